Context: an optimization exercise on an open-source flow, tuned for small area, a short achievable clock period and few clock cycles. The choices shown serve that exercise and are no tape-out recipe. RTL that was checked went through simulation tests only; none was proved equivalent to the original. The runs stand in the order in which they began. Some may have run side by side, so a run need not build on the results above it, and the first need not be the original design. Some runs may be left out. An edit can pass the tests and still lose a function that they never use. The RTL of runs 5 to 7, 11 and 12 was laid out without a check of its function.

File: flow/config.mk
export PLATFORM = sky130hd
export DESIGN_NAME = matrix_alu
export DESIGN_NICKNAME = matrix_alu
export VERILOG_FILES = /design/flow/design.v
export SDC_FILE = /design/flow/constraint.sdc
export NUM_CORES = 4
export LEC_CHECK = 0
export CAP_MARGIN = 20
export CORE_MARGIN = 2
export CORE_UTILIZATION = 40
export SLEW_MARGIN = 20
File: flow/design.v
`timescale 1ns / 1ps
module matrix_alu (
    input wire clk,
    input wire rst_n,
    input wire        start,
    input wire [2:0]  opcode,      
    input wire [15:0] scalar_val,  
    input wire [1:0]  slot_a_idx,  
    input wire [1:0]  slot_b_idx,  
    output reg        done,        
    output reg        error,       
    output reg [1:0]  mem_rd_slot, 
    output reg [2:0]  mem_rd_row,
    output reg [2:0]  mem_rd_col,
    input  wire [15:0] mem_rd_data, 
    input wire [2:0]  mem_current_m, 
    input wire [2:0]  mem_current_n,
    output wire [1:0]  mem_wr_slot, 
    output reg [2:0]  mem_wr_row,
    output reg [2:0]  mem_wr_col,
    output reg [15:0] mem_wr_data,
    output reg        mem_wr_we,
    output reg [2:0]  mem_res_m,   
    output reg [2:0]  mem_res_n,
    output reg        mem_dim_we   
);
    localparam OP_ADD = 3'b000;
    localparam OP_SUB = 3'b001;
    localparam OP_MUL = 3'b010;
    localparam OP_SCA = 3'b011;
    localparam OP_TRA = 3'b100;
    localparam SLOT_C = 2'd2;
    localparam S_IDLE        = 0;
    localparam S_GET_DIM_A   = 1;
    localparam S_GET_DIM_B   = 2;
    localparam S_CHECK       = 3;
    localparam S_INIT_CALC   = 4;
    localparam S_READ_OP1    = 5; 
    localparam S_READ_OP2    = 6; 
    localparam S_MAT_MUL_ACC = 7; 
    localparam S_WRITE       = 8; 
    localparam S_DONE        = 9;
    localparam S_ERROR       = 10;
    reg [3:0] state;
    reg [2:0] dim_ma, dim_na, dim_mb, dim_nb;
    reg [2:0] i, j, k;
    reg signed [15:0] reg_op_a;
    reg signed [15:0] reg_op_b;
    reg signed [31:0] accumulator; 
    assign mem_wr_slot = SLOT_C;
    always @(posedge clk or negedge rst_n) begin
        if (!rst_n) begin
            state <= S_IDLE;
            done <= 0; error <= 0;
            mem_wr_we <= 0; mem_dim_we <= 0;
            i <= 0; j <= 0; k <= 0;
            mem_res_m <= 0; mem_res_n <= 0;
            dim_ma <=0; dim_na<=0; dim_mb<=0; dim_nb<=0;
            reg_op_a <= 0; reg_op_b <= 0; accumulator <= 0;
        end else begin
            mem_wr_we <= 0;
            mem_dim_we <= 0;
            done <= 0;
            if (start) error <= 0;
            case (state)
                S_IDLE: if (start) state <= S_GET_DIM_A;
                S_GET_DIM_A: begin
                    dim_ma <= mem_current_m; 
                    dim_na <= mem_current_n;
                    state <= S_GET_DIM_B;
                end
                S_GET_DIM_B: begin
                    dim_mb <= mem_current_m;
                    dim_nb <= mem_current_n;
                    state <= S_CHECK; 
                end
                S_CHECK: begin
                    case (opcode)
                        OP_ADD, OP_SUB: begin
                            if (dim_ma == dim_mb && dim_na == dim_nb) begin
                                mem_res_m <= dim_ma; mem_res_n <= dim_na;
                                state <= S_INIT_CALC;
                            end else state <= S_ERROR;
                        end
                        OP_MUL: begin
                            if (dim_na == dim_mb) begin  
                                mem_res_m <= dim_ma; mem_res_n <= dim_nb;
                                state <= S_INIT_CALC;
                            end else state <= S_ERROR;
                        end
                        OP_TRA: begin
                            mem_res_m <= dim_na; mem_res_n <= dim_ma; 
                            state <= S_INIT_CALC;
                        end
                        OP_SCA: begin
                            mem_res_m <= dim_ma; mem_res_n <= dim_na;
                            state <= S_INIT_CALC;
                        end
                        default: state <= S_ERROR;
                    endcase
                end
                S_INIT_CALC: begin
                    mem_dim_we <= 1;  
                    i <= 0; j <= 0; k <= 0;
                    accumulator <= 0;
                    state <= S_READ_OP1;
                end
                S_READ_OP1: begin
                    reg_op_a <= mem_rd_data;  
                    if (opcode == OP_TRA || opcode == OP_SCA) begin
                        state <= S_WRITE; 
                    end else if (opcode == OP_MUL) begin
                        state <= S_MAT_MUL_ACC; 
                    end else begin
                        state <= S_READ_OP2; 
                    end
                end
                S_READ_OP2: begin
                    reg_op_b <= mem_rd_data;  
                    state <= S_WRITE;
                end
                S_MAT_MUL_ACC: begin
                    accumulator <= accumulator + $signed(reg_op_a) * $signed(mem_rd_data);
                    if (k == dim_na - 1) begin
                        state <= S_WRITE;
                    end else begin
                        k <= k + 1;
                        state <= S_READ_OP1;  
                    end
                end
                S_WRITE: begin
                    mem_wr_we <= 1;
                    mem_wr_row <= i;
                    mem_wr_col <= j;
                    case (opcode)
                        OP_ADD: mem_wr_data <= $signed(reg_op_a) + $signed(reg_op_b);
                        OP_SUB: mem_wr_data <= $signed(reg_op_a) - $signed(reg_op_b);
                        OP_SCA: mem_wr_data <= $signed(reg_op_a) * $signed(scalar_val);
                        OP_TRA: mem_wr_data <= reg_op_a;
                        OP_MUL: mem_wr_data <= accumulator[15:0];
                    endcase
                    if (j == mem_res_n - 1) begin
                        j <= 0;
                        if (i == mem_res_m - 1) begin
                            state <= S_DONE;
                        end else begin
                            i <= i + 1;
                            k <= 0; accumulator <= 0;
                            state <= S_READ_OP1;
                        end
                    end else begin
                        j <= j + 1;
                        k <= 0; accumulator <= 0;
                        state <= S_READ_OP1;
                    end
                end
                S_DONE: begin
                    done <= 1;
                    if (!start) state <= S_IDLE;
                end
                S_ERROR: begin
                    error <= 1;
                    if (!start) state <= S_IDLE;
                end
            endcase
        end
    end
    always @(*) begin
        mem_rd_slot = slot_a_idx;
        mem_rd_row = 0;
        mem_rd_col = 0;
        case (state)
            S_IDLE:      mem_rd_slot = slot_a_idx;
            S_GET_DIM_A: mem_rd_slot = slot_a_idx;  
            S_GET_DIM_B: mem_rd_slot = slot_b_idx;  
            S_READ_OP1: begin
                mem_rd_slot = slot_a_idx;
                if (opcode == OP_TRA) begin
                    mem_rd_row = j;  
                    mem_rd_col = i;
                end else if (opcode == OP_MUL) begin
                    mem_rd_row = i;  
                    mem_rd_col = k;
                end else begin
                    mem_rd_row = i;  
                    mem_rd_col = j;
                end
            end
            S_READ_OP2: begin
                mem_rd_slot = slot_b_idx;
                mem_rd_row = i; 
                mem_rd_col = j;
            end
            S_MAT_MUL_ACC: begin
                mem_rd_slot = slot_b_idx;
                mem_rd_row = k;  
                mem_rd_col = j;
            end
        endcase
    end
endmodule
File: flow/run.sh
#!/bin/bash
# synth_recipe.tcl (not shown) runs the flow's synth.tcl, then flattens the netlist and writes it again
# the make line also repeats each setting of config.mk as NAME=value (left out here)
make -C /OpenROAD-flow-scripts/flow DESIGN_CONFIG=/design/flow/config.mk WORK_HOME=/design/flow/orfs CLKGATE_MAP_FILE= SYNTH_SCRIPT=/design/flow/synth_recipe.tcl finish
File: flow/constraint.sdc
create_clock -name core_clock -period 8.0 [get_ports {clk}]
set_input_delay 1.6000 -clock core_clock [delete_from_list [all_inputs] [get_ports {clk}]]
set_output_delay 1.6000 -clock core_clock [all_outputs]
set_load 0.01 [all_outputs]
==> flow_summary.yaml, run 1 <==
run_status:
  status: "finished clean"
global_route:
  largest_net_degree_at_the_start_of_global_routing: 75
  gr-total-overflow: 0
  number_of_global_route_vias_before_repair: 12135
  first_pass_grt_wire_length_mm: 65.71
  global_route.usage.total_pct: 21.66
  grt_antenna_before_repair: 1
critical_path:
  crit_arrival_ns: 7.50
  crit_path_max_incr_delay_ns: 0.76
  worst_r2r_path_depth: 19
  reg2reg_from: "reg_op_a[5]$_DFFE_PN0P_"
  worst_path_dominant_cell_family: "adder cells"
  worst_setup_path_start_kind: "input port"
  critical_path_required_ns: 8.25
  reg2reg_setup_slack_ns: 1.83
  crit_type: "in2reg"
  crit_path_end_kind: "flop"
  highest_delay_cell_along_the_critical_path: "sky130_fd_sc_hd__clkdlybuf4s50_1"
  most_prevalent_standard_cell_on_the_critical_path: "sky130_fd_sc_hd__fa_1"
  worst_r2r_endpoint: "mem_wr_data[13]$_DFFE_PP_"
  critical_path_cell_by_cell: "clkdlybuf4s50_1, and2_1, fa_1, inv_1, fa_1, fa_1, fa_1, inv_1, fa_1, inv_1, fa_1, inv_1, ha_1, o2111a_1, a221o_1, a21oi_1, o21bai_1, xnor2_1, a22o_1"
  path_buf_inv: 5
  worstSetupStartpoint: "mem_rd_data[5]"
  crit_fanout: 13
route:
  detail_route.vias_per_cell: 5.240
  detail_route.drc_violations: 0
  vias: 11444
  wl_per_cell_um: 18.32
  finalWirelength_mm: 40.02
  dr.pass1.iters: 6
  final_antenna_net_count: 0
  drt-initial-drc-count: 585
final_layout:
  multi_input_comb_area_um2: 10670
  fillerInstances: 3596
  layout-drive-gt1-share_pct: 5.594
  syn_to_final_growth_pct: 11.24
  area.sequential_um2: 2738
  fin_cells: 2184
  antenna_cells_inserted: 0
  layout_common_cells: "327 x sky130_fd_sc_hd__inv_1, 183 x sky130_fd_sc_hd__nand2_1, 173 x sky130_fd_sc_hd__fa_1"
  finish.instance_area_um2: 16600
  final_net_count: 2081
  mostFrequentLayoutCell: "sky130_fd_sc_hd__inv_1"
timing:
  timing_hold_violations_final: 0
  fin_worst_skew_ns: 0.01906
  drv_slew: 0
  period_minus_slack_ns: 7.245
  layout_worst_path_cycle_share_pct: 90.56
  timing.fmax_mhz: 138.0
  fin_setup_tns_ns: 0
  whs_ns: 0.5191
  worst_pin_slew_ns: 0.8909
  grt_setup_unrepaired: "false"
  timing.slew.headroom_pct: 40.61
  report.final.setup_viol: 0
placement:
  hpwl_mm: 31.21
  numPortBuffers: 87
  placed_cells_incl_taps: 2167
  place_area_um2: 16270
  final_estimated_routing_congestion_in_global_placement: 0.8331
floorplanning:
  core_area_um2: 36700
  fp.dieW_um: 197.2
  die_y_um: 197.2
  die_ar_um2: 38870
  num_io_pins: 90
  initial_core_util_pct: 40.66
  rows: 70
cts:
  hold_buffers: 0
  number_of_instances_resized_during_post_cts_repair: 0
  cts-htree-levels: 3
  cts-buffers-inserted: 9
  clock_sink_count: 105
  clock_edge_transition_at_the_registers_on_the_reported_setup_and_hold_paths_ns: 0.08
  cts_tree: "yes"
  cts_setup_buffers: 0
  cts-root-to-sink-buffers: 2
  clk_root_buffer_cell: "sky130_fd_sc_hd__clkbuf_16"
  clock_insertion_delay_worst_skew_ns: 0.37
logic_synthesis:
  postSynthRegisterBits: 105
  synth_warnings: 1
  post_synth_fa_ha_maj_area_fraction_pct: 35.77
  yosys.area.top_type_share_pct: 23.21
  synth_edf_count: 22
  post_synth_xor_area_fraction_pct: 7.311
  syn_area_per_cell_um2: 8.995
  synth-seq-area-share_pct: 18.34
  synth.largest_area_cell: "sky130_fd_sc_hd__fa_1"
  synth-compound-area-share_pct: 9.910
  async_reset_ff_share_pct: 79.05
  dominantRegCellSynth: "sky130_fd_sc_hd__dfrtp_1"
  yosys.area_share.simple_pct: 14.58
  synth_area_leaders: "sky130_fd_sc_hd__fa_1 23%, sky130_fd_sc_hd__dfrtp_1 14%, sky130_fd_sc_hd__ha_1 12%"
  yosys-mux-area-fraction_pct: 3.832
  syn_inst: 1659
  largest_family_of_logic_cells_by_synthesized_area: "adder cells"
  yosys.cell_types.count: 71
  mappedNetlistNets: 2029
  netlist_area_um2: 14920
min_path:
  min-delay-start: "reg_op_a[4]$_DFFE_PN0P_"
  hold_depth: 1
  timing.hold.worst_endpoint: "reg_op_a[4]$_DFFE_PN0P_"
  hold_crit_class: "reg2reg"
flow_run:
  max_cap_violations: 0
[cells by family after synthesis]
| logic type | count (synthesis) |
|---|---|
| AOI/OAI and AO/OA | 219 |
| xor gates and xnor gates | 119 |
| adders and majority gates | 323 |
| buffers and inverters | 400 |
| DFF | 105 |
| muxes | 52 |
| other | 2 |
| and+or+nand+nor | 439 |
[area by class of cell]
class / instances / share of cell area [%]
sequential: 105 / 16.49
clock inverter: 6 / 0.5125
inverter: 328 / 7.416
multi-input combinational: 1154 / 64.26
tap: 468 / 3.527
timing repair buffer: 113 / 6.414
clock buffer: 10 / 1.379
[metal layers]
metal | share of wire (%) | vias up | GRT usage, % | wire, um
li1 | - | 5351 | - | -
met1 | 44 | 5765 | 29.49 | 17750
met2 | 48 | 272 | 36.74 | 19350
met3 | 5.2 | 56 | 2.749 | 2099
met4 | 2.1 | 0 | 5.235 | 822
met5 | 0 | - | 0 | 0
[cells in the mapped netlist, types with 3 or more instances]
cell	count
sky130_fd_sc_hd__a222oi_1	6
sky130_fd_sc_hd__a21o_1	14
sky130_fd_sc_hd__a21oi_1	43
sky130_fd_sc_hd__a22oi_1	6
sky130_fd_sc_hd__xnor2_1	84
sky130_fd_sc_hd__o21a_1	9
sky130_fd_sc_hd__dfrtp_1	83
sky130_fd_sc_hd__o21ai_0	51
sky130_fd_sc_hd__edfxtp_1	22
sky130_fd_sc_hd__buf_2	8
sky130_fd_sc_hd__o31ai_1	3
sky130_fd_sc_hd__xor2_1	31
sky130_fd_sc_hd__a221o_1	3
sky130_fd_sc_hd__a21boi_0	7
sky130_fd_sc_hd__a211o_1	4
sky130_fd_sc_hd__a31oi_1	7
sky130_fd_sc_hd__inv_1	327
sky130_fd_sc_hd__nand2_1	183
sky130_fd_sc_hd__nor2_1	42
sky130_fd_sc_hd__nor2b_1	12
sky130_fd_sc_hd__nor4_1	4
sky130_fd_sc_hd__o211ai_1	5
sky130_fd_sc_hd__or3_1	6
sky130_fd_sc_hd__and3_1	5
sky130_fd_sc_hd__nand3_1	10
sky130_fd_sc_hd__o21bai_1	7
sky130_fd_sc_hd__ha_1	149
sky130_fd_sc_hd__a22o_1	12
sky130_fd_sc_hd__fa_1	173
sky130_fd_sc_hd__o22ai_1	7
sky130_fd_sc_hd__a211oi_1	7
sky130_fd_sc_hd__buf_4	3
sky130_fd_sc_hd__nor3_1	20
sky130_fd_sc_hd__o221ai_1	4
sky130_fd_sc_hd__mux2_2	41
sky130_fd_sc_hd__mux2i_1	11
sky130_fd_sc_hd__and2_1	137
sky130_fd_sc_hd__xnor3_1	3
sky130_fd_sc_hd__clkbuf_1	60
sky130_fd_sc_hd__nand2b_1	9
[how the worst max path moves through the flow]
stage / endpoint / slack (ns) / depth (start not counted)
after floorplan: accumulator[15]$_DFFE_PN0P_ / 1.37 / 19
after global placement: accumulator[15]$_DFFE_PN0P_ / 0.44 / 19
after detailed placement: accumulator[15]$_DFFE_PN0P_ / 0.36 / 19
after CTS: accumulator[15]$_DFFE_PN0P_ / 0.74 / 19
after global routing: mem_wr_data[13]$_DFFE_PP_ / 0.43 / 19
final: accumulator[15]$_DFFE_PN0P_ / 0.76 / 19
[per-stage QoR]
| step | worst slack, ns | utilization (%) |
|---|---|---|
| after floorplan | 1.366 | - |
| after global routing | 0.4308 | 45.24 |
| final | 0.7553 | 45.24 |
| after global placement | 0.4396 | 44.34 |
| after detailed placement | 0.3610 | 44.34 |
| after CTS | 0.7392 | 45.20 |
Testbench counts, summed over its fixed seeds: cycles 16,084.
Power of run 1 is not shown: the default activity estimate is doubtful for this run.
==> run 2, diff against run 1 <==
==> flow/design.v (replaced) <==
`timescale 1ns / 1ps
module matrix_alu (
    input wire clk,
    input wire rst_n,
    input wire        start,
    input wire [2:0]  opcode,
    input wire [15:0] scalar_val,
    input wire [1:0]  slot_a_idx,
    input wire [1:0]  slot_b_idx,
    output reg        done,
    output reg        error,
    output reg [1:0]  mem_rd_slot,
    output reg [2:0]  mem_rd_row,
    output reg [2:0]  mem_rd_col,
    input  wire [15:0] mem_rd_data,
    input wire [2:0]  mem_current_m,
    input wire [2:0]  mem_current_n,
    output wire [1:0]  mem_wr_slot,
    output reg [2:0]  mem_wr_row,
    output reg [2:0]  mem_wr_col,
    output reg [15:0] mem_wr_data,
    output reg        mem_wr_we,
    output reg [2:0]  mem_res_m,
    output reg [2:0]  mem_res_n,
    output reg        mem_dim_we
);
    assign mem_wr_slot = 2'd2;
    wire is_add = (opcode == 3'd0);
    wire is_sub = (opcode == 3'd1);
    wire is_mul = (opcode == 3'd2);
    wire is_sca = (opcode == 3'd3);
    wire is_tra = (opcode == 3'd4);
    wire bad_op = opcode[2] & (opcode[1] | opcode[0]);
    wire two_ph = ~opcode[2] & ~(opcode[1] & opcode[0]);    
    reg       rd_act;      
    reg       c1;          
    reg       phb;         
    reg       phbm;        
    reg [2:0] i, j, k;
    reg [2:0] dma, dna;    
    reg        e_cmp, e_first, e_last;
    reg [15:0] rd_reg, a_reg;
    always @(*) begin
        mem_rd_slot = phb ? slot_b_idx : slot_a_idx;
        mem_rd_row  = phbm ? k : i;
        mem_rd_col  = phbm ? j : k;
    end
    wire       go     = start & ~bad_op;
    wire       rd_now = go | rd_act;
    wire [2:0] ma_e   = start ? mem_current_m : dma;
    wire [2:0] na_e   = start ? mem_current_n : dna;
    wire [2:0] nb_e   = c1 ? mem_current_n : mem_res_n;
    wire mism = c1 & (((is_add | is_sub) & ((mem_current_m != dma) | (mem_current_n != dna))) |
                      (is_mul & (mem_current_m != dna)));
    wire i_max = (i == ma_e - 3'd1);
    wire k_max = (k == na_e - 3'd1);
    wire j_max = (j == nb_e - 3'd1);
    wire adv = rd_now & (phb | ~two_ph) & ~mism;
    wire end_rd = adv & i_max & k_max & (~is_mul | j_max);
    always @(posedge clk or negedge rst_n) begin
        if (!rst_n) begin
            rd_act <= 1'b0; c1 <= 1'b0; phb <= 1'b0; phbm <= 1'b0;
            i <= 3'd0; j <= 3'd0; k <= 3'd0;
            dma <= 3'd0; dna <= 3'd0;
            e_cmp <= 1'b0; e_first <= 1'b0; e_last <= 1'b0;
            mem_wr_we <= 1'b0; mem_wr_row <= 3'd0; mem_wr_col <= 3'd0;
            mem_res_m <= 3'd0; mem_res_n <= 3'd0; mem_dim_we <= 1'b0;
            done <= 1'b0; error <= 1'b0;
        end else begin
            c1 <= go & two_ph;
            if (start) begin
                dma <= mem_current_m;
                dna <= mem_current_n;
                mem_res_m <= is_tra ? mem_current_n : mem_current_m;
                mem_res_n <= is_tra ? mem_current_m : mem_current_n;
            end
            if (c1 & is_mul) mem_res_n <= mem_current_n;
            if (mism | end_rd) rd_act <= 1'b0;
            else if (rd_now) rd_act <= 1'b1;
            if (rd_now & two_ph & ~mism) begin
                phb  <= ~phb;
                phbm <= ~phb & is_mul;
            end else begin
                phb  <= 1'b0;
                phbm <= 1'b0;
            end
            if (adv) begin
                if (is_tra) begin
                    if (i_max) begin
                        i <= 3'd0;
                        k <= k_max ? 3'd0 : k + 3'd1;
                    end else i <= i + 3'd1;
                end else if (k_max) begin
                    k <= 3'd0;
                    if (~is_mul | j_max) begin
                        j <= 3'd0;
                        i <= i_max ? 3'd0 : i + 3'd1;
                    end else j <= j + 3'd1;
                end else k <= k + 3'd1;
            end
            e_cmp   <= adv;
            e_first <= ~is_mul | (k == 3'd0);
            e_last  <= ~is_mul | k_max;
            mem_wr_we <= e_cmp & e_last;
            done <= 1'b0;
            if (mem_wr_we) begin
                if (mem_wr_col == mem_res_n - 3'd1) begin
                    mem_wr_col <= 3'd0;
                    if (mem_wr_row == mem_res_m - 3'd1) begin
                        mem_wr_row <= 3'd0;
                        done <= 1'b1;
                    end else mem_wr_row <= mem_wr_row + 3'd1;
                end else mem_wr_col <= mem_wr_col + 3'd1;
            end
            mem_dim_we <= (go & ~two_ph) | (c1 & two_ph & ~mism);
            if (start) error <= bad_op;
            else if (mism) error <= 1'b1;
        end
    end
    wire [15:0] prod = a_reg * rd_reg;
    wire [15:0] base = e_first ? 16'd0 : mem_wr_data;
    always @(posedge clk) begin
        rd_reg <= mem_rd_data;
        if (start | (rd_now & two_ph & ~phb))
            a_reg <= is_sca ? scalar_val : mem_rd_data;
        if (e_cmp) begin
            if (is_add)      mem_wr_data <= a_reg + rd_reg;
            else if (is_sub) mem_wr_data <= a_reg - rd_reg;
            else if (is_tra) mem_wr_data <= rd_reg;
            else             mem_wr_data <= base + prod;
        end
    end
endmodule
==> run 2 against run 1 <==
Compared with the run above:
- final area shrank 32%
- fmax grew 13%
- die area shrank 33%
- via count shrank 33%
- clock-buffer cell count shrank 1
==> flow_summary.yaml, run 2 <==
run_status:
  status: "finished clean"
critical_path:
  worst_path_dominant_cell_family: "adder cells"
  highest_delay_cell_along_the_critical_path: "sky130_fd_sc_hd__o41ai_1"
  crit_arrival_ns: 6.50
  crit_fanout: 11
  crit_path_max_incr_delay_ns: 0.77
  most_prevalent_standard_cell_on_the_critical_path: "sky130_fd_sc_hd__fa_1"
  worst_setup_path_start_kind: "flop"
  critical_path_cell_by_cell: "inv_1, nor2_1, fa_1, fa_1, ha_1, fa_1, inv_1, fa_1, fa_1, inv_1, ha_1, o21ai_0, a21oi_1, o41ai_1, o21ai_0, a31oi_1, xnor2_1, o211ai_1"
  critical_path_required_ns: 8.10
  crit_type: "reg2reg"
  crit_path_end_kind: "flop"
  path_buf_inv: 3
route:
  dr.pass1.iters: 4
  detail_route.vias_per_cell: 5.160
  final_antenna_net_count: 0
  detail_route.drc_violations: 0
  vias: 7688
  finalWirelength_mm: 26.35
  drt-initial-drc-count: 564
  wl_per_cell_um: 17.68
logic_synthesis:
  yosys.area.top_type_share_pct: 19.29
  netlist_area_um2: 9962
  synthTopCellsByCount: "192 x sky130_fd_sc_hd__inv_1, 130 x sky130_fd_sc_hd__nand2_1, 96 x sky130_fd_sc_hd__fa_1"
  synth_area_leaders: "sky130_fd_sc_hd__fa_1 19%, sky130_fd_sc_hd__ha_1 12%, sky130_fd_sc_hd__edfxtp_1 9.6%"
  synth-compound-area-share_pct: 11.55
  yosys-mux-area-fraction_pct: 4.446
  syn_area_per_cell_um2: 8.991
  async_reset_ff_share_pct: 44.19
  largest_family_of_logic_cells_by_synthesized_area: "adder cells"
  yosys.area_share.simple_pct: 14.91
  synth.largest_area_cell: "sky130_fd_sc_hd__fa_1"
  dominantRegCellSynth: "sky130_fd_sc_hd__dfrtp_1"
  post_synth_xor_area_fraction_pct: 6.330
  postSynthRegisterBits: 86
  synth-seq-area-share_pct: 22.41
  yosys.cell_types.count: 71
  syn_inst: 1108
  mappedNetlistNets: 1345
  synth_warnings: 1
  synth_edf_count: 32
  post-synth-top-count-cell: "sky130_fd_sc_hd__inv_1"
  post_synth_fa_ha_maj_area_fraction_pct: 30.97
global_route:
  global_route.usage.total_pct: 21.03
  largest_net_degree_at_the_start_of_global_routing: 39
  gr-total-overflow: 0
  number_of_global_route_vias_before_repair: 7724
  grt_antenna_before_repair: 0
  first_pass_grt_wire_length_mm: 42.45
flow_run:
  max_cap_violations: 0
timing:
  layout_worst_path_cycle_share_pct: 80.06
  setup_ws_ns: 1.595
  fin_setup_tns_ns: 0
  worst_pin_slew_ns: 1.146
  report.final.setup_viol: 0
  timing.slew.headroom_pct: 23.33
  timing.fmax_mhz: 156.1
  drv_slew: 0
  grt_setup_unrepaired: "false"
  whs_ns: 0.4448
  period_minus_slack_ns: 6.405
  timing_hold_violations_final: 0
  fin_worst_skew_ns: 0.01516
cts:
  clock_insertion_delay_worst_skew_ns: 0.37
  clk_root_buffer_cell: "sky130_fd_sc_hd__clkbuf_16"
  cts-buffers-inserted: 9
  hold_buffers: 0
  cts_tree: "yes"
  number_of_instances_resized_during_post_cts_repair: 0
  cts-root-to-sink-buffers: 2
  clock_edge_transition_at_the_registers_on_the_reported_setup_and_hold_paths_ns: 0.08
  clock_sink_count: 86
  cts_setup_buffers: 0
  cts-htree-levels: 3
floorplanning:
  num_io_pins: 90
  initial_core_util_pct: 40.84
  fp.dieW_um: 161.8
  core_area_um2: 24390
  die_y_um: 161.8
  rows: 57
  die_ar_um2: 26180
placement:
  numPortBuffers: 87
  place_area_um2: 11030
  hpwl_mm: 20.43
  place_ws_ns: 1.735
  final_estimated_routing_congestion_in_global_placement: 0.9148
final_layout:
  final_net_count: 1398
  fillerInstances: 2416
  layout-drive-gt1-share_pct: 5.060
  layout_common_cells: "192 x sky130_fd_sc_hd__inv_1, 130 x sky130_fd_sc_hd__nand2_1, 96 x sky130_fd_sc_hd__fa_1"
  mostFrequentLayoutCell: "sky130_fd_sc_hd__inv_1"
  antenna_cells_inserted: 0
  syn_to_final_growth_pct: 13.82
  finish.instance_area_um2: 11340
min_path:
  hold_crit_class: "reg2reg"
==> run 2: changes by cell type after synthesis, sizes merged, moves of 15 or more <==
cell and change:
dfrtp -45, fa -77, inv -135, xor2 -15
mux2 -17, and2 -98, clkbuf -28, xnor2 -29
dfxtp +16, nor2 +17, nand2 -53, ha -56
==> run 2: path summary, 6_finish.rpt <==
kind                               startpoint                        end  slack [ns]  cells past startpoint
hold / removal               e_last$_DFF_PN0_        mem_wr_we$_DFF_PN0_        0.44                      1
setup / recovery           a_reg[1]$_DFFE_PP_  mem_wr_data[15]$_DFFE_PP_        1.60                     18
min in group asynchronous               rst_n           i[2]$_DFFE_PN0P_        1.33                      1
hold reg to reg              e_last$_DFF_PN0_        mem_wr_we$_DFF_PN0_        0.44                      1
setup reg to reg           a_reg[1]$_DFFE_PP_  mem_wr_data[15]$_DFFE_PP_        1.60                     18
max in group asynchronous               rst_n   mem_res_m[1]$_DFFE_PN0P_        6.11                      1
==> run 2: cell type report <==
type / instances / area, um^2 / share of cell area (%)
multi-input combinational: 784 / 6803 / 60.00
sequential: 86 / 2232 / 19.69
timing repair buffer: 88 / 873.3 / 7.702
inverter: 192 / 720.7 / 6.356
tap: 324 / 405.4 / 3.575
clock buffer: 9 / 225.2 / 1.986
clock inverter: 7 / 78.83 / 0.6952
==> run 2: routing by layer <==
| metal | up-vias | global-route usage [%] | share of wire [%] |
|---|---|---|---|
| met4 | 0 | 6.879 | 2.2 |
| met1 | 3714 | 30.11 | 47 |
| li1 | 3681 | - | - |
| met2 | 257 | 33.29 | 45 |
| met5 | - | 0 | 0 |
| met3 | 36 | 2.477 | 5.3 |
==> run 2: through the flow <==
stage	utilization (%)	std cells
after floorplan	-	1108
after global placement	45.24	1474
after detailed placement	45.24	1474
after CTS	46.49	1490
after global routing	46.49	1490
final	46.49	1490
==> run 2: cells by family after synthesis <==
logic type | after synthesis
fa+ha+maj | 189
other cells | 2
simple gates | 312
mux | 40
flops | 86
buf+inv | 238
compound gates | 169
xor+xnor | 72
==> run 2: worst register-to-register path, delay by kind of cell, from the launching register on <==
kind	cells	cell delay (ns)
buffers and inverters	3	0.51
DFF	1	0.72
AOI/OAI and AO/OA	6	1.66
adders and majority gates	7	2.87
and+or+nand+nor	1	0.22
xor gates and xnor gates	1	0.17
Testbench counts for the RTL of run 2, summed over its fixed seeds: cycles 10,321.
Power of run 2 is not shown: the default activity estimate is doubtful for this run.
==> run 3, diff against run 2 <==
--- a/flow/config.mk
+++ b/flow/config.mk
@@ -9,3 +9,4 @@
 export CORE_MARGIN = 2
 export CORE_UTILIZATION = 40
+export SETUP_SLACK_MARGIN = 4
 export SLEW_MARGIN = 20
==> run 3 against run 2 <==
Compared with the run above:
- die area did not move
- via count rose by 3.9%
- clock skew decreased by 0.0045 ns
- clock-buffer cell count grew 3
- global-route usage up 0.71 points
==> flow_summary.yaml, run 3 <==
run_status:
  status: "finished clean"
timing:
  fin_setup_tns_ns: 0
  setup_ws_ns: 2.601
  layout_worst_path_cycle_share_pct: 67.49
  timing.fmax_mhz: 185.2
  drv_slew: 0
  timing_hold_violations_final: 0
  timing.slew.headroom_pct: 22.20
  worst_pin_slew_ns: 1.163
  period_minus_slack_ns: 5.399
  fin_worst_skew_ns: 0.01065
  grt_setup_unrepaired: "true"
  report.final.setup_viol: 0
route:
  detail_route.vias_per_cell: 5.178
  wl_per_cell_um: 18.06
  detail_route.drc_violations: 0
  dr.pass1.iters: 8
  final_antenna_net_count: 0
  drt-initial-drc-count: 741
  finalWirelength_mm: 27.85
  vias: 7984
critical_path:
  crit_path_end_kind: "flop"
  crit_type: "reg2reg"
  critical_path_required_ns: 8.10
  crit_fanout: 4
  crit_arrival_ns: 5.50
  worst_setup_path_start_kind: "flop"
floorplanning:
  core_area_um2: 24390
  rows: 57
  num_io_pins: 90
  fp.dieW_um: 161.8
  die_ar_um2: 26180
  initial_core_util_pct: 40.84
  die_y_um: 161.8
logic_synthesis:
  syn_area_per_cell_um2: 8.991
  synth_warnings: 1
  dominantRegCellSynth: "sky130_fd_sc_hd__dfrtp_1"
  yosys.area.top_type_share_pct: 19.29
  yosys.cell_types.count: 71
  post-synth-top-count-cell: "sky130_fd_sc_hd__inv_1"
  netlist_area_um2: 9962
  postSynthRegisterBits: 86
  synth-seq-area-share_pct: 22.41
  synth.largest_area_cell: "sky130_fd_sc_hd__fa_1"
  mappedNetlistNets: 1345
  synth_edf_count: 32
  synth_area_leaders: "sky130_fd_sc_hd__fa_1 19%, sky130_fd_sc_hd__ha_1 12%, sky130_fd_sc_hd__edfxtp_1 9.6%"
  async_reset_ff_share_pct: 44.19
  syn_inst: 1108
  synthTopCellsByCount: "192 x sky130_fd_sc_hd__inv_1, 130 x sky130_fd_sc_hd__nand2_1, 96 x sky130_fd_sc_hd__fa_1"
global_route:
  largest_net_degree_at_the_start_of_global_routing: 39
  gr-total-overflow: 0
  grt_antenna_before_repair: 0
  number_of_global_route_vias_before_repair: 8166
  global_route.usage.total_pct: 21.74
  first_pass_grt_wire_length_mm: 44.33
final_layout:
  antenna_cells_inserted: 0
  area.sequential_um2: 2248
  finish.utilization_pct: 50.79
  final_net_count: 1450
  syn_to_final_growth_pct: 24.35
  fillerInstances: 2326
  mostFrequentLayoutCell: "sky130_fd_sc_hd__inv_1"
  layout-drive-gt1-share_pct: 17.65
  fin_cells: 1542
  multi_input_comb_area_um2: 7376
  layout_common_cells: "181 x sky130_fd_sc_hd__inv_1, 126 x sky130_fd_sc_hd__nand2_1, 89 x sky130_fd_sc_hd__fa_1"
cts:
  cts-htree-levels: 3
  cts-buffers-inserted: 9
  clk_root_buffer_cell: "sky130_fd_sc_hd__clkbuf_16"
  clock_sink_count: 86
  clock_insertion_delay_worst_skew_ns: 0.35
  cts_tree: "yes"
  clock_edge_transition_at_the_registers_on_the_reported_setup_and_hold_paths_ns: 0.07
  cts-root-to-sink-buffers: 2
  hold_buffers: 0
flow_run:
  max_cap_violations: 0
placement:
  numPortBuffers: 87
  hpwl_mm: 20.42
  placed_cells_incl_taps: 1475
  final_estimated_routing_congestion_in_global_placement: 0.9492
  place_ws_ns: 2.269
min_path:
  hold_crit_class: "reg2reg"
## run 3: changes by cell type in the layout (fill, tap and decap cells not counted), sizes merged
cell	delta
buf	+54
clkbuf	+3
clkdlybuf4s15	+1
clkdlybuf4s50	-8
clkinv	-2
clkinvlp	+1
dlymetal6s2s	+5
inv	-2
## run 3: cells by family (layout without fill, tap and decap cells)
group	after synthesis	in the layout	share of synthesized area [%]
xor+xnor	72	72	6.330
flops	86	86	22.41
other cells	2	2	0.07539
simple gates	312	312	14.91
fa+ha+maj	189	189	30.97
compound gates	169	169	11.55
mux	40	40	4.446
buf+inv	238	348	9.307
## run 3: worst max-delay path, cell delays in order, from the launching register on
cell,delay (ns)
sky130_fd_sc_hd__edfxtp_1,0.43
sky130_fd_sc_hd__buf_4,0.16
sky130_fd_sc_hd__ha_2,0.21
sky130_fd_sc_hd__fa_1,0.49
sky130_fd_sc_hd__inv_1,0.05
sky130_fd_sc_hd__fa_1,0.47
sky130_fd_sc_hd__inv_1,0.05
sky130_fd_sc_hd__fa_1,0.47
sky130_fd_sc_hd__fa_2,0.59
sky130_fd_sc_hd__fa_1,0.42
sky130_fd_sc_hd__inv_1,0.08
sky130_fd_sc_hd__fa_1,0.42
sky130_fd_sc_hd__inv_1,0.11
sky130_fd_sc_hd__ha_4,0.22
sky130_fd_sc_hd__or3_1,0.40
sky130_fd_sc_hd__o21ai_1,0.13
sky130_fd_sc_hd__o21a_1,0.15
sky130_fd_sc_hd__o21ai_1,0.07
sky130_fd_sc_hd__a22o_1,0.25
## run 3: final cells by class
| class | instances | area share [%] |
|---|---|---|
| flip-flops and latches | 86 | 18.15 |
| multi-input cells | 784 | 59.54 |
| clock inverters | 4 | 0.2828 |
| clock buffers | 12 | 2.242 |
| inverters | 192 | 5.848 |
| repair buffers | 140 | 10.67 |
| well taps | 324 | 3.272 |
## run 3: what timing repair did
item / CTS / global route
pin swaps: 43 / 28
resized for setup: 80 / 34
setup buffers: 45 / 6
endpoints found under the setup margin: 26 / 19
## run 3: metal layers
metal,GRT usage (%),vias up,part of all wire (%)
li1,-,3782,-
met1,30.45,3900,45
met2,34.87,264,46
met3,3.856,38,6.9
met4,5.792,0,2.0
met5,0,-,0
## run 3: metrics by stage
stage | cell area, um^2 | hold slack, ns
3_3_place_gp | 11220 | 0.4419
5_1_grt | 12390 | 0.4801
3_5_place_dp | 11220 | 0.4393
2_1_floorplan | 10230 | 0.4277
6_report | 12390 | 0.4481
4_1_cts | 12170 | 0.4532
## run 3: path summary, 6_finish.rpt
kind | from | slack (ns) | endpoint | cells after the start
max in group asynchronous | rst_n | 6.09 | c1$_DFF_PN0_ | 1
worst min-delay path | e_last$_DFF_PN0_ | 0.45 | mem_wr_we$_DFF_PN0_ | 1
worst max-delay path | a_reg[6]$_DFFE_PP_ | 2.60 | mem_wr_data[14]$_DFFE_PP_ | 18
worst min register to register | e_last$_DFF_PN0_ | 0.45 | mem_wr_we$_DFF_PN0_ | 1
min in group asynchronous | rst_n | 1.36 | i[1]$_DFFE_PN0P_ | 1
worst max register to register | a_reg[6]$_DFFE_PP_ | 2.60 | mem_wr_data[14]$_DFFE_PP_ | 18
Power of run 3 is not shown: the default activity estimate is doubtful for this run.
==> run 4, diff against run 3 <==
--- a/flow/config.mk
+++ b/flow/config.mk
@@ -9,4 +9,4 @@
 export CORE_MARGIN = 2
 export CORE_UTILIZATION = 40
-export SETUP_SLACK_MARGIN = 4
+export SETUP_SLACK_MARGIN = 2.5
 export SLEW_MARGIN = 20
==> run 4 against run 3 <==
Compared with the run above:
- worst hold slack worse by 0.0033 ns
- critical path depth stayed put
- synthesized cell count unchanged
- clock skew increased by 0.0055 ns
- sequential share of layout area is 0.73 points higher
- non-clock buffer count decreased by 11
- die area did not move
- clock-buffer cell count is 3 lower
- fmax is 2.2% lower
- first-iteration DRC count decreased by 11%
- utilization decreased by 2.0 points
==> flow_summary.yaml, run 4 <==
critical_path:
  crit_path_end_kind: "flop"
  crit_fanout: 4
  reg2reg_from: "a_reg[7]$_DFFE_PP_"
  critical_path_required_ns: 8.10
  reg2reg_setup_slack_ns: 2.48
  crit_type: "reg2reg"
  worst_setup_path_start_kind: "flop"
  worst_r2r_endpoint: "mem_wr_data[15]$_DFFE_PP_"
  crit_arrival_ns: 5.62
  worst_r2r_path_depth: 18
min_path:
  hold_crit_class: "reg2reg"
  hold_depth: 1
  timing.hold.worst_endpoint: "mem_wr_we$_DFF_PN0_"
  min-delay-start: "e_last$_DFF_PN0_"
global_route:
  gr-usage-met2_pct: 34.27
  globalRouteMet3Util_pct: 2.732
  use_met1_pct: 30.84
  gr-total-overflow: 0
  global_route.usage.total_pct: 21.53
  number_of_global_route_vias_before_repair: 7831
  top_usage_layer: "met2"
  first_pass_grt_wire_length_mm: 43.35
  largest_net_degree_at_the_start_of_global_routing: 39
  grt_antenna_before_repair: 0
route:
  final_antenna_net_count: 0
  vias: 7901
  detail_route.vias_per_cell: 5.161
  finalWirelength_mm: 27.31
  dr.pass1.iters: 5
  drt-initial-drc-count: 661
  detail_route.drc_violations: 0
  wl_per_cell_um: 17.84
cts:
  clock_edge_transition_at_the_registers_on_the_reported_setup_and_hold_paths_ns: 0.08
  cts-htree-levels: 3
  cts-buffers-inserted: 9
  cts-root-to-sink-buffers: 2
  clk_root_buffer_cell: "sky130_fd_sc_hd__clkbuf_16"
  hold_buffers: 0
  clock_insertion_delay_worst_skew_ns: 0.37
  cts_tree: "yes"
  clock_sink_count: 86
logic_synthesis:
  syn_inst: 1108
  dominantRegCellSynth: "sky130_fd_sc_hd__dfrtp_1"
  syn_area_per_cell_um2: 8.991
  yosys.cell_types.count: 71
  postSynthRegisterBits: 86
  synthTopCellsByCount: "192 x sky130_fd_sc_hd__inv_1, 130 x sky130_fd_sc_hd__nand2_1, 96 x sky130_fd_sc_hd__fa_1"
  netlist_area_um2: 9962
  yosys.area.top_type_share_pct: 19.29
  mappedNetlistNets: 1345
  synth.largest_area_cell: "sky130_fd_sc_hd__fa_1"
  synth-seq-area-share_pct: 22.41
  post-synth-top-count-cell: "sky130_fd_sc_hd__inv_1"
  synth_warnings: 1
  synth_edf_count: 32
  async_reset_ff_share_pct: 44.19
  synth_area_leaders: "sky130_fd_sc_hd__fa_1 19%, sky130_fd_sc_hd__ha_1 12%, sky130_fd_sc_hd__edfxtp_1 9.6%"
floorplanning:
  rows: 57
  fp.dieW_um: 161.8
  die_ar_um2: 26180
  die_y_um: 161.8
  initial_core_util_pct: 40.84
  core_area_um2: 24390
  num_io_pins: 90
timing:
  drv_slew: 0
  grt_setup_unrepaired: "true"
  timing.fmax_mhz: 181.2
  period_minus_slack_ns: 5.519
  layout_worst_path_cycle_share_pct: 68.99
  timing_hold_violations_final: 0
  report.final.setup_viol: 0
  timing.slew.headroom_pct: 23.14
  fin_worst_skew_ns: 0.01618
  worst_pin_slew_ns: 1.149
  fin_setup_tns_ns: 0
run_status:
  status: "finished clean"
final_layout:
  final_net_count: 1439
  mostFrequentLayoutCell: "sky130_fd_sc_hd__inv_1"
  syn_to_final_growth_pct: 19.44
  layout_common_cells: "189 x sky130_fd_sc_hd__inv_1, 130 x sky130_fd_sc_hd__nand2_1, 91 x sky130_fd_sc_hd__fa_1"
  antenna_cells_inserted: 0
  layout-drive-gt1-share_pct: 11.35
placement:
  hpwl_mm: 20.43
  final_estimated_routing_congestion_in_global_placement: 0.9148
  numPortBuffers: 87
flow_run:
  max_cap_violations: 0
## run 4: worst max-delay path by stage
stage | from | endpoint | slack [ns]
2_1_floorplan | rd_reg[1]$_DFF_P_ | mem_wr_data[14]$_DFFE_PP_ | 2.72
3_3_place_gp | a_reg[1]$_DFFE_PP_ | mem_wr_data[15]$_DFFE_PP_ | 1.82
3_5_place_dp | a_reg[1]$_DFFE_PP_ | mem_wr_data[15]$_DFFE_PP_ | 1.74
4_1_cts | a_reg[8]$_DFFE_PP_ | mem_wr_data[14]$_DFFE_PP_ | 2.49
5_1_grt | a_reg[7]$_DFFE_PP_ | mem_wr_data[15]$_DFFE_PP_ | 2.37
6_report | a_reg[7]$_DFFE_PP_ | mem_wr_data[15]$_DFFE_PP_ | 2.48
## run 4: cells by family after synthesis
| group | share of synthesized area [%] |
|---|---|
| multiplexers | 4.446 |
| XOR/XNOR | 6.330 |
| AO/OA/AOI/OAI | 11.55 |
| other | 0.07539 |
| AND/OR/NAND/NOR | 14.91 |
| flip-flops | 22.41 |
| adder cells (fa/ha/maj) | 30.97 |
| buffers and inverters | 9.307 |
## run 4: cell type report
class                   count  area, um^2
clock buffers               9       225.2
repair buffers            129        1225
inverters                 192       724.4
clock inverters             7       78.83
flip-flops and latches     86        2246
well taps                 324       405.4
fillers                  2354       12490
multi-input cells         784        6994
## run 4: what timing repair did
item | CTS | global route
buffers inserted | 28 | 13
pin swaps | 9 | 19
setup endpoints to repair | 6 | 5
gates resized for setup | 27 | 26
## run 4: critical path: stages, from the launching register on
cell and delay [ns]:
sky130_fd_sc_hd__edfxtp_1 0.47, sky130_fd_sc_hd__buf_6 0.17, sky130_fd_sc_hd__ha_1 0.27, sky130_fd_sc_hd__inv_1 0.12, sky130_fd_sc_hd__fa_1 0.44, sky130_fd_sc_hd__fa_1 0.53, sky130_fd_sc_hd__inv_1 0.07, sky130_fd_sc_hd__fa_1 0.52
sky130_fd_sc_hd__fa_1 0.51, sky130_fd_sc_hd__inv_1 0.05, sky130_fd_sc_hd__fa_1 0.46, sky130_fd_sc_hd__fa_2 0.40, sky130_fd_sc_hd__xnor2_2 0.17, sky130_fd_sc_hd__xnor2_2 0.15, sky130_fd_sc_hd__xnor2_1 0.15, sky130_fd_sc_hd__xnor2_1 0.27
sky130_fd_sc_hd__xnor2_1 0.21, sky130_fd_sc_hd__xnor2_1 0.19, sky130_fd_sc_hd__o211ai_1 0.11
## run 4: layer usage
metal | wire length (um) | vias up
li1 | - | 3770
met1 | 12560 | 3802
met2 | 12470 | 291
met3 | 1732 | 38
met4 | 548 | 0
met5 | 0 | -
## run 4: per-stage QoR
stage / instance area [um^2] / utilization, % / hold WS [ns] / worst slack, ns / cells
3_5_place_dp: 11030 / 45.24 / 0.4404 / 1.735 / 1474
2_1_floorplan: 9962 / - / 0.4277 / 2.717 / 1108
3_3_place_gp: 11030 / 45.24 / 0.4380 / 1.824 / 1474
5_1_grt: 11900 / 48.78 / 0.4627 / 2.373 / 1531
4_1_cts: 11690 / 47.91 / 0.4485 / 2.490 / 1518
6_report: 11900 / 48.78 / 0.4447 / 2.481 / 1531
Power of run 4 is not shown: the default activity estimate is doubtful for this run.
==> run 5, diff against run 4 <==
--- a/flow/design.v
+++ b/flow/design.v
@@ -33,4 +33,6 @@
     wire bad_op = opcode[2] & (opcode[1] | opcode[0]);
     wire two_ph = ~opcode[2] & ~(opcode[1] & opcode[0]);    
+    wire mulsca = is_mul | is_sca;
+    reg       s1;          
     reg       rd_act;      
     reg       c1;          
@@ -39,15 +41,14 @@
     reg [2:0] i, j, k;
     reg [2:0] dma, dna;    
-    reg        e_cmp, e_first, e_last;
-    reg [15:0] rd_reg, a_reg;
+    reg        e_cmp, e_first, e_last, f_v;
+    reg [15:0] rd_reg, a_reg, cs_s, cs_c;
     always @(*) begin
-        mem_rd_slot = phb ? slot_b_idx : slot_a_idx;
-        mem_rd_row  = phbm ? k : i;
-        mem_rd_col  = phbm ? j : k;
+        mem_rd_row = phbm ? k : i;
+        mem_rd_col = phbm ? j : k;
     end
     wire       go     = start & ~bad_op;
-    wire       rd_now = go | rd_act;
-    wire [2:0] ma_e   = start ? mem_current_m : dma;
-    wire [2:0] na_e   = start ? mem_current_n : dna;
+    wire       rd_now = s1 | rd_act;
+    wire [2:0] ma_e   = s1 ? mem_current_m : dma;
+    wire [2:0] na_e   = s1 ? mem_current_n : dna;
     wire [2:0] nb_e   = c1 ? mem_current_n : mem_res_n;
     wire mism = c1 & (((is_add | is_sub) & ((mem_current_m != dma) | (mem_current_n != dna))) |
@@ -56,18 +57,21 @@
     wire k_max = (k == na_e - 3'd1);
     wire j_max = (j == nb_e - 3'd1);
-    wire adv = rd_now & (phb | ~two_ph) & ~mism;
+    wire adv    = rd_now & (phb | ~two_ph) & ~mism;
     wire end_rd = adv & i_max & k_max & (~is_mul | j_max);
+    wire nphb   = rd_now & two_ph & ~mism & ~phb;
     always @(posedge clk or negedge rst_n) begin
         if (!rst_n) begin
-            rd_act <= 1'b0; c1 <= 1'b0; phb <= 1'b0; phbm <= 1'b0;
+            s1 <= 1'b0; rd_act <= 1'b0; c1 <= 1'b0; phb <= 1'b0; phbm <= 1'b0;
+            mem_rd_slot <= 2'd0;
             i <= 3'd0; j <= 3'd0; k <= 3'd0;
             dma <= 3'd0; dna <= 3'd0;
-            e_cmp <= 1'b0; e_first <= 1'b0; e_last <= 1'b0;
+            e_cmp <= 1'b0; e_first <= 1'b0; e_last <= 1'b0; f_v <= 1'b0;
             mem_wr_we <= 1'b0; mem_wr_row <= 3'd0; mem_wr_col <= 3'd0;
             mem_res_m <= 3'd0; mem_res_n <= 3'd0; mem_dim_we <= 1'b0;
             done <= 1'b0; error <= 1'b0;
         end else begin
-            c1 <= go & two_ph;
-            if (start) begin
+            s1 <= go;
+            c1 <= s1 & two_ph;
+            if (s1) begin
                 dma <= mem_current_m;
                 dna <= mem_current_n;
@@ -78,11 +82,7 @@
             if (mism | end_rd) rd_act <= 1'b0;
             else if (rd_now) rd_act <= 1'b1;
-            if (rd_now & two_ph & ~mism) begin
-                phb  <= ~phb;
-                phbm <= ~phb & is_mul;
-            end else begin
-                phb  <= 1'b0;
-                phbm <= 1'b0;
-            end
+            phb  <= nphb;
+            phbm <= nphb & is_mul;
+            mem_rd_slot <= nphb ? slot_b_idx : slot_a_idx;
             if (adv) begin
                 if (is_tra) begin
@@ -102,5 +102,6 @@
             e_first <= ~is_mul | (k == 3'd0);
             e_last  <= ~is_mul | k_max;
-            mem_wr_we <= e_cmp & e_last;
+            f_v     <= e_cmp & e_last & mulsca;
+            mem_wr_we <= (e_cmp & e_last & ~mulsca) | f_v;
             done <= 1'b0;
             if (mem_wr_we) begin
@@ -113,20 +114,450 @@
                 end else mem_wr_col <= mem_wr_col + 3'd1;
             end
-            mem_dim_we <= (go & ~two_ph) | (c1 & two_ph & ~mism);
+            mem_dim_we <= (s1 & ~two_ph) | (c1 & two_ph & ~mism);
             if (start) error <= bad_op;
             else if (mism) error <= 1'b1;
         end
     end
-    wire [15:0] prod = a_reg * rd_reg;
-    wire [15:0] base = e_first ? 16'd0 : mem_wr_data;
+    wire acc_en = ~e_first;
+    wire t_w0 = a_reg[0] & rd_reg[0];
+    wire t_w1 = a_reg[0] & rd_reg[1];
+    wire t_w2 = a_reg[0] & rd_reg[2];
+    wire t_w3 = a_reg[0] & rd_reg[3];
+    wire t_w4 = a_reg[0] & rd_reg[4];
+    wire t_w5 = a_reg[0] & rd_reg[5];
+    wire t_w6 = a_reg[0] & rd_reg[6];
+    wire t_w7 = a_reg[0] & rd_reg[7];
+    wire t_w8 = a_reg[0] & rd_reg[8];
+    wire t_w9 = a_reg[0] & rd_reg[9];
+    wire t_w10 = a_reg[0] & rd_reg[10];
+    wire t_w11 = a_reg[0] & rd_reg[11];
+    wire t_w12 = a_reg[0] & rd_reg[12];
+    wire t_w13 = a_reg[0] & rd_reg[13];
+    wire t_w14 = a_reg[0] & rd_reg[14];
+    wire t_w15 = a_reg[0] & rd_reg[15];
+    wire t_w16 = a_reg[1] & rd_reg[0];
+    wire t_w17 = a_reg[1] & rd_reg[1];
+    wire t_w18 = a_reg[1] & rd_reg[2];
+    wire t_w19 = a_reg[1] & rd_reg[3];
+    wire t_w20 = a_reg[1] & rd_reg[4];
+    wire t_w21 = a_reg[1] & rd_reg[5];
+    wire t_w22 = a_reg[1] & rd_reg[6];
+    wire t_w23 = a_reg[1] & rd_reg[7];
+    wire t_w24 = a_reg[1] & rd_reg[8];
+    wire t_w25 = a_reg[1] & rd_reg[9];
+    wire t_w26 = a_reg[1] & rd_reg[10];
+    wire t_w27 = a_reg[1] & rd_reg[11];
+    wire t_w28 = a_reg[1] & rd_reg[12];
+    wire t_w29 = a_reg[1] & rd_reg[13];
+    wire t_w30 = a_reg[1] & rd_reg[14];
+    wire t_w31 = a_reg[2] & rd_reg[0];
+    wire t_w32 = a_reg[2] & rd_reg[1];
+    wire t_w33 = a_reg[2] & rd_reg[2];
+    wire t_w34 = a_reg[2] & rd_reg[3];
+    wire t_w35 = a_reg[2] & rd_reg[4];
+    wire t_w36 = a_reg[2] & rd_reg[5];
+    wire t_w37 = a_reg[2] & rd_reg[6];
+    wire t_w38 = a_reg[2] & rd_reg[7];
+    wire t_w39 = a_reg[2] & rd_reg[8];
+    wire t_w40 = a_reg[2] & rd_reg[9];
+    wire t_w41 = a_reg[2] & rd_reg[10];
+    wire t_w42 = a_reg[2] & rd_reg[11];
+    wire t_w43 = a_reg[2] & rd_reg[12];
+    wire t_w44 = a_reg[2] & rd_reg[13];
+    wire t_w45 = a_reg[3] & rd_reg[0];
+    wire t_w46 = a_reg[3] & rd_reg[1];
+    wire t_w47 = a_reg[3] & rd_reg[2];
+    wire t_w48 = a_reg[3] & rd_reg[3];
+    wire t_w49 = a_reg[3] & rd_reg[4];
+    wire t_w50 = a_reg[3] & rd_reg[5];
+    wire t_w51 = a_reg[3] & rd_reg[6];
+    wire t_w52 = a_reg[3] & rd_reg[7];
+    wire t_w53 = a_reg[3] & rd_reg[8];
+    wire t_w54 = a_reg[3] & rd_reg[9];
+    wire t_w55 = a_reg[3] & rd_reg[10];
+    wire t_w56 = a_reg[3] & rd_reg[11];
+    wire t_w57 = a_reg[3] & rd_reg[12];
+    wire t_w58 = a_reg[4] & rd_reg[0];
+    wire t_w59 = a_reg[4] & rd_reg[1];
+    wire t_w60 = a_reg[4] & rd_reg[2];
+    wire t_w61 = a_reg[4] & rd_reg[3];
+    wire t_w62 = a_reg[4] & rd_reg[4];
+    wire t_w63 = a_reg[4] & rd_reg[5];
+    wire t_w64 = a_reg[4] & rd_reg[6];
+    wire t_w65 = a_reg[4] & rd_reg[7];
+    wire t_w66 = a_reg[4] & rd_reg[8];
+    wire t_w67 = a_reg[4] & rd_reg[9];
+    wire t_w68 = a_reg[4] & rd_reg[10];
+    wire t_w69 = a_reg[4] & rd_reg[11];
+    wire t_w70 = a_reg[5] & rd_reg[0];
+    wire t_w71 = a_reg[5] & rd_reg[1];
+    wire t_w72 = a_reg[5] & rd_reg[2];
+    wire t_w73 = a_reg[5] & rd_reg[3];
+    wire t_w74 = a_reg[5] & rd_reg[4];
+    wire t_w75 = a_reg[5] & rd_reg[5];
+    wire t_w76 = a_reg[5] & rd_reg[6];
+    wire t_w77 = a_reg[5] & rd_reg[7];
+    wire t_w78 = a_reg[5] & rd_reg[8];
+    wire t_w79 = a_reg[5] & rd_reg[9];
+    wire t_w80 = a_reg[5] & rd_reg[10];
+    wire t_w81 = a_reg[6] & rd_reg[0];
+    wire t_w82 = a_reg[6] & rd_reg[1];
+    wire t_w83 = a_reg[6] & rd_reg[2];
+    wire t_w84 = a_reg[6] & rd_reg[3];
+    wire t_w85 = a_reg[6] & rd_reg[4];
+    wire t_w86 = a_reg[6] & rd_reg[5];
+    wire t_w87 = a_reg[6] & rd_reg[6];
+    wire t_w88 = a_reg[6] & rd_reg[7];
+    wire t_w89 = a_reg[6] & rd_reg[8];
+    wire t_w90 = a_reg[6] & rd_reg[9];
+    wire t_w91 = a_reg[7] & rd_reg[0];
+    wire t_w92 = a_reg[7] & rd_reg[1];
+    wire t_w93 = a_reg[7] & rd_reg[2];
+    wire t_w94 = a_reg[7] & rd_reg[3];
+    wire t_w95 = a_reg[7] & rd_reg[4];
+    wire t_w96 = a_reg[7] & rd_reg[5];
+    wire t_w97 = a_reg[7] & rd_reg[6];
+    wire t_w98 = a_reg[7] & rd_reg[7];
+    wire t_w99 = a_reg[7] & rd_reg[8];
+    wire t_w100 = a_reg[8] & rd_reg[0];
+    wire t_w101 = a_reg[8] & rd_reg[1];
+    wire t_w102 = a_reg[8] & rd_reg[2];
+    wire t_w103 = a_reg[8] & rd_reg[3];
+    wire t_w104 = a_reg[8] & rd_reg[4];
+    wire t_w105 = a_reg[8] & rd_reg[5];
+    wire t_w106 = a_reg[8] & rd_reg[6];
+    wire t_w107 = a_reg[8] & rd_reg[7];
+    wire t_w108 = a_reg[9] & rd_reg[0];
+    wire t_w109 = a_reg[9] & rd_reg[1];
+    wire t_w110 = a_reg[9] & rd_reg[2];
+    wire t_w111 = a_reg[9] & rd_reg[3];
+    wire t_w112 = a_reg[9] & rd_reg[4];
+    wire t_w113 = a_reg[9] & rd_reg[5];
+    wire t_w114 = a_reg[9] & rd_reg[6];
+    wire t_w115 = a_reg[10] & rd_reg[0];
+    wire t_w116 = a_reg[10] & rd_reg[1];
+    wire t_w117 = a_reg[10] & rd_reg[2];
+    wire t_w118 = a_reg[10] & rd_reg[3];
+    wire t_w119 = a_reg[10] & rd_reg[4];
+    wire t_w120 = a_reg[10] & rd_reg[5];
+    wire t_w121 = a_reg[11] & rd_reg[0];
+    wire t_w122 = a_reg[11] & rd_reg[1];
+    wire t_w123 = a_reg[11] & rd_reg[2];
+    wire t_w124 = a_reg[11] & rd_reg[3];
+    wire t_w125 = a_reg[11] & rd_reg[4];
+    wire t_w126 = a_reg[12] & rd_reg[0];
+    wire t_w127 = a_reg[12] & rd_reg[1];
+    wire t_w128 = a_reg[12] & rd_reg[2];
+    wire t_w129 = a_reg[12] & rd_reg[3];
+    wire t_w130 = a_reg[13] & rd_reg[0];
+    wire t_w131 = a_reg[13] & rd_reg[1];
+    wire t_w132 = a_reg[13] & rd_reg[2];
+    wire t_w133 = a_reg[14] & rd_reg[0];
+    wire t_w134 = a_reg[14] & rd_reg[1];
+    wire t_w135 = a_reg[15] & rd_reg[0];
+    wire t_w136 = acc_en & cs_s[0];
+    wire t_w137 = acc_en & cs_c[0];
+    wire t_w138 = acc_en & cs_s[1];
+    wire t_w139 = acc_en & cs_c[1];
+    wire t_w140 = acc_en & cs_s[2];
+    wire t_w141 = acc_en & cs_c[2];
+    wire t_w142 = acc_en & cs_s[3];
+    wire t_w143 = acc_en & cs_c[3];
+    wire t_w144 = acc_en & cs_s[4];
+    wire t_w145 = acc_en & cs_c[4];
+    wire t_w146 = acc_en & cs_s[5];
+    wire t_w147 = acc_en & cs_c[5];
+    wire t_w148 = acc_en & cs_s[6];
+    wire t_w149 = acc_en & cs_c[6];
+    wire t_w150 = acc_en & cs_s[7];
+    wire t_w151 = acc_en & cs_c[7];
+    wire t_w152 = acc_en & cs_s[8];
+    wire t_w153 = acc_en & cs_c[8];
+    wire t_w154 = acc_en & cs_s[9];
+    wire t_w155 = acc_en & cs_c[9];
+    wire t_w156 = acc_en & cs_s[10];
+    wire t_w157 = acc_en & cs_c[10];
+    wire t_w158 = acc_en & cs_s[11];
+    wire t_w159 = acc_en & cs_c[11];
+    wire t_w160 = acc_en & cs_s[12];
+    wire t_w161 = acc_en & cs_c[12];
+    wire t_w162 = acc_en & cs_s[13];
+    wire t_w163 = acc_en & cs_c[13];
+    wire t_w164 = acc_en & cs_s[14];
+    wire t_w165 = acc_en & cs_c[14];
+    wire t_w166 = acc_en & cs_s[15];
+    wire t_w167 = acc_en & cs_c[15];
+    wire t_w168 = t_w0 ^ t_w136;
+    wire t_w169 = t_w0 & t_w136;
+    wire t_w170 = t_w1 ^ t_w138 ^ t_w139;
+    wire t_w171 = (t_w1 & t_w138) | (t_w1 & t_w139) | (t_w138 & t_w139);
+    wire t_w172 = t_w16 ^ t_w169;
+    wire t_w173 = t_w16 & t_w169;
+    wire t_w174 = t_w140 ^ t_w141 ^ t_w17;
+    wire t_w175 = (t_w140 & t_w141) | (t_w140 & t_w17) | (t_w141 & t_w17);
+    wire t_w176 = t_w2 ^ t_w31 ^ t_w171;
+    wire t_w177 = (t_w2 & t_w31) | (t_w2 & t_w171) | (t_w31 & t_w171);
+    wire t_w178 = t_w173 ^ t_w174;
+    wire t_w179 = t_w173 & t_w174;
+    wire t_w180 = t_w142 ^ t_w143 ^ t_w18;
+    wire t_w181 = (t_w142 & t_w143) | (t_w142 & t_w18) | (t_w143 & t_w18);
+    wire t_w182 = t_w3 ^ t_w32 ^ t_w45;
+    wire t_w183 = (t_w3 & t_w32) | (t_w3 & t_w45) | (t_w32 & t_w45);
+    wire t_w184 = t_w175 ^ t_w180 ^ t_w182;
+    wire t_w185 = (t_w175 & t_w180) | (t_w175 & t_w182) | (t_w180 & t_w182);
+    wire t_w186 = t_w179 ^ t_w177;
+    wire t_w187 = t_w179 & t_w177;
+    wire t_w188 = t_w144 ^ t_w145 ^ t_w19;
+    wire t_w189 = (t_w144 & t_w145) | (t_w144 & t_w19) | (t_w145 & t_w19);
+    wire t_w190 = t_w33 ^ t_w4 ^ t_w46;
+    wire t_w191 = (t_w33 & t_w4) | (t_w33 & t_w46) | (t_w4 & t_w46);
+    wire t_w192 = t_w58 ^ t_w181 ^ t_w183;
+    wire t_w193 = (t_w58 & t_w181) | (t_w58 & t_w183) | (t_w181 & t_w183);
+    wire t_w194 = t_w188 ^ t_w190 ^ t_w185;
+    wire t_w195 = (t_w188 & t_w190) | (t_w188 & t_w185) | (t_w190 & t_w185);
+    wire t_w196 = t_w192 ^ t_w187;
+    wire t_w197 = t_w192 & t_w187;
+    wire t_w198 = t_w146 ^ t_w147 ^ t_w20;
+    wire t_w199 = (t_w146 & t_w147) | (t_w146 & t_w20) | (t_w147 & t_w20);
+    wire t_w200 = t_w34 ^ t_w47 ^ t_w5;
+    wire t_w201 = (t_w34 & t_w47) | (t_w34 & t_w5) | (t_w47 & t_w5);
+    wire t_w202 = t_w59 ^ t_w70 ^ t_w189;
+    wire t_w203 = (t_w59 & t_w70) | (t_w59 & t_w189) | (t_w70 & t_w189);
+    wire t_w204 = t_w191 ^ t_w198 ^ t_w200;
+    wire t_w205 = (t_w191 & t_w198) | (t_w191 & t_w200) | (t_w198 & t_w200);
+    wire t_w206 = t_w193 ^ t_w202 ^ t_w204;
+    wire t_w207 = (t_w193 & t_w202) | (t_w193 & t_w204) | (t_w202 & t_w204);
+    wire t_w208 = t_w195 ^ t_w197;
+    wire t_w209 = t_w195 & t_w197;
+    wire t_w210 = t_w148 ^ t_w149 ^ t_w21;
+    wire t_w211 = (t_w148 & t_w149) | (t_w148 & t_w21) | (t_w149 & t_w21);
+    wire t_w212 = t_w35 ^ t_w48 ^ t_w6;
+    wire t_w213 = (t_w35 & t_w48) | (t_w35 & t_w6) | (t_w48 & t_w6);
+    wire t_w214 = t_w60 ^ t_w71 ^ t_w81;
+    wire t_w215 = (t_w60 & t_w71) | (t_w60 & t_w81) | (t_w71 & t_w81);
+    wire t_w216 = t_w199 ^ t_w201 ^ t_w210;
+    wire t_w217 = (t_w199 & t_w201) | (t_w199 & t_w210) | (t_w201 & t_w210);
+    wire t_w218 = t_w212 ^ t_w214 ^ t_w203;
+    wire t_w219 = (t_w212 & t_w214) | (t_w212 & t_w203) | (t_w214 & t_w203);
+    wire t_w220 = t_w205 ^ t_w216 ^ t_w218;
+    wire t_w221 = (t_w205 & t_w216) | (t_w205 & t_w218) | (t_w216 & t_w218);
+    wire t_w222 = t_w207 ^ t_w209;
+    wire t_w223 = t_w207 & t_w209;
+    wire t_w224 = t_w150 ^ t_w151 ^ t_w22;
+    wire t_w225 = (t_w150 & t_w151) | (t_w150 & t_w22) | (t_w151 & t_w22);
+    wire t_w226 = t_w36 ^ t_w49 ^ t_w61;
+    wire t_w227 = (t_w36 & t_w49) | (t_w36 & t_w61) | (t_w49 & t_w61);
+    wire t_w228 = t_w7 ^ t_w72 ^ t_w82;
+    wire t_w229 = (t_w7 & t_w72) | (t_w7 & t_w82) | (t_w72 & t_w82);
+    wire t_w230 = t_w91 ^ t_w211 ^ t_w213;
+    wire t_w231 = (t_w91 & t_w211) | (t_w91 & t_w213) | (t_w211 & t_w213);
+    wire t_w232 = t_w215 ^ t_w224 ^ t_w226;
+    wire t_w233 = (t_w215 & t_w224) | (t_w215 & t_w226) | (t_w224 & t_w226);
+    wire t_w234 = t_w228 ^ t_w217 ^ t_w230;
+    wire t_w235 = (t_w228 & t_w217) | (t_w228 & t_w230) | (t_w217 & t_w230);
+    wire t_w236 = t_w232 ^ t_w219 ^ t_w234;
+    wire t_w237 = (t_w232 & t_w219) | (t_w232 & t_w234) | (t_w219 & t_w234);
+    wire t_w238 = t_w221 ^ t_w223;
+    wire t_w239 = t_w221 & t_w223;
+    wire t_w240 = t_w100 ^ t_w152 ^ t_w153;
+    wire t_w241 = (t_w100 & t_w152) | (t_w100 & t_w153) | (t_w152 & t_w153);
+    wire t_w242 = t_w23 ^ t_w37 ^ t_w50;
+    wire t_w243 = (t_w23 & t_w37) | (t_w23 & t_w50) | (t_w37 & t_w50);
+    wire t_w244 = t_w62 ^ t_w73 ^ t_w8;
+    wire t_w245 = (t_w62 & t_w73) | (t_w62 & t_w8) | (t_w73 & t_w8);
+    wire t_w246 = t_w83 ^ t_w92 ^ t_w225;
+    wire t_w247 = (t_w83 & t_w92) | (t_w83 & t_w225) | (t_w92 & t_w225);
+    wire t_w248 = t_w227 ^ t_w229 ^ t_w240;
+    wire t_w249 = (t_w227 & t_w229) | (t_w227 & t_w240) | (t_w229 & t_w240);
+    wire t_w250 = t_w242 ^ t_w244 ^ t_w231;
+    wire t_w251 = (t_w242 & t_w244) | (t_w242 & t_w231) | (t_w244 & t_w231);
+    wire t_w252 = t_w233 ^ t_w246 ^ t_w248;
+    wire t_w253 = (t_w233 & t_w246) | (t_w233 & t_w248) | (t_w246 & t_w248);
+    wire t_w254 = t_w235 ^ t_w250 ^ t_w252;
+    wire t_w255 = (t_w235 & t_w250) | (t_w235 & t_w252) | (t_w250 & t_w252);
+    wire t_w256 = t_w237 ^ t_w254;
+    wire t_w257 = t_w237 & t_w254;
+    wire t_w258 = t_w101 ^ t_w108 ^ t_w154;
+    wire t_w259 = (t_w101 & t_w108) | (t_w101 & t_w154) | (t_w108 & t_w154);
+    wire t_w260 = t_w155 ^ t_w24 ^ t_w38;
+    wire t_w261 = (t_w155 & t_w24) | (t_w155 & t_w38) | (t_w24 & t_w38);
+    wire t_w262 = t_w51 ^ t_w63 ^ t_w74;
+    wire t_w263 = (t_w51 & t_w63) | (t_w51 & t_w74) | (t_w63 & t_w74);
+    wire t_w264 = t_w84 ^ t_w9 ^ t_w93;
+    wire t_w265 = (t_w84 & t_w9) | (t_w84 & t_w93) | (t_w9 & t_w93);
+    wire t_w266 = t_w241 ^ t_w243 ^ t_w245;
+    wire t_w267 = (t_w241 & t_w243) | (t_w241 & t_w245) | (t_w243 & t_w245);
+    wire t_w268 = t_w258 ^ t_w260 ^ t_w262;
+    wire t_w269 = (t_w258 & t_w260) | (t_w258 & t_w262) | (t_w260 & t_w262);
+    wire t_w270 = t_w264 ^ t_w247 ^ t_w249;
+    wire t_w271 = (t_w264 & t_w247) | (t_w264 & t_w249) | (t_w247 & t_w249);
+    wire t_w272 = t_w266 ^ t_w268 ^ t_w251;
+    wire t_w273 = (t_w266 & t_w268) | (t_w266 & t_w251) | (t_w268 & t_w251);
+    wire t_w274 = t_w253 ^ t_w270 ^ t_w272;
+    wire t_w275 = (t_w253 & t_w270) | (t_w253 & t_w272) | (t_w270 & t_w272);
+    wire t_w276 = t_w255 ^ t_w274;
+    wire t_w277 = t_w255 & t_w274;
+    wire t_w278 = t_w10 ^ t_w102 ^ t_w109;
+    wire t_w279 = (t_w10 & t_w102) | (t_w10 & t_w109) | (t_w102 & t_w109);
+    wire t_w280 = t_w115 ^ t_w156 ^ t_w157;
+    wire t_w281 = (t_w115 & t_w156) | (t_w115 & t_w157) | (t_w156 & t_w157);
+    wire t_w282 = t_w25 ^ t_w39 ^ t_w52;
+    wire t_w283 = (t_w25 & t_w39) | (t_w25 & t_w52) | (t_w39 & t_w52);
+    wire t_w284 = t_w64 ^ t_w75 ^ t_w85;
+    wire t_w285 = (t_w64 & t_w75) | (t_w64 & t_w85) | (t_w75 & t_w85);
+    wire t_w286 = t_w94 ^ t_w259 ^ t_w261;
+    wire t_w287 = (t_w94 & t_w259) | (t_w94 & t_w261) | (t_w259 & t_w261);
+    wire t_w288 = t_w263 ^ t_w265 ^ t_w278;
+    wire t_w289 = (t_w263 & t_w265) | (t_w263 & t_w278) | (t_w265 & t_w278);
+    wire t_w290 = t_w280 ^ t_w282 ^ t_w284;
+    wire t_w291 = (t_w280 & t_w282) | (t_w280 & t_w284) | (t_w282 & t_w284);
+    wire t_w292 = t_w267 ^ t_w269 ^ t_w286;
+    wire t_w293 = (t_w267 & t_w269) | (t_w267 & t_w286) | (t_w269 & t_w286);
+    wire t_w294 = t_w288 ^ t_w290 ^ t_w271;
+    wire t_w295 = (t_w288 & t_w290) | (t_w288 & t_w271) | (t_w290 & t_w271);
+    wire t_w296 = t_w292 ^ t_w273 ^ t_w294;
+    wire t_w297 = (t_w292 & t_w273) | (t_w292 & t_w294) | (t_w273 & t_w294);
+    wire t_w298 = t_w275 ^ t_w296;
+    wire t_w299 = t_w275 & t_w296;
+    wire t_w300 = t_w103 ^ t_w11 ^ t_w110;
+    wire t_w301 = (t_w103 & t_w11) | (t_w103 & t_w110) | (t_w11 & t_w110);
+    wire t_w302 = t_w116 ^ t_w121 ^ t_w158;
+    wire t_w303 = (t_w116 & t_w121) | (t_w116 & t_w158) | (t_w121 & t_w158);
+    wire t_w304 = t_w159 ^ t_w26 ^ t_w40;
+    wire t_w305 = (t_w159 & t_w26) | (t_w159 & t_w40) | (t_w26 & t_w40);
+    wire t_w306 = t_w53 ^ t_w65 ^ t_w76;
+    wire t_w307 = (t_w53 & t_w65) | (t_w53 & t_w76) | (t_w65 & t_w76);
+    wire t_w308 = t_w86 ^ t_w95 ^ t_w279;
+    wire t_w309 = (t_w86 & t_w95) | (t_w86 & t_w279) | (t_w95 & t_w279);
+    wire t_w310 = t_w281 ^ t_w283 ^ t_w285;
+    wire t_w311 = (t_w281 & t_w283) | (t_w281 & t_w285) | (t_w283 & t_w285);
+    wire t_w312 = t_w300 ^ t_w302 ^ t_w304;
+    wire t_w313 = (t_w300 & t_w302) | (t_w300 & t_w304) | (t_w302 & t_w304);
+    wire t_w314 = t_w306 ^ t_w287 ^ t_w289;
+    wire t_w315 = (t_w306 & t_w287) | (t_w306 & t_w289) | (t_w287 & t_w289);
+    wire t_w316 = t_w291 ^ t_w308 ^ t_w310;
+    wire t_w317 = (t_w291 & t_w308) | (t_w291 & t_w310) | (t_w308 & t_w310);
+    wire t_w318 = t_w312 ^ t_w293 ^ t_w314;
+    wire t_w319 = (t_w312 & t_w293) | (t_w312 & t_w314) | (t_w293 & t_w314);
+    wire t_w320 = t_w316 ^ t_w295 ^ t_w318;
+    wire t_w321 = (t_w316 & t_w295) | (t_w316 & t_w318) | (t_w295 & t_w318);
+    wire t_w322 = t_w297 ^ t_w320;
+    wire t_w323 = t_w297 & t_w320;
+    wire t_w324 = t_w104 ^ t_w111 ^ t_w117;
+    wire t_w325 = (t_w104 & t_w111) | (t_w104 & t_w117) | (t_w111 & t_w117);
+    wire t_w326 = t_w12 ^ t_w122 ^ t_w126;
+    wire t_w327 = (t_w12 & t_w122) | (t_w12 & t_w126) | (t_w122 & t_w126);
+    wire t_w328 = t_w160 ^ t_w161 ^ t_w27;
+    wire t_w329 = (t_w160 & t_w161) | (t_w160 & t_w27) | (t_w161 & t_w27);
+    wire t_w330 = t_w41 ^ t_w54 ^ t_w66;
+    wire t_w331 = (t_w41 & t_w54) | (t_w41 & t_w66) | (t_w54 & t_w66);
+    wire t_w332 = t_w77 ^ t_w87 ^ t_w96;
+    wire t_w333 = (t_w77 & t_w87) | (t_w77 & t_w96) | (t_w87 & t_w96);
+    wire t_w334 = t_w301 ^ t_w303 ^ t_w305;
+    wire t_w335 = (t_w301 & t_w303) | (t_w301 & t_w305) | (t_w303 & t_w305);
+    wire t_w336 = t_w307 ^ t_w324 ^ t_w326;
+    wire t_w337 = (t_w307 & t_w324) | (t_w307 & t_w326) | (t_w324 & t_w326);
+    wire t_w338 = t_w328 ^ t_w330 ^ t_w332;
+    wire t_w339 = (t_w328 & t_w330) | (t_w328 & t_w332) | (t_w330 & t_w332);
+    wire t_w340 = t_w309 ^ t_w311 ^ t_w313;
+    wire t_w341 = (t_w309 & t_w311) | (t_w309 & t_w313) | (t_w311 & t_w313);
+    wire t_w342 = t_w334 ^ t_w336 ^ t_w338;
+    wire t_w343 = (t_w334 & t_w336) | (t_w334 & t_w338) | (t_w336 & t_w338);
+    wire t_w344 = t_w315 ^ t_w317 ^ t_w340;
+    wire t_w345 = (t_w315 & t_w317) | (t_w315 & t_w340) | (t_w317 & t_w340);
+    wire t_w346 = t_w342 ^ t_w319 ^ t_w344;
+    wire t_w347 = (t_w342 & t_w319) | (t_w342 & t_w344) | (t_w319 & t_w344);
+    wire t_w348 = t_w321 ^ t_w346;
+    wire t_w349 = t_w321 & t_w346;
+    wire t_w350 = t_w105 ^ t_w112 ^ t_w118;
+    wire t_w351 = (t_w105 & t_w112) | (t_w105 & t_w118) | (t_w112 & t_w118);
+    wire t_w352 = t_w123 ^ t_w127 ^ t_w13;
+    wire t_w353 = (t_w123 & t_w127) | (t_w123 & t_w13) | (t_w127 & t_w13);
+    wire t_w354 = t_w130 ^ t_w162 ^ t_w163;
+    wire t_w355 = (t_w130 & t_w162) | (t_w130 & t_w163) | (t_w162 & t_w163);
+    wire t_w356 = t_w28 ^ t_w42 ^ t_w55;
+    wire t_w357 = (t_w28 & t_w42) | (t_w28 & t_w55) | (t_w42 & t_w55);
+    wire t_w358 = t_w67 ^ t_w78 ^ t_w88;
+    wire t_w359 = (t_w67 & t_w78) | (t_w67 & t_w88) | (t_w78 & t_w88);
+    wire t_w360 = t_w97 ^ t_w325 ^ t_w327;
+    wire t_w361 = (t_w97 & t_w325) | (t_w97 & t_w327) | (t_w325 & t_w327);
+    wire t_w362 = t_w329 ^ t_w331 ^ t_w333;
+    wire t_w363 = (t_w329 & t_w331) | (t_w329 & t_w333) | (t_w331 & t_w333);
+    wire t_w364 = t_w350 ^ t_w352 ^ t_w354;
+    wire t_w365 = (t_w350 & t_w352) | (t_w350 & t_w354) | (t_w352 & t_w354);
+    wire t_w366 = t_w356 ^ t_w358 ^ t_w335;
+    wire t_w367 = (t_w356 & t_w358) | (t_w356 & t_w335) | (t_w358 & t_w335);
+    wire t_w368 = t_w337 ^ t_w339 ^ t_w360;
+    wire t_w369 = (t_w337 & t_w339) | (t_w337 & t_w360) | (t_w339 & t_w360);
+    wire t_w370 = t_w362 ^ t_w364 ^ t_w341;
+    wire t_w371 = (t_w362 & t_w364) | (t_w362 & t_w341) | (t_w364 & t_w341);
+    wire t_w372 = t_w366 ^ t_w343 ^ t_w368;
+    wire t_w373 = (t_w366 & t_w343) | (t_w366 & t_w368) | (t_w343 & t_w368);
+    wire t_w374 = t_w345 ^ t_w370 ^ t_w372;
+    wire t_w375 = (t_w345 & t_w370) | (t_w345 & t_w372) | (t_w370 & t_w372);
+    wire t_w376 = t_w347 ^ t_w374;
+    wire t_w377 = t_w347 & t_w374;
+    wire t_w378 = t_w106 ^ t_w113 ^ t_w119;
+    wire t_w379 = (t_w106 & t_w113) | (t_w106 & t_w119) | (t_w113 & t_w119);
+    wire t_w380 = t_w124 ^ t_w128 ^ t_w131;
+    wire t_w381 = (t_w124 & t_w128) | (t_w124 & t_w131) | (t_w128 & t_w131);
+    wire t_w382 = t_w133 ^ t_w14 ^ t_w164;
+    wire t_w383 = (t_w133 & t_w14) | (t_w133 & t_w164) | (t_w14 & t_w164);
+    wire t_w384 = t_w165 ^ t_w29 ^ t_w43;
+    wire t_w385 = (t_w165 & t_w29) | (t_w165 & t_w43) | (t_w29 & t_w43);
+    wire t_w386 = t_w56 ^ t_w68 ^ t_w79;
+    wire t_w387 = (t_w56 & t_w68) | (t_w56 & t_w79) | (t_w68 & t_w79);
+    wire t_w388 = t_w89 ^ t_w98 ^ t_w351;
+    wire t_w389 = (t_w89 & t_w98) | (t_w89 & t_w351) | (t_w98 & t_w351);
+    wire t_w390 = t_w353 ^ t_w355 ^ t_w357;
+    wire t_w391 = (t_w353 & t_w355) | (t_w353 & t_w357) | (t_w355 & t_w357);
+    wire t_w392 = t_w359 ^ t_w378 ^ t_w380;
+    wire t_w393 = (t_w359 & t_w378) | (t_w359 & t_w380) | (t_w378 & t_w380);
+    wire t_w394 = t_w382 ^ t_w384 ^ t_w386;
+    wire t_w395 = (t_w382 & t_w384) | (t_w382 & t_w386) | (t_w384 & t_w386);
+    wire t_w396 = t_w361 ^ t_w363 ^ t_w365;
+    wire t_w397 = (t_w361 & t_w363) | (t_w361 & t_w365) | (t_w363 & t_w365);
+    wire t_w398 = t_w388 ^ t_w390 ^ t_w392;
+    wire t_w399 = (t_w388 & t_w390) | (t_w388 & t_w392) | (t_w390 & t_w392);
+    wire t_w400 = t_w394 ^ t_w367 ^ t_w369;
+    wire t_w401 = (t_w394 & t_w367) | (t_w394 & t_w369) | (t_w367 & t_w369);
+    wire t_w402 = t_w396 ^ t_w398 ^ t_w371;
+    wire t_w403 = (t_w396 & t_w398) | (t_w396 & t_w371) | (t_w398 & t_w371);
+    wire t_w404 = t_w373 ^ t_w400 ^ t_w402;
+    wire t_w405 = (t_w373 & t_w400) | (t_w373 & t_w402) | (t_w400 & t_w402);
+    wire t_w406 = t_w375 ^ t_w377;
+    wire t_w407 = t_w375 & t_w377;
+    wire t_w408 = t_w107 ^ t_w114 ^ t_w120;
+    wire t_w409 = t_w125 ^ t_w129 ^ t_w132;
+    wire t_w410 = t_w134 ^ t_w135 ^ t_w15;
+    wire t_w411 = t_w166 ^ t_w167 ^ t_w30;
+    wire t_w412 = t_w44 ^ t_w57 ^ t_w69;
+    wire t_w413 = t_w80 ^ t_w90 ^ t_w99;
+    wire t_w414 = t_w379 ^ t_w381 ^ t_w383;
+    wire t_w415 = t_w385 ^ t_w387 ^ t_w408;
+    wire t_w416 = t_w409 ^ t_w410 ^ t_w411;
+    wire t_w417 = t_w412 ^ t_w413 ^ t_w389;
+    wire t_w418 = t_w391 ^ t_w393 ^ t_w395;
+    wire t_w419 = t_w414 ^ t_w415 ^ t_w416;
+    wire t_w420 = t_w397 ^ t_w417 ^ t_w399;
+    wire t_w421 = t_w418 ^ t_w419 ^ t_w401;
+    wire t_w422 = t_w420 ^ t_w403 ^ t_w421;
+    wire t_w423 = t_w405 ^ t_w422 ^ t_w407;
+    wire [15:0] cs_s_n = {t_w423, t_w404, t_w349, t_w323, t_w299, t_w277, t_w257, t_w239, t_w236, t_w220, t_w206, t_w196, t_w184, t_w178, t_w170, t_w137};
+    wire [15:0] cs_c_n = {1'b0, t_w406, t_w376, t_w348, t_w322, t_w298, t_w276, t_w256, t_w238, t_w222, t_w208, t_w194, t_w186, t_w176, t_w172, t_w168};
     always @(posedge clk) begin
         rd_reg <= mem_rd_data;
         if (start | (rd_now & two_ph & ~phb))
             a_reg <= is_sca ? scalar_val : mem_rd_data;
-        if (e_cmp) begin
+        if (e_cmp & mulsca) begin
+            cs_s <= cs_s_n;
+            cs_c <= cs_c_n;
+        end
+        if (f_v)
+            mem_wr_data <= cs_s + cs_c;
+        else if (e_cmp) begin
             if (is_add)      mem_wr_data <= a_reg + rd_reg;
             else if (is_sub) mem_wr_data <= a_reg - rd_reg;
-            else if (is_tra) mem_wr_data <= rd_reg;
-            else             mem_wr_data <= base + prod;
+            else             mem_wr_data <= rd_reg;
         end
     end
--- a/flow/config.mk
+++ b/flow/config.mk
@@ -9,4 +9,4 @@
 export CORE_MARGIN = 2
 export CORE_UTILIZATION = 40
-export SETUP_SLACK_MARGIN = 2.5
+export SETUP_SLACK_MARGIN = 5
 export SLEW_MARGIN = 20
==> run 5 against run 4 <==
Compared with the run above:
- still clean on timing, DRC and antenna
- fmax increased by 22%
- register-to-register slack improved by 1.0 ns
- die area increased by 9.6%
- final area increased by 19%
- via count increased by 8.5%
- synthesized area increased by 9.9%
- global-route usage increased by 0.42 points
- utilization increased by 4.0 points
- non-clock buffer count increased by 31
- clock skew decreased by 0.0029 ns
- first-iteration DRC count decreased by 5.1%
- sequential share of layout area increased by 4.4 points
- largest cell class unchanged
- highest routed layer is now met5
==> flow_summary.yaml, run 5 <==
timing:
  drv_slew: 0
  timing.slew.headroom_pct: 35.25
  worst_pin_slew_ns: 0.9712
  fin_worst_skew_ns: 0.01325
  report.final.setup_viol: 0
  grt_setup_unrepaired: "true"
  timing_hold_violations_final: 0
  period_minus_slack_ns: 4.517
  whs_ns: 0.5216
  layout_worst_path_cycle_share_pct: 56.47
  timing.fmax_mhz: 221.4
  fin_setup_tns_ns: 0
route:
  finalWirelength_mm: 30.76
  wl_per_cell_um: 19.08
  dr.pass1.iters: 5
  final_antenna_net_count: 0
  detail_route.drc_violations: 0
  vias: 8571
  detail_route.vias_per_cell: 5.317
  drt-initial-drc-count: 627
final_layout:
  final_net_count: 1485
  area.sequential_um2: 3301
  fin_cells: 1612
  layout_common_cells: "136 x sky130_fd_sc_hd__inv_1, 98 x sky130_fd_sc_hd__nand2_1, 72 x sky130_fd_sc_hd__fa_1"
  syn_to_final_growth_pct: 29.70
  multi_input_comb_area_um2: 7689
  antenna_cells_inserted: 0
  fillerInstances: 2428
  mostFrequentLayoutCell: "sky130_fd_sc_hd__inv_1"
  layout-drive-gt1-share_pct: 26.75
  finish.utilization_pct: 52.82
logic_synthesis:
  syn_area_per_cell_um2: 9.798
  synth_edf_count: 63
  post_synth_fa_ha_maj_area_fraction_pct: 27.87
  synth_warnings: 1
  synth-compound-area-share_pct: 9.763
  async_reset_ff_share_pct: 34.71
  dominantRegCellSynth: "sky130_fd_sc_hd__edfxtp_1"
  synth.largest_area_cell: "sky130_fd_sc_hd__fa_1"
  mappedNetlistNets: 1344
  largest_family_of_logic_cells_by_synthesized_area: "adder cells"
  synth_area_leaders: "sky130_fd_sc_hd__fa_1 20%, sky130_fd_sc_hd__edfxtp_1 17%, sky130_fd_sc_hd__dfrtp_1 9.6%"
  post-synth-top-count-cell: "sky130_fd_sc_hd__inv_1"
  yosys.cell_types.count: 67
  yosys-mux-area-fraction_pct: 4.436
  yosys.area.top_type_share_pct: 19.76
  yosys.area_share.simple_pct: 14.89
  syn_inst: 1117
  postSynthRegisterBits: 121
  netlist_area_um2: 10940
  synthTopCellsByCount: "154 x sky130_fd_sc_hd__inv_1, 108 x sky130_fd_sc_hd__fa_1, 100 x sky130_fd_sc_hd__nand2_1"
  post_synth_xor_area_fraction_pct: 6.242
  synth-seq-area-share_pct: 29.82
cts:
  cts-root-to-sink-buffers: 2
  clock_sink_count: 121
  cts_tree: "yes"
  cts-htree-levels: 4
  hold_buffers: 0
  cts-buffers-inserted: 17
  clock_edge_transition_at_the_registers_on_the_reported_setup_and_hold_paths_ns: 0.07
  clk_root_buffer_cell: "sky130_fd_sc_hd__clkbuf_16"
  clock_insertion_delay_worst_skew_ns: 0.43
placement:
  final_estimated_routing_congestion_in_global_placement: 0.8996
  numPortBuffers: 87
  placed_cells_incl_taps: 1511
  hpwl_mm: 21.17
critical_path:
  worst_setup_path_start_kind: "flop"
  critical_path_cell_by_cell: "and2_4, fa_1, inv_2, fa_2, inv_2, fa_2, fa_1, inv_1, fa_1, inv_2, ha_4, ha_4, xnor2_4, xnor2_2, xnor2_1, xnor2_1, xnor2_1"
  worstSetupStartpoint: "a_reg[3]$_DFFE_PP_"
  crit_arrival_ns: 4.70
  highest_delay_cell_along_the_critical_path: "sky130_fd_sc_hd__fa_2"
  reg2reg_setup_slack_ns: 3.48
  critical_path_required_ns: 8.18
  crit_type: "reg2reg"
  reg2reg_from: "a_reg[3]$_DFFE_PP_"
  crit_path_max_incr_delay_ns: 0.57
  crit_path_end_kind: "flop"
  crit_fanout: 3
global_route:
  global_route.usage.total_pct: 21.95
  gr-total-overflow: 0
  largest_net_degree_at_the_start_of_global_routing: 43
  first_pass_grt_wire_length_mm: 47.68
  grt_antenna_before_repair: 1
  number_of_global_route_vias_before_repair: 8754
min_path:
  min-delay-start: "e_last$_DFF_PN0_"
  hold_crit_class: "reg2reg"
flow_run:
  max_cap_violations: 0
floorplanning:
  num_io_pins: 90
  fp.dieW_um: 169.4
  rows: 60
  initial_core_util_pct: 40.72
  core_area_um2: 26880
  die_ar_um2: 28700
  die_y_um: 169.4
run_status:
  status: "finished clean"
[run 5: critical path, delay by kind of cell (launching register included)]
kind | cells | cell delay, ns
xor gates and xnor gates | 5 | 0.68
adders and majority gates | 7 | 2.74
buffers and inverters | 4 | 0.19
DFF | 1 | 0.46
and+or+nand+nor | 1 | 0.20
[run 5: metrics by stage]
stage	worst slack, ns	instance area, um^2
after floorplan	3.571	11200
final	3.483	14190
after CTS	3.461	13820
after detailed placement	3.187	12270
after global routing	3.339	14190
after global placement	3.226	12270
[run 5: cells by family (layout without fill, tap and decap cells)]
| logic type | after synthesis | in the layout |
|---|---|---|
| compound gates | 170 | 170 |
| buf+inv | 197 | 350 |
| fa+ha+maj | 179 | 179 |
| xor+xnor | 78 | 78 |
| simple gates | 326 | 327 |
| mux | 44 | 44 |
| other cells | 2 | 2 |
| flops | 121 | 121 |
[run 5: routing by layer]
layer	GRT usage (%)	part of all wire (%)	up-vias	wire (um)
met1	28.51	42	4213	12960
met3	3.405	5.9	76	1819
met2	36.33	48	335	14700
met5	0	0.042	-	13
li1	-	-	3945	-
met4	9.885	4.1	2	1266
[run 5: worst paths after layout]
path | endpoint | cells past startpoint
max in group asynchronous | mem_res_n[0]$_DFFE_PN0P_ | 1
worst min register to register | f_v$_DFF_PN0_ | 1
min in group asynchronous | dma[1]$_DFF_PN0_ | 1
worst min-delay path | f_v$_DFF_PN0_ | 1
worst max register to register | cs_s[15]$_DFFE_PP_ | 17
worst max-delay path | cs_s[15]$_DFFE_PP_ | 17
[run 5: timing repair]
item | CTS | global route
cloned | 3 | 0
pin swaps | 54 | 49
resized for setup | 199 | 76
setup endpoints to repair | 124 | 64
setup buffers | 54 | 12
[run 5: area by class of cell]
class | count | area share (%)
Clock buffer | 18 | 3.173
Clock inverter | 14 | 1.040
Inverter | 158 | 4.319
Multi-Input combinational cell | 800 | 54.16
Sequential cell | 121 | 23.25
Tap cell | 341 | 3.006
Timing Repair Buffer | 160 | 11.04
Power of run 5 is not shown: the default activity estimate is doubtful for this run.
==> run 6, diff against run 5 <==
==> flow/design.v (replaced) <==
`timescale 1ns / 1ps
module matrix_alu (
    input wire clk,
    input wire rst_n,
    input wire        start,
    input wire [2:0]  opcode,
    input wire [15:0] scalar_val,
    input wire [1:0]  slot_a_idx,
    input wire [1:0]  slot_b_idx,
    output reg        done,
    output reg        error,
    output reg [1:0]  mem_rd_slot,
    output reg [2:0]  mem_rd_row,
    output reg [2:0]  mem_rd_col,
    input  wire [15:0] mem_rd_data,
    input wire [2:0]  mem_current_m,
    input wire [2:0]  mem_current_n,
    output wire [1:0]  mem_wr_slot,
    output reg [2:0]  mem_wr_row,
    output reg [2:0]  mem_wr_col,
    output reg [15:0] mem_wr_data,
    output reg        mem_wr_we,
    output reg [2:0]  mem_res_m,
    output reg [2:0]  mem_res_n,
    output reg        mem_dim_we
);
    assign mem_wr_slot = 2'd2;
    wire is_add = (opcode == 3'd0);
    wire is_sub = (opcode == 3'd1);
    wire is_mul = (opcode == 3'd2);
    wire is_sca = (opcode == 3'd3);
    wire is_tra = (opcode == 3'd4);
    wire bad_op = opcode[2] & (opcode[1] | opcode[0]);
    wire two_ph = ~opcode[2];                   
    wire mulsca = is_mul | is_sca;
    reg       s1;          
    reg       rd_act;      
    reg       c1;          
    reg       phb;         
    reg       phbm;        
    reg [2:0] i, j, k;
    reg [2:0] dma, dna;    
    reg        e1, e2, e_first, e_last, e2_last, f_v;
    reg [15:0] a_hold, b_cur, cs_s, cs_c;
    reg [3:0]  bo, bt, bn;    
    always @(*) begin
        mem_rd_row = phbm ? k : i;
        mem_rd_col = phbm ? j : k;
    end
    wire       go     = start & ~bad_op;
    wire       rd_now = s1 | rd_act;
    wire [2:0] ma_e   = s1 ? mem_current_m : dma;
    wire [2:0] na_e   = s1 ? mem_current_n : dna;
    wire [2:0] nb_e   = c1 ? mem_current_n : mem_res_n;
    wire mism = c1 & (((is_add | is_sub) & ((mem_current_m != dma) | (mem_current_n != dna))) |
                      (is_mul & (mem_current_m != dna)));
    wire i_max = (i == ma_e - 3'd1);
    wire k_max = (k == na_e - 3'd1);
    wire j_max = (j == nb_e - 3'd1);
    wire adv    = rd_now & (phb | ~two_ph) & ~mism;
    wire end_rd = adv & i_max & k_max & (~is_mul | j_max);
    wire nphb   = rd_now & two_ph & ~mism & ~phb;
    always @(posedge clk or negedge rst_n) begin
        if (!rst_n) begin
            s1 <= 1'b0; rd_act <= 1'b0; c1 <= 1'b0; phb <= 1'b0; phbm <= 1'b0;
            mem_rd_slot <= 2'd0;
            i <= 3'd0; j <= 3'd0; k <= 3'd0;
            dma <= 3'd0; dna <= 3'd0;
            e1 <= 1'b0; e2 <= 1'b0; e_first <= 1'b0; e_last <= 1'b0; e2_last <= 1'b0; f_v <= 1'b0;
            mem_wr_we <= 1'b0; mem_wr_row <= 3'd0; mem_wr_col <= 3'd0;
            mem_res_m <= 3'd0; mem_res_n <= 3'd0; mem_dim_we <= 1'b0;
            done <= 1'b0; error <= 1'b0;
        end else begin
            s1 <= go;
            c1 <= s1 & two_ph;
            if (s1) begin
                dma <= mem_current_m;
                dna <= mem_current_n;
                mem_res_m <= is_tra ? mem_current_n : mem_current_m;
                mem_res_n <= is_tra ? mem_current_m : mem_current_n;
            end
            if (c1 & is_mul) mem_res_n <= mem_current_n;
            if (mism | end_rd) rd_act <= 1'b0;
            else if (rd_now) rd_act <= 1'b1;
            phb  <= nphb;
            phbm <= nphb & is_mul;
            mem_rd_slot <= (nphb & ~is_sca) ? slot_b_idx : slot_a_idx;
            if (adv) begin
                if (is_tra) begin
                    if (i_max) begin
                        i <= 3'd0;
                        k <= k_max ? 3'd0 : k + 3'd1;
                    end else i <= i + 3'd1;
                end else if (k_max) begin
                    k <= 3'd0;
                    if (~is_mul | j_max) begin
                        j <= 3'd0;
                        i <= i_max ? 3'd0 : i + 3'd1;
                    end else j <= j + 3'd1;
                end else k <= k + 3'd1;
            end
            e1      <= adv & mulsca;
            e_first <= ~is_mul | (k == 3'd0);
            e_last  <= ~is_mul | k_max;
            e2      <= e1;
            e2_last <= e_last;
            f_v     <= e2 & e2_last;
            mem_wr_we <= (adv & ~mulsca) | f_v;
            done <= 1'b0;
            if (mem_wr_we) begin
                if (mem_wr_col == mem_res_n - 3'd1) begin
                    mem_wr_col <= 3'd0;
                    if (mem_wr_row == mem_res_m - 3'd1) begin
                        mem_wr_row <= 3'd0;
                        done <= 1'b1;
                    end else mem_wr_row <= mem_wr_row + 3'd1;
                end else mem_wr_col <= mem_wr_col + 3'd1;
            end
            mem_dim_we <= (s1 & ~two_ph) | (c1 & two_ph & ~mism);
            if (start) error <= bad_op;
            else if (mism) error <= 1'b1;
        end
    end
    wire [8:0] bsrc = phb ? {a_hold[7:0], 1'b0} : a_hold[15:7];
    integer d;
    wire acc_en = ~(e1 & e_first);
    wire t0 = (bo[0] & b_cur[0]) ^ bn[0];
    wire t1 = ((bo[0] & b_cur[1]) | (bt[0] & b_cur[0])) ^ bn[0];
    wire t2 = ((bo[0] & b_cur[2]) | (bt[0] & b_cur[1])) ^ bn[0];
    wire t3 = ((bo[0] & b_cur[3]) | (bt[0] & b_cur[2])) ^ bn[0];
    wire t4 = ((bo[0] & b_cur[4]) | (bt[0] & b_cur[3])) ^ bn[0];
    wire t5 = ((bo[0] & b_cur[5]) | (bt[0] & b_cur[4])) ^ bn[0];
    wire t6 = ((bo[0] & b_cur[6]) | (bt[0] & b_cur[5])) ^ bn[0];
    wire t7 = ((bo[0] & b_cur[7]) | (bt[0] & b_cur[6])) ^ bn[0];
    wire t8 = ((bo[0] & b_cur[8]) | (bt[0] & b_cur[7])) ^ bn[0];
    wire t9 = ((bo[0] & b_cur[9]) | (bt[0] & b_cur[8])) ^ bn[0];
    wire t10 = ((bo[0] & b_cur[10]) | (bt[0] & b_cur[9])) ^ bn[0];
    wire t11 = ((bo[0] & b_cur[11]) | (bt[0] & b_cur[10])) ^ bn[0];
    wire t12 = ((bo[0] & b_cur[12]) | (bt[0] & b_cur[11])) ^ bn[0];
    wire t13 = ((bo[0] & b_cur[13]) | (bt[0] & b_cur[12])) ^ bn[0];
    wire t14 = ((bo[0] & b_cur[14]) | (bt[0] & b_cur[13])) ^ bn[0];
    wire t15 = ((bo[0] & b_cur[15]) | (bt[0] & b_cur[14])) ^ bn[0];
    wire t16 = bn[0];
    wire t17 = (bo[1] & b_cur[0]) ^ bn[1];
    wire t18 = ((bo[1] & b_cur[1]) | (bt[1] & b_cur[0])) ^ bn[1];
    wire t19 = ((bo[1] & b_cur[2]) | (bt[1] & b_cur[1])) ^ bn[1];
    wire t20 = ((bo[1] & b_cur[3]) | (bt[1] & b_cur[2])) ^ bn[1];
    wire t21 = ((bo[1] & b_cur[4]) | (bt[1] & b_cur[3])) ^ bn[1];
    wire t22 = ((bo[1] & b_cur[5]) | (bt[1] & b_cur[4])) ^ bn[1];
    wire t23 = ((bo[1] & b_cur[6]) | (bt[1] & b_cur[5])) ^ bn[1];
    wire t24 = ((bo[1] & b_cur[7]) | (bt[1] & b_cur[6])) ^ bn[1];
    wire t25 = ((bo[1] & b_cur[8]) | (bt[1] & b_cur[7])) ^ bn[1];
    wire t26 = ((bo[1] & b_cur[9]) | (bt[1] & b_cur[8])) ^ bn[1];
    wire t27 = ((bo[1] & b_cur[10]) | (bt[1] & b_cur[9])) ^ bn[1];
    wire t28 = ((bo[1] & b_cur[11]) | (bt[1] & b_cur[10])) ^ bn[1];
    wire t29 = ((bo[1] & b_cur[12]) | (bt[1] & b_cur[11])) ^ bn[1];
    wire t30 = ((bo[1] & b_cur[13]) | (bt[1] & b_cur[12])) ^ bn[1];
    wire t31 = bn[1];
    wire t32 = (bo[2] & b_cur[0]) ^ bn[2];
    wire t33 = ((bo[2] & b_cur[1]) | (bt[2] & b_cur[0])) ^ bn[2];
    wire t34 = ((bo[2] & b_cur[2]) | (bt[2] & b_cur[1])) ^ bn[2];
    wire t35 = ((bo[2] & b_cur[3]) | (bt[2] & b_cur[2])) ^ bn[2];
    wire t36 = ((bo[2] & b_cur[4]) | (bt[2] & b_cur[3])) ^ bn[2];
    wire t37 = ((bo[2] & b_cur[5]) | (bt[2] & b_cur[4])) ^ bn[2];
    wire t38 = ((bo[2] & b_cur[6]) | (bt[2] & b_cur[5])) ^ bn[2];
    wire t39 = ((bo[2] & b_cur[7]) | (bt[2] & b_cur[6])) ^ bn[2];
    wire t40 = ((bo[2] & b_cur[8]) | (bt[2] & b_cur[7])) ^ bn[2];
    wire t41 = ((bo[2] & b_cur[9]) | (bt[2] & b_cur[8])) ^ bn[2];
    wire t42 = ((bo[2] & b_cur[10]) | (bt[2] & b_cur[9])) ^ bn[2];
    wire t43 = ((bo[2] & b_cur[11]) | (bt[2] & b_cur[10])) ^ bn[2];
    wire t44 = bn[2];
    wire t45 = (bo[3] & b_cur[0]) ^ bn[3];
    wire t46 = ((bo[3] & b_cur[1]) | (bt[3] & b_cur[0])) ^ bn[3];
    wire t47 = ((bo[3] & b_cur[2]) | (bt[3] & b_cur[1])) ^ bn[3];
    wire t48 = ((bo[3] & b_cur[3]) | (bt[3] & b_cur[2])) ^ bn[3];
    wire t49 = ((bo[3] & b_cur[4]) | (bt[3] & b_cur[3])) ^ bn[3];
    wire t50 = ((bo[3] & b_cur[5]) | (bt[3] & b_cur[4])) ^ bn[3];
    wire t51 = ((bo[3] & b_cur[6]) | (bt[3] & b_cur[5])) ^ bn[3];
    wire t52 = ((bo[3] & b_cur[7]) | (bt[3] & b_cur[6])) ^ bn[3];
    wire t53 = ((bo[3] & b_cur[8]) | (bt[3] & b_cur[7])) ^ bn[3];
    wire t54 = ((bo[3] & b_cur[9]) | (bt[3] & b_cur[8])) ^ bn[3];
    wire t55 = bn[3];
    wire t56 = acc_en & cs_s[0];
    wire t57 = acc_en & cs_c[0];
    wire t58 = acc_en & cs_s[1];
    wire t59 = acc_en & cs_c[1];
    wire t60 = acc_en & cs_s[2];
    wire t61 = acc_en & cs_c[2];
    wire t62 = acc_en & cs_s[3];
    wire t63 = acc_en & cs_c[3];
    wire t64 = acc_en & cs_s[4];
    wire t65 = acc_en & cs_c[4];
    wire t66 = acc_en & cs_s[5];
    wire t67 = acc_en & cs_c[5];
    wire t68 = acc_en & cs_s[6];
    wire t69 = acc_en & cs_c[6];
    wire t70 = acc_en & cs_s[7];
    wire t71 = acc_en & cs_c[7];
    wire t72 = acc_en & cs_s[8];
    wire t73 = acc_en & cs_c[8];
    wire t74 = acc_en & cs_s[9];
    wire t75 = acc_en & cs_c[9];
    wire t76 = acc_en & cs_s[10];
    wire t77 = acc_en & cs_c[10];
    wire t78 = acc_en & cs_s[11];
    wire t79 = acc_en & cs_c[11];
    wire t80 = acc_en & cs_s[12];
    wire t81 = acc_en & cs_c[12];
    wire t82 = acc_en & cs_s[13];
    wire t83 = acc_en & cs_c[13];
    wire t84 = acc_en & cs_s[14];
    wire t85 = acc_en & cs_c[14];
    wire t86 = acc_en & cs_s[15];
    wire t87 = acc_en & cs_c[15];
    wire t88 = t16 ^ t56 ^ t57;
    wire t89 = (t16 & t56) | (t16 & t57) | (t56 & t57);
    wire t90 = t58 ^ t59 ^ t1;
    wire t91 = (t58 & t59) | (t58 & t1) | (t59 & t1);
    wire t92 = t31 ^ t60 ^ t61;
    wire t93 = (t31 & t60) | (t31 & t61) | (t60 & t61);
    wire t94 = t17 ^ t2 ^ t91;
    wire t95 = (t17 & t2) | (t17 & t91) | (t2 & t91);
    wire t96 = t62 ^ t63 ^ t18;
    wire t97 = (t62 & t63) | (t62 & t18) | (t63 & t18);
    wire t98 = t3 ^ t93 ^ t96;
    wire t99 = (t3 & t93) | (t3 & t96) | (t93 & t96);
    wire t100 = t44 ^ t64 ^ t65;
    wire t101 = (t44 & t64) | (t44 & t65) | (t64 & t65);
    wire t102 = t19 ^ t32 ^ t4;
    wire t103 = (t19 & t32) | (t19 & t4) | (t32 & t4);
    wire t104 = t100 ^ t97 ^ t102;
    wire t105 = (t100 & t97) | (t100 & t102) | (t97 & t102);
    wire t106 = t66 ^ t67 ^ t20;
    wire t107 = (t66 & t67) | (t66 & t20) | (t67 & t20);
    wire t108 = t33 ^ t5 ^ t101;
    wire t109 = (t33 & t5) | (t33 & t101) | (t5 & t101);
    wire t110 = t103 ^ t106 ^ t108;
    wire t111 = (t103 & t106) | (t103 & t108) | (t106 & t108);
    wire t112 = t55 ^ t68 ^ t69;
    wire t113 = (t55 & t68) | (t55 & t69) | (t68 & t69);
    wire t114 = t21 ^ t34 ^ t45;
    wire t115 = (t21 & t34) | (t21 & t45) | (t34 & t45);
    wire t116 = t6 ^ t107 ^ t112;
    wire t117 = (t6 & t107) | (t6 & t112) | (t107 & t112);
    wire t118 = t114 ^ t109 ^ t116;
    wire t119 = (t114 & t109) | (t114 & t116) | (t109 & t116);
    wire t120 = t70 ^ t71 ^ t22;
    wire t121 = (t70 & t71) | (t70 & t22) | (t71 & t22);
    wire t122 = t35 ^ t46 ^ t7;
    wire t123 = (t35 & t46) | (t35 & t7) | (t46 & t7);
    wire t124 = t113 ^ t115 ^ t120;
    wire t125 = (t113 & t115) | (t113 & t120) | (t115 & t120);
    wire t126 = t122 ^ t117 ^ t124;
    wire t127 = (t122 & t117) | (t122 & t124) | (t117 & t124);
    wire t128 = t72 ^ t73 ^ t23;
    wire t129 = (t72 & t73) | (t72 & t23) | (t73 & t23);
    wire t130 = t36 ^ t47 ^ t8;
    wire t131 = (t36 & t47) | (t36 & t8) | (t47 & t8);
    wire t132 = t121 ^ t123 ^ t128;
    wire t133 = (t121 & t123) | (t121 & t128) | (t123 & t128);
    wire t134 = t130 ^ t125 ^ t132;
    wire t135 = (t130 & t125) | (t130 & t132) | (t125 & t132);
    wire t136 = t74 ^ t75 ^ t24;
    wire t137 = (t74 & t75) | (t74 & t24) | (t75 & t24);
    wire t138 = t37 ^ t48 ^ t9;
    wire t139 = (t37 & t48) | (t37 & t9) | (t48 & t9);
    wire t140 = t129 ^ t131 ^ t136;
    wire t141 = (t129 & t131) | (t129 & t136) | (t131 & t136);
    wire t142 = t138 ^ t133 ^ t140;
    wire t143 = (t138 & t133) | (t138 & t140) | (t133 & t140);
    wire t144 = t76 ^ t77 ^ t10;
    wire t145 = (t76 & t77) | (t76 & t10) | (t77 & t10);
    wire t146 = t25 ^ t38 ^ t49;
    wire t147 = (t25 & t38) | (t25 & t49) | (t38 & t49);
    wire t148 = t137 ^ t139 ^ t144;
    wire t149 = (t137 & t139) | (t137 & t144) | (t139 & t144);
    wire t150 = t146 ^ t141 ^ t148;
    wire t151 = (t146 & t141) | (t146 & t148) | (t141 & t148);
    wire t152 = t78 ^ t79 ^ t11;
    wire t153 = (t78 & t79) | (t78 & t11) | (t79 & t11);
    wire t154 = t26 ^ t39 ^ t50;
    wire t155 = (t26 & t39) | (t26 & t50) | (t39 & t50);
    wire t156 = t145 ^ t147 ^ t152;
    wire t157 = (t145 & t147) | (t145 & t152) | (t147 & t152);
    wire t158 = t154 ^ t149 ^ t156;
    wire t159 = (t154 & t149) | (t154 & t156) | (t149 & t156);
    wire t160 = t80 ^ t81 ^ t12;
    wire t161 = (t80 & t81) | (t80 & t12) | (t81 & t12);
    wire t162 = t27 ^ t40 ^ t51;
    wire t163 = (t27 & t40) | (t27 & t51) | (t40 & t51);
    wire t164 = t153 ^ t155 ^ t160;
    wire t165 = (t153 & t155) | (t153 & t160) | (t155 & t160);
    wire t166 = t162 ^ t157 ^ t164;
    wire t167 = (t162 & t157) | (t162 & t164) | (t157 & t164);
    wire t168 = t82 ^ t83 ^ t13;
    wire t169 = (t82 & t83) | (t82 & t13) | (t83 & t13);
    wire t170 = t28 ^ t41 ^ t52;
    wire t171 = (t28 & t41) | (t28 & t52) | (t41 & t52);
    wire t172 = t161 ^ t163 ^ t168;
    wire t173 = (t161 & t163) | (t161 & t168) | (t163 & t168);
    wire t174 = t170 ^ t165 ^ t172;
    wire t175 = (t170 & t165) | (t170 & t172) | (t165 & t172);
    wire t176 = t84 ^ t85 ^ t14;
    wire t177 = (t84 & t85) | (t84 & t14) | (t85 & t14);
    wire t178 = t29 ^ t42 ^ t53;
    wire t179 = (t29 & t42) | (t29 & t53) | (t42 & t53);
    wire t180 = t169 ^ t171 ^ t176;
    wire t181 = (t169 & t171) | (t169 & t176) | (t171 & t176);
    wire t182 = t178 ^ t173 ^ t180;
    wire t183 = (t178 & t173) | (t178 & t180) | (t173 & t180);
    wire t184 = t86 ^ t87 ^ t15;
    wire t185 = t30 ^ t43 ^ t54;
    wire t186 = t177 ^ t179 ^ t184;
    wire t187 = t185 ^ t181 ^ t186;
    wire t188 = t183 ^ t187;
    wire [15:0] cs_s_n = {t188, t175, t167, t159, t151, t143, t135, t127, t119, t111, t105, t99, t95, t92, t89, t0};
    wire [15:0] cs_c_n = {1'b0, t182, t174, t166, t158, t150, t142, t134, t126, t118, t110, t104, t98, t94, t90, t88};
    always @(posedge clk) begin
        if (start | (rd_now & two_ph & ~phb & ~is_sca))
            a_hold <= is_sca ? scalar_val : mem_rd_data;
        b_cur <= phb ? mem_rd_data : {b_cur[7:0], 8'd0};
        for (d = 0; d < 4; d = d + 1) begin
            bo[d] <= bsrc[2*d+1] ^ bsrc[2*d];
            bt[d] <= (bsrc[2*d+2] & ~bsrc[2*d+1] & ~bsrc[2*d]) | (~bsrc[2*d+2] & bsrc[2*d+1] & bsrc[2*d]);
            bn[d] <= bsrc[2*d+2];
        end
        cs_s <= cs_s_n;
        cs_c <= cs_c_n;
        if (mulsca)      mem_wr_data <= cs_s + cs_c;
        else if (is_add) mem_wr_data <= a_hold + mem_rd_data;
        else if (is_sub) mem_wr_data <= a_hold - mem_rd_data;
        else             mem_wr_data <= mem_rd_data;
    end
endmodule
==> run 6 against run 5 <==
Compared with the run above:
- clock-buffer cell count up 1
- first-iteration DRC count down 22%
- critical path depth down 5
- final area down 8.8%
- sequential share of layout area up 0.99 points
- fmax up 31%
- routed wire length down 3.5%
==> flow_summary.yaml, run 6 <==
logic_synthesis:
  synth-seq-area-share_pct: 31.86
  yosys.area.top_type_share_pct: 15.52
  synth.largest_area_cell: "sky130_fd_sc_hd__dfxtp_1"
  async_reset_ff_share_pct: 32.59
  dominantRegCellSynth: "sky130_fd_sc_hd__dfxtp_1"
  synth_warnings: 1
  mappedNetlistNets: 1162
  synthTopCellsByCount: "92 x sky130_fd_sc_hd__inv_1, 88 x sky130_fd_sc_hd__xnor2_1, 76 x sky130_fd_sc_hd__nand2_1"
  syn_area_per_cell_um2: 9.608
  synth_area_leaders: "sky130_fd_sc_hd__dfxtp_1 16%, sky130_fd_sc_hd__dfrtp_1 11%, sky130_fd_sc_hd__fa_1 11%"
  yosys.cell_types.count: 81
  netlist_area_um2: 9676
  post-synth-top-count-cell: "sky130_fd_sc_hd__inv_1"
  postSynthRegisterBits: 135
  syn_inst: 1007
  synth_edf_count: 16
global_route:
  first_pass_grt_wire_length_mm: 46.09
  gr-total-overflow: 0
  number_of_global_route_vias_before_repair: 8134
  largest_net_degree_at_the_start_of_global_routing: 45
  grt_antenna_before_repair: 0
  global_route.usage.total_pct: 23.38
floorplanning:
  die_ar_um2: 25450
  initial_core_util_pct: 40.98
  rows: 56
  num_io_pins: 90
  fp.dieW_um: 159.5
  die_y_um: 159.5
  core_area_um2: 23610
critical_path:
  critical_path_required_ns: 8.33
  crit_path_end_kind: "flop"
  crit_type: "in2reg"
  crit_path_max_incr_delay_ns: 0.37
  highest_delay_cell_along_the_critical_path: "sky130_fd_sc_hd__o31a_1"
  crit_fanout: 3
  worst_setup_path_start_kind: "input port"
  critical_path_cell_by_cell: "buf_12, ha_4, inv_2, fa_2, o21bai_4, a221oi_4, a2111oi_4, o31a_1, a221oi_2, or3_1, a31oi_1, o32ai_1"
  crit_arrival_ns: 3.78
cts:
  cts-buffers-inserted: 17
  cts-root-to-sink-buffers: 2
  clock_edge_transition_at_the_registers_on_the_reported_setup_and_hold_paths_ns: 0.06
  cts-htree-levels: 4
  clock_sink_count: 135
  cts_tree: "yes"
  clock_insertion_delay_worst_skew_ns: 0.43
  clk_root_buffer_cell: "sky130_fd_sc_hd__clkbuf_16"
  hold_buffers: 0
final_layout:
  layout_common_cells: "86 x sky130_fd_sc_hd__xnor2_1, 81 x sky130_fd_sc_hd__buf_4, 80 x sky130_fd_sc_hd__inv_1"
  mostFrequentLayoutCell: "sky130_fd_sc_hd__xnor2_1"
  syn_to_final_growth_pct: 33.84
  layout-drive-gt1-share_pct: 27.92
  antenna_cells_inserted: 0
  final_net_count: 1306
  finish.instance_area_um2: 12950
flow_run:
  max_cap_violations: 0
min_path:
  hold_crit_class: "reg2reg"
timing:
  fin_worst_skew_ns: 0.009281
  setup_ws_ns: 4.552
  report.final.setup_viol: 0
  layout_worst_path_cycle_share_pct: 43.10
  grt_setup_unrepaired: "true"
  worst_pin_slew_ns: 0.9325
  timing.slew.headroom_pct: 37.84
  timing_hold_violations_final: 0
  timing.fmax_mhz: 290.0
  drv_slew: 0
  period_minus_slack_ns: 3.448
  fin_setup_tns_ns: 0
route:
  finalWirelength_mm: 29.67
  final_antenna_net_count: 0
  drt-initial-drc-count: 488
  wl_per_cell_um: 20.01
  vias: 8090
  dr.pass1.iters: 6
  detail_route.drc_violations: 0
  detail_route.vias_per_cell: 5.455
placement:
  place_ws_ns: 3.425
  place_area_um2: 10970
  hpwl_mm: 19.91
  final_estimated_routing_congestion_in_global_placement: 0.8702
  numPortBuffers: 87
run_status:
  status: "finished clean"
## run 6: cell count changes in the layout (fill, tap and decap cells not counted), sizes merged, moves of 30 or more
cell | previous run | this run
inv | 165 | 98
edfxtp | 63 | 16
xnor2 | 58 | 88
fa | 108 | 51
dfxtp | 16 | 75
and2 | 56 | 16
a22oi | 2 | 49
## run 6: layout make-up
class                           instances  area, um^2
Multi-Input combinational cell        724        6769
Inverter                               95       380.4
Clock buffer                           19       464.2
Timing Repair Buffer                  178        1703
Fill cell                            2093       10660
Sequential cell                       135        3139
Clock inverter                         13       95.09
Tap cell                              319       399.1
## run 6: cells by family (layout without fill, tap and decap cells)
kind of cell / after synthesis / in the layout / synth area share (%)
adder cells (fa/ha/maj): 107 / 107 / 17.79
AO/OA/AOI/OAI: 219 / 219 / 15.78
buffers and inverters: 149 / 305 / 6.091
other: 2 / 2 / 0.07762
flip-flops: 135 / 135 / 31.86
multiplexers: 62 / 62 / 6.880
XOR/XNOR: 114 / 114 / 10.32
AND/OR/NAND/NOR: 219 / 220 / 11.20
## run 6: critical path, delay by kind of cell
kind                       cells  cell delay (ns)
AOI/OAI and AO/OA              7             1.51
adders and majority gates      2             0.37
buffers and inverters          2             0.16
and+or+nand+nor                1             0.14
## run 6: metal layers
layer  vias up  part of all wire (%)  global-route usage [%]
li1       3760                     -                       -
met1      3954                    45                   32.16
met2       322                    45                   36.60
met3        54                   7.3                   4.819
met4         0                   2.7                   8.058
met5         -                     0                       0
## run 6: what timing repair did
item,CTS,global route
gates cloned,4,1
pin swaps,39,40
setup buffers,45,37
resized for setup,245,62
setup endpoints to repair,101,51
## run 6: worst paths after layout
kind	to	cells past startpoint	slack, ns	start
setup / recovery	mem_wr_data[14]$_DFF_P_	12	4.55	mem_rd_data[0]
hold reg to reg	e2_last$_DFF_PN0_	0	0.36	e_last$_DFF_PN0_
setup reg to reg	mem_wr_data[14]$_DFF_P_	10	5.07	cs_s[0]$_DFF_P_
max in group asynchronous	mem_wr_col[2]$_DFFE_PN0P_	1	6.40	rst_n
hold / removal	e2_last$_DFF_PN0_	0	0.36	e_last$_DFF_PN0_
min in group asynchronous	i[2]$_DFFE_PN0P_	1	1.16	rst_n
## run 6: metrics by stage
stage / hold WS (ns) / std cells / util, %
global route: 0.3637 / 1483 / 54.84
detailed placement: 0.3419 / 1364 / 46.44
finish: 0.3609 / 1483 / 54.84
CTS: 0.3602 / 1445 / 52.56
global placement: 0.3380 / 1364 / 46.44
floorplan: 0.3312 / 1007 / -
Power of run 6 is not shown: the default activity estimate is doubtful for this run.
==> run 7, diff against run 6 <==
--- a/flow/config.mk
+++ b/flow/config.mk
@@ -9,4 +9,4 @@
 export CORE_MARGIN = 2
 export CORE_UTILIZATION = 40
-export SETUP_SLACK_MARGIN = 5
+export SETUP_SLACK_MARGIN = 4
 export SLEW_MARGIN = 20
==> run 7 against run 6 <==
Compared with the run above:
- still clean on timing, DRC and antenna
- synthesized cell count is the same
- clock-buffer cell count grew 1
- final cell count shrank 5.5%
- global-route usage shrank 2.3 points
- die area is the same
- synthesized area is the same
- non-clock buffer count shrank 81
- critical path depth shrank 1
- worst hold slack lost 0.013 ns
- critical endpoint unchanged
==> flow_summary.yaml, run 7 <==
run_status:
  status: "finished clean"
final_layout:
  final_net_count: 1224
  antenna_cells_inserted: 0
  finish.utilization_pct: 49.21
  syn_to_final_growth_pct: 20.10
  layout_common_cells: "92 x sky130_fd_sc_hd__inv_1, 88 x sky130_fd_sc_hd__xnor2_1, 77 x sky130_fd_sc_hd__clkdlybuf4s50_1"
  layout-drive-gt1-share_pct: 10.44
  mostFrequentLayoutCell: "sky130_fd_sc_hd__inv_1"
logic_synthesis:
  post-synth-top-count-cell: "sky130_fd_sc_hd__inv_1"
  synth_area_leaders: "sky130_fd_sc_hd__dfxtp_1 16%, sky130_fd_sc_hd__dfrtp_1 11%, sky130_fd_sc_hd__fa_1 11%"
  mappedNetlistNets: 1162
  yosys.area.top_type_share_pct: 15.52
  synth.largest_area_cell: "sky130_fd_sc_hd__dfxtp_1"
  dominantRegCellSynth: "sky130_fd_sc_hd__dfxtp_1"
  synth_warnings: 1
  synth_edf_count: 16
  synthTopCellsByCount: "92 x sky130_fd_sc_hd__inv_1, 88 x sky130_fd_sc_hd__xnor2_1, 76 x sky130_fd_sc_hd__nand2_1"
  yosys.cell_types.count: 81
  syn_area_per_cell_um2: 9.608
  async_reset_ff_share_pct: 32.59
  synth-seq-area-share_pct: 31.86
  netlist_area_um2: 9676
  syn_inst: 1007
  postSynthRegisterBits: 135
timing:
  fin_worst_skew_ns: 0.01063
  timing.slew.headroom_pct: 20.93
  period_minus_slack_ns: 3.894
  fin_setup_tns_ns: 0
  layout_worst_path_cycle_share_pct: 48.68
  timing_hold_violations_final: 0
  worst_pin_slew_ns: 1.177
  report.final.setup_viol: 0
  drv_slew: 0
  grt_setup_unrepaired: "true"
  timing.fmax_mhz: 256.8
placement:
  hpwl_mm: 19.53
  numPortBuffers: 87
  final_estimated_routing_congestion_in_global_placement: 0.8764
floorplanning:
  fp.dieW_um: 159.5
  die_ar_um2: 25450
  die_y_um: 159.5
  core_area_um2: 23610
  rows: 56
  num_io_pins: 90
  initial_core_util_pct: 40.98
route:
  dr.pass1.iters: 5
  detail_route.drc_violations: 0
  drt-initial-drc-count: 662
  wl_per_cell_um: 18.74
  final_antenna_net_count: 0
  vias: 7443
  detail_route.vias_per_cell: 5.313
  finalWirelength_mm: 26.25
cts:
  cts-buffers-inserted: 17
  hold_buffers: 0
  cts-htree-levels: 4
  clock_edge_transition_at_the_registers_on_the_reported_setup_and_hold_paths_ns: 0.07
  clk_root_buffer_cell: "sky130_fd_sc_hd__clkbuf_16"
  cts-root-to-sink-buffers: 2
  clock_insertion_delay_worst_skew_ns: 0.43
  cts_tree: "yes"
  clock_sink_count: 135
global_route:
  gr-total-overflow: 0
  largest_net_degree_at_the_start_of_global_routing: 45
  global_route.usage.total_pct: 21.09
  grt_antenna_before_repair: 0
  first_pass_grt_wire_length_mm: 42.05
  number_of_global_route_vias_before_repair: 7520
critical_path:
  crit_type: "in2reg"
  reg2reg_setup_slack_ns: 4.71
  crit_path_max_incr_delay_ns: 0.57
  reg2reg_from: "bn[0]$_DFF_P_"
  highest_delay_cell_along_the_critical_path: "sky130_fd_sc_hd__clkdlybuf4s50_1"
  crit_arrival_ns: 4.20
  worst_setup_path_start_kind: "input port"
  worst_r2r_path_depth: 10
  critical_path_required_ns: 8.30
  path_buf_inv: 3
  worstSetupStartpoint: "mem_rd_data[5]"
  worst_r2r_endpoint: "cs_s[15]$_DFF_P_"
  crit_fanout: 6
  worst_path_dominant_cell_family: "compound AO/OA/AOI/OAI gates"
  critical_path_cell_by_cell: "clkdlybuf4s50_1, inv_1, ha_4, buf_4, a21oi_1, nor2b_1, o31a_1, o41ai_4, o21ai_0, o41ai_2, o32ai_1"
  crit_path_end_kind: "flop"
min_path:
  timing.hold.worst_endpoint: "e2_last$_DFF_PN0_"
  hold_depth: 0
  min-delay-start: "e_last$_DFF_PN0_"
  hold_crit_class: "reg2reg"
flow_run:
  max_cap_violations: 0
==> run 7: cell counts after synthesis <==
No cell type changed its count.
==> run 7: cell families after synthesis <==
| kind of cell | after synthesis | share of synthesized area (%) |
|---|---|---|
| AO/OA/AOI/OAI | 219 | 15.78 |
| flip-flops | 135 | 31.86 |
| other | 2 | 0.07762 |
| buffers and inverters | 149 | 6.091 |
| multiplexers | 62 | 6.880 |
| XOR/XNOR | 114 | 10.32 |
| AND/OR/NAND/NOR | 219 | 11.20 |
| adder cells (fa/ha/maj) | 107 | 17.79 |
==> run 7: through the flow <==
stage          setup slack (ns)  std cells  hold slack [ns]  instance area (um^2)
2_1_floorplan             4.264       1007           0.3312                  9676
3_3_place_gp              3.344       1365           0.3357                 10750
3_5_place_dp              3.310       1365           0.3347                 10750
4_1_cts                   3.981       1398           0.3480                 11530
5_1_grt                   3.983       1401           0.3583                 11620
6_report                  4.106       1401           0.3477                 11620
==> run 7: cell type report <==
class | instances | area [um^2]
fill | 2224 | 11990
multi-input combinational | 723 | 6128
sequential | 135 | 3083
timing repair buffer | 97 | 949.7
clock buffer | 20 | 457.9
tap | 319 | 399.1
inverter | 95 | 356.6
clock inverter | 12 | 245.2
==> run 7: routing by layer <==
metal	vias to the layer above	part of all wire (%)	GRT usage (%)
met2	212	46	32.84
met4	0	1.5	5.331
met3	27	4.4	3.647
met1	3623	48	30.38
li1	3581	-	-
met5	-	0	0
==> run 7: worst max path at each step <==
stage	end	slack [ns]	cells after the start
3_3_place_gp	mem_wr_data[14]$_DFF_P_	3.34	10
4_1_cts	a_hold[11]$_DFFE_PP_	3.98	5
2_1_floorplan	mem_wr_data[15]$_DFF_P_	4.26	8
5_1_grt	mem_wr_data[12]$_DFF_P_	3.98	11
6_report	mem_wr_data[14]$_DFF_P_	4.11	11
3_5_place_dp	mem_wr_data[15]$_DFF_P_	3.31	11
==> run 7: repair_timing <==
item,in CTS,in global routing
endpoints found under the setup margin,9,28
gates resized for setup,18,18
buffers inserted,1,3
pin swaps,3,6
Power of run 7 is not shown: the default activity estimate is doubtful for this run.
==> run 8, diff against run 7 <==
--- a/flow/design.v
+++ b/flow/design.v
@@ -41,5 +41,5 @@
     reg [2:0] i, j, k;
     reg [2:0] dma, dna;    
-    reg        e1, e2, e_first, e_last, e2_last, f_v;
+    reg        e1, e2, e_first, e_last, e2_last, f_v, e_ew;
     reg [15:0] a_hold, b_cur, cs_s, cs_c;
     reg [3:0]  bo, bt, bn;    
@@ -60,30 +60,19 @@
     wire adv    = rd_now & (phb | ~two_ph) & ~mism;
     wire end_rd = adv & i_max & k_max & (~is_mul | j_max);
-    wire nphb   = rd_now & two_ph & ~mism & ~phb;
+    wire nphb   = (rd_now & two_ph & ~mism & ~phb) | (go & is_sca);
     always @(posedge clk or negedge rst_n) begin
         if (!rst_n) begin
-            s1 <= 1'b0; rd_act <= 1'b0; c1 <= 1'b0; phb <= 1'b0; phbm <= 1'b0;
-            mem_rd_slot <= 2'd0;
+            s1 <= 1'b0; rd_act <= 1'b0; c1 <= 1'b0; phb <= 1'b0;
             i <= 3'd0; j <= 3'd0; k <= 3'd0;
-            dma <= 3'd0; dna <= 3'd0;
-            e1 <= 1'b0; e2 <= 1'b0; e_first <= 1'b0; e_last <= 1'b0; e2_last <= 1'b0; f_v <= 1'b0;
+            e1 <= 1'b0; e2 <= 1'b0; f_v <= 1'b0; e_ew <= 1'b0;
             mem_wr_we <= 1'b0; mem_wr_row <= 3'd0; mem_wr_col <= 3'd0;
-            mem_res_m <= 3'd0; mem_res_n <= 3'd0; mem_dim_we <= 1'b0;
+            mem_dim_we <= 1'b0;
             done <= 1'b0; error <= 1'b0;
         end else begin
             s1 <= go;
             c1 <= s1 & two_ph;
-            if (s1) begin
-                dma <= mem_current_m;
-                dna <= mem_current_n;
-                mem_res_m <= is_tra ? mem_current_n : mem_current_m;
-                mem_res_n <= is_tra ? mem_current_m : mem_current_n;
-            end
-            if (c1 & is_mul) mem_res_n <= mem_current_n;
             if (mism | end_rd) rd_act <= 1'b0;
             else if (rd_now) rd_act <= 1'b1;
             phb  <= nphb;
-            phbm <= nphb & is_mul;
-            mem_rd_slot <= (nphb & ~is_sca) ? slot_b_idx : slot_a_idx;
             if (adv) begin
                 if (is_tra) begin
@@ -101,10 +90,8 @@
             end
             e1      <= adv & mulsca;
-            e_first <= ~is_mul | (k == 3'd0);
-            e_last  <= ~is_mul | k_max;
             e2      <= e1;
-            e2_last <= e_last;
             f_v     <= e2 & e2_last;
-            mem_wr_we <= (adv & ~mulsca) | f_v;
+            e_ew    <= adv & ~mulsca;
+            mem_wr_we <= e_ew | f_v;
             done <= 1'b0;
             if (mem_wr_we) begin
@@ -317,7 +304,21 @@
     wire [15:0] cs_c_n = {1'b0, t182, t174, t166, t158, t150, t142, t134, t126, t118, t110, t104, t98, t94, t90, t88};
     always @(posedge clk) begin
+        if (s1) begin
+            dma <= mem_current_m;
+            dna <= mem_current_n;
+            mem_res_m <= is_tra ? mem_current_n : mem_current_m;
+            mem_res_n <= is_tra ? mem_current_m : mem_current_n;
+        end
+        if (c1 & is_mul) mem_res_n <= mem_current_n;
+        phbm <= nphb & is_mul;
+        mem_rd_slot <= (nphb & ~is_sca) ? slot_b_idx : slot_a_idx;
+        e_first <= ~is_mul | (k == 3'd0);
+        e_last  <= ~is_mul | k_max;
+        e2_last <= e_last;
+    end
+    always @(posedge clk) begin
         if (start | (rd_now & two_ph & ~phb & ~is_sca))
             a_hold <= is_sca ? scalar_val : mem_rd_data;
-        b_cur <= phb ? mem_rd_data : {b_cur[7:0], 8'd0};
+        b_cur <= (phb | ~two_ph) ? mem_rd_data : {b_cur[7:0], 8'd0};
         for (d = 0; d < 4; d = d + 1) begin
             bo[d] <= bsrc[2*d+1] ^ bsrc[2*d];
@@ -328,7 +329,7 @@
         cs_c <= cs_c_n;
         if (mulsca)      mem_wr_data <= cs_s + cs_c;
-        else if (is_add) mem_wr_data <= a_hold + mem_rd_data;
-        else if (is_sub) mem_wr_data <= a_hold - mem_rd_data;
-        else             mem_wr_data <= mem_rd_data;
+        else if (is_add) mem_wr_data <= a_hold + b_cur;
+        else if (is_sub) mem_wr_data <= a_hold - b_cur;
+        else             mem_wr_data <= b_cur;
     end
 endmodule
--- a/flow/config.mk
+++ b/flow/config.mk
@@ -9,4 +9,4 @@
 export CORE_MARGIN = 2
 export CORE_UTILIZATION = 40
-export SETUP_SLACK_MARGIN = 4
+export SETUP_SLACK_MARGIN = 4.5
 export SLEW_MARGIN = 20
==> run 8 against run 7 <==
Compared with the run above:
- routed wire length is 6.2% lower
- sequential share of layout area grew 1.0 points
- synthesized area down 2.9%
- utilization fell by 1.0 points
- clock skew shrank 0.00090 ns
- final cell count fell by 2.2%
- worst hold slack worse by 0.019 ns
- largest cell class unchanged
==> flow_summary.yaml, run 8 <==
run_status:
  status: "finished clean"
logic_synthesis:
  largest_family_of_logic_cells_by_synthesized_area: "adder cells"
  synth_warnings: 1
  post-synth-top-count-cell: "sky130_fd_sc_hd__xnor2_1"
  yosys.cell_types.count: 68
  netlist_area_um2: 9394
  yosys.area_share.simple_pct: 10.27
  synth_area_leaders: "sky130_fd_sc_hd__dfxtp_1 19%, sky130_fd_sc_hd__fa_1 11%, sky130_fd_sc_hd__xnor2_1 9.0%"
  syn_area_per_cell_um2: 9.675
  synth-seq-area-share_pct: 32.77
  synth-compound-area-share_pct: 14.56
  yosys.area.top_type_share_pct: 18.54
  post_synth_xor_area_fraction_pct: 11.19
  synth.largest_area_cell: "sky130_fd_sc_hd__dfxtp_1"
  syn_inst: 971
  dominantRegCellSynth: "sky130_fd_sc_hd__dfxtp_1"
  post_synth_fa_ha_maj_area_fraction_pct: 18.33
  async_reset_ff_share_pct: 19.85
  mappedNetlistNets: 1126
  synth_edf_count: 22
  postSynthRegisterBits: 136
  yosys-mux-area-fraction_pct: 6.953
  synthTopCellsByCount: "97 x sky130_fd_sc_hd__xnor2_1, 90 x sky130_fd_sc_hd__inv_1, 87 x sky130_fd_sc_hd__dfxtp_1"
timing:
  drv_slew: 0
  timing.fmax_mhz: 289.4
  grt_setup_unrepaired: "false"
  timing.slew.headroom_pct: 42.78
  layout_worst_path_cycle_share_pct: 43.19
  period_minus_slack_ns: 3.455
  worst_pin_slew_ns: 0.8572
  setup_ws_ns: 4.545
  fin_worst_skew_ns: 0.009731
  fin_setup_tns_ns: 0
  report.final.setup_viol: 0
  timing_hold_violations_final: 0
critical_path:
  worst_setup_path_start_kind: "input port"
  crit_path_end_kind: "flop"
  crit_fanout: 26
  critical_path_required_ns: 8.32
  crit_arrival_ns: 3.78
  crit_type: "in2reg"
cts:
  clock_sink_count: 136
  cts-buffers-inserted: 17
  clk_root_buffer_cell: "sky130_fd_sc_hd__clkbuf_16"
  clock_insertion_delay_worst_skew_ns: 0.43
  cts-htree-levels: 4
  clock_edge_transition_at_the_registers_on_the_reported_setup_and_hold_paths_ns: 0.07
  cts-root-to-sink-buffers: 2
  cts_tree: "yes"
placement:
  numPortBuffers: 87
  place_ws_ns: 3.716
  final_estimated_routing_congestion_in_global_placement: 0.9074
  hpwl_mm: 18.33
global_route:
  largest_net_degree_at_the_start_of_global_routing: 39
  number_of_global_route_vias_before_repair: 7088
  gr-total-overflow: 0
  first_pass_grt_wire_length_mm: 38.95
  global_route.usage.total_pct: 20.57
  grt_antenna_before_repair: 0
route:
  detail_route.vias_per_cell: 5.281
  final_antenna_net_count: 0
  wl_per_cell_um: 17.97
  dr.pass1.iters: 6
  detail_route.drc_violations: 0
  vias: 7235
  drt-initial-drc-count: 594
  finalWirelength_mm: 24.63
final_layout:
  final_net_count: 1193
  antenna_cells_inserted: 0
  syn_to_final_growth_pct: 19.37
  mostFrequentLayoutCell: "sky130_fd_sc_hd__xnor2_1"
  fillerInstances: 2194
  layout_common_cells: "97 x sky130_fd_sc_hd__xnor2_1, 90 x sky130_fd_sc_hd__inv_1, 81 x sky130_fd_sc_hd__dfxtp_1"
  layout-drive-gt1-share_pct: 10.47
floorplanning:
  core_area_um2: 23260
  rows: 56
  initial_core_util_pct: 40.38
  die_ar_um2: 24730
  fp.dieW_um: 157.3
  die_y_um: 157.3
  num_io_pins: 90
min_path:
  hold_crit_class: "reg2reg"
flow_run:
  max_cap_violations: 0
## run 8: cell types whose count changed in the layout (fill, tap and decap cells not counted), moves of 7 or more
cell | before | now
sky130_fd_sc_hd__dfrtp_1 | 44 | 26
sky130_fd_sc_hd__ha_1 | 47 | 56
sky130_fd_sc_hd__mux2_2 | 32 | 40
sky130_fd_sc_hd__mux2i_1 | 28 | 18
sky130_fd_sc_hd__nor2_1 | 38 | 45
sky130_fd_sc_hd__o21ai_0 | 29 | 37
sky130_fd_sc_hd__o21ai_1 | 17 | 3
sky130_fd_sc_hd__xnor2_1 | 88 | 97
## run 8: path summary, 6_finish.rpt
check | start | depth (start not counted) | to | slack [ns]
setup / recovery | opcode[1] | 11 | i[2]$_DFFE_PN0P_ | 4.54
hold / removal | e_last$_DFF_P_ | 0 | e2_last$_DFF_P_ | 0.33
setup reg to reg | bn[0]$_DFF_P_ | 10 | cs_s[15]$_DFF_P_ | 4.76
hold reg to reg | e_last$_DFF_P_ | 0 | e2_last$_DFF_P_ | 0.33
max in group asynchronous | rst_n | 2 | k[1]$_DFFE_PN0P_ | 6.16
min in group asynchronous | rst_n | 2 | i[2]$_DFFE_PN0P_ | 1.55
## run 8: metrics by stage
stage                     cell area [um^2]  std cells  utilization (%)  hold slack, ns
after CTS                            11130       1368            47.86          0.3324
after global placement               10510       1336            45.19          0.3135
after floorplan                       9394        971                -          0.3096
after detailed placement             10510       1336            45.19          0.3160
after global routing                 11210       1370            48.20          0.3388
final                                11210       1370            48.20          0.3284
## run 8: cell type report
cell class	instances	area, um^2	area share [%]
inverter	92	345.3	3.080
clock inverter	15	162.7	1.451
tap	319	399.1	3.559
sequential	136	3087	27.53
timing repair buffer	96	987.2	8.804
clock buffer	17	425.4	3.794
multi-input combinational	695	5807	51.79
## run 8: cells by family after synthesis
logic type / after synthesis
muxes: 59
buffers and inverters: 140
and+or+nand+nor: 202
other: 2
adders and majority gates: 107
xor gates and xnor gates: 120
DFF: 136
AOI/OAI and AO/OA: 205
## run 8: repair_timing
| action | 4_1_cts | 5_1_grt |
|---|---|---|
| pin swaps | 1 | 1 |
| resized for setup | 16 | 17 |
| hold buffers | 0 | 0 |
| buffers inserted | 0 | 1 |
| cloned | 0 | 1 |
| endpoints found under the setup margin | 29 | 19 |
## run 8: worst max-delay path, cell delays in order
cell and delay [ns]:
sky130_fd_sc_hd__clkdlybuf4s50_1 0.52, sky130_fd_sc_hd__buf_8 0.22, sky130_fd_sc_hd__nor2b_4 0.25, sky130_fd_sc_hd__nand2b_2 0.13, sky130_fd_sc_hd__a31oi_2 0.24, sky130_fd_sc_hd__o21ai_2 0.11, sky130_fd_sc_hd__o21ai_2 0.10, sky130_fd_sc_hd__or2_4 0.20
sky130_fd_sc_hd__a211o_1 0.19, sky130_fd_sc_hd__nand2b_4 0.16, sky130_fd_sc_hd__o21ai_2 0.06
## run 8: routing by layer
metal	part of all wire [%]	global-route usage, %	vias to the layer above	wire (um)
met3	5.5	3.497	39	1347
met1	46	28.98	3510	11350
met4	2.2	6.407	0	543
met5	0	0	-	0
met2	46	32.27	240	11380
li1	-	-	3446	-
Testbench counts for the RTL of run 8, summed over its fixed seeds: cycles 11,568.
Power of run 8 is not shown: the default activity estimate is doubtful for this run.
==> run 9, diff against run 8 <==
--- a/flow/config.mk
+++ b/flow/config.mk
@@ -9,4 +9,4 @@
 export CORE_MARGIN = 2
 export CORE_UTILIZATION = 40
-export SETUP_SLACK_MARGIN = 4.5
+export SETUP_SLACK_MARGIN = 5
 export SLEW_MARGIN = 20
==> run 9 against run 8 <==
Compared with the run above:
- critical endpoint unchanged
- utilization is 3.0 points higher
- largest cell class unchanged
- global-route usage increased by 0.92 points
- highest routed layer unchanged
- worst hold slack gained 0.013 ns
- clock skew rose by 0.0035 ns
- worst setup slack better by 0.39 ns
==> flow_summary.yaml, run 9 <==
run_status:
  status: "finished clean"
final_layout:
  antenna_cells_inserted: 0
  layout-drive-gt1-share_pct: 19.78
  finish.utilization_pct: 51.16
  mostFrequentLayoutCell: "sky130_fd_sc_hd__xnor2_1"
  fin_cells: 1411
  layout_common_cells: "92 x sky130_fd_sc_hd__xnor2_1, 87 x sky130_fd_sc_hd__inv_1, 68 x sky130_fd_sc_hd__nand2_1"
  final_net_count: 1234
  fillerInstances: 2177
  syn_to_final_growth_pct: 26.69
logic_synthesis:
  yosys.area.top_type_share_pct: 18.54
  yosys-mux-area-fraction_pct: 6.953
  synth_edf_count: 22
  synth-seq-area-share_pct: 32.77
  synth_area_leaders: "sky130_fd_sc_hd__dfxtp_1 19%, sky130_fd_sc_hd__fa_1 11%, sky130_fd_sc_hd__xnor2_1 9.0%"
  post_synth_xor_area_fraction_pct: 11.19
  syn_area_per_cell_um2: 9.675
  synth.largest_area_cell: "sky130_fd_sc_hd__dfxtp_1"
  netlist_area_um2: 9394
  post_synth_fa_ha_maj_area_fraction_pct: 18.33
  yosys.cell_types.count: 68
  async_reset_ff_share_pct: 19.85
  dominantRegCellSynth: "sky130_fd_sc_hd__dfxtp_1"
  post-synth-top-count-cell: "sky130_fd_sc_hd__xnor2_1"
  largest_family_of_logic_cells_by_synthesized_area: "adder cells"
  mappedNetlistNets: 1126
  synthTopCellsByCount: "97 x sky130_fd_sc_hd__xnor2_1, 90 x sky130_fd_sc_hd__inv_1, 87 x sky130_fd_sc_hd__dfxtp_1"
  postSynthRegisterBits: 136
  yosys.area_share.simple_pct: 10.27
  synth-compound-area-share_pct: 14.56
  syn_inst: 971
  synth_warnings: 1
timing:
  drv_slew: 0
  worst_pin_slew_ns: 0.7523
  fin_setup_tns_ns: 0
  timing.slew.headroom_pct: 49.85
  layout_worst_path_cycle_share_pct: 38.32
  period_minus_slack_ns: 3.065
  timing.fmax_mhz: 326.2
  whs_ns: 0.3416
  report.final.setup_viol: 0
  fin_worst_skew_ns: 0.01320
  timing_hold_violations_final: 0
  grt_setup_unrepaired: "true"
cts:
  clk_root_buffer_cell: "sky130_fd_sc_hd__clkbuf_16"
  cts-buffers-inserted: 17
  clock_insertion_delay_worst_skew_ns: 0.44
  clock_edge_transition_at_the_registers_on_the_reported_setup_and_hold_paths_ns: 0.07
  hold_buffers: 0
  cts-htree-levels: 4
  cts-root-to-sink-buffers: 2
  clock_sink_count: 136
  cts_tree: "yes"
critical_path:
  worst_setup_path_start_kind: "input port"
  critical_path_required_ns: 8.36
  crit_type: "in2reg"
  reg2reg_from: "b_cur[0]$_SDFF_PP0_"
  reg2reg_setup_slack_ns: 5.11
  crit_path_end_kind: "flop"
  crit_arrival_ns: 3.43
  worst_r2r_path_depth: 13
  worst_r2r_endpoint: "mem_wr_data[12]$_DFF_P_"
  crit_fanout: 5
placement:
  placed_cells_incl_taps: 1335
  numPortBuffers: 87
  final_estimated_routing_congestion_in_global_placement: 0.9079
  hpwl_mm: 18.55
floorplanning:
  num_io_pins: 90
  core_area_um2: 23260
  rows: 56
  initial_core_util_pct: 40.38
  die_ar_um2: 24730
  die_y_um: 157.3
  fp.dieW_um: 157.3
global_route:
  global_route.usage.total_pct: 21.49
  gr-total-overflow: 0
  grt_antenna_before_repair: 0
  largest_net_degree_at_the_start_of_global_routing: 28
  first_pass_grt_wire_length_mm: 40.47
  number_of_global_route_vias_before_repair: 7453
flow_run:
  max_cap_violations: 0
min_path:
  hold_crit_class: "reg2reg"
  min-delay-start: "e_last$_DFF_P_"
  timing.hold.worst_endpoint: "e2_last$_DFF_P_"
  hold_depth: 0
route:
  wl_per_cell_um: 18.27
  final_antenna_net_count: 0
  detail_route.drc_violations: 0
  detail_route.vias_per_cell: 5.247
  drt-initial-drc-count: 548
  vias: 7403
  dr.pass1.iters: 6
  finalWirelength_mm: 25.77
[run 9: cell counts after synthesis]
Identical to the previous run, type by type.
[run 9: how the worst max path moves through the flow]
stage | depth (start not counted) | endpoint | startpoint
final | 10 | i[2]$_DFFE_PN0P_ | mem_current_m[1]
after global routing | 10 | i[2]$_DFFE_PN0P_ | mem_current_m[0]
after CTS | 10 | i[2]$_DFFE_PN0P_ | mem_current_n[1]
after detailed placement | 9 | j[2]$_DFFE_PN0P_ | opcode[1]
after global placement | 9 | k[2]$_DFFE_PN0P_ | opcode[1]
after floorplan | 8 | i[2]$_DFFE_PN0P_ | mem_current_n[1]
[run 9: layer usage]
layer	track usage, %	vias up	routed length (um)	part of all wire [%]
met3	3.882	31	1430	5.5
met1	29.57	3595	11790	46
li1	-	3528	-	-
met4	5.195	0	393	1.5
met2	35.14	249	12160	47
met5	0	-	0	0
[run 9: stage by stage]
stage,setup slack [ns],cell area (um^2)
after floorplan,4.749,9407
after global placement,3.516,10510
after detailed placement,3.399,10510
after CTS,4.864,11580
after global routing,4.880,11900
final,4.935,11900
[run 9: kinds of logic after synthesis]
kind of cell	count (synthesis)
AO/OA/AOI/OAI	205
AND/OR/NAND/NOR	202
buffers and inverters	140
flip-flops	136
XOR/XNOR	120
adder cells (fa/ha/maj)	107
multiplexers	59
other	2
[run 9: layout make-up]
| cell class | count | area [um^2] | area share [%] |
|---|---|---|---|
| Clock buffer | 17 | 425.4 | 3.574 |
| Clock inverter | 15 | 201.4 | 1.693 |
| Inverter | 92 | 347.8 | 2.923 |
| Multi-Input combinational cell | 695 | 5979 | 50.24 |
| Sequential cell | 136 | 3141 | 26.39 |
| Tap cell | 319 | 399.1 | 3.354 |
| Timing Repair Buffer | 137 | 1408 | 11.83 |
[run 9: what timing repair did]
item | CTS | global route
gates resized for setup | 122 | 60
buffers inserted | 23 | 17
pin swaps | 11 | 17
gates cloned | 3 | 1
setup endpoints to repair | 90 | 63
[run 9: worst max-delay path: stages]
cell,delay [ns]
sky130_fd_sc_hd__buf_6,0.11
sky130_fd_sc_hd__xnor2_2,0.11
sky130_fd_sc_hd__nand4_1,0.16
sky130_fd_sc_hd__o31a_1,0.31
sky130_fd_sc_hd__o21ai_2,0.18
sky130_fd_sc_hd__o21ai_2,0.08
sky130_fd_sc_hd__or2_4,0.29
sky130_fd_sc_hd__a211o_4,0.30
sky130_fd_sc_hd__nand2b_4,0.16
sky130_fd_sc_hd__o21ai_2,0.12
Power of run 9 is not shown: the default activity estimate is doubtful for this run.
==> run 10, diff against run 9 <==
--- a/flow/config.mk
+++ b/flow/config.mk
@@ -8,5 +8,6 @@
 export CAP_MARGIN = 20
 export CORE_MARGIN = 2
-export CORE_UTILIZATION = 40
+export CORE_UTILIZATION = 60
+export CTS_BUF_LIST = sky130_fd_sc_hd__clkbuf_4 sky130_fd_sc_hd__clkbuf_8
 export SETUP_SLACK_MARGIN = 5
 export SLEW_MARGIN = 20
==> run 10 against run 9 <==
Compared with the run above:
- still clean
- via count is essentially flat
- register-to-register slack worse by 0.03 ns
- first-iteration DRC count is 1.3% higher
- synthesized area did not move
- routed wire length down 9.5%
- final cell count down 8.2%
- clock skew rose by 0.0042 ns
- critical path type unchanged
==> flow_summary.yaml, run 10 <==
run_status:
  status: "finished clean"
critical_path:
  worst_r2r_path_depth: 12
  reg2reg_from: "a_hold[0]$_DFFE_PP_"
  crit_fanout: 5
  crit_arrival_ns: 3.45
  critical_path_required_ns: 8.34
  reg2reg_setup_slack_ns: 5.08
  worst_r2r_endpoint: "mem_wr_data[8]$_DFF_P_"
  crit_type: "in2reg"
  worst_setup_path_start_kind: "input port"
  crit_path_end_kind: "flop"
timing:
  drv_slew: 0
  period_minus_slack_ns: 3.110
  whs_ns: 0.3314
  fin_setup_tns_ns: 0
  timing.slew.headroom_pct: 48.95
  layout_worst_path_cycle_share_pct: 38.87
  grt_setup_unrepaired: "true"
  timing_hold_violations_final: 0
  timing.fmax_mhz: 321.6
  worst_pin_slew_ns: 0.7658
  report.final.setup_viol: 0
  fin_worst_skew_ns: 0.01744
logic_synthesis:
  synthTopCellsByCount: "97 x sky130_fd_sc_hd__xnor2_1, 90 x sky130_fd_sc_hd__inv_1, 87 x sky130_fd_sc_hd__dfxtp_1"
  synth_area_leaders: "sky130_fd_sc_hd__dfxtp_1 19%, sky130_fd_sc_hd__fa_1 11%, sky130_fd_sc_hd__xnor2_1 9.0%"
  yosys.area.top_type_share_pct: 18.54
  mappedNetlistNets: 1126
  synth_warnings: 1
  synth.largest_area_cell: "sky130_fd_sc_hd__dfxtp_1"
  synth_edf_count: 22
  post-synth-top-count-cell: "sky130_fd_sc_hd__xnor2_1"
  syn_area_per_cell_um2: 9.675
  dominantRegCellSynth: "sky130_fd_sc_hd__dfxtp_1"
  synth-seq-area-share_pct: 32.77
  postSynthRegisterBits: 136
  netlist_area_um2: 9394
  async_reset_ff_share_pct: 19.85
  syn_inst: 971
  yosys.cell_types.count: 68
route:
  detail_route.drc_violations: 0
  wl_per_cell_um: 18.00
  dr.pass1.iters: 5
  drt-initial-drc-count: 555
  finalWirelength_mm: 23.33
  detail_route.vias_per_cell: 5.709
  vias: 7399
  final_antenna_net_count: 0
min_path:
  min-delay-start: "e_last$_DFF_P_"
  timing.hold.worst_endpoint: "e2_last$_DFF_P_"
  hold_crit_class: "reg2reg"
  hold_depth: 0
cts:
  cts-buffers-inserted: 17
  hold_buffers: 0
  clk_root_buffer_cell: "sky130_fd_sc_hd__clkbuf_8"
  cts_tree: "yes"
  clock_edge_transition_at_the_registers_on_the_reported_setup_and_hold_paths_ns: 0.08
  cts-root-to-sink-buffers: 2
  cts-htree-levels: 4
  clock_insertion_delay_worst_skew_ns: 0.46
  clock_sink_count: 136
global_route:
  grt_antenna_before_repair: 1
  largest_net_degree_at_the_start_of_global_routing: 28
  number_of_global_route_vias_before_repair: 7131
  gr-total-overflow: 0
  global_route.usage.total_pct: 29.02
  first_pass_grt_wire_length_mm: 37.11
final_layout:
  layout-drive-gt1-share_pct: 17.88
  antenna_cells_inserted: 0
  syn_to_final_growth_pct: 21.94
  fillerInstances: 1098
  final_net_count: 1227
  layout_common_cells: "92 x sky130_fd_sc_hd__xnor2_1, 88 x sky130_fd_sc_hd__inv_1, 69 x sky130_fd_sc_hd__nand2_1"
  mostFrequentLayoutCell: "sky130_fd_sc_hd__xnor2_1"
floorplanning:
  rows: 45
  fp.dieW_um: 129.1
  num_io_pins: 90
  die_ar_um2: 16670
  core_area_um2: 15260
  die_y_um: 129.1
  initial_core_util_pct: 61.57
placement:
  numPortBuffers: 87
  final_estimated_routing_congestion_in_global_placement: 0.9543
  hpwl_mm: 16.77
flow_run:
  max_cap_violations: 0
[run 10: cell count changes in the layout (fill, tap and decap cells not counted), sizes merged, moves of 3 or more]
cell / delta
dlymetal6s2s: +6
clkdlybuf4s15: -3
clkdlybuf4s50: -7
buf: -4
clkinvlp: +3
inv: -5
[run 10: what timing repair did]
item	CTS	global route
setup buffers	30	4
gates resized for setup	116	51
pin swaps	12	11
cloned	3	0
setup endpoints to repair	89	70
[run 10: stage by stage]
| step | area, um^2 | instances | utilization [%] | setup WS, ns |
|---|---|---|---|---|
| after global placement | 10370 | 1227 | 67.99 | 3.560 |
| after CTS | 11300 | 1292 | 74.03 | 4.960 |
| final | 11450 | 1296 | 75.07 | 4.890 |
| after global routing | 11450 | 1296 | 75.07 | 4.873 |
| after floorplan | 9407 | 971 | - | 4.749 |
| after detailed placement | 10370 | 1227 | 67.99 | 3.463 |
[run 10: worst max-delay path, cell delays in order]
cell and delay, ns:
sky130_fd_sc_hd__buf_12 0.11, sky130_fd_sc_hd__xnor2_2 0.12, sky130_fd_sc_hd__nand4_1 0.15, sky130_fd_sc_hd__o31a_1 0.30, sky130_fd_sc_hd__o21ai_2 0.22, sky130_fd_sc_hd__o21ai_2 0.09, sky130_fd_sc_hd__or2_4 0.29, sky130_fd_sc_hd__buf_12 0.13
sky130_fd_sc_hd__nor3_4 0.21, sky130_fd_sc_hd__o21ai_1 0.10, sky130_fd_sc_hd__o2bb2ai_1 0.13
[run 10: layout make-up]
| class | count | area (um^2) | share of cell area, % |
|---|---|---|---|
| Clock buffer | 18 | 241.5 | 2.108 |
| Tap cell | 211 | 264.0 | 2.305 |
| Multi-Input combinational cell | 695 | 5929 | 51.76 |
| Sequential cell | 136 | 3122 | 27.25 |
| Inverter | 92 | 345.3 | 3.015 |
| Clock inverter | 14 | 197.7 | 1.726 |
| Timing Repair Buffer | 130 | 1355 | 11.83 |
[run 10: routing by layer]
metal	part of all wire (%)	track usage [%]	wire length [um]	vias up
met5	0	0	0	-
met2	45	44.89	10590	288
li1	-	-	-	3516
met3	6.8	5.656	1584	40
met1	45	41.49	10600	3555
met4	2.3	8.951	548	0
[run 10: kinds of logic after synthesis]
kind of cell             after synthesis  share of synthesized area, %
buffers and inverters                140                         5.860
adder cells (fa/ha/maj)              107                         18.33
other                                  2                       0.07994
AO/OA/AOI/OAI                        205                         14.56
multiplexers                          59                         6.953
XOR/XNOR                             120                         11.19
AND/OR/NAND/NOR                      202                         10.27
flip-flops                           136                         32.77
[run 10: worst max path at each step]
stage	from	endpoint	slack, ns	cells past startpoint
after CTS	mem_current_m[1]	k[2]$_DFFE_PN0P_	4.96	9
after global placement	opcode[1]	k[2]$_DFFE_PN0P_	3.56	9
after detailed placement	opcode[1]	k[2]$_DFFE_PN0P_	3.46	9
after global routing	mem_current_m[0]	j[0]$_DFFE_PN0P_	4.87	11
after floorplan	mem_current_n[1]	i[2]$_DFFE_PN0P_	4.75	8
final	mem_current_m[0]	j[2]$_DFFE_PN0P_	4.89	11
Power of run 10 is not shown: the default activity estimate is doubtful for this run.
==> run 11, diff against run 10 <==
--- a/flow/design.v
+++ b/flow/design.v
@@ -58,10 +58,11 @@
     wire k_max = (k == na_e - 3'd1);
     wire j_max = (j == nb_e - 3'd1);
-    wire adv    = rd_now & (phb | ~two_ph) & ~mism;
+    reg  kill;             
+    wire adv    = rd_now & (phb | ~two_ph) & ~kill;
     wire end_rd = adv & i_max & k_max & (~is_mul | j_max);
-    wire nphb   = (rd_now & two_ph & ~mism & ~phb) | (go & is_sca);
+    wire nphb   = (rd_now & two_ph & ~kill & ~phb) | (go & is_sca);
     always @(posedge clk or negedge rst_n) begin
         if (!rst_n) begin
-            s1 <= 1'b0; rd_act <= 1'b0; c1 <= 1'b0; phb <= 1'b0;
+            s1 <= 1'b0; rd_act <= 1'b0; c1 <= 1'b0; phb <= 1'b0; kill <= 1'b0;
             i <= 3'd0; j <= 3'd0; k <= 3'd0;
             e1 <= 1'b0; e2 <= 1'b0; f_v <= 1'b0; e_ew <= 1'b0;
@@ -72,8 +73,11 @@
             s1 <= go;
             c1 <= s1 & two_ph;
-            if (mism | end_rd) rd_act <= 1'b0;
+            kill <= mism;
+            if (kill | end_rd) rd_act <= 1'b0;
             else if (rd_now) rd_act <= 1'b1;
             phb  <= nphb;
-            if (adv) begin
+            if (kill) begin
+                i <= 3'd0; j <= 3'd0; k <= 3'd0;
+            end else if (adv) begin
                 if (is_tra) begin
                     if (i_max) begin
@@ -90,8 +94,8 @@
             end
             e1      <= adv & mulsca;
-            e2      <= e1;
+            e2      <= e1 & ~kill;
             f_v     <= e2 & e2_last;
             e_ew    <= adv & ~mulsca;
-            mem_wr_we <= e_ew | f_v;
+            mem_wr_we <= (e_ew & ~kill) | f_v;
             done <= 1'b0;
             if (mem_wr_we) begin
--- a/flow/config.mk
+++ b/flow/config.mk
@@ -8,6 +8,5 @@
 export CAP_MARGIN = 20
 export CORE_MARGIN = 2
-export CORE_UTILIZATION = 60
-export CTS_BUF_LIST = sky130_fd_sc_hd__clkbuf_4 sky130_fd_sc_hd__clkbuf_8
+export CORE_UTILIZATION = 40
 export SETUP_SLACK_MARGIN = 5
 export SLEW_MARGIN = 20
==> run 11 against run 10 <==
Compared with the run above:
- still clean on timing, DRC and antenna
- die area rose by 54%
- final cell count rose by 13%
- utilization fell by 24 points
- routed wire length rose by 17%
- sequential share of layout area fell by 1.6 points
- final area rose by 7.2%
- fmax rose by 4.0%
- flip-flop and latch count rose by 1
- non-clock buffer count rose by 7
- worst setup slack improved by 0.12 ns
- clock skew fell by 0.0033 ns
- worst hold slack got worse by 0.0050 ns
- critical path type is now reg2reg
==> flow_summary.yaml, run 11 <==
route:
  detail_route.vias_per_cell: 5.401
  final_antenna_net_count: 0
  drt-initial-drc-count: 597
  detail_route.drc_violations: 0
  finalWirelength_mm: 27.37
  dr.pass1.iters: 5
  vias: 7907
  wl_per_cell_um: 18.69
timing:
  fin_worst_skew_ns: 0.01416
  period_minus_slack_ns: 2.990
  layout_worst_path_cycle_share_pct: 37.37
  grt_setup_unrepaired: "true"
  drv_slew: 0
  report.final.setup_viol: 0
  timing.slew.headroom_pct: 44.22
  setup_ws_ns: 5.010
  worst_pin_slew_ns: 0.8368
  fin_setup_tns_ns: 0
  timing.fmax_mhz: 334.5
  timing_hold_violations_final: 0
global_route:
  top_usage_layer: "met2"
  global_route.usage.total_pct: 21.43
  first_pass_grt_wire_length_mm: 42.93
  grt_antenna_before_repair: 0
  largest_net_degree_at_the_start_of_global_routing: 29
  gr-total-overflow: 0
  globalRouteMet3Util_pct: 3.745
  number_of_global_route_vias_before_repair: 7718
  use_met1_pct: 28.40
  gr-usage-met2_pct: 36.03
logic_synthesis:
  synthTopCellsByCount: "93 x sky130_fd_sc_hd__xnor2_1, 87 x sky130_fd_sc_hd__dfxtp_1, 82 x sky130_fd_sc_hd__inv_1"
  yosys.cell_types.count: 78
  synth_edf_count: 22
  netlist_area_um2: 9771
  syn_area_per_cell_um2: 9.504
  synth.largest_area_cell: "sky130_fd_sc_hd__dfxtp_1"
  async_reset_ff_share_pct: 20.44
  mappedNetlistNets: 1183
  synth_area_leaders: "sky130_fd_sc_hd__dfxtp_1 18%, sky130_fd_sc_hd__fa_1 10%, sky130_fd_sc_hd__xnor2_1 8.3%"
  synth_warnings: 1
  postSynthRegisterBits: 137
  post-synth-top-count-cell: "sky130_fd_sc_hd__xnor2_1"
  syn_inst: 1028
  dominantRegCellSynth: "sky130_fd_sc_hd__dfxtp_1"
  yosys.area.top_type_share_pct: 17.83
  synth-seq-area-share_pct: 31.76
critical_path:
  worst_r2r_path_depth: 11
  worstSetupStartpoint: "b_cur[0]$_SDFF_PP0_"
  crit_arrival_ns: 3.30
  reg2reg_from: "b_cur[0]$_SDFF_PP0_"
  worst_r2r_endpoint: "mem_wr_data[12]$_DFF_P_"
  crit_path_end_kind: "flop"
  crit_end: "mem_wr_data[12]$_DFF_P_"
  crit_type: "reg2reg"
  crit_fanout: 10
  reg2reg_setup_slack_ns: 5.01
  critical_path_required_ns: 8.31
  worst_setup_path_start_kind: "flop"
min_path:
  hold_crit_class: "reg2reg"
floorplanning:
  fp.dieW_um: 160.3
  core_area_um2: 24180
  die_y_um: 160.3
  initial_core_util_pct: 40.41
  num_io_pins: 90
  die_ar_um2: 25690
  rows: 57
cts:
  clock_sink_count: 137
  cts-htree-levels: 4
  clk_root_buffer_cell: "sky130_fd_sc_hd__clkbuf_16"
  clock_edge_transition_at_the_registers_on_the_reported_setup_and_hold_paths_ns: 0.07
  cts-buffers-inserted: 17
  cts-root-to-sink-buffers: 2
  cts_tree: "yes"
  clock_insertion_delay_worst_skew_ns: 0.43
  hold_buffers: 0
flow_run:
  max_cap_violations: 0
placement:
  place_ws_ns: 3.452
  hpwl_mm: 19.73
  place_area_um2: 10960
  numPortBuffers: 87
  final_estimated_routing_congestion_in_global_placement: 0.9383
final_layout:
  layout_common_cells: "90 x sky130_fd_sc_hd__xnor2_1, 81 x sky130_fd_sc_hd__inv_1, 71 x sky130_fd_sc_hd__nand2_1"
  final_net_count: 1282
  syn_to_final_growth_pct: 25.69
  mostFrequentLayoutCell: "sky130_fd_sc_hd__xnor2_1"
  antenna_cells_inserted: 0
  layout-drive-gt1-share_pct: 19.39
  fillerInstances: 2208
  finish.instance_area_um2: 12280
run_status:
  status: "finished clean"
==> run 11: cells by family after synthesis <==
group                      after synthesis  share of synthesized area [%]
AOI/OAI and AO/OA                      217                          14.66
other                                    2                        0.07686
DFF                                    137                          31.76
adders and majority gates              107                          17.62
muxes                                   65                          7.312
xor gates and xnor gates               119                          10.67
and+or+nand+nor                        239                          12.00
buffers and inverters                  142                          5.904
==> run 11: how the worst min path moves through the flow <==
| stage | from | endpoint | cells past startpoint |
|---|---|---|---|
| 2_1_floorplan | e_last$_DFF_P_ | e2_last$_DFF_P_ | 0 |
| 4_1_cts | e_last$_DFF_P_ | e2_last$_DFF_P_ | 0 |
| 5_1_grt | e_last$_DFF_P_ | e2_last$_DFF_P_ | 0 |
| 6_report | e_last$_DFF_P_ | e2_last$_DFF_P_ | 0 |
| 3_3_place_gp | e_last$_DFF_P_ | e2_last$_DFF_P_ | 0 |
| 3_5_place_dp | e_last$_DFF_P_ | e2_last$_DFF_P_ | 0 |
==> run 11: cell type report <==
class                   count  area (um^2)  share of cell area, %
clock buffers              21        504.2                  4.106
well taps                 324        405.4                  3.301
inverters                  85        327.8                  2.669
multi-input cells         749         6435                  52.40
repair buffers            137         1313                  10.69
flip-flops and latches    137         3156                  25.70
clock inverters            11        140.1                  1.141
==> run 11: critical path, cell delays in order, from the launching register on <==
cell and delay (ns):
sky130_fd_sc_hd__dfxtp_1 0.37, sky130_fd_sc_hd__buf_4 0.23, sky130_fd_sc_hd__ha_1 0.22, sky130_fd_sc_hd__fa_1 0.20, sky130_fd_sc_hd__and2b_1 0.20, sky130_fd_sc_hd__o2111ai_1 0.25
sky130_fd_sc_hd__nand4_1 0.24, sky130_fd_sc_hd__a31oi_4 0.28, sky130_fd_sc_hd__o21ai_1 0.14, sky130_fd_sc_hd__mux2i_1 0.14, sky130_fd_sc_hd__o31a_1 0.33, sky130_fd_sc_hd__o32ai_4 0.28
==> run 11: timing repair <==
| item | CTS | global route |
|---|---|---|
| pin swaps | 14 | 18 |
| endpoints found under the setup margin | 93 | 25 |
| setup buffers | 19 | 22 |
| gates cloned | 2 | 1 |
| resized for setup | 106 | 48 |
==> run 11: metal layers <==
layer  share of wire (%)  up-vias
met4                 2.5        0
met5                   0        -
met3                 5.4       45
li1                    -     3734
met1                  44     3858
met2                  48      270
==> run 11: through the flow <==
step,util (%),cells,hold WS [ns]
finish,50.79,1464,0.3263
global route,50.79,1464,0.3307
CTS,49.37,1441,0.3290
detailed placement,45.31,1388,0.3132
global placement,45.31,1388,0.3127
floorplan,-,1028,0.3096
Power of run 11 is not shown: the default activity estimate is doubtful for this run.
==> run 12, diff against run 11 <==
--- a/flow/config.mk
+++ b/flow/config.mk
@@ -8,5 +8,6 @@
 export CAP_MARGIN = 20
 export CORE_MARGIN = 2
-export CORE_UTILIZATION = 40
+export CORE_UTILIZATION = 60
+export CTS_BUF_LIST = sky130_fd_sc_hd__clkbuf_4 sky130_fd_sc_hd__clkbuf_8
 export SETUP_SLACK_MARGIN = 5
 export SLEW_MARGIN = 20
==> run 12 against run 11 <==
Compared with the run above:
- flip-flop and latch count stayed put
- clock skew about the same
- clock-buffer cell count unchanged
- first-iteration DRC count is 23% higher
- via count rose by 1.1%
- utilization rose by 24 points
- critical endpoint is now mem_wr_data[15]
- synthesized area unchanged
- critical path depth is 10 lower
- fmax up 0.37%
- global-route usage increased by 9.1 points
- die area down 33%
- sequential share of layout area up 0.95 points
==> flow_summary.yaml, run 12 <==
route:
  vias: 7992
  detail_route.drc_violations: 0
  finalWirelength_mm: 26.38
  drt-initial-drc-count: 736
  met2RoutedLength_mm: 12.58
  route.layer.met1.wl_mm: 11.15
  dr.pass1.iters: 5
  detail_route.vias_per_cell: 5.903
  highest_signal_layer_in_the_routed_design: "met4"
  wl_per_cell_um: 19.48
  final_antenna_net_count: 0
  met3_routed_wl_mm: 1.960
logic_synthesis:
  synthTopCellsByCount: "93 x sky130_fd_sc_hd__xnor2_1, 87 x sky130_fd_sc_hd__dfxtp_1, 82 x sky130_fd_sc_hd__inv_1"
  synth_area_leaders: "sky130_fd_sc_hd__dfxtp_1 18%, sky130_fd_sc_hd__fa_1 10%, sky130_fd_sc_hd__xnor2_1 8.3%"
  synth_edf_count: 22
  netlist_area_um2: 9771
  synth_warnings: 1
  yosys.cell_types.count: 78
  dominantRegCellSynth: "sky130_fd_sc_hd__dfxtp_1"
  post-synth-top-count-cell: "sky130_fd_sc_hd__xnor2_1"
  yosys.area.top_type_share_pct: 17.83
  syn_area_per_cell_um2: 9.504
  synth-seq-area-share_pct: 31.76
  mappedNetlistNets: 1183
  postSynthRegisterBits: 137
  synth.largest_area_cell: "sky130_fd_sc_hd__dfxtp_1"
  async_reset_ff_share_pct: 20.44
  syn_inst: 1028
critical_path:
  critical_path_cell_by_cell: "clkdlybuf4s50_1"
  crit_type: "reg2out"
  crit_path_max_incr_delay_ns: 0.55
  highest_delay_cell_along_the_critical_path: "sky130_fd_sc_hd__clkdlybuf4s50_1"
  worst_path_dominant_cell_family: "buffers and inverters"
  reg2reg_from: "b_cur[6]$_SDFF_PP0_"
  crit_fanout: 1
  crit_arrival_ns: 1.38
  worst_setup_path_start_kind: "flop"
  worstSetupStartpoint: "mem_wr_data[15]$_DFF_P_"
  crit_path_end_kind: "primary output"
  path_buf_inv: 1
  critical_path_required_ns: 6.40
timing:
  drv_slew: 0
  period_minus_slack_ns: 2.979
  timing.fmax_mhz: 335.7
  timing_hold_violations_final: 0
  fin_setup_tns_ns: 0
  fin_worst_skew_ns: 0.01389
  layout_worst_path_cycle_share_pct: 37.24
  timing.slew.headroom_pct: 43.47
  report.final.setup_viol: 0
  setup_ws_ns: 5.021
  worst_pin_slew_ns: 0.8479
  grt_setup_unrepaired: "true"
final_layout:
  fillerInstances: 1236
  antenna_cells_inserted: 0
  final_net_count: 1280
  layout-drive-gt1-share_pct: 19.77
  syn_to_final_growth_pct: 21.65
  layout_common_cells: "91 x sky130_fd_sc_hd__xnor2_1, 80 x sky130_fd_sc_hd__inv_1, 71 x sky130_fd_sc_hd__nand2_1"
  mostFrequentLayoutCell: "sky130_fd_sc_hd__xnor2_1"
  finish.instance_area_um2: 11890
cts:
  clock_insertion_delay_worst_skew_ns: 0.47
  cts-buffers-inserted: 17
  clk_root_buffer_cell: "sky130_fd_sc_hd__clkbuf_8"
  hold_buffers: 0
  cts-htree-levels: 4
  cts-root-to-sink-buffers: 2
  clock_edge_transition_at_the_registers_on_the_reported_setup_and_hold_paths_ns: 0.08
  cts_tree: "yes"
  clock_sink_count: 137
run_status:
  status: "finished clean"
global_route:
  largest_net_degree_at_the_start_of_global_routing: 30
  global_route.usage.total_pct: 30.56
  first_pass_grt_wire_length_mm: 41.16
  grt_antenna_before_repair: 0
  number_of_global_route_vias_before_repair: 7690
  gr-total-overflow: 0
floorplanning:
  fp.dieW_um: 131.6
  rows: 46
  die_y_um: 131.6
  num_io_pins: 90
  core_area_um2: 15890
  die_ar_um2: 17320
  initial_core_util_pct: 61.51
min_path:
  min-delay-start: "e_last$_DFF_P_"
  hold_crit_class: "reg2reg"
placement:
  final_estimated_routing_congestion_in_global_placement: 0.9435
  hpwl_mm: 19.03
  place_ws_ns: 3.550
  place_area_um2: 10810
  numPortBuffers: 87
flow_run:
  max_cap_violations: 0
[run 12: path summary, 6_finish.rpt]
path,to,slack (ns),depth (start not counted)
worst max register to register,mem_wr_data[15]$_DFF_P_,5.10,10
worst min-delay path,e2_last$_DFF_P_,0.34,0
max in group asynchronous,mem_wr_we$_DFF_PN0_,6.16,2
worst max-delay path,mem_wr_data[15],5.02,1
min in group asynchronous,error$_DFFE_PN0P_,1.53,2
worst min register to register,e2_last$_DFF_P_,0.34,0
[run 12: what timing repair did]
action / 4_1_cts / 5_1_grt
endpoints found under the setup margin: 93 / 23
setup buffers: 20 / 21
cloned: 1 / 1
hold endpoints to repair: 0 / 0
resized for setup: 106 / 60
pin swaps: 9 / 18
[run 12: per-layer routing]
layer  vias to the layer above  track usage, %
li1                       3720               -
met1                      3893           40.51
met2                       335           49.65
met3                        44           6.752
met4                         0           10.39
met5                         -               0
[run 12: area by class of cell]
| cell class | count | area, um^2 | area share, % |
|---|---|---|---|
| clock inverters | 11 | 143.9 | 1.211 |
| well taps | 216 | 270.3 | 2.274 |
| flip-flops and latches | 137 | 3167 | 26.64 |
| clock buffers | 21 | 276.5 | 2.326 |
| repair buffers | 135 | 1285 | 10.81 |
| inverters | 85 | 324.1 | 2.726 |
| multi-input cells | 749 | 6420 | 54.01 |
[run 12: worst reg2reg max path, cell delays in order, from the launching register on]
cell	delay, ns
sky130_fd_sc_hd__dfxtp_4	0.47
sky130_fd_sc_hd__inv_1	0.11
sky130_fd_sc_hd__ha_1	0.47
sky130_fd_sc_hd__nor2b_1	0.10
sky130_fd_sc_hd__nor3_1	0.15
sky130_fd_sc_hd__nand3_1	0.17
sky130_fd_sc_hd__a311o_1	0.43
sky130_fd_sc_hd__a31oi_1	0.24
sky130_fd_sc_hd__mux2i_1	0.25
sky130_fd_sc_hd__nand4_1	0.12
sky130_fd_sc_hd__a221o_1	0.30
[run 12: per-stage QoR]
step	util (%)	instances	hold slack [ns]
6_report	74.83	1354	0.3420
5_1_grt	74.83	1354	0.3488
4_1_cts	72.58	1332	0.3347
3_5_place_dp	68.05	1279	0.3193
3_3_place_gp	68.05	1279	0.3131
2_1_floorplan	-	1028	0.3096
[run 12: kinds of logic after synthesis]
family | after synthesis | share of synthesized area (%)
muxes | 65 | 7.312
other | 2 | 0.07686
AOI/OAI and AO/OA | 217 | 14.66
and+or+nand+nor | 239 | 12.00
adders and majority gates | 107 | 17.62
DFF | 137 | 31.76
buffers and inverters | 142 | 5.904
xor gates and xnor gates | 119 | 10.67
Power of run 12 is not shown: the default activity estimate is doubtful for this run.
==> run 13, diff against run 12 <==
--- a/flow/design.v
+++ b/flow/design.v
@@ -41,5 +41,5 @@
     reg [2:0] i, j, k;
     reg [2:0] dma, dna;    
-    reg        e1, e2, e_first, e_last, e2_last, f_v, e_ew;
+    reg        e1, e2, e_last, e2_last, f_v, e_ew, acc_clr;
     reg [15:0] a_hold, b_cur, cs_s, cs_c;
     reg [3:0]  bo, bt, bn;    
@@ -95,7 +95,7 @@
             e1      <= adv & mulsca;
             e2      <= e1 & ~kill;
-            f_v     <= e2 & e2_last;
+            f_v     <= (e_ew & ~kill) | (e2 & e2_last);
             e_ew    <= adv & ~mulsca;
-            mem_wr_we <= (e_ew & ~kill) | f_v;
+            mem_wr_we <= f_v;
             done <= 1'b0;
             if (mem_wr_we) begin
@@ -113,7 +113,8 @@
         end
     end
-    wire [8:0] bsrc = phb ? {a_hold[7:0], 1'b0} : a_hold[15:7];
+    wire [8:0] bsrc = ~mulsca ? ((is_sub & phb) ? 9'b111111110 : 9'b000000010) :
+                      phb ? {a_hold[7:0], 1'b0} : a_hold[15:7];
     integer d;
-    wire acc_en = ~(e1 & e_first);
+    wire acc_en = ~acc_clr;
     wire t0 = (bo[0] & b_cur[0]) ^ bn[0];
     wire t1 = ((bo[0] & b_cur[1]) | (bt[0] & b_cur[0])) ^ bn[0];
@@ -317,12 +318,12 @@
         phbm <= nphb & is_mul;
         mem_rd_slot <= (nphb & ~is_sca) ? slot_b_idx : slot_a_idx;
-        e_first <= ~is_mul | (k == 3'd0);
+        acc_clr <= mulsca ? (adv & (~is_mul | (k == 3'd0))) : (~two_ph | ~phb);
         e_last  <= ~is_mul | k_max;
         e2_last <= e_last;
     end
     always @(posedge clk) begin
-        if (start | (rd_now & two_ph & ~phb & ~is_sca))
+        if (start | (rd_now & is_mul & ~phb))
             a_hold <= is_sca ? scalar_val : mem_rd_data;
-        b_cur <= (phb | ~two_ph) ? mem_rd_data : {b_cur[7:0], 8'd0};
+        b_cur <= (phb | ~mulsca) ? mem_rd_data : {b_cur[7:0], 8'd0};
         for (d = 0; d < 4; d = d + 1) begin
             bo[d] <= bsrc[2*d+1] ^ bsrc[2*d];
@@ -332,8 +333,5 @@
         cs_s <= cs_s_n;
         cs_c <= cs_c_n;
-        if (mulsca)      mem_wr_data <= cs_s + cs_c;
-        else if (is_add) mem_wr_data <= a_hold + b_cur;
-        else if (is_sub) mem_wr_data <= a_hold - b_cur;
-        else             mem_wr_data <= b_cur;
+        mem_wr_data <= cs_s + cs_c;
     end
 endmodule
--- a/flow/config.mk
+++ b/flow/config.mk
@@ -8,6 +8,5 @@
 export CAP_MARGIN = 20
 export CORE_MARGIN = 2
-export CORE_UTILIZATION = 60
-export CTS_BUF_LIST = sky130_fd_sc_hd__clkbuf_4 sky130_fd_sc_hd__clkbuf_8
+export CORE_UTILIZATION = 40
 export SETUP_SLACK_MARGIN = 5
 export SLEW_MARGIN = 20
==> run 13 against run 12 <==
Compared with the run above:
- first-iteration DRC count down 63%
- highest routed layer unchanged
- sequential share of layout area up 4.1 points
- final cell count down 15%
- clock-buffer cell count down 1
- critical endpoint is now i[1]$_DFFE_PN0P_
- still clean on timing, DRC and antenna
- clock skew down 0.0061 ns
- worst setup slack worse by 0.077 ns
- critical path type is now in2reg
- fmax down 2.5%
==> flow_summary.yaml, run 13 <==
final_layout:
  fillerInstances: 1877
  layout_common_cells: "76 x sky130_fd_sc_hd__dfxtp_1, 73 x sky130_fd_sc_hd__xnor2_1, 67 x sky130_fd_sc_hd__clkdlybuf4s50_1"
  fin_cells: 1147
  syn_to_final_growth_pct: 24.53
  finish.utilization_pct: 50.58
  layout-drive-gt1-share_pct: 18.81
  antenna_cells_inserted: 0
  mostFrequentLayoutCell: "sky130_fd_sc_hd__dfxtp_1"
  final_net_count: 987
logic_synthesis:
  synthTopCellsByCount: "87 x sky130_fd_sc_hd__dfxtp_1, 76 x sky130_fd_sc_hd__xnor2_1, 58 x sky130_fd_sc_hd__inv_1"
  postSynthRegisterBits: 137
  dominantRegCellSynth: "sky130_fd_sc_hd__dfxtp_1"
  syn_inst: 773
  post_synth_xor_area_fraction_pct: 11.43
  synth_area_leaders: "sky130_fd_sc_hd__dfxtp_1 21%, sky130_fd_sc_hd__fa_1 12%, sky130_fd_sc_hd__dfrtp_1 8.6%"
  synth-seq-area-share_pct: 37.88
  syn_area_per_cell_um2: 10.60
  largest_family_of_logic_cells_by_synthesized_area: "adder cells"
  yosys-mux-area-fraction_pct: 7.393
  yosys.area_share.simple_pct: 10.59
  yosys.cell_types.count: 66
  yosys.area.top_type_share_pct: 21.26
  netlist_area_um2: 8192
  synth-compound-area-share_pct: 11.44
  mappedNetlistNets: 896
  synth_warnings: 1
  post_synth_fa_ha_maj_area_fraction_pct: 15.95
  async_reset_ff_share_pct: 20.44
  post-synth-top-count-cell: "sky130_fd_sc_hd__dfxtp_1"
  synth.largest_area_cell: "sky130_fd_sc_hd__dfxtp_1"
  synth_edf_count: 22
global_route:
  number_of_global_route_vias_before_repair: 5571
  grt_antenna_before_repair: 0
  largest_net_degree_at_the_start_of_global_routing: 32
  first_pass_grt_wire_length_mm: 29.18
  gr-total-overflow: 0
  global_route.usage.total_pct: 16.98
timing:
  report.final.setup_viol: 0
  fin_worst_skew_ns: 0.007780
  layout_worst_path_cycle_share_pct: 38.21
  fin_setup_tns_ns: 0
  grt_setup_unrepaired: "true"
  timing_hold_violations_final: 0
  period_minus_slack_ns: 3.056
  timing.slew.headroom_pct: 46.99
  worst_pin_slew_ns: 0.7951
  timing.fmax_mhz: 327.2
  drv_slew: 0
  setup_ws_ns: 4.944
floorplanning:
  die_y_um: 147.1
  rows: 52
  fp.dieW_um: 147.1
  core_area_um2: 20170
  num_io_pins: 90
  initial_core_util_pct: 40.61
  die_ar_um2: 21640
route:
  detail_route.drc_violations: 0
  wl_per_cell_um: 15.30
  final_antenna_net_count: 0
  vias: 5599
  drt-initial-drc-count: 269
  dr.pass1.iters: 4
  detail_route.vias_per_cell: 4.881
  finalWirelength_mm: 17.55
critical_path:
  crit_arrival_ns: 3.40
  worst_setup_path_start_kind: "input port"
  crit_fanout: 6
  reg2reg_from: "bo[3]$_DFF_P_"
  reg2reg_setup_slack_ns: 5.11
  worst_r2r_path_depth: 9
  crit_path_end_kind: "flop"
  crit_type: "in2reg"
  critical_path_required_ns: 8.35
  worst_r2r_endpoint: "cs_s[15]$_DFF_P_"
cts:
  cts-buffers-inserted: 17
  clk_root_buffer_cell: "sky130_fd_sc_hd__clkbuf_16"
  cts-htree-levels: 4
  cts-root-to-sink-buffers: 2
  clock_sink_count: 137
  clock_insertion_delay_worst_skew_ns: 0.42
  cts_tree: "yes"
  clock_edge_transition_at_the_registers_on_the_reported_setup_and_hold_paths_ns: 0.06
placement:
  final_estimated_routing_congestion_in_global_placement: 0.7863
  hpwl_mm: 12.80
  numPortBuffers: 87
  placed_cells_incl_taps: 1091
  place_ws_ns: 3.931
flow_run:
  max_cap_violations: 0
min_path:
  hold_depth: 0
  hold_crit_class: "reg2reg"
  timing.hold.worst_endpoint: "e2_last$_DFF_P_"
  min-delay-start: "e_last$_DFF_P_"
run_status:
  status: "finished clean"
-- run 13: metal layers --
metal	routed length, um	GRT usage, %
met5	0	0
met4	282	5.721
met3	576	3.106
met2	8124	26.26
met1	8570	24.11
-- run 13: kinds of logic after synthesis --
kind of cell / after synthesis
xor gates and xnor gates: 106
other: 2
buffers and inverters: 101
AOI/OAI and AO/OA: 134
muxes: 54
DFF: 137
adders and majority gates: 75
and+or+nand+nor: 164
-- run 13: worst max-delay path by stage --
stage	startpoint	to	slack [ns]	cells past startpoint
after global routing	mem_current_n[0]	i[1]$_DFFE_PN0P_	4.89	9
after floorplan	mem_current_n[0]	i[0]$_DFFE_PN0P_	4.78	7
after global placement	opcode[1]	mem_rd_slot[1]$_DFF_P_	4.01	5
after detailed placement	mem_current_n[0]	i[1]$_DFFE_PN0P_	3.93	9
final	mem_current_n[0]	i[1]$_DFFE_PN0P_	4.94	9
after CTS	mem_current_n[0]	i[1]$_DFFE_PN0P_	4.93	9
-- run 13: repair_timing --
| item | in CTS | in global routing |
|---|---|---|
| setup buffers | 16 | 8 |
| setup endpoints to repair | 91 | 31 |
| pin swaps | 11 | 10 |
| gates resized for setup | 71 | 34 |
| endpoints found under the hold margin | 0 | 0 |
| hold buffers | 0 | 0 |
-- run 13: layout make-up --
| class | instances | area, um^2 | area share (%) |
|---|---|---|---|
| Clock buffer | 20 | 467.9 | 4.587 |
| Clock inverter | 12 | 160.2 | 1.570 |
| Inverter | 59 | 224.0 | 2.196 |
| Multi-Input combinational cell | 535 | 4832 | 47.37 |
| Sequential cell | 137 | 3133 | 30.71 |
| Tap cell | 270 | 337.8 | 3.312 |
| Timing Repair Buffer | 114 | 1046 | 10.25 |
-- run 13: worst max-delay path: stages --
cell	delay, ns
sky130_fd_sc_hd__buf_12	0.11
sky130_fd_sc_hd__mux2i_4	0.16
sky130_fd_sc_hd__ha_4	0.18
sky130_fd_sc_hd__xor2_4	0.17
sky130_fd_sc_hd__xnor2_2	0.10
sky130_fd_sc_hd__o31ai_4	0.26
sky130_fd_sc_hd__a21oi_4	0.12
sky130_fd_sc_hd__or4_4	0.55
sky130_fd_sc_hd__a21oi_2	0.15
-- run 13: through the flow --
stage / area [um^2] / hold slack (ns)
final: 10200 / 0.3263
after global routing: 10200 / 0.3428
after CTS: 10070 / 0.3297
after detailed placement: 9295 / 0.3154
after global placement: 9295 / 0.3129
after floorplan: 8277 / 0.3096
Testbench counts for the RTL of run 13, summed over its fixed seeds: cycles 11,863.
Power of run 13 is not shown: the default activity estimate is doubtful for this run.
==> run 14, diff against run 13 <==
--- a/flow/config.mk
+++ b/flow/config.mk
@@ -8,5 +8,6 @@
 export CAP_MARGIN = 20
 export CORE_MARGIN = 2
-export CORE_UTILIZATION = 40
+export CORE_UTILIZATION = 60
+export CTS_BUF_LIST = sky130_fd_sc_hd__clkbuf_4 sky130_fd_sc_hd__clkbuf_8
 export SETUP_SLACK_MARGIN = 5
 export SLEW_MARGIN = 20
==> run 14 against run 13 <==
Compared with the run above:
- worst hold slack gained 0.0098 ns
- utilization grew 25 points
- global-route usage grew 8.6 points
- routed wire length grew 4.4%
- clock skew grew 0.0069 ns
- register-to-register slack is essentially flat
- worst setup slack gained 0.037 ns
- die area shrank 33%
- still clean
- fmax grew 1.2%
- critical path type is now reg2out
- non-clock buffer count grew 7
==> flow_summary.yaml, run 14 <==
run_status:
  status: "finished clean"
floorplanning:
  die_ar_um2: 14600
  num_io_pins: 90
  core_area_um2: 13300
  die_y_um: 120.8
  fp.dieW_um: 120.8
  initial_core_util_pct: 61.61
  rows: 42
route:
  dr.pass1.iters: 5
  met2RoutedLength_mm: 9.093
  wl_per_cell_um: 17.29
  vias: 5976
  final_antenna_net_count: 0
  highest_signal_layer_in_the_routed_design: "met4"
  drt-initial-drc-count: 345
  route.layer.met1.wl_mm: 7.767
  detail_route.drc_violations: 0
  finalWirelength_mm: 18.33
  met3_routed_wl_um: 910
  detail_route.vias_per_cell: 5.638
min_path:
  min-delay-start: "e_last$_DFF_P_"
  hold_crit_class: "reg2reg"
final_layout:
  antenna_cells_inserted: 0
  syn_to_final_growth_pct: 22.35
  finish.utilization_pct: 75.38
  final_net_count: 994
  multi_input_comb_area_um2: 4916
  area.sequential_um2: 3148
  mostFrequentLayoutCell: "sky130_fd_sc_hd__dfxtp_1"
  layout-drive-gt1-share_pct: 20.93
  fillerInstances: 907
  layout_common_cells: "72 x sky130_fd_sc_hd__dfxtp_1, 70 x sky130_fd_sc_hd__xnor2_1, 62 x sky130_fd_sc_hd__clkdlybuf4s50_1"
  fin_cells: 1060
global_route:
  number_of_global_route_vias_before_repair: 6059
  global_route.usage.total_pct: 25.60
  gr-total-overflow: 0
  grt_antenna_before_repair: 0
  largest_net_degree_at_the_start_of_global_routing: 32
  first_pass_grt_wire_length_mm: 29.32
placement:
  final_estimated_routing_congestion_in_global_placement: 0.9107
  hpwl_mm: 12.87
  placed_cells_incl_taps: 995
  numPortBuffers: 87
cts:
  cts-buffers-inserted: 17
  clock_insertion_delay_worst_skew_ns: 0.46
  clock_sink_count: 137
  cts-htree-levels: 4
  clk_root_buffer_cell: "sky130_fd_sc_hd__clkbuf_8"
  clock_edge_transition_at_the_registers_on_the_reported_setup_and_hold_paths_ns: 0.08
  cts_tree: "yes"
  cts-root-to-sink-buffers: 2
timing:
  layout_worst_path_cycle_share_pct: 37.74
  report.final.setup_viol: 0
  period_minus_slack_ns: 3.019
  drv_slew: 0
  timing.slew.headroom_pct: 37.01
  fin_setup_tns_ns: 0
  fin_worst_skew_ns: 0.01468
  timing.fmax_mhz: 331.2
  timing_hold_violations_final: 0
  grt_setup_unrepaired: "true"
  worst_pin_slew_ns: 0.9448
critical_path:
  crit_arrival_ns: 1.42
  reg2reg_from: "s1$_DFF_PN0_"
  path_buf_inv: 2
  worst_setup_path_start_kind: "flop"
  crit_path_max_incr_delay_ns: 0.39
  critical_path_required_ns: 6.40
  critical_path_cell_by_cell: "buf_12, mux2_2, buf_6"
  cp_num_cells: 3
  worst_r2r_endpoint: "k[1]$_DFFE_PN0P_"
  reg2reg_setup_slack_ns: 5.10
  worst_path_dominant_cell_family: "flip-flops"
  crit_type: "reg2out"
  crit_path_end_kind: "primary output"
  crit_fanout: 4
  worstSetupStartpoint: "phbm$_DFF_P_"
  worst_r2r_path_depth: 9
  crit_end: "mem_rd_col[2]"
  highest_delay_cell_along_the_critical_path: "sky130_fd_sc_hd__dfxtp_4"
logic_synthesis:
  syn_inst: 773
  yosys.area.top_type_share_pct: 21.26
  mappedNetlistNets: 896
  yosys.cell_types.count: 66
  synth_area_leaders: "sky130_fd_sc_hd__dfxtp_1 21%, sky130_fd_sc_hd__fa_1 12%, sky130_fd_sc_hd__dfrtp_1 8.6%"
  dominantRegCellSynth: "sky130_fd_sc_hd__dfxtp_1"
  synth_warnings: 1
  synth.largest_area_cell: "sky130_fd_sc_hd__dfxtp_1"
  netlist_area_um2: 8192
  syn_area_per_cell_um2: 10.60
  synthTopCellsByCount: "87 x sky130_fd_sc_hd__dfxtp_1, 76 x sky130_fd_sc_hd__xnor2_1, 58 x sky130_fd_sc_hd__inv_1"
  post-synth-top-count-cell: "sky130_fd_sc_hd__dfxtp_1"
  synth_edf_count: 22
  postSynthRegisterBits: 137
  async_reset_ff_share_pct: 20.44
  synth-seq-area-share_pct: 37.88
flow_run:
  max_cap_violations: 0
run 14: worst min path at each step:
stage | slack, ns | cells after the start | to
after floorplan | 0.31 | 0 | e2_last$_DFF_P_
after global placement | 0.32 | 0 | e2_last$_DFF_P_
after detailed placement | 0.32 | 0 | e2_last$_DFF_P_
after CTS | 0.34 | 0 | e2_last$_DFF_P_
after global routing | 0.35 | 0 | e2_last$_DFF_P_
final | 0.34 | 0 | e2_last$_DFF_P_
run 14: cells by family (layout without fill, tap and decap cells):
family / count (synthesis) / after routing / synth area share (%)
AOI/OAI and AO/OA: 134 / 134 / 11.44
xor gates and xnor gates: 106 / 106 / 11.43
adders and majority gates: 75 / 75 / 15.95
buffers and inverters: 101 / 212 / 5.239
DFF: 137 / 137 / 37.88
muxes: 54 / 54 / 7.393
other: 2 / 2 / 0.09168
and+or+nand+nor: 164 / 164 / 10.59
run 14: timing repair:
item / 4_1_cts / 5_1_grt
setup buffers: 30 / 3
pin swaps: 13 / 13
endpoints found under the setup margin: 91 / 28
hold buffers: 0 / 0
cloned: 0 / 0
gates resized for setup: 76 / 53
run 14: area by class of cell:
cell class | instances | area share [%]
clock inverters | 15 | 1.523
clock buffers | 17 | 2.335
well taps | 176 | 2.197
multi-input cells | 535 | 49.05
repair buffers | 121 | 11.25
inverters | 59 | 2.235
flip-flops and latches | 137 | 31.41
run 14: layer usage:
metal	vias up	GRT usage, %
li1	2803	-
met1	2908	32.65
met2	213	42.66
met3	52	4.575
met4	0	11.26
met5	-	0
run 14: through the flow:
stage,cell area [um^2],setup slack [ns],hold slack (ns)
finish,10020,4.981,0.3361
global route,10020,4.945,0.3508
CTS,9804,4.965,0.3423
detailed placement,9163,3.936,0.3237
global placement,9163,4.025,0.3158
floorplan,8277,4.785,0.3096
Power of run 14 is not shown: the default activity estimate is doubtful for this run.
==> run 15, diff against run 14 <==
--- a/flow/config.mk
+++ b/flow/config.mk
@@ -6,8 +6,8 @@
 export NUM_CORES = 4
 export LEC_CHECK = 0
-export CAP_MARGIN = 20
+export CAP_MARGIN = 0
 export CORE_MARGIN = 2
 export CORE_UTILIZATION = 60
 export CTS_BUF_LIST = sky130_fd_sc_hd__clkbuf_4 sky130_fd_sc_hd__clkbuf_8
 export SETUP_SLACK_MARGIN = 5
-export SLEW_MARGIN = 20
+export SLEW_MARGIN = 0
==> run 15 against run 14 <==
Compared with the run above:
- still clean
- worst hold slack unchanged
- synthesized area unchanged
- flip-flop and latch count unchanged
- final area unchanged
- highest routed layer unchanged
- critical path depth unchanged
- worst setup slack unchanged
- global-route usage unchanged
- die area unchanged
==> flow_summary.yaml, run 15 <==
final_layout:
  layout-drive-gt1-share_pct: 20.93
  multi_input_comb_area_um2: 4916
  final_net_count: 994
  fin_cells: 1060
  fillerInstances: 907
  finish.instance_area_um2: 10020
  area.sequential_um2: 3148
  antenna_cells_inserted: 0
  mostFrequentLayoutCell: "sky130_fd_sc_hd__dfxtp_1"
  syn_to_final_growth_pct: 22.35
  layout_common_cells: "72 x sky130_fd_sc_hd__dfxtp_1, 70 x sky130_fd_sc_hd__xnor2_1, 62 x sky130_fd_sc_hd__clkdlybuf4s50_1"
logic_synthesis:
  syn_inst: 773
  largest_family_of_logic_cells_by_synthesized_area: "adder cells"
  yosys.cell_types.count: 66
  synth_edf_count: 22
  synth.largest_area_cell: "sky130_fd_sc_hd__dfxtp_1"
  synth_warnings: 1
  synth-seq-area-share_pct: 37.88
  yosys.area.top_type_share_pct: 21.26
  post-synth-top-count-cell: "sky130_fd_sc_hd__dfxtp_1"
  syn_area_per_cell_um2: 10.60
  postSynthRegisterBits: 137
  yosys.area_share.simple_pct: 10.59
  dominantRegCellSynth: "sky130_fd_sc_hd__dfxtp_1"
  yosys-mux-area-fraction_pct: 7.393
  async_reset_ff_share_pct: 20.44
  netlist_area_um2: 8192
  post_synth_fa_ha_maj_area_fraction_pct: 15.95
  synth-compound-area-share_pct: 11.44
  post_synth_xor_area_fraction_pct: 11.43
  mappedNetlistNets: 896
  synthTopCellsByCount: "87 x sky130_fd_sc_hd__dfxtp_1, 76 x sky130_fd_sc_hd__xnor2_1, 58 x sky130_fd_sc_hd__inv_1"
  synth_area_leaders: "sky130_fd_sc_hd__dfxtp_1 21%, sky130_fd_sc_hd__fa_1 12%, sky130_fd_sc_hd__dfrtp_1 8.6%"
floorplanning:
  rows: 42
  fp.dieW_um: 120.8
  die_y_um: 120.8
  core_area_um2: 13300
  initial_core_util_pct: 61.61
  num_io_pins: 90
  die_ar_um2: 14600
min_path:
  hold_crit_class: "reg2reg"
  min-delay-start: "e_last$_DFF_P_"
timing:
  timing_hold_violations_final: 0
  layout_worst_path_cycle_share_pct: 37.74
  timing.fmax_mhz: 331.2
  period_minus_slack_ns: 3.019
  report.final.setup_viol: 0
  fin_setup_tns_ns: 0
  drv_slew: 0
  worst_pin_slew_ns: 0.9448
  fin_worst_skew_ns: 0.01468
  grt_setup_unrepaired: "true"
  timing.slew.headroom_pct: 37.01
cts:
  cts_tree: "yes"
  hold_buffers: 0
  clock_insertion_delay_worst_skew_ns: 0.46
  clock_edge_transition_at_the_registers_on_the_reported_setup_and_hold_paths_ns: 0.08
  clk_root_buffer_cell: "sky130_fd_sc_hd__clkbuf_8"
  cts-htree-levels: 4
  cts-buffers-inserted: 17
  cts-root-to-sink-buffers: 2
  clock_sink_count: 137
placement:
  numPortBuffers: 87
  placed_cells_incl_taps: 995
  hpwl_mm: 12.87
  final_estimated_routing_congestion_in_global_placement: 0.9107
  place_area_um2: 9163
global_route:
  largest_net_degree_at_the_start_of_global_routing: 32
  gr-total-overflow: 0
  global_route.usage.total_pct: 25.60
  grt_antenna_before_repair: 0
  number_of_global_route_vias_before_repair: 6059
  first_pass_grt_wire_length_mm: 29.32
route:
  vias: 5976
  finalWirelength_mm: 18.33
  wl_per_cell_um: 17.29
  drt-initial-drc-count: 345
  dr.pass1.iters: 5
  detail_route.drc_violations: 0
  final_antenna_net_count: 0
  detail_route.vias_per_cell: 5.638
run_status:
  status: "finished clean"
critical_path:
  crit_type: "reg2out"
  crit_arrival_ns: 1.42
  critical_path_required_ns: 6.40
  crit_path_end_kind: "primary output"
  crit_fanout: 4
  reg2reg_from: "s1$_DFF_PN0_"
  worstSetupStartpoint: "phbm$_DFF_P_"
  worst_setup_path_start_kind: "flop"
flow_run:
  max_cap_violations: 0
==> run 15: area by class of cell <==
| type | instances | share of cell area [%] |
|---|---|---|
| Clock inverter | 15 | 1.523 |
| Timing Repair Buffer | 121 | 11.25 |
| Inverter | 59 | 2.235 |
| Multi-Input combinational cell | 535 | 49.05 |
| Tap cell | 176 | 2.197 |
| Sequential cell | 137 | 31.41 |
| Clock buffer | 17 | 2.335 |
==> run 15: worst max-delay path, cell delays in order, from the launching register on <==
cell and delay, ns:
sky130_fd_sc_hd__dfxtp_4 0.39, sky130_fd_sc_hd__buf_12 0.11, sky130_fd_sc_hd__mux2_2 0.34, sky130_fd_sc_hd__buf_6 0.12
==> run 15: per-layer routing <==
| layer | up-vias | part of all wire [%] | GRT usage, % |
|---|---|---|---|
| met4 | 0 | 3.0 | 11.26 |
| met3 | 52 | 5.0 | 4.575 |
| met1 | 2908 | 42 | 32.65 |
| met5 | - | 0 | 0 |
| li1 | 2803 | - | - |
| met2 | 213 | 50 | 42.66 |
==> run 15: logic make-up (layout without fill, tap and decap cells) <==
kind of cell	count (synthesis)	count (layout)
AO/OA/AOI/OAI	134	134
AND/OR/NAND/NOR	164	164
buffers and inverters	101	212
flip-flops	137	137
other	2	2
adder cells (fa/ha/maj)	75	75
multiplexers	54	54
XOR/XNOR	106	106
==> run 15: timing repair <==
item                                   in CTS  in global routing
setup endpoints to repair                  91                 28
endpoints found under the hold margin       0                  0
resized for setup                          76                 53
setup buffers                              30                  3
pin swaps                                  13                 13
==> run 15: metrics by stage <==
stage / hold slack [ns] / utilization (%) / setup WS [ns]
2_1_floorplan: 0.3096 / - / 4.785
3_3_place_gp: 0.3158 / 68.92 / 4.025
3_5_place_dp: 0.3237 / 68.92 / 3.936
4_1_cts: 0.3423 / 73.74 / 4.965
5_1_grt: 0.3508 / 75.38 / 4.945
6_report: 0.3361 / 75.38 / 4.981
==> run 15: final timing paths <==
check | end | slack, ns | cells after the start
worst max-delay path | mem_rd_col[2] | 4.98 | 3
worst min-delay path | e2_last$_DFF_P_ | 0.34 | 0
worst max register to register | k[1]$_DFFE_PN0P_ | 5.10 | 9
worst min register to register | e2_last$_DFF_P_ | 0.34 | 0
max in group asynchronous | mem_wr_we$_DFF_PN0_ | 6.17 | 2
min in group asynchronous | k[0]$_DFFE_PN0P_ | 1.53 | 2
Power of run 15 is not shown: the default activity estimate is doubtful for this run.
==> run 16, diff against run 15 <==
--- a/flow/config.mk
+++ b/flow/config.mk
@@ -6,8 +6,9 @@
 export NUM_CORES = 4
 export LEC_CHECK = 0
-export CAP_MARGIN = 0
+export CAP_MARGIN = 20
 export CORE_MARGIN = 2
-export CORE_UTILIZATION = 60
+export CORE_UTILIZATION = 70
 export CTS_BUF_LIST = sky130_fd_sc_hd__clkbuf_4 sky130_fd_sc_hd__clkbuf_8
+export PLACE_DENSITY = 0.8
 export SETUP_SLACK_MARGIN = 5
-export SLEW_MARGIN = 0
+export SLEW_MARGIN = 20
==> run 16 against run 15 <==
Compared with the run above:
- still clean
- worst setup slack better by 0.024 ns
- routed wire length rose by 3.6%
- synthesized cell count is the same
- via count grew 3.0%
- largest cell class unchanged
- highest routed layer unchanged
==> flow_summary.yaml, run 16 <==
critical_path:
  crit_arrival_ns: 3.38
  crit_path_end_kind: "flop"
  critical_path_required_ns: 8.39
  crit_type: "in2reg"
  worst_setup_path_start_kind: "input port"
  crit_fanout: 5
logic_synthesis:
  yosys.area.top_type_share_pct: 21.26
  synth-seq-area-share_pct: 37.88
  post-synth-top-count-cell: "sky130_fd_sc_hd__dfxtp_1"
  synth_edf_count: 22
  syn_inst: 773
  dominantRegCellSynth: "sky130_fd_sc_hd__dfxtp_1"
  postSynthRegisterBits: 137
  yosys.cell_types.count: 66
  netlist_area_um2: 8192
  synth.largest_area_cell: "sky130_fd_sc_hd__dfxtp_1"
  async_reset_ff_share_pct: 20.44
  mappedNetlistNets: 896
  synth_area_leaders: "sky130_fd_sc_hd__dfxtp_1 21%, sky130_fd_sc_hd__fa_1 12%, sky130_fd_sc_hd__dfrtp_1 8.6%"
  syn_area_per_cell_um2: 10.60
  synthTopCellsByCount: "87 x sky130_fd_sc_hd__dfxtp_1, 76 x sky130_fd_sc_hd__xnor2_1, 58 x sky130_fd_sc_hd__inv_1"
  synth_warnings: 1
global_route:
  largest_net_degree_at_the_start_of_global_routing: 32
  number_of_global_route_vias_before_repair: 6364
  grt_antenna_before_repair: 0
  global_route.usage.total_pct: 31.15
  gr-total-overflow: 0
  first_pass_grt_wire_length_mm: 31.14
placement:
  final_estimated_routing_congestion_in_global_placement: 0.9261
  hpwl_mm: 13.05
  numPortBuffers: 87
cts:
  clock_edge_transition_at_the_registers_on_the_reported_setup_and_hold_paths_ns: 0.09
  cts-htree-levels: 4
  clk_root_buffer_cell: "sky130_fd_sc_hd__clkbuf_8"
  clock_sink_count: 137
  cts-buffers-inserted: 17
  hold_buffers: 0
  cts-root-to-sink-buffers: 2
  cts_tree: "yes"
  clock_insertion_delay_worst_skew_ns: 0.46
timing:
  timing.fmax_mhz: 333.9
  layout_worst_path_cycle_share_pct: 37.44
  fin_worst_skew_ns: 0.01201
  drv_slew: 0
  period_minus_slack_ns: 2.995
  timing.slew.headroom_pct: 48.40
  grt_setup_unrepaired: "true"
  timing_hold_violations_final: 0
  report.final.setup_viol: 0
  fin_setup_tns_ns: 0
  worst_pin_slew_ns: 0.7741
final_layout:
  layout-drive-gt1-share_pct: 18.98
  mostFrequentLayoutCell: "sky130_fd_sc_hd__dfxtp_1"
  finish.utilization_pct: 86.05
  layout_common_cells: "76 x sky130_fd_sc_hd__dfxtp_1, 72 x sky130_fd_sc_hd__xnor2_1, 58 x sky130_fd_sc_hd__inv_1, 58 x sky130_fd_sc_hd__clkdlybuf4s50_1"
  antenna_cells_inserted: 0
  final_net_count: 990
  syn_to_final_growth_pct: 19.95
floorplanning:
  fp.dieW_um: 112.2
  num_io_pins: 90
  core_area_um2: 11420
  die_ar_um2: 12580
  die_y_um: 112.2
  initial_core_util_pct: 71.74
  rows: 39
route:
  detail_route.vias_per_cell: 6.015
  final_antenna_net_count: 0
  detail_route.drc_violations: 0
  drt-initial-drc-count: 470
  wl_per_cell_um: 18.57
  vias: 6153
  finalWirelength_mm: 18.99
  dr.pass1.iters: 5
run_status:
  status: "finished clean"
flow_run:
  max_cap_violations: 0
min_path:
  hold_crit_class: "reg2reg"
run 16: changes by cell type in the layout (fill, tap and decap cells not counted), moves of 3 or more:
cell and change:
sky130_fd_sc_hd__dfrtp_1 +3, sky130_fd_sc_hd__clkinv_2 -4, sky130_fd_sc_hd__dfxtp_4 -4, sky130_fd_sc_hd__dfrtp_2 -3, sky130_fd_sc_hd__dfxtp_1 +4, sky130_fd_sc_hd__buf_2 +3
sky130_fd_sc_hd__clkinv_4 -3, sky130_fd_sc_hd__inv_6 +4, sky130_fd_sc_hd__clkdlybuf4s50_1 -4, sky130_fd_sc_hd__inv_8 +6, sky130_fd_sc_hd__buf_4 -5
run 16: cell families after synthesis:
family	synth area share (%)
simple gates	10.59
flops	37.88
compound gates	11.44
xor+xnor	11.43
buf+inv	5.239
fa+ha+maj	15.95
mux	7.393
other cells	0.09168
run 16: layer usage:
| layer | wire length (um) | GRT usage [%] | vias to the layer above |
|---|---|---|---|
| met5 | 0 | 0 | - |
| met4 | 526 | 13.58 | 0 |
| met3 | 1114 | 6.533 | 54 |
| met2 | 9758 | 52.89 | 271 |
| met1 | 7594 | 38.79 | 3036 |
| li1 | - | - | 2792 |
run 16: area by class of cell:
cell class | instances | area, um^2
well taps | 143 | 178.9
fillers | 580 | 1593
multi-input cells | 535 | 4836
clock buffers | 17 | 234.0
clock inverters | 15 | 150.1
repair buffers | 117 | 1076
inverters | 59 | 221.5
flip-flops and latches | 137 | 3129
run 16: worst paths after layout:
path / from / end / slack (ns) / cells past startpoint
max in group asynchronous: rst_n / mem_wr_we$_DFF_PN0_ / 6.18 / 2
hold reg to reg: e_last$_DFF_P_ / e2_last$_DFF_P_ / 0.34 / 0
setup / recovery: mem_current_n[0] / i[1]$_DFFE_PN0P_ / 5.01 / 8
min in group asynchronous: rst_n / j[1]$_DFFE_PN0P_ / 1.52 / 2
hold / removal: e_last$_DFF_P_ / e2_last$_DFF_P_ / 0.34 / 0
setup reg to reg: bn[3]$_DFF_P_ / cs_s[15]$_DFF_P_ / 5.06 / 8
run 16: what timing repair did:
item / in CTS / in global routing
setup endpoints to repair: 95 / 28
gates resized for setup: 75 / 31
pin swaps: 12 / 9
setup buffers: 27 / 2
hold endpoints to repair: 0 / 0
run 16: stage by stage:
stage | area [um^2] | worst slack (ns) | hold slack (ns) | cells
3_5_place_dp | 9121 | 3.933 | 0.3205 | 962
4_1_cts | 9714 | 4.966 | 0.3440 | 1021
3_3_place_gp | 9121 | 4.037 | 0.3154 | 962
6_report | 9826 | 5.005 | 0.3428 | 1023
5_1_grt | 9826 | 4.854 | 0.3471 | 1023
2_1_floorplan | 8277 | 4.785 | 0.3096 | 773
run 16: worst max-delay path: stages:
cell	delay, ns
sky130_fd_sc_hd__buf_4	0.15
sky130_fd_sc_hd__mux2i_4	0.18
sky130_fd_sc_hd__ha_4	0.24
sky130_fd_sc_hd__xnor2_2	0.14
sky130_fd_sc_hd__o31ai_4	0.30
sky130_fd_sc_hd__a21oi_2	0.13
sky130_fd_sc_hd__or4_1	0.49
sky130_fd_sc_hd__a21oi_1	0.14
Power of run 16 is not shown: the default activity estimate is doubtful for this run.
==> run 17, diff against run 16 <==
==> flow/flow/run.sh (new file) <==
#!/bin/bash
set -euo pipefail
export BUFFER_PORTS_ARGS="-buffer_cell sky130_fd_sc_hd__buf_1"
bash standard.sh finish > flow_make.log 2>&1
==> flow/standard.sh (new file) <==
#!/bin/bash
# synth_recipe.tcl (not shown) runs the flow's synth.tcl, then flattens the netlist and writes it again
# the make line also repeats each setting of config.mk as NAME=value (left out here)
make -C /OpenROAD-flow-scripts/flow DESIGN_CONFIG=/design/flow/config.mk WORK_HOME=/design/flow/orfs CLKGATE_MAP_FILE= SYNTH_SCRIPT=/design/flow/synth_recipe.tcl "${@:-finish}"
--- a/flow/config.mk
+++ b/flow/config.mk
@@ -8,7 +8,6 @@
 export CAP_MARGIN = 20
 export CORE_MARGIN = 2
-export CORE_UTILIZATION = 70
+export CORE_UTILIZATION = 60
 export CTS_BUF_LIST = sky130_fd_sc_hd__clkbuf_4 sky130_fd_sc_hd__clkbuf_8
-export PLACE_DENSITY = 0.8
 export SETUP_SLACK_MARGIN = 5
 export SLEW_MARGIN = 20
removed: flow/run.sh
==> run 17 against run 16 <==
Compared with the run above:
- still clean
- clock skew decreased by 0.00090 ns
- final area is 5.4% lower
- global-route usage decreased by 7.2 points
- critical path depth grew 1
- clock-buffer cell count is the same
- critical path type unchanged
- highest routed layer unchanged
==> flow_summary.yaml, run 17 <==
flow_run:
  max_cap_violations: 0
floorplanning:
  num_io_pins: 90
  fp.dieW_um: 120.8
  die_y_um: 120.8
  die_ar_um2: 14600
  core_area_um2: 13300
  rows: 42
  initial_core_util_pct: 61.61
route:
  highest_signal_layer_in_the_routed_design: "met4"
  wl_per_cell_um: 15.90
  vias: 5717
  finalWirelength_mm: 16.53
  drt-initial-drc-count: 213
  detail_route.vias_per_cell: 5.497
  final_antenna_net_count: 0
  met3_routed_wl_um: 639
  route.layer.met1.wl_mm: 7.537
  detail_route.drc_violations: 0
  met2RoutedLength_mm: 8.013
  dr.pass1.iters: 5
cts:
  clock_insertion_delay_worst_skew_ns: 0.46
  cts-htree-levels: 4
  cts-root-to-sink-buffers: 2
  clock_sink_count: 137
  cts-buffers-inserted: 17
  clock_edge_transition_at_the_registers_on_the_reported_setup_and_hold_paths_ns: 0.08
  cts_tree: "yes"
  clk_root_buffer_cell: "sky130_fd_sc_hd__clkbuf_8"
logic_synthesis:
  yosys.area.top_type_share_pct: 21.26
  async_reset_ff_share_pct: 20.44
  mappedNetlistNets: 896
  synth.largest_area_cell: "sky130_fd_sc_hd__dfxtp_1"
  largest_family_of_logic_cells_by_synthesized_area: "adder cells"
  postSynthRegisterBits: 137
  synth_area_leaders: "sky130_fd_sc_hd__dfxtp_1 21%, sky130_fd_sc_hd__fa_1 12%, sky130_fd_sc_hd__dfrtp_1 8.6%"
  yosys.area_share.simple_pct: 10.59
  post_synth_xor_area_fraction_pct: 11.43
  synth_warnings: 1
  post-synth-top-count-cell: "sky130_fd_sc_hd__dfxtp_1"
  yosys.cell_types.count: 66
  dominantRegCellSynth: "sky130_fd_sc_hd__dfxtp_1"
  netlist_area_um2: 8192
  post_synth_fa_ha_maj_area_fraction_pct: 15.95
  synthTopCellsByCount: "87 x sky130_fd_sc_hd__dfxtp_1, 76 x sky130_fd_sc_hd__xnor2_1, 58 x sky130_fd_sc_hd__inv_1"
  syn_area_per_cell_um2: 10.60
  yosys-mux-area-fraction_pct: 7.393
  syn_inst: 773
  synth-seq-area-share_pct: 37.88
  synth-compound-area-share_pct: 11.44
  synth_edf_count: 22
final_layout:
  final_net_count: 974
  layout_common_cells: "80 x sky130_fd_sc_hd__buf_1, 73 x sky130_fd_sc_hd__xnor2_1, 71 x sky130_fd_sc_hd__dfxtp_1"
  finish.utilization_pct: 69.89
  layout-drive-gt1-share_pct: 17.82
  antenna_cells_inserted: 0
  fillerInstances: 1029
  mostFrequentLayoutCell: "sky130_fd_sc_hd__buf_1"
  syn_to_final_growth_pct: 13.44
critical_path:
  worst_path_dominant_cell_family: "simple AND/OR/NAND/NOR gates"
  path_buf_inv: 1
  crit_type: "in2reg"
  crit_fanout: 5
  reg2reg_from: "s1$_DFF_PN0_"
  reg2reg_setup_slack_ns: 5.10
  crit_arrival_ns: 3.43
  critical_path_required_ns: 8.38
  cp_num_cells: 9
  highest_delay_cell_along_the_critical_path: "sky130_fd_sc_hd__or4_4"
  worst_r2r_path_depth: 8
  crit_path_max_incr_delay_ns: 0.56
  worst_r2r_endpoint: "i[0]$_DFFE_PN0P_"
  crit_path_end_kind: "flop"
  critical_path_cell_by_cell: "buf_4, mux2i_4, ha_2, xnor2_2, xnor2_1, and3_4, a21oi_4, or4_4, a21oi_2"
  worst_setup_path_start_kind: "input port"
global_route:
  first_pass_grt_wire_length_mm: 27.18
  gr-total-overflow: 0
  largest_net_degree_at_the_start_of_global_routing: 32
  grt_antenna_before_repair: 0
  global_route.usage.total_pct: 23.94
  number_of_global_route_vias_before_repair: 5642
timing:
  timing.fmax_mhz: 327.8
  worst_pin_slew_ns: 0.8685
  period_minus_slack_ns: 3.050
  whs_ns: 0.3346
  drv_slew: 0
  grt_setup_unrepaired: "true"
  timing.slew.headroom_pct: 42.10
  fin_worst_skew_ns: 0.01111
  layout_worst_path_cycle_share_pct: 38.13
  timing_hold_violations_final: 0
  fin_setup_tns_ns: 0
  report.final.setup_viol: 0
run_status:
  status: "finished clean"
min_path:
  hold_depth: 0
  hold_crit_class: "reg2reg"
  timing.hold.worst_endpoint: "e2_last$_DFF_P_"
  min-delay-start: "e_last$_DFF_P_"
placement:
  hpwl_mm: 12.26
  final_estimated_routing_congestion_in_global_placement: 0.8887
  numPortBuffers: 87
[run 17: changes by cell type in the layout (fill, tap and decap cells not counted), moves of 4 or more]
cell | before | now
sky130_fd_sc_hd__buf_4 | 30 | 15
sky130_fd_sc_hd__clkdlybuf4s50_1 | 58 | 0
sky130_fd_sc_hd__dlygate4sd2_1 | 8 | 0
sky130_fd_sc_hd__buf_2 | 6 | 2
sky130_fd_sc_hd__buf_1 | 0 | 80
sky130_fd_sc_hd__dfxtp_1 | 76 | 71
sky130_fd_sc_hd__dlymetal6s2s_1 | 9 | 0
[run 17: cell families (layout without fill, tap and decap cells)]
logic type	after synthesis	count (layout)
buf+inv	101	192
compound gates	134	134
other cells	2	2
fa+ha+maj	75	75
flops	137	137
mux	54	54
xor+xnor	106	106
simple gates	164	164
[run 17: layout make-up]
cell class	instances	area [um^2]	share of cell area, %
clock buffers	17	234.0	2.518
well taps	176	220.2	2.370
clock inverters	15	128.9	1.387
multi-input cells	535	4867	52.38
inverters	59	224.0	2.410
repair buffers	101	474.2	5.103
flip-flops and latches	137	3144	33.84
[run 17: worst max-delay path by stage]
stage,to,slack (ns),from
2_1_floorplan,i[0]$_DFFE_PN0P_,4.78,mem_current_n[0]
3_3_place_gp,i[1]$_DFFE_PN0P_,4.39,mem_current_n[0]
3_5_place_dp,mem_rd_slot[0]$_DFF_P_,4.26,opcode[1]
4_1_cts,cs_s[15]$_DFF_P_,4.89,bt[1]$_DFF_P_
5_1_grt,i[0]$_DFFE_PN0P_,4.94,mem_current_n[1]
6_report,i[0]$_DFFE_PN0P_,4.95,mem_current_n[1]
[run 17: timing repair]
action	in CTS	in global routing
hold buffers	0	0
pin swaps	2	15
cloned	0	0
gates resized for setup	15	61
buffers inserted	4	9
endpoints found under the setup margin	44	10
[run 17: through the flow]
| stage | setup slack (ns) | cell area, um^2 | cells |
|---|---|---|---|
| after detailed placement | 4.256 | 8618 | 995 |
| after floorplan | 4.785 | 8277 | 773 |
| after global placement | 4.390 | 8618 | 995 |
| final | 4.950 | 9293 | 1040 |
| after global routing | 4.937 | 9293 | 1040 |
| after CTS | 4.894 | 9036 | 1031 |
[run 17: metal layers]
metal / global-route usage (%) / vias up
li1: - / 2774
met1: 32.16 / 2755
met2: 37.32 / 158
met3: 4.953 / 30
met4: 10.97 / 0
met5: 0 / -
Power of run 17 is not shown: the default activity estimate is doubtful for this run.
==> run 18, diff against run 17 <==
--- a/flow/design.v
+++ b/flow/design.v
@@ -40,5 +40,5 @@
     reg       phbm;        
     reg [2:0] i, j, k;
-    reg [2:0] dma, dna;    
+    reg [2:0] dml, dnl;    
     reg        e1, e2, e_last, e2_last, f_v, e_ew, acc_clr;
     reg [15:0] a_hold, b_cur, cs_s, cs_c;
@@ -50,12 +50,11 @@
     wire       go     = start & ~bad_op;
     wire       rd_now = s1 | rd_act;
-    wire [2:0] ma_e   = s1 ? mem_current_m : dma;
-    wire [2:0] na_e   = s1 ? mem_current_n : dna;
-    wire [2:0] nb_e   = c1 ? mem_current_n : mem_res_n;
-    wire mism = c1 & (((is_add | is_sub) & ((mem_current_m != dma) | (mem_current_n != dna))) |
-                      (is_mul & (mem_current_m != dna)));
-    wire i_max = (i == ma_e - 3'd1);
-    wire k_max = (k == na_e - 3'd1);
-    wire j_max = (j == nb_e - 3'd1);
+    wire [2:0] ma = dml + 3'd1;
+    wire [2:0] na = dnl + 3'd1;
+    wire mism = c1 & (((is_add | is_sub) & ((mem_current_m != ma) | (mem_current_n != na))) |
+                      (is_mul & (mem_current_m != na)));
+    wire i_max = s1 ? (mem_current_m == 3'd1) : (i == dml);
+    wire k_max = s1 ? (mem_current_n == 3'd1) : (k == dnl);
+    wire j_max = c1 ? (mem_current_n == 3'd1) : (j == mem_res_n - 3'd1);
     reg  kill;             
     wire adv    = rd_now & (phb | ~two_ph) & ~kill;
@@ -113,6 +112,7 @@
         end
     end
-    wire [8:0] bsrc = ~mulsca ? ((is_sub & phb) ? 9'b111111110 : 9'b000000010) :
-                      phb ? {a_hold[7:0], 1'b0} : a_hold[15:7];
+    wire [15:0] dsrc = is_sca ? scalar_val : a_hold;
+    wire [8:0]  bsrc = ~mulsca ? ((is_sub & phb) ? 9'b111111110 : 9'b000000010) :
+                       phb ? {dsrc[7:0], 1'b0} : dsrc[15:7];
     integer d;
     wire acc_en = ~acc_clr;
@@ -310,6 +310,6 @@
     always @(posedge clk) begin
         if (s1) begin
-            dma <= mem_current_m;
-            dna <= mem_current_n;
+            dml <= mem_current_m - 3'd1;
+            dnl <= mem_current_n - 3'd1;
             mem_res_m <= is_tra ? mem_current_n : mem_current_m;
             mem_res_n <= is_tra ? mem_current_m : mem_current_n;
@@ -323,6 +323,6 @@
     end
     always @(posedge clk) begin
-        if (start | (rd_now & is_mul & ~phb))
-            a_hold <= is_sca ? scalar_val : mem_rd_data;
+        if (rd_now & is_mul & ~phb)
+            a_hold <= mem_rd_data;
         b_cur <= (phb | ~mulsca) ? mem_rd_data : {b_cur[7:0], 8'd0};
         for (d = 0; d < 4; d = d + 1) begin
==> run 18 against run 17 <==
Compared with the run above:
- still clean
- clock-buffer cell count unchanged
- synthesized cell count fell by 0.26%
- via count is 0.16% higher
- clock skew decreased by 0.0032 ns
- routed wire length is 2.1% higher
- final area fell by 2.6%
- global-route usage grew 0.91 points
- non-clock buffer count shrank 9
- critical path type is now reg2reg
==> flow_summary.yaml, run 18 <==
run_status:
  status: "finished clean"
critical_path:
  crit_type: "reg2reg"
  crit_path_max_incr_delay_ns: 0.52
  crit_fanout: 13
  worst_setup_path_start_kind: "flop"
  crit_arrival_ns: 3.32
  critical_path_required_ns: 8.37
  critical_path_cell_by_cell: "a22oi_1, xnor2_1, fa_1, fa_1, fa_1, xor2_1, xnor2_1, xnor2_1, xnor2_1"
  worst_path_dominant_cell_family: "adder cells"
  highest_delay_cell_along_the_critical_path: "sky130_fd_sc_hd__dfxtp_2"
  path_buf_inv: 0
  crit_path_end_kind: "flop"
  most_prevalent_standard_cell_on_the_critical_path: "sky130_fd_sc_hd__xnor2_1"
cts:
  clock_insertion_delay_worst_skew_ns: 0.45
  cts-buffers-inserted: 17
  clock_edge_transition_at_the_registers_on_the_reported_setup_and_hold_paths_ns: 0.09
  cts_tree: "yes"
  cts-htree-levels: 4
  clock_sink_count: 137
  clk_root_buffer_cell: "sky130_fd_sc_hd__clkbuf_8"
  cts-root-to-sink-buffers: 2
  hold_buffers: 0
logic_synthesis:
  netlist_area_um2: 8165
  postSynthRegisterBits: 137
  synth-seq-area-share_pct: 38.74
  synthTopCellsByCount: "81 x sky130_fd_sc_hd__dfxtp_1, 76 x sky130_fd_sc_hd__xnor2_1, 63 x sky130_fd_sc_hd__inv_1"
  syn_inst: 771
  yosys.cell_types.count: 67
  synth_warnings: 1
  dominantRegCellSynth: "sky130_fd_sc_hd__dfxtp_1"
  mappedNetlistNets: 897
  synth.largest_area_cell: "sky130_fd_sc_hd__dfxtp_1"
  synth_area_leaders: "sky130_fd_sc_hd__dfxtp_1 20%, sky130_fd_sc_hd__fa_1 12%, sky130_fd_sc_hd__edfxtp_1 10%"
  synth_edf_count: 28
  syn_area_per_cell_um2: 10.59
  post-synth-top-count-cell: "sky130_fd_sc_hd__dfxtp_1"
  yosys.area.top_type_share_pct: 19.86
  async_reset_ff_share_pct: 20.44
placement:
  placed_cells_incl_taps: 993
  hpwl_mm: 13.04
  numPortBuffers: 87
  final_estimated_routing_congestion_in_global_placement: 0.8209
floorplanning:
  rows: 42
  core_area_um2: 13240
  die_ar_um2: 14560
  initial_core_util_pct: 61.66
  fp.dieW_um: 120.7
  num_io_pins: 90
  die_y_um: 120.7
global_route:
  first_pass_grt_wire_length_mm: 28.32
  global_route.usage.total_pct: 24.85
  grt_antenna_before_repair: 0
  number_of_global_route_vias_before_repair: 5804
  gr-total-overflow: 0
  largest_net_degree_at_the_start_of_global_routing: 32
timing:
  whs_ns: 0.3420
  timing.slew.headroom_pct: 44.30
  timing.fmax_mhz: 339.2
  layout_worst_path_cycle_share_pct: 36.86
  timing_hold_violations_final: 0
  fin_worst_skew_ns: 0.007906
  drv_slew: 0
  worst_pin_slew_ns: 0.8356
  period_minus_slack_ns: 2.949
  grt_setup_unrepaired: "true"
  report.final.setup_viol: 0
  fin_setup_tns_ns: 0
route:
  drt-initial-drc-count: 308
  finalWirelength_mm: 16.89
  detail_route.vias_per_cell: 5.570
  wl_per_cell_um: 16.43
  final_antenna_net_count: 0
  dr.pass1.iters: 5
  vias: 5726
  detail_route.drc_violations: 0
final_layout:
  area.sequential_um2: 3202
  antenna_cells_inserted: 0
  syn_to_final_growth_pct: 10.82
  multi_input_comb_area_um2: 4593
  fillerInstances: 1062
  final_net_count: 965
  mostFrequentLayoutCell: "sky130_fd_sc_hd__buf_1"
  layout-drive-gt1-share_pct: 11.38
  layout_common_cells: "83 x sky130_fd_sc_hd__buf_1, 76 x sky130_fd_sc_hd__xnor2_1, 64 x sky130_fd_sc_hd__dfxtp_1"
  fin_cells: 1028
flow_run:
  max_cap_violations: 0
min_path:
  hold_crit_class: "reg2reg"
## run 18: cell count changes after synthesis, sizes merged, moves of 6 or more
cell    change
mux2       -24
mux4        +7
dfxtp       -6
edfxtp      +6
mux2i       -7
## run 18: cell families after synthesis
group | share of synthesized area [%]
xor gates and xnor gates | 11.14
DFF | 38.74
adders and majority gates | 16.46
buffers and inverters | 5.302
and+or+nand+nor | 11.74
other | 0.09197
AOI/OAI and AO/OA | 11.42
muxes | 5.118
## run 18: final timing paths
kind | startpoint | end | slack (ns) | cells after the start
hold / removal | e_last$_DFF_P_ | e2_last$_DFF_P_ | 0.34 | 0
setup reg to reg | bt[1]$_DFF_P_ | cs_s[15]$_DFF_P_ | 5.05 | 9
setup / recovery | bt[1]$_DFF_P_ | cs_s[15]$_DFF_P_ | 5.05 | 9
hold reg to reg | e_last$_DFF_P_ | e2_last$_DFF_P_ | 0.34 | 0
min in group asynchronous | rst_n | k[1]$_DFFE_PN0P_ | 1.14 | 2
max in group asynchronous | rst_n | j[1]$_DFFE_PN0P_ | 6.58 | 2
## run 18: through the flow
step / setup WS (ns) / util [%] / area [um^2]
floorplan: 4.963 / - / 8187
global placement: 4.559 / 64.59 / 8553
detailed placement: 4.419 / 64.59 / 8553
CTS: 4.958 / 67.95 / 8999
global route: 4.945 / 68.33 / 9049
finish: 5.051 / 68.33 / 9049
## run 18: worst reg2reg max path: stages, from the launching register on
cell and delay, ns:
sky130_fd_sc_hd__dfxtp_2 0.52, sky130_fd_sc_hd__a22oi_1 0.18, sky130_fd_sc_hd__xnor2_1 0.17, sky130_fd_sc_hd__fa_1 0.46, sky130_fd_sc_hd__fa_1 0.43, sky130_fd_sc_hd__fa_1 0.43, sky130_fd_sc_hd__xor2_1 0.18, sky130_fd_sc_hd__xnor2_1 0.19
sky130_fd_sc_hd__xnor2_1 0.15, sky130_fd_sc_hd__xnor2_1 0.15
## run 18: layout make-up
type / instances / share of cell area, %
clock buffer: 17 / 2.586
clock inverter: 15 / 2.074
inverter: 64 / 2.683
multi-input combinational: 527 / 50.76
sequential: 137 / 35.38
tap: 176 / 2.434
timing repair buffer: 92 / 4.079
## run 18: routing by layer
layer  vias to the layer above  part of all wire [%]  track usage, %
li1                       2757                     -               -
met1                      2772                    44           33.11
met2                       185                    50           41.56
met3                        12                   5.1           4.717
met4                         0                  0.72           7.267
met5                         -                     0               0
## run 18: repair_timing
action / CTS / global route
gates resized for setup: 13 / 20
setup endpoints to repair: 9 / 14
setup buffers: 1 / 2
gates cloned: 0 / 0
Testbench counts for the RTL of run 18, summed over its fixed seeds: cycles 11,863.
Power of run 18 is not shown: the default activity estimate is doubtful for this run.
==> run 19, diff against run 18 <==
--- a/flow/design.v
+++ b/flow/design.v
@@ -26,11 +26,13 @@
 );
     assign mem_wr_slot = 2'd2;
-    wire is_add = (opcode == 3'd0);
-    wire is_sub = (opcode == 3'd1);
-    wire is_mul = (opcode == 3'd2);
-    wire is_sca = (opcode == 3'd3);
-    wire is_tra = (opcode == 3'd4);
+    reg  [2:0] op_r;
     wire bad_op = opcode[2] & (opcode[1] | opcode[0]);
-    wire two_ph = ~opcode[2];                   
+    wire sca_in = (opcode == 3'd3);
+    wire is_add = (op_r == 3'd0);
+    wire is_sub = (op_r == 3'd1);
+    wire is_mul = (op_r == 3'd2);
+    wire is_sca = (op_r == 3'd3);
+    wire is_tra = (op_r == 3'd4);
+    wire two_ph = ~op_r[2];                     
     wire mulsca = is_mul | is_sca;
     reg       s1;          
@@ -38,5 +40,4 @@
     reg       c1;          
     reg       phb;         
-    reg       phbm;        
     reg [2:0] i, j, k;
     reg [2:0] dml, dnl;    
@@ -44,8 +45,4 @@
     reg [15:0] a_hold, b_cur, cs_s, cs_c;
     reg [3:0]  bo, bt, bn;    
-    always @(*) begin
-        mem_rd_row = phbm ? k : i;
-        mem_rd_col = phbm ? j : k;
-    end
     wire       go     = start & ~bad_op;
     wire       rd_now = s1 | rd_act;
@@ -60,5 +57,26 @@
     wire adv    = rd_now & (phb | ~two_ph) & ~kill;
     wire end_rd = adv & i_max & k_max & (~is_mul | j_max);
-    wire nphb   = (rd_now & two_ph & ~kill & ~phb) | (go & is_sca);
+    wire nphb_r = rd_now & two_ph & ~kill & ~phb;
+    wire nphb   = nphb_r | (go & sca_in);
+    reg [2:0] i_n, j_n, k_n;
+    always @(*) begin
+        i_n = i; j_n = j; k_n = k;
+        if (kill) begin
+            i_n = 3'd0; j_n = 3'd0; k_n = 3'd0;
+        end else if (adv) begin
+            if (is_tra) begin
+                if (i_max) begin
+                    i_n = 3'd0;
+                    k_n = k_max ? 3'd0 : k + 3'd1;
+                end else i_n = i + 3'd1;
+            end else if (k_max) begin
+                k_n = 3'd0;
+                if (~is_mul | j_max) begin
+                    j_n = 3'd0;
+                    i_n = i_max ? 3'd0 : i + 3'd1;
+                end else j_n = j + 3'd1;
+            end else k_n = k + 3'd1;
+        end
+    end
     always @(posedge clk or negedge rst_n) begin
         if (!rst_n) begin
@@ -76,20 +94,5 @@
             else if (rd_now) rd_act <= 1'b1;
             phb  <= nphb;
-            if (kill) begin
-                i <= 3'd0; j <= 3'd0; k <= 3'd0;
-            end else if (adv) begin
-                if (is_tra) begin
-                    if (i_max) begin
-                        i <= 3'd0;
-                        k <= k_max ? 3'd0 : k + 3'd1;
-                    end else i <= i + 3'd1;
-                end else if (k_max) begin
-                    k <= 3'd0;
-                    if (~is_mul | j_max) begin
-                        j <= 3'd0;
-                        i <= i_max ? 3'd0 : i + 3'd1;
-                    end else j <= j + 3'd1;
-                end else k <= k + 3'd1;
-            end
+            i <= i_n; j <= j_n; k <= k_n;
             e1      <= adv & mulsca;
             e2      <= e1 & ~kill;
@@ -316,6 +319,8 @@
         end
         if (c1 & is_mul) mem_res_n <= mem_current_n;
-        phbm <= nphb & is_mul;
-        mem_rd_slot <= (nphb & ~is_sca) ? slot_b_idx : slot_a_idx;
+        op_r <= opcode;
+        mem_rd_row <= (nphb_r & is_mul) ? k_n : i_n;
+        mem_rd_col <= (nphb_r & is_mul) ? j_n : k_n;
+        mem_rd_slot <= (nphb_r & ~is_sca) ? slot_b_idx : slot_a_idx;
         acc_clr <= mulsca ? (adv & (~is_mul | (k == 3'd0))) : (~two_ph | ~phb);
         e_last  <= ~is_mul | k_max;
==> flow/flow/run.sh (replaced) <==
#!/bin/bash
set -euo pipefail
export BUFFER_PORTS_ARGS="-buffer_cell sky130_fd_sc_hd__buf_1"
bash standard.sh SETUP_SLACK_MARGIN=5.3 finish > flow_make.log 2>&1
--- a/flow/config.mk
+++ b/flow/config.mk
@@ -10,4 +10,3 @@
 export CORE_UTILIZATION = 60
 export CTS_BUF_LIST = sky130_fd_sc_hd__clkbuf_4 sky130_fd_sc_hd__clkbuf_8
-export SETUP_SLACK_MARGIN = 5
 export SLEW_MARGIN = 20
==> run 19 against run 18 <==
Compared with the run above:
- still clean on timing, DRC and antenna
- final cell count increased by 3.9%
- synthesized cell count increased by 3.2%
- synthesized area increased by 1.6%
- largest cell class unchanged
- highest routed layer unchanged
==> flow_summary.yaml, run 19 <==
global_route:
  gr-total-overflow: 0
  first_pass_grt_wire_length_mm: 29.34
  grt_antenna_before_repair: 0
  largest_net_degree_at_the_start_of_global_routing: 32
  global_route.usage.total_pct: 25.53
  number_of_global_route_vias_before_repair: 6018
timing:
  fin_setup_tns_ns: 0
  timing_hold_violations_final: 0
  fin_worst_skew_ns: 0.007717
  report.final.setup_viol: 0
  grt_setup_unrepaired: "true"
  layout_worst_path_cycle_share_pct: 34.58
  drv_slew: 0
  whs_ns: 0.3394
  worst_pin_slew_ns: 1.035
  period_minus_slack_ns: 2.767
  timing.slew.headroom_pct: 30.48
  timing.fmax_mhz: 361.4
route:
  detail_route.drc_violations: 0
  dr.pass1.iters: 5
  detail_route.vias_per_cell: 5.525
  drt-initial-drc-count: 362
  vias: 5901
  highest_signal_layer_in_the_routed_design: "met4"
  met3_routed_wl_um: 854
  finalWirelength_mm: 17.85
  wl_per_cell_um: 16.71
  route.layer.met1.wl_mm: 8.162
  final_antenna_net_count: 0
  met2RoutedLength_mm: 8.532
logic_synthesis:
  synthTopCellsByCount: "89 x sky130_fd_sc_hd__dfxtp_1, 71 x sky130_fd_sc_hd__xnor2_1, 67 x sky130_fd_sc_hd__inv_1"
  syn_inst: 796
  synth_area_leaders: "sky130_fd_sc_hd__dfxtp_1 21%, sky130_fd_sc_hd__fa_1 12%, sky130_fd_sc_hd__edfxtp_1 10%"
  netlist_area_um2: 8299
  synth_edf_count: 28
  yosys.cell_types.count: 65
  post-synth-top-count-cell: "sky130_fd_sc_hd__dfxtp_1"
  yosys.area.top_type_share_pct: 21.47
  async_reset_ff_share_pct: 19.31
  dominantRegCellSynth: "sky130_fd_sc_hd__dfxtp_1"
  synth_warnings: 1
  synth-seq-area-share_pct: 40.04
  mappedNetlistNets: 922
  postSynthRegisterBits: 145
  synth.largest_area_cell: "sky130_fd_sc_hd__dfxtp_1"
  syn_area_per_cell_um2: 10.43
final_layout:
  layout-drive-gt1-share_pct: 13.79
  mostFrequentLayoutCell: "sky130_fd_sc_hd__buf_1"
  multi_input_comb_area_um2: 4682
  final_net_count: 1005
  area.sequential_um2: 3364
  layout_common_cells: "82 x sky130_fd_sc_hd__buf_1, 72 x sky130_fd_sc_hd__dfxtp_1, 70 x sky130_fd_sc_hd__xnor2_1"
  antenna_cells_inserted: 0
  fillerInstances: 1003
  syn_to_final_growth_pct: 15.08
critical_path:
  most_prevalent_standard_cell_on_the_critical_path: "sky130_fd_sc_hd__xnor2_1"
  crit_arrival_ns: 3.15
  critical_path_required_ns: 8.39
  worstSetupStartpoint: "bt[0]$_DFF_P_"
  critical_path_cell_by_cell: "a22oi_2, xnor2_2, fa_1, fa_1, inv_1, fa_2, xor2_1, xnor2_1, xnor2_1, xnor2_1"
  worst_setup_path_start_kind: "flop"
  highest_delay_cell_along_the_critical_path: "sky130_fd_sc_hd__fa_1"
  crit_path_max_incr_delay_ns: 0.49
  crit_fanout: 5
  worst_path_dominant_cell_family: "adder cells"
  crit_path_end_kind: "flop"
  crit_type: "reg2reg"
  reg2reg_from: "bt[0]$_DFF_P_"
  path_buf_inv: 1
floorplanning:
  die_ar_um2: 14790
  die_y_um: 121.6
  rows: 42
  num_io_pins: 90
  core_area_um2: 13400
  fp.dieW_um: 121.6
  initial_core_util_pct: 61.93
min_path:
  hold_crit_class: "reg2reg"
  min-delay-start: "e_last$_DFF_P_"
run_status:
  status: "finished clean"
cts:
  clock_insertion_delay_worst_skew_ns: 0.46
  clock_edge_transition_at_the_registers_on_the_reported_setup_and_hold_paths_ns: 0.08
  cts-buffers-inserted: 17
  clock_sink_count: 145
  clk_root_buffer_cell: "sky130_fd_sc_hd__clkbuf_8"
  cts_tree: "yes"
  cts-htree-levels: 4
  cts-root-to-sink-buffers: 2
  hold_buffers: 0
placement:
  numPortBuffers: 87
  final_estimated_routing_congestion_in_global_placement: 0.8737
  hpwl_mm: 12.99
flow_run:
  max_cap_violations: 0
## run 19: changes by cell type in the layout (fill, tap and decap cells not counted), moves of 4 or more
cell,change
sky130_fd_sc_hd__and2_1,+10
sky130_fd_sc_hd__buf_4,+12
sky130_fd_sc_hd__dfxtp_1,+8
sky130_fd_sc_hd__mux2_2,-14
sky130_fd_sc_hd__nand2_1,+31
sky130_fd_sc_hd__nand2b_1,-5
sky130_fd_sc_hd__nand4_1,-4
sky130_fd_sc_hd__nor2b_1,-9
sky130_fd_sc_hd__xnor2_1,-6
sky130_fd_sc_hd__xor2_1,+6
## run 19: timing repair
| item | in CTS | in global routing |
|---|---|---|
| resized for setup | 31 | 25 |
| pin swaps | 4 | 6 |
| setup buffers | 8 | 7 |
| gates cloned | 0 | 1 |
| setup endpoints to repair | 15 | 12 |
## run 19: final cells by class
type                       instances  area share [%]
clock buffer                      19           2.738
timing repair buffer             105           5.424
multi-input combinational        542           49.02
tap                              176           2.306
clock inverter                    13           2.319
inverter                          68           2.961
sequential                       145           35.23
## run 19: stage by stage
stage,util [%],cell area [um^2],setup slack [ns],instances
after floorplan,-,8419,5.031,796
after global placement,65.56,8785,4.667,1020
after detailed placement,65.56,8785,4.614,1020
after CTS,70.09,9393,5.168,1060
after global routing,71.27,9550,5.093,1068
final,71.27,9550,5.233,1068
## run 19: worst register-to-register path: stages, from the launching register on
cell	delay [ns]
sky130_fd_sc_hd__dfxtp_4	0.38
sky130_fd_sc_hd__a22oi_2	0.20
sky130_fd_sc_hd__xnor2_2	0.09
sky130_fd_sc_hd__fa_1	0.49
sky130_fd_sc_hd__fa_1	0.49
sky130_fd_sc_hd__inv_1	0.06
sky130_fd_sc_hd__fa_2	0.34
sky130_fd_sc_hd__xor2_1	0.19
sky130_fd_sc_hd__xnor2_1	0.16
sky130_fd_sc_hd__xnor2_1	0.16
sky130_fd_sc_hd__xnor2_1	0.14
## run 19: cell families (layout without fill, tap and decap cells)
group           count (synthesis)  after routing  synth area share, %
simple gates                  209            209                12.77
flops                         145            145                40.04
compound gates                131            131                11.08
buf+inv                       109            205                5.307
xor+xnor                      103            103                10.87
fa+ha+maj                      78             78                16.19
mux                            19             19                3.648
other cells                     2              2              0.09049
## run 19: routing by layer
layer | GRT usage (%) | vias to the layer above
met4 | 8.477 | 0
met2 | 41.57 | 168
met3 | 4.588 | 25
met1 | 34.87 | 2874
met5 | 0 | -
li1 | - | 2834
## run 19: path summary, 6_finish.rpt
kind / to / slack [ns] / cells past startpoint
max in group asynchronous: mem_wr_we$_DFF_PN0_ / 6.53 / 2
setup reg to reg: cs_s[15]$_DFF_P_ / 5.23 / 10
hold reg to reg: e2_last$_DFF_P_ / 0.34 / 0
min in group asynchronous: mem_dim_we$_DFF_PN0_ / 1.16 / 2
hold / removal: e2_last$_DFF_P_ / 0.34 / 0
setup / recovery: cs_s[15]$_DFF_P_ / 5.23 / 10
Testbench counts for the RTL of run 19, summed over its fixed seeds: cycles 11,863.
Power of run 19 is not shown: the default activity estimate is doubtful for this run.
==> run 20, diff against run 19 <==
--- a/flow/design.v
+++ b/flow/design.v
@@ -40,4 +40,5 @@
     reg       c1;          
     reg       phb;         
+    reg       phbm;        
     reg [2:0] i, j, k;
     reg [2:0] dml, dnl;    
@@ -45,4 +46,8 @@
     reg [15:0] a_hold, b_cur, cs_s, cs_c;
     reg [3:0]  bo, bt, bn;    
+    always @(*) begin
+        mem_rd_row = phbm ? k : i;
+        mem_rd_col = phbm ? j : k;
+    end
     wire       go     = start & ~bad_op;
     wire       rd_now = s1 | rd_act;
@@ -59,24 +64,4 @@
     wire nphb_r = rd_now & two_ph & ~kill & ~phb;
     wire nphb   = nphb_r | (go & sca_in);
-    reg [2:0] i_n, j_n, k_n;
-    always @(*) begin
-        i_n = i; j_n = j; k_n = k;
-        if (kill) begin
-            i_n = 3'd0; j_n = 3'd0; k_n = 3'd0;
-        end else if (adv) begin
-            if (is_tra) begin
-                if (i_max) begin
-                    i_n = 3'd0;
-                    k_n = k_max ? 3'd0 : k + 3'd1;
-                end else i_n = i + 3'd1;
-            end else if (k_max) begin
-                k_n = 3'd0;
-                if (~is_mul | j_max) begin
-                    j_n = 3'd0;
-                    i_n = i_max ? 3'd0 : i + 3'd1;
-                end else j_n = j + 3'd1;
-            end else k_n = k + 3'd1;
-        end
-    end
     always @(posedge clk or negedge rst_n) begin
         if (!rst_n) begin
@@ -94,5 +79,20 @@
             else if (rd_now) rd_act <= 1'b1;
             phb  <= nphb;
-            i <= i_n; j <= j_n; k <= k_n;
+            if (kill) begin
+                i <= 3'd0; j <= 3'd0; k <= 3'd0;
+            end else if (adv) begin
+                if (is_tra) begin
+                    if (i_max) begin
+                        i <= 3'd0;
+                        k <= k_max ? 3'd0 : k + 3'd1;
+                    end else i <= i + 3'd1;
+                end else if (k_max) begin
+                    k <= 3'd0;
+                    if (~is_mul | j_max) begin
+                        j <= 3'd0;
+                        i <= i_max ? 3'd0 : i + 3'd1;
+                    end else j <= j + 3'd1;
+                end else k <= k + 3'd1;
+            end
             e1      <= adv & mulsca;
             e2      <= e1 & ~kill;
@@ -320,6 +320,5 @@
         if (c1 & is_mul) mem_res_n <= mem_current_n;
         op_r <= opcode;
-        mem_rd_row <= (nphb_r & is_mul) ? k_n : i_n;
-        mem_rd_col <= (nphb_r & is_mul) ? j_n : k_n;
+        phbm <= nphb_r & is_mul;
         mem_rd_slot <= (nphb_r & ~is_sca) ? slot_b_idx : slot_a_idx;
         acc_clr <= mulsca ? (adv & (~is_mul | (k == 3'd0))) : (~two_ph | ~phb);
==> flow/flow/run.sh (replaced) <==
#!/bin/bash
set -euo pipefail
export BUFFER_PORTS_ARGS="-buffer_cell sky130_fd_sc_hd__buf_1"
bash standard.sh finish > flow_make.log 2>&1
--- a/flow/config.mk
+++ b/flow/config.mk
@@ -10,3 +10,4 @@
 export CORE_UTILIZATION = 60
 export CTS_BUF_LIST = sky130_fd_sc_hd__clkbuf_4 sky130_fd_sc_hd__clkbuf_8
+export SETUP_SLACK_MARGIN = 5
 export SLEW_MARGIN = 20
==> run 20 against run 19 <==
Compared with the run above:
- first-iteration DRC count shrank 16%
- highest routed layer unchanged
- synthesized area down 2.3%
- worst setup slack got worse by 0.18 ns
- worst hold slack gained 0.0028 ns
- critical path depth down 8
- non-clock buffer count is 14 lower
- routed wire length is 8.7% lower
- final area decreased by 5.8%
- final cell count is 4.6% lower
- via count fell by 6.3%
- critical endpoint is now mem_rd_row[2]
- die area shrank 2.2%
- sequential share of layout area up 1.0 points
==> flow_summary.yaml, run 20 <==
run_status:
  status: "finished clean"
global_route:
  global_route.usage.total_pct: 24.15
  gr-total-overflow: 0
  grt_antenna_before_repair: 0
  number_of_global_route_vias_before_repair: 5602
  largest_net_degree_at_the_start_of_global_routing: 32
  first_pass_grt_wire_length_mm: 27.31
critical_path:
  crit_path_max_incr_delay_ns: 0.41
  crit_type: "reg2out"
  highest_delay_cell_along_the_critical_path: "sky130_fd_sc_hd__dfxtp_4"
  worst_r2r_path_depth: 9
  crit_path_end_kind: "primary output"
  critical_path_cell_by_cell: "mux2_2, buf_1"
  reg2reg_setup_slack_ns: 5.14
  crit_fanout: 11
  critical_path_required_ns: 6.40
  worst_setup_path_start_kind: "flop"
  reg2reg_from: "bt[1]$_DFF_P_"
  worst_r2r_endpoint: "cs_s[15]$_DFF_P_"
  crit_arrival_ns: 1.34
route:
  dr.pass1.iters: 7
  finalWirelength_mm: 16.30
  detail_route.vias_per_cell: 5.429
  drt-initial-drc-count: 304
  final_antenna_net_count: 0
  detail_route.drc_violations: 0
  vias: 5532
  wl_per_cell_um: 15.99
logic_synthesis:
  dominantRegCellSynth: "sky130_fd_sc_hd__dfxtp_1"
  synth_area_leaders: "sky130_fd_sc_hd__dfxtp_1 21%, sky130_fd_sc_hd__fa_1 12%, sky130_fd_sc_hd__edfxtp_1 10%"
  synth_edf_count: 28
  async_reset_ff_share_pct: 20.00
  synth_warnings: 1
  netlist_area_um2: 8107
  post_synth_fa_ha_maj_area_fraction_pct: 16.58
  synth-compound-area-share_pct: 10.68
  postSynthRegisterBits: 140
  synth.largest_area_cell: "sky130_fd_sc_hd__dfxtp_1"
  synthTopCellsByCount: "84 x sky130_fd_sc_hd__dfxtp_1, 80 x sky130_fd_sc_hd__xnor2_1, 64 x sky130_fd_sc_hd__inv_1"
  syn_area_per_cell_um2: 10.68
  largest_family_of_logic_cells_by_synthesized_area: "adder cells"
  yosys.cell_types.count: 66
  yosys.area.top_type_share_pct: 20.74
  mappedNetlistNets: 885
  yosys-mux-area-fraction_pct: 4.954
  post-synth-top-count-cell: "sky130_fd_sc_hd__dfxtp_1"
  synth-seq-area-share_pct: 39.76
  yosys.area_share.simple_pct: 11.31
  post_synth_xor_area_fraction_pct: 11.44
  syn_inst: 759
timing:
  timing.slew.headroom_pct: 46.15
  timing.fmax_mhz: 339.8
  grt_setup_unrepaired: "true"
  worst_pin_slew_ns: 0.8042
  fin_worst_skew_ns: 0.01398
  fin_setup_tns_ns: 0
  report.final.setup_viol: 0
  timing_hold_violations_final: 0
  layout_worst_path_cycle_share_pct: 36.78
  drv_slew: 0
  period_minus_slack_ns: 2.943
min_path:
  hold_depth: 0
  hold_crit_class: "reg2reg"
  min-delay-start: "e_last$_DFF_P_"
  timing.hold.worst_endpoint: "e2_last$_DFF_P_"
floorplanning:
  num_io_pins: 90
  fp.dieW_um: 120.2
  initial_core_util_pct: 61.22
  rows: 42
  die_y_um: 120.2
  core_area_um2: 13240
  die_ar_um2: 14460
cts:
  clk_root_buffer_cell: "sky130_fd_sc_hd__clkbuf_8"
  clock_edge_transition_at_the_registers_on_the_reported_setup_and_hold_paths_ns: 0.08
  cts_tree: "yes"
  cts-buffers-inserted: 17
  cts-htree-levels: 4
  clock_sink_count: 140
  cts-root-to-sink-buffers: 2
  hold_buffers: 0
  clock_insertion_delay_worst_skew_ns: 0.45
final_layout:
  fillerInstances: 1065
  layout_common_cells: "87 x sky130_fd_sc_hd__buf_1, 79 x sky130_fd_sc_hd__xnor2_1, 68 x sky130_fd_sc_hd__dfxtp_1"
  final_net_count: 956
  mostFrequentLayoutCell: "sky130_fd_sc_hd__buf_1"
  syn_to_final_growth_pct: 11.00
  antenna_cells_inserted: 0
  finish.instance_area_um2: 8999
  fin_cells: 1019
  layout-drive-gt1-share_pct: 10.56
placement:
  numPortBuffers: 87
  place_area_um2: 8503
  final_estimated_routing_congestion_in_global_placement: 0.8359
  hpwl_mm: 12.32
  placed_cells_incl_taps: 985
flow_run:
  max_cap_violations: 0
[run 20: changes by cell type after synthesis, sizes merged, moves of 6 or more]
cell and change:
and2 -13, mux2 +6, mux2i +8, nand2 -21
nor2b +11, xnor2 +9, xor2 -7
[run 20: cell families (layout without fill, tap and decap cells)]
kind of cell / after synthesis / count (layout)
multiplexers: 31 / 31
AND/OR/NAND/NOR: 175 / 175
other: 2 / 2
AO/OA/AOI/OAI: 124 / 124
XOR/XNOR: 105 / 105
flip-flops: 140 / 140
buffers and inverters: 104 / 188
adder cells (fa/ha/maj): 78 / 78
[run 20: repair_timing]
item,CTS,global route
pin swaps,0,0
buffers inserted,1,1
setup endpoints to repair,5,4
gates resized for setup,8,23
[run 20: worst max-delay path by stage]
| stage | from | endpoint |
|---|---|---|
| 3_5_place_dp | mem_current_n[1] | i[2]$_DFFE_PN0P_ |
| 6_report | phbm$_DFF_P_ | mem_rd_row[2] |
| 5_1_grt | bt[1]$_DFF_P_ | cs_s[15]$_DFF_P_ |
| 2_1_floorplan | bo[0]$_DFF_P_ | cs_s[15]$_DFF_P_ |
| 4_1_cts | bn[2]$_DFF_P_ | cs_s[15]$_DFF_P_ |
| 3_3_place_gp | mem_current_n[1] | i[2]$_DFFE_PN0P_ |
[run 20: stage by stage]
stage	setup WS (ns)	hold slack, ns	utilization [%]
floorplan	5.011	0.3096	-
global placement	4.775	0.3126	64.16
detailed placement	4.727	0.3147	64.21
CTS	4.895	0.3390	67.52
global route	4.960	0.3535	67.95
finish	5.057	0.3422	67.95
[run 20: cell type report]
class	count	area, um^2	area share [%]
clock buffer	17	234.0	2.600
clock inverter	15	187.7	2.086
inverter	65	246.5	2.739
multi-input combinational	515	4492	49.92
sequential	140	3262	36.25
tap	176	220.2	2.447
timing repair buffer	91	356.6	3.963
[run 20: layer usage]
metal	wire length, um	vias to the layer above	track usage (%)
met5	0	-	0
met4	141	0	6.032
met3	789	14	5.094
met2	8062	156	39.42
met1	7302	2674	33.27
li1	-	2688	-
[run 20: worst max-delay path: cells and delay by family, from the launching register on]
| family | cells | cell delay (ns) |
|---|---|---|
| buf+inv | 1 | 0.13 |
| mux | 1 | 0.35 |
| flops | 1 | 0.41 |
Testbench counts for the RTL of run 20, summed over its fixed seeds: cycles 11,863.
Power of run 20 is not shown: the default activity estimate is doubtful for this run.

[afterwards: timing with drivers on the ports]
Ports are ideal in the flow. The routed layouts listed here were re-timed in OpenROAD.
Step 1 (the two cells are an assumption about what drives the block):
set clk [get_ports {clk}]
set_driving_cell -lib_cell sky130_fd_sc_hd__clkbuf_16 $clk
set_driving_cell -lib_cell sky130_fd_sc_hd__buf_2 [delete_from_list [all_inputs] $clk]
Step 2, shift: input delay + t, output delay - t, t = (earliest + latest rising clock arrival at the registers) / 2. This alone moves slack from input paths to output paths.
Three values: ideal, step 1, step 2; two values: the first two.
run | shift t [ns] | slack for setup (ns) | worst hold slack (ns) | worst register clock-pin slew, ns | pins driven straight from the clock port
run 1 | 0.405 | 0.755 / 0.783 / 0.378 | 0.519 / 0.519 / 0.519 | 0.09 / 0.09 | 1
run 2 | 0.405 | 1.595 / 1.595 / 1.595 | 0.445 / 0.445 / 0.445 | 0.08 / 0.08 | 1
run 3 | 0.384 | 2.601 / 2.601 / 2.601 | 0.448 / 0.448 / 0.448 | 0.07 / 0.07 | 1
run 4 | 0.407 | 2.481 / 2.481 / 2.481 | 0.445 / 0.445 / 0.445 | 0.08 / 0.08 | 1
run 5 | 0.470 | 3.483 / 3.483 / 3.483 | 0.522 / 0.522 / 0.522 | 0.07 / 0.07 | 1
run 6 | 0.473 | 4.552 / 4.546 / 4.073 | 0.361 / 0.361 / 0.361 | 0.07 / 0.07 | 1
run 7 | 0.473 | 4.106 / 4.133 / 3.661 | 0.348 / 0.348 / 0.348 | 0.07 / 0.07 | 1
run 8 | 0.476 | 4.545 / 4.537 / 4.095 | 0.328 / 0.328 / 0.328 | 0.07 / 0.07 | 1
run 9 | 0.477 | 4.935 / 4.942 / 4.465 | 0.342 / 0.342 / 0.342 | 0.07 / 0.07 | 1
run 10 | 0.486 | 4.890 / 4.884 / 4.398 | 0.331 / 0.331 / 0.331 | 0.09 / 0.09 | 1
run 11 | 0.469 | 5.010 / 4.980 / 4.614 | 0.326 / 0.326 / 0.326 | 0.07 / 0.07 | 1
run 12 | 0.504 | 5.021 / 4.978 / 4.619 | 0.342 / 0.342 / 0.342 | 0.09 / 0.09 | 1
run 13 | 0.461 | 4.944 / 4.940 / 4.479 | 0.326 / 0.326 / 0.326 | 0.06 / 0.06 | 1
run 14 | 0.486 | 4.981 / 4.943 / 4.516 | 0.336 / 0.336 / 0.336 | 0.09 / 0.09 | 1
run 15 | 0.486 | 4.981 / 4.943 / 4.516 | 0.336 / 0.336 / 0.336 | 0.09 / 0.09 | 1
run 16 | 0.490 | 5.005 / 4.993 / 4.531 | 0.343 / 0.343 / 0.343 | 0.09 / 0.09 | 1
run 17 | 0.492 | 4.950 / 4.944 / 4.452 | 0.335 / 0.335 / 0.335 | 0.09 / 0.09 | 1
run 18 | 0.479 | 5.051 / 5.035 / 4.681 | 0.342 / 0.342 / 0.342 | 0.09 / 0.09 | 1
run 19 | 0.489 | 5.233 / 5.233 / 4.795 | 0.339 / 0.339 / 0.339 | 0.09 / 0.09 | 1
run 20 | 0.486 | 5.057 / 5.018 / 4.716 | 0.342 / 0.342 / 0.342 | 0.09 / 0.09 | 1
After both steps every run listed still meets setup and hold. For run 17, which loses most, drivers alone change the setup slack by -0.006 ns; drivers and shift together by -0.498 ns.
